From an optimization exercise on the open Yosys and OpenROAD flow, aimed at small area and a short achievable clock period; shortcuts taken in it are not production practice.
The RTL was checked by simulation tests, not by an equivalence proof against the original design.
Order is by start time. A run may have started before the one above it ended, and the first run may already hold edits.
The series may have gaps, and a smaller design here may also do less where the tests do not look.

==> flow/design.v <==
module STACK_BASED_ALU #(parameter n = 32) (input signed [n-1:0] input_data,input clk,input rst,input [2:0] opcode,output reg signed [n-1:0] output_data,output reg overflow,output reg [4:0] sp);
    reg signed [n-1:0] stack [0:31];
    reg signed [2*n-1:0] real_res;
    reg signed  [2*n-1:0] se_out;
    reg signed  [2*n-1:0]  se_stacko;
    reg signed  [2*n-1:0]  se_stackt;
    integer i;
    always @(posedge clk or posedge rst) 
    begin
        if (rst) 
        begin
            sp = 0;
            output_data = 0;
            overflow = 0;
        end 
        else 
        begin
            case (opcode)
                3'b100: 
                begin  
                    if (sp >= 2) 
                    begin
                        output_data = stack[sp-1] + stack[sp-2];
                        se_out={ {n{output_data[n-1]}}, output_data };
                        se_stacko={ {n{stack[sp-1][n-1]}}, stack[sp-1] };
                        se_stackt={ {n{stack[sp-2][n-1]}}, stack[sp-2] };
                        real_res = se_stacko + se_stackt ;
                        if(real_res==se_out)
                        begin
                            overflow=0;
                        end 
                        else
                        begin
                            overflow=1;
                        end 
                    end 
                    else 
                    begin
                        overflow <= 0;
                    end
                end
                3'b101: 
                begin  
                    if (sp >= 2) 
                    begin
                        output_data = stack[sp-1] * stack[sp-2];
                        se_out={ {n{output_data[n-1]}}, output_data };
                        se_stacko={ {n{stack[sp-1][n-1]}}, stack[sp-1] };
                        se_stackt={ {n{stack[sp-2][n-1]}}, stack[sp-2] };
                        real_res = se_stacko * se_stackt ;
                        if(real_res==se_out)
                        begin
                            overflow=0;
                        end 
                        else
                        begin
                            overflow=1;
                        end 
                    end 
                    else 
                    begin
                        overflow <= 0;
                    end
                end
                3'b110: begin  
                    if (sp < 32) 
                    begin
                        stack[sp] <= input_data;
                        sp <= sp + 1;
                    end
                end
                3'b111: begin  
                    if (sp > 0) 
                    begin
                        output_data <= stack[sp-1]; 
                        stack[sp-1] = {n{0}};
                        sp <= sp - 1;
                    end
                end
                default: 
                begin 
                    output_data <= output_data;
                    overflow <= overflow;
                end
            endcase
        end
    end
endmodule
==> flow/run.sh <==
#!/bin/bash
# synth_recipe.tcl (not shown) runs the flow's synth.tcl, then flattens the netlist and writes it again
# the make line also repeats each setting of config.mk as NAME=value (left out here)
make -C /OpenROAD-flow-scripts/flow DESIGN_CONFIG=/design/flow/config.mk WORK_HOME=/design/flow/orfs CLKGATE_MAP_FILE= SYNTH_SCRIPT=/design/flow/synth_recipe.tcl finish
==> flow/config.mk <==
export PLATFORM = sky130hd
export DESIGN_NAME = STACK_BASED_ALU
export DESIGN_NICKNAME = STACK_BASED_ALU
export VERILOG_FILES = /design/flow/design.v
export SDC_FILE = /design/flow/constraint.sdc
export NUM_CORES = 4
export LEC_CHECK = 0
export CAP_MARGIN = 20
export CORE_MARGIN = 2
export CORE_UTILIZATION = 40
export SLEW_MARGIN = 20
==> flow/constraint.sdc <==
create_clock -name core_clock -period 14.0 [get_ports {clk}]
set_input_delay 2.8000 -clock core_clock [delete_from_list [all_inputs] [get_ports {clk}]]
set_output_delay 2.8000 -clock core_clock [all_outputs]
set_load 0.01 [all_outputs]
==> flow_summary.toml, run 1 <==
[status]
outcome = "complete, no violations"

[die]
placementRows = 167
dieWidth_um = 461
die_h_um = 461
die-area_mm2 = 0.212
ios = 75
core_area_mm2 = 0.207
initial_core_util = 0.403

[cts]
postCtsSetupBuffers = 0
clk_latency_ps = 790
numClockSinks = 1062
htree_levels = 3
cts_tree = "built"
numCtsBuffers = 110
root_buffer = "clkbuf_16"
cts_max_path_buffers = 3
clkSlewWorstSetupHoldPaths_ps = 60

[global_route]
grt_pass1_wl_um = 522000
grt_pass1_vias = 69200
track_usage = 0.350
antenna_found_initial = 16
grt_remaining_overflow = 0
grt_max_degree = 65

[drt]
wl_per_cell_um = 36.5
dr.pass1.iters = 11
drc_errors = 0
antenna_left = 0
routed_wirelength_um = 377000
viasPerCell = 6.61
dr_total_vias = 68200
first_iter_violations = 12300

[setup_path]
cp_data_arrival_time_ps = 14300
crit_fanout = 29
cp.required_ps = 14620
cp_slowest_cell = "nor3_2"
reg2reg_from = "sp[1]"
reg2reg_slack_ps = 330
slowest_delay_ps = 1000
endpoint_kind = "flip-flop"
start_kind = "flip-flop"
crit_type = "reg -> reg"
crit_top_cell = "fa_1"
crit_path_start = "sp[1]"

[synthesis]
synth_area_leader_cell = "edfxtp_1"
synth_top_area_frac = 0.368
synth_area_mm2 = 0.0835
synth_ff_type = "edfxtp_1"
synthArstFlopShare = 0.0358
syn-mean-instance-area_um2 = 11.3
synth_edf_count = 1024
seq_area_frac_synth = 0.380
yosys_register_bits = 1062
syn_inst = 7388
synth.area.top_cells = "edfxtp_1, fa_1, inv_1"
ys_types = 81
synth_warnings = 2

[placement]
postPlaceCellArea_mm2 = 0.0900
port_buffers = 74
globalplace.congestion = 1.02
dp_hpwl_um = 253000

[sta]
finalSetupViolations = 0
worstMarginPinSlew_ps = 1360
setup_tns_ps = 0
slew_headroom = 0.0897
fin_skew_ps = 61.0
fmaxAchievable_ghz = 0.0731
slew_violations = 0
period_needed_ps = 13670
hold_viol = 0
rsz0062_at_grt = "false"
period_share = 0.977

[worst_hold_path]
hold_path_class = "reg -> reg"
hp-start = "output_data[18]"

[job]
maxCapViolCount = 0

[layout]
ff_latch_area_mm2 = 0.0317
fin_nets = 8777
nFillCells = 19000
syn2layout_area_growth_pct = 12.5
multiInputGateArea_mm2 = 0.0477
final_cell_area_mm2 = 0.0939
drive_above_1_share = 0.0951
finish.utilization = 0.453
synthesized netlist by cell type (all sizes together), types with 5 or more instances:
cell and n:
inv 980, or3 8, buf 111, xor2 44, nand4 120, nor3 128
and4 5, or2 15, fa 1083, nor4 20, dfrtp 38, nor2 384
o211ai 20, a222oi 126, nand2b 13, o21ai 106, xnor2 64, clkbuf 354
a2111oi 8, a31oi 48, o21a 23, o21bai 5, a22oi 416, a41oi 6
o31ai 9, o22ai 8, clkinv 10, nor2b 309, nand2 586, nand3 131
a21boi 8, a211oi 17, mux2i 6, a221oi 195, ha 228, a21o 35
and3 33, and2 199, edfxtp 1024, a21oi 232, a22o 174
flip-flops by register name, summed over array words and instances, names as in the netlist:
register / count
stack: 1024
sp: 5
overflow: 1
output_data: 32
cell usage in the layout, fill, tap and decap left out, types with 32 or more instances in the layout:
cell type,Yosys,routed
a21o_1,35,35
a21oi_1,231,209
a221oi_1,195,195
a222oi_1,126,126
a22o_1,174,174
a22oi_1,416,416
a31oi_1,47,32
and2_1,199,199
buf_12,0,32
buf_4,2,286
clkbuf_16,0,111
clkdlybuf4s50_1,0,74
dfrtp_1,38,38
edfxtp_1,1024,1024
fa_1,1083,1083
ha_1,228,228
inv_1,976,975
nand2_1,586,585
nand3_1,131,129
nand4_1,120,120
nor2_1,384,356
nor2b_1,309,277
nor3_1,127,77
nor3_2,1,49
o21ai_0,87,83
xnor2_1,64,63
xor2_1,43,43
path summary, 6_finish.rpt:
| check | end | cells past startpoint |
|---|---|---|
| worst max-delay path | overflow | 35 |
| worst min-delay path | output_data[18] | 1 |
| worst max register to register | overflow | 35 |
| worst min register to register | output_data[18] | 1 |
| max in group asynchronous | output_data[25] | 3 |
| min in group asynchronous | sp[4] | 3 |
final cells by class:
class	count	area share
clock buffers	125	0.0301
flip-flops and latches	1062	0.337
repair buffers	394	0.0378
inverters	990	0.0396
multi-input cells	4871	0.508
clock inverters	78	0.0101
well taps	2788	0.0371
diodes	9	0.000240
cells by family (layout without fill, tap and decap cells):
logic type,Yosys count,count (layout),synth area share
AO/OA/AOI/OAI,1473,1473,0.132
XOR/XNOR,108,108,0.0114
adder cells (fa/ha/maj),1311,1311,0.294
buffers and inverters,1455,1587,0.0667
flip-flops,1062,1062,0.380
multiplexers,9,9,0.00112
other,0,9,0
AND/OR/NAND/NOR,1970,1970,0.116
per-layer routing:
metal  wire length [µm]  vias to the layer above  track usage  share of wire
met2             165000                     6167        0.538           0.44
met4              36900                       16        0.261          0.098
li1                   -                    25900            -              -
met1             125000                    34100        0.415           0.33
met5                105                        -     0.000689        0.00028
met3              50200                     1983        0.105           0.13
what timing repair did:
action	in CTS	in global routing
resized for setup	0	1
hold buffers	0	0
endpoints found under the setup margin	0	1
worst max-delay path: cells and delay by family (launching register included):
kind | cells | cell delay (ps)
DFF | 1 | 510
and+or+nand+nor | 8 | 2930
xor gates and xnor gates | 2 | 400
buffers and inverters | 5 | 1660
AOI/OAI and AO/OA | 10 | 3240
adders and majority gates | 10 | 4710
through the flow:
step	cells	setup WS, ps	hold slack (ps)
3_5_place_dp	10100	520	484
3_3_place_gp	10100	561	480
5_1_grt	10300	109	527
6_report	10300	326	493
2_1_floorplan	7388	2360	531
4_1_cts	10300	487	496
Power of run 1 is not shown: default switching activity piles up to over one toggle a cycle in this logic, so the estimate is an artifact.
## Run 2: large edit since run 1, in outline
flow/design.v: 88 -> 2616 lines; modules unchanged: 0
  STACK_BASED_ALU: edited, 88 -> 2616 lines, shown in part
==> module STACK_BASED_ALU, changes in run 2, first 47 of 2700 lines <==
@@ -1,88 +1,2616 @@
 module STACK_BASED_ALU #(parameter n = 32) (input signed [n-1:0] input_data,input clk,input rst,input [2:0] opcode,output reg signed [n-1:0] output_data,output reg overflow,output reg [4:0] sp);
-    reg signed [n-1:0] stack [0:31];
-    reg signed [2*n-1:0] real_res;
-    reg signed  [2*n-1:0] se_out;
-    reg signed  [2*n-1:0]  se_stacko;
-    reg signed  [2*n-1:0]  se_stackt;
+    localparam D = 31;                  
+    reg [31:0] st [0:D-1];
+    reg [15:0] b_one, b_two, b_neg;     
+    wire op_add  = opcode == 3'b100;
+    wire op_mul  = opcode == 3'b101;
+    wire op_push = opcode == 3'b110;
+    wire op_pop  = opcode == 3'b111;
+    wire op_hold = ~(op_push | op_pop);
+    wire sp_ge2 = |sp[4:1];
+    wire sp_ne0 = |sp;
+    wire [31:0] T = st[0];
+    wire [31:0] U = st[1];
     integer i;
-    always @(posedge clk or posedge rst) 
-    begin
-        if (rst) 
-        begin
-            sp = 0;
-            output_data = 0;
-            overflow = 0;
-        end 
-        else 
-        begin
-            case (opcode)
-                3'b100: 
-                begin  
-                    if (sp >= 2) 
-                    begin
-                        output_data = stack[sp-1] + stack[sp-2];
-                        se_out={ {n{output_data[n-1]}}, output_data };
-                        se_stacko={ {n{stack[sp-1][n-1]}}, stack[sp-1] };
-                        se_stackt={ {n{stack[sp-2][n-1]}}, stack[sp-2] };
-                        real_res = se_stacko + se_stackt ;
-                        if(real_res==se_out)
-                        begin
-                            overflow=0;
-                        end 
-                        else
-                        begin
-                            overflow=1;
==> run 2 against run 1 <==
Effect of this change: synthesized area fell by 18%; final cell count fell by 8.0%; worst setup slack improved by 6900 ps; core utilization fell by 1.6 points; critical path type unchanged; critical endpoint is now overflow; highest routed layer unchanged.
==> flow_summary.toml, run 2 <==
[sta]
fin_skew_ps = 24.7
setup_tns_ps = 0
slew_headroom = 0.272
period_share = 0.482
rsz0062_at_grt = "false"
slew_violations = 0
fmaxAchievable_ghz = 0.148
period_needed_ps = 6750
hold_viol = 0
worstMarginPinSlew_ps = 1090
finalSetupViolations = 0

[synthesis]
ys_types = 65
synth.area.top_cells = "dfxtp_1, mux2i_1, fa_1"
synth_edf_count = 32
synth_area_leader_cell = "dfxtp_1"
syn-mean-instance-area_um2 = 9.06
synth_most_common_cell = "nand2_1"
synth_warnings = 2
synth_ff_type = "dfxtp_1"
syn_inst = 7537
synth_top_area_frac = 0.290
yosys_register_bits = 1061
yosys-top-cells-count = "nand2_1, o21ai_0, dfxtp_1"
synthArstFlopShare = 0.0358
synth_area_mm2 = 0.0683
seq_area_frac_synth = 0.318

[cts]
ctsResizeCount = 0
root_buffer = "clkbuf_16"
cts_hold_buf = 0
cts_max_path_buffers = 3
htree_levels = 3
numClockSinks = 1061
clkSlewWorstSetupHoldPaths_ps = 80
numCtsBuffers = 108
postCtsSetupBuffers = 0
clk_latency_ps = 740
cts_tree = "built"

[setup_path]
slowest_delay_ps = 590
crit_top_cell = "fa_1"
endpoint_kind = "flip-flop"
setup.worst_path.end = "overflow"
cp.required_ps = 14610
r2r_cells = 20
cp_data_arrival_time_ps = 7360
cp_slowest_cell = "nor4_1"
crit_fanout = 18
reg2reg_from = "st[1][27]"
crit_type = "reg -> reg"
cp_cell_sequence = "buf_4 -> inv_2 -> xnor2_1 -> fa_1 -> inv_1 -> fa_1 -> fa_1 -> inv_1 -> fa_1 -> fa_1 -> fa_1 -> inv_1 -> ha_1 -> xnor2_1 -> nor4_1 -> nand4_1 -> nor4_1 -> o21ai_0 -> mux2i_1 -> o31ai_1"
reg2reg_slack_ps = 7250
start_kind = "flip-flop"
crit_path_start = "st[1][27]"
r2r_end = "overflow"

[layout]
largest_register = "st"
reg.largest.list = "st (959), output_data (32), b_two (16)"
mostFrequentLayoutCells = "nand2_1, o21ai_0, mux2i_1"
fin_nets = 7845
finish.utilization = 0.437
syn2layout_area_growth_pct = 8.35
layout_commonest_cell = "nand2_1"
drive_above_1_share = 0.0480
nFillCells = 16100
n_antenna_cell = 0
largest_reg_flops = 959

[global_route]
grt_remaining_overflow = 0
grt_pass1_wl_um = 288000
track_usage = 0.206
grt_pass1_vias = 50100
antenna_found_initial = 4
grt_max_degree = 294

[die]
core_area_mm2 = 0.169
die_h_um = 417
initial_core_util = 0.403
placementRows = 151
dieWidth_um = 417
die-area_mm2 = 0.174
ios = 75

[placement]
globalplace.congestion = 0.920
dp_hpwl_um = 114000
port_buffers = 74

[job]
maxCapViolCount = 0

[drt]
wl_per_cell_um = 19.2
routed_wirelength_um = 182000
dr_total_vias = 51500
viasPerCell = 5.43
drc_errors = 0
dr.pass1.iters = 8
antenna_left = 0
first_iter_violations = 4935

[status]
outcome = "complete, no violations"

[worst_hold_path]
hold_path_class = "reg -> reg"
[run 2: changes by cell type after synthesis, moves of 299 or more]
cell / previous run / this run
mux2i_1: 6 / 966
o21ai_0: 87 / 1021
nor2b_1: 309 / 3
inv_1: 976 / 556
nor2_1: 384 / 85
edfxtp_1: 1024 / 32
dfxtp_1: 0 / 991
xnor2_1: 64 / 422
fa_1: 1083 / 435
nand2_1: 586 / 1064
[run 2: per-stage QoR]
step           hold WS [ps]  cells  worst slack [ps]  instance area (µm²)
2_1_floorplan           430   7537              7720                68300
3_3_place_gp            435   9291              6970                70400
3_5_place_dp            442   9291              6910                70400
4_1_cts                 457   9495              7310                74000
5_1_grt                 476   9495              7000                74000
6_report                453   9495              7250                74000
[run 2: kinds of logic (layout without fill, tap and decap cells)]
family | after synthesis | count (layout) | synth area share
AO/OA/AOI/OAI | 1768 | 1768 | 0.154
XOR/XNOR | 665 | 665 | 0.0853
AND/OR/NAND/NOR | 1239 | 1239 | 0.0711
adder cells (fa/ha/maj) | 626 | 626 | 0.162
multiplexers | 969 | 969 | 0.142
flip-flops | 1061 | 1061 | 0.318
buffers and inverters | 1209 | 949 | 0.0666
[run 2: final cells by class]
type | instances | area [µm²] | area share
Tap cell | 2218 | 2780 | 0.0375
Clock inverter | 34 | 347 | 0.00468
Multi-Input combinational cell | 5267 | 42000 | 0.568
Inverter | 561 | 2110 | 0.0285
Sequential cell | 1061 | 21800 | 0.295
Clock buffer | 170 | 3290 | 0.0445
Timing Repair Buffer | 184 | 1650 | 0.0223
[run 2: routing by layer]
metal  share of wire  wire length, µm  vias to the layer above  GRT usage
met2            0.44            79900                     1977      0.324
met4           0.044             8090                        4     0.0854
met3           0.092            16800                      511     0.0511
met5         0.00019               34                        -          0
met1            0.42            77400                    24400      0.270
li1                -                -                    24700          -
[run 2: critical path, delay by kind of cell, from the launching register on]
kind            cells  cell delay [ps]
compound gates      2              290
xor+xnor            2              420
fa+ha+maj           7             3360
buf+inv             5              990
flops               1              320
mux                 1              190
simple gates        3             1030
[run 2: worst min path at each step]
stage          startpoint        end  slack (ps)  cells after the start
2_1_floorplan  st[29][31]  flip-flop         430                      0
6_report         st[0][5]   st[0][5]         450                      2
3_5_place_dp   st[29][24]  flip-flop         440                      0
3_3_place_gp     st[0][5]   st[0][5]         440                      2
4_1_cts          st[0][5]   st[0][5]         460                      2
5_1_grt          st[0][5]   st[0][5]         480                      2
Power of run 2 is left out for the same reason.
==> run 3: changes to the inputs <==
--- a/flow/config.mk
+++ b/flow/config.mk
@@ -7,5 +7,5 @@
 export LEC_CHECK = 0
 export CAP_MARGIN = 20
 export CORE_MARGIN = 2
-export CORE_UTILIZATION = 40
+export CORE_UTILIZATION = 30
 export SLEW_MARGIN = 20
==> run 3 against run 2 <==
Effect of this change: register-to-register slack got worse by 420 ps; non-clock buffer count increased by 4; sequential cell count unchanged; global-route usage decreased by 4.6 points; synthesized cell count unchanged; design area increased by 1.4%; synthesized area unchanged; sequential share of layout area decreased by 0.42 points; largest cell class unchanged.
==> flow_summary.toml, run 3 <==
[drt]
dr_total_vias = 51800
dr.pass1.iters = 8
first_iter_violations = 5022
routed_wirelength_um = 189000
drc_errors = 0
wl_per_cell_um = 18.4
viasPerCell = 5.04
antenna_left = 0

[status]
outcome = "complete, no violations"

[cts]
cts_tree = "built"
numClockSinks = 1061
ctsResizeCount = 0
htree_levels = 3
postCtsSetupBuffers = 0
clk_latency_ps = 750
cts_hold_buf = 0
cts_max_path_buffers = 3
root_buffer = "clkbuf_16"
numCtsBuffers = 107
clkSlewWorstSetupHoldPaths_ps = 70

[worst_hold_path]
hp-start = "st[29][21]"
hold_path_class = "reg -> reg"
hold_path_depth = 0

[sta]
hold_viol = 0
worstMarginPinSlew_ps = 1170
fin_skew_ps = 42.0
slew_headroom = 0.219
layout_setup_ws_ps = 6830
slew_violations = 0
rsz0062_at_grt = "false"
fmaxAchievable_ghz = 0.139
period_needed_ps = 7170
setup_tns_ps = 0
period_share = 0.512
finalSetupViolations = 0

[die]
placementRows = 175
die-area_mm2 = 0.232
dieWidth_um = 481
ios = 75
die_h_um = 481
initial_core_util = 0.301
core_area_mm2 = 0.227

[layout]
drive_above_1_share = 0.0478
reg.largest.list = "st (959), output_data (32), b_two (16)"
largest_register = "st"
fin_nets = 7848
syn2layout_area_growth_pct = 9.91
largest_reg_flops = 959
finish.utilization = 0.331
final_cell_area_mm2 = 0.0751
mostFrequentLayoutCells = "nand2_1, o21ai_0, mux2i_1"
nFillCells = 23200
layout_commonest_cell = "nand2_1"

[synthesis]
yosys_register_bits = 1061
ys_types = 65
seq_area_frac_synth = 0.318
synth_most_common_cell = "nand2_1"
yosys-top-cells-count = "nand2_1, o21ai_0, dfxtp_1"
synth_area_mm2 = 0.0683
synthArstFlopShare = 0.0358
synth_edf_count = 32
synth_warnings = 2
synth_top_area_frac = 0.290
synth.area.top_cells = "dfxtp_1, mux2i_1, fa_1"
synth_ff_type = "dfxtp_1"
syn-mean-instance-area_um2 = 9.06
synth_area_leader_cell = "dfxtp_1"
syn_inst = 7537

[placement]
port_buffers = 74
globalplace.congestion = 0.934
dp_hpwl_um = 119000
postPlaceCellArea_mm2 = 0.0714
pre_cts_ws_ps = 6330

[global_route]
antenna_found_initial = 7
grt_pass1_vias = 51000
grt_max_degree = 310
grt_remaining_overflow = 0
track_usage = 0.160
grt_pass1_wl_um = 296000

[setup_path]
reg2reg_from = "st[0][19]"
r2r_end = "overflow"
crit_fanout = 30
r2r_cells = 21
crit_type = "reg -> reg"
start_kind = "flip-flop"
reg2reg_slack_ps = 6830
slowest_delay_ps = 680
endpoint_kind = "flip-flop"
cpLargestDelayFamily = "adder cells"
cp.required_ps = 14620
cp_slowest_cell = "fa_1"
worst-path-buf-inv = 5
crit_top_cell = "fa_1"
cp_cell_sequence = "buf_4 -> a22oi_1 -> xor2_1 -> fa_1 -> fa_1 -> inv_1 -> fa_1 -> inv_1 -> fa_1 -> fa_1 -> fa_1 -> inv_1 -> ha_1 -> xnor2_1 -> nor4_1 -> nand4_1 -> nor4_1 -> buf_4 -> o21ai_0 -> mux2i_1 -> o31ai_1"
cp_data_arrival_time_ps = 7790

[job]
maxCapViolCount = 0
[run 3: worst reg2reg max path: cells and delay by family, from the launching register on]
kind            cells  cell delay [ps]
buf+inv             5             1040
xor+xnor            2              370
mux                 1              160
flops               1              470
compound gates      3              450
simple gates        3             1040
fa+ha+maj           7             3550
[run 3: stage by stage]
step / hold WS [ps] / cells
floorplan: 430 / 7537
global placement: 441 / 10100
detailed placement: 447 / 10100
CTS: 461 / 10300
global route: 479 / 10300
finish: 459 / 10300
[run 3: cells by family (layout without fill, tap and decap cells)]
group / after synthesis / count (layout) / share of synthesized area
muxes: 969 / 969 / 0.142
xor gates and xnor gates: 665 / 665 / 0.0853
DFF: 1061 / 1061 / 0.318
adders and majority gates: 626 / 626 / 0.162
buffers and inverters: 1209 / 947 / 0.0666
and+or+nand+nor: 1239 / 1239 / 0.0711
other: 0 / 2 / 0
AOI/OAI and AO/OA: 1768 / 1768 / 0.154
[run 3: layer usage]
layer	wire length, µm	GRT usage	vias to the layer above	part of all wire
li1	-	-	24700	-
met1	79200	0.208	24600	0.42
met2	84700	0.255	2013	0.45
met3	16500	0.0345	524	0.087
met4	8880	0.0710	6	0.047
met5	46	0	-	0.00024
[run 3: how the worst max path moves through the flow]
| stage | to | from | slack [ps] | cells after the start |
|---|---|---|---|---|
| floorplan | overflow | st[1][1] | 7720 | 23 |
| global placement | st[27][29] | opcode[0] | 6550 | 7 |
| detailed placement | st[14][25] | opcode[0] | 6330 | 7 |
| CTS | overflow | st[1][9] | 6910 | 21 |
| global route | overflow | st[1][9] | 6610 | 22 |
| finish | overflow | st[0][19] | 6830 | 21 |
[run 3: cell type report]
type,instances,area (µm²),area share
Timing Repair Buffer,188,1720,0.0229
Inverter,561,2110,0.0280
Multi-Input combinational cell,5267,42000,0.560
Sequential cell,1061,21800,0.291
Clock buffer,161,3110,0.0414
Tap cell,3009,3760,0.0501
Clock inverter,37,524,0.00698
Antenna cell,2,5.00,0.0000667
Power of run 3 is left out for the same reason.
==> run 4: changes to the inputs <==
--- a/flow/design.v
+++ b/flow/design.v
@@ -11,12 +11,18 @@
     wire sp_ne0 = |sp;
     wire [31:0] T = st[0];
     wire [31:0] U = st[1];
+    reg [D-1:0] mv_dn, mv_up;
     integer i;
+    always @(*) begin
+        for (i = 0; i < D; i = i + 1) begin
+            mv_dn[i] = op_push & (i < 2 || sp >= i);
+            mv_up[i] = op_pop  & (i < 2 || sp >= i + 2);
+        end
+    end
     always @(posedge clk) begin
-        st[0] <= ({32{op_hold}} & st[0]) | ({32{op_push}} & input_data) | ({32{op_pop}} & st[1]);
-        for (i = 1; i < D-1; i = i + 1)
-            st[i] <= ({32{op_hold}} & st[i]) | ({32{op_push}} & st[i-1]) | ({32{op_pop}} & st[i+1]);
-        st[D-1] <= ({32{~op_push}} & st[D-1]) | ({32{op_push}} & st[D-2]);
+        for (i = 0; i < D-1; i = i + 1)
+            st[i] <= ({32{~(mv_dn[i] | mv_up[i])}} & st[i]) | ({32{mv_dn[i]}} & (i == 0 ? input_data : st[i-1])) | ({32{mv_up[i]}} & st[i+1]);
+        st[D-1] <= ({32{~mv_dn[D-1]}} & st[D-1]) | ({32{mv_dn[D-1]}} & st[D-2]);
     end
     wire [31:0] U_next = ({32{op_hold}} & st[1]) | ({32{op_push}} & st[0]) | ({32{op_pop}} & st[2]);
     wire [32:0] ue = {U_next, 1'b0};
@@ -1752,72 +1758,72 @@
     assign c180 = (pp10_8 & pp11_6) | (pp10_8 & pp12_4) | (pp11_6 & pp12_4);
     assign s181 = pp13_2 ^ pp14_0 ^ c28;
     assign c182 = (pp13_2 & pp14_0) | (pp13_2 & c28) | (pp14_0 & c28);
-    assign s183 = s33 ^ c26 ^ c170;
-    assign c184 = (s33 & c26) | (s33 & c170) | (c26 & c170);
+    assign s183 = s33 ^ c26 ^ s29;
+    assign c184 = (s33 & c26) | (s33 & s29) | (c26 & s29);
     assign s185 = pp8_13 ^ pp9_11 ^ pp10_9;
     assign c186 = (pp8_13 & pp9_11) | (pp8_13 & pp10_9) | (pp9_11 & pp10_9);
     assign s187 = pp11_7 ^ pp12_5 ^ pp13_3;
     assign c188 = (pp11_7 & pp12_5) | (pp11_7 & pp13_3) | (pp12_5 & pp13_3);
     assign s189 = pp14_1 ^ c34 ^ s39;
     assign c190 = (pp14_1 & c34) | (pp14_1 & s39) | (c34 & s39);
-    assign s191 = c30 ^ c32 ^ c178;
-    assign c192 = (c30 & c32) | (c30 & c178) | (c32 & c178);
+    assign s191 = c30 ^ c32 ^ s35;
+    assign c192 = (c30 & c32) | (c30 & s35) | (c32 & s35);
     assign s193 = pp10_10 ^ pp11_8 ^ pp12_6;
     assign c194 = (pp10_10 & pp11_8) | (pp10_10 & pp12_6) | (pp11_8 & pp12_6);
     assign s195 = pp13_4 ^ pp14_2 ^ pp15_0;
     assign c196 = (pp13_4 & pp14_2) | (pp13_4 & pp15_0) | (pp14_2 & pp15_0);
     assign s197 = c40 ^ s47 ^ c36;
     assign c198 = (c40 & s47) | (c40 & c36) | (s47 & c36);
-    assign s199 = c38 ^ c186 ^ c188;
-    assign c200 = (c38 & c186) | (c38 & c188) | (c186 & c188);
+    assign s199 = c38 ^ s41 ^ s43;
+    assign c200 = (c38 & s41) | (c38 & s43) | (s41 & s43);
     assign s201 = pp11_9 ^ pp12_7 ^ pp13_5;
     assign c202 = (pp11_9 & pp12_7) | (pp11_9 & pp13_5) | (pp12_7 & pp13_5);
     assign s203 = pp14_3 ^ pp15_1 ^ c48;
     assign c204 = (pp14_3 & pp15_1) | (pp14_3 & c48) | (pp15_1 & c48);
     assign s205 = s55 ^ c42 ^ c44;
     assign c206 = (s55 & c42) | (s55 & c44) | (c42 & c44);
-    assign s207 = c46 ^ c194 ^ c196;
-    assign c208 = (c46 & c194) | (c46 & c196) | (c194 & c196);
+    assign s207 = c46 ^ s49 ^ s51;
+    assign c208 = (c46 & s49) | (c46 & s51) | (s49 & s51);
     assign s209 = pp12_8 ^ pp13_6 ^ pp14_4;
     assign c210 = (pp12_8 & pp13_6) | (pp12_8 & pp14_4) | (pp13_6 & pp14_4);
     assign s211 = pp15_2 ^ k1 ^ c56;
     assign c212 = (pp15_2 & k1) | (pp15_2 & c56) | (k1 & c56);
     assign s213 = s63 ^ c50 ^ c52;
     assign c214 = (s63 & c50) | (s63 & c52) | (c50 & c52);
-    assign s215 = c54 ^ c202 ^ s57;
-    assign c216 = (c54 & c202) | (c54 & s57) | (c202 & s57);
+    assign s215 = c54 ^ s57 ^ s59;
+    assign c216 = (c54 & s57) | (c54 & s59) | (s57 & s59);
     assign s217 = pp13_7 ^ pp14_5 ^ pp15_3;
     assign c218 = (pp13_7 & pp14_5) | (pp13_7 & pp15_3) | (pp14_5 & pp15_3);
     assign s219 = pp0_32 ^ k2 ^ c64;
     assign c220 = (pp0_32 & k2) | (pp0_32 & c64) | (k2 & c64);
     assign s221 = s71 ^ c58 ^ c60;
     assign c222 = (s71 & c58) | (s71 & c60) | (c58 & c60);
-    assign s223 = c62 ^ c210 ^ s65;
-    assign c224 = (c62 & c210) | (c62 & s65) | (c210 & s65);
+    assign s223 = c62 ^ s65 ^ s67;
+    assign c224 = (c62 & s65) | (c62 & s67) | (s65 & s67);
     assign s225 = pp12_10 ^ pp13_8 ^ pp14_6;
     assign c226 = (pp12_10 & pp13_8) | (pp12_10 & pp14_6) | (pp13_8 & pp14_6);
     assign s227 = pp15_4 ^ pp1_31 ^ c72;
     assign c228 = (pp15_4 & pp1_31) | (pp15_4 & c72) | (pp1_31 & c72);
     assign s229 = s79 ^ c66 ^ c68;
     assign c230 = (s79 & c66) | (s79 & c68) | (c66 & c68);
-    assign s231 = c70 ^ c218 ^ s73;
-    assign c232 = (c70 & c218) | (c70 & s73) | (c218 & s73);
+    assign s231 = c70 ^ s73 ^ s75;
+    assign c232 = (c70 & s73) | (c70 & s75) | (s73 & s75);
     assign s233 = pp11_13 ^ pp12_11 ^ pp13_9;
     assign c234 = (pp11_13 & pp12_11) | (pp11_13 & pp13_9) | (pp12_11 & pp13_9);
     assign s235 = pp14_7 ^ pp15_5 ^ k3;
     assign c236 = (pp14_7 & pp15_5) | (pp14_7 & k3) | (pp15_5 & k3);
     assign s237 = c80 ^ s85 ^ c74;
     assign c238 = (c80 & s85) | (c80 & c74) | (s85 & c74);
-    assign s239 = c76 ^ c78 ^ c226;
-    assign c240 = (c76 & c78) | (c76 & c226) | (c78 & c226);
+    assign s239 = c76 ^ c78 ^ s81;
+    assign c240 = (c76 & c78) | (c76 & s81) | (c78 & s81);
     assign s241 = pp10_16 ^ pp11_14 ^ pp12_12;
     assign c242 = (pp10_16 & pp11_14) | (pp10_16 & pp12_12) | (pp11_14 & pp12_12);
     assign s243 = pp13_10 ^ pp14_8 ^ pp15_6;
     assign c244 = (pp13_10 & pp14_8) | (pp13_10 & pp15_6) | (pp14_8 & pp15_6);
     assign s245 = pp2_31 ^ c86 ^ s91;
     assign c246 = (pp2_31 & c86) | (pp2_31 & s91) | (c86 & s91);
-    assign s247 = c82 ^ c84 ^ c234;
-    assign c248 = (c82 & c84) | (c82 & c234) | (c84 & c234);
+    assign s247 = c82 ^ c84 ^ s87;
+    assign c248 = (c82 & c84) | (c82 & s87) | (c84 & s87);
     assign s249 = pp9_19 ^ pp10_17 ^ pp11_15;
     assign c250 = (pp9_19 & pp10_17) | (pp9_19 & pp11_15) | (pp10_17 & pp11_15);
     assign s251 = pp12_13 ^ pp13_11 ^ pp14_9;
@@ -1918,8 +1924,8 @@
     assign c346 = (pp1_14 & pp2_12) | (pp1_14 & pp3_10) | (pp2_12 & pp3_10);
     assign s347 = pp4_8 ^ pp5_6 ^ pp6_4;
     assign c348 = (pp4_8 & pp5_6) | (pp4_8 & pp6_4) | (pp5_6 & pp6_4);
-    assign s349 = pp7_2 ^ pp8_0 ^ c344;
-    assign c350 = (pp7_2 & pp8_0) | (pp7_2 & c344) | (pp8_0 & c344);
+    assign s349 = pp7_2 ^ pp8_0 ^ s105;
+    assign c350 = (pp7_2 & pp8_0) | (pp7_2 & s105) | (pp8_0 & s105);
     assign s351 = pp2_13 ^ pp3_11 ^ pp4_9;
     assign c352 = (pp2_13 & pp3_11) | (pp2_13 & pp4_9) | (pp3_11 & pp4_9);
     assign s353 = pp5_7 ^ pp6_5 ^ pp7_3;
@@ -1930,32 +1936,32 @@
     assign c358 = (pp4_10 & pp5_8) | (pp4_10 & pp6_6) | (pp5_8 & pp6_6);
     assign s359 = pp7_4 ^ pp8_2 ^ pp9_0;
     assign c360 = (pp7_4 & pp8_2) | (pp7_4 & pp9_0) | (pp8_2 & pp9_0);
-    assign s361 = c108 ^ s111 ^ c352;
-    assign c362 = (c108 & s111) | (c108 & c352) | (s111 & c352);
+    assign s361 = c108 ^ s111 ^ s109;
+    assign c362 = (c108 & s111) | (c108 & s109) | (s111 & s109);
     assign s363 = pp5_9 ^ pp6_7 ^ pp7_5;
     assign c364 = (pp5_9 & pp6_7) | (pp5_9 & pp7_5) | (pp6_7 & pp7_5);
     assign s365 = pp8_3 ^ pp9_1 ^ c112;
     assign c366 = (pp8_3 & pp9_1) | (pp8_3 & c112) | (pp9_1 & c112);
-    assign s367 = s115 ^ c110 ^ c358;
-    assign c368 = (s115 & c110) | (s115 & c358) | (c110 & c358);
+    assign s367 = s115 ^ c110 ^ s113;
+    assign c368 = (s115 & c110) | (s115 & s113) | (c110 & s113);
     assign s369 = pp7_6 ^ pp8_4 ^ pp9_2;
     assign c370 = (pp7_6 & pp8_4) | (pp7_6 & pp9_2) | (pp8_4 & pp9_2);
     assign s371 = pp10_0 ^ c116 ^ s121;
     assign c372 = (pp10_0 & c116) | (pp10_0 & s121) | (c116 & s121);
-    assign s373 = c114 ^ c364 ^ s117;
-    assign c374 = (c114 & c364) | (c114 & s117) | (c364 & s117);
+    assign s373 = c114 ^ s117 ^ s119;
+    assign c374 = (c114 & s117) | (c114 & s119) | (s117 & s119);
     assign s375 = pp8_5 ^ pp9_3 ^ pp10_1;
     assign c376 = (pp8_5 & pp9_3) | (pp8_5 & pp10_1) | (pp9_3 & pp10_1);
     assign s377 = c122 ^ s127 ^ c118;
     assign c378 = (c122 & s127) | (c122 & c118) | (s127 & c118);
-    assign s379 = c120 ^ c370 ^ s123;
-    assign c380 = (c120 & c370) | (c120 & s123) | (c370 & s123);
+    assign s379 = c120 ^ s123 ^ s125;
+    assign c380 = (c120 & s123) | (c120 & s125) | (s123 & s125);
     assign s381 = pp10_2 ^ pp11_0 ^ c128;
     assign c382 = (pp10_2 & pp11_0) | (pp10_2 & c128) | (pp11_0 & c128);
     assign s383 = s135 ^ c124 ^ c126;
     assign c384 = (s135 & c124) | (s135 & c126) | (c124 & c126);
-    assign s385 = c376 ^ s129 ^ s131;
-    assign c386 = (c376 & s129) | (c376 & s131) | (s129 & s131);
+    assign s385 = s129 ^ s131 ^ s133;
+    assign c386 = (s129 & s131) | (s129 & s133) | (s131 & s133);
     assign s387 = pp11_1 ^ c136 ^ s143;
     assign c388 = (pp11_1 & c136) | (pp11_1 & s143) | (c136 & s143);
     assign s389 = c130 ^ c132 ^ c134;
@@ -1984,62 +1990,62 @@
     assign c412 = (c162 & c164) | (c162 & c166) | (c164 & c166);
     assign s413 = s25 ^ s169 ^ s171;
     assign c414 = (s25 & s169) | (s25 & s171) | (s169 & s171);
-    assign s415 = s173 ^ c168 ^ c406;
-    assign c416 = (s173 & c168) | (s173 & c406) | (c168 & c406);
-    assign s417 = c172 ^ c174 ^ s29;
-    assign c418 = (c172 & c174) | (c172 & s29) | (c174 & s29);
+    assign s415 = s173 ^ c168 ^ s175;
+    assign c416 = (s173 & c168) | (s173 & s175) | (c168 & s175);
+    assign s417 = c170 ^ c172 ^ c174;
+    assign c418 = (c170 & c172) | (c170 & c174) | (c172 & c174);
     assign s419 = s31 ^ s177 ^ s179;
     assign c420 = (s31 & s177) | (s31 & s179) | (s177 & s179);
-    assign s421 = s181 ^ c176 ^ c412;
-    assign c422 = (s181 & c176) | (s181 & c412) | (c176 & c412);
-    assign s423 = c180 ^ s35 ^ s37;
-    assign c424 = (c180 & s35) | (c180 & s37) | (s35 & s37);
+    assign s421 = s181 ^ c176 ^ s183;
+    assign c422 = (s181 & c176) | (s181 & s183) | (c176 & s183);
+    assign s423 = c178 ^ c180 ^ s37;
+    assign c424 = (c178 & c180) | (c178 & s37) | (c180 & s37);
     assign s425 = s185 ^ s187 ^ c182;
     assign c426 = (s185 & s187) | (s185 & c182) | (s187 & c182);
-    assign s427 = c184 ^ s189 ^ s191;
-    assign c428 = (c184 & s189) | (c184 & s191) | (s189 & s191);
-    assign s429 = s41 ^ s43 ^ s45;
-    assign c430 = (s41 & s43) | (s41 & s45) | (s43 & s45);
+    assign s427 = s189 ^ c184 ^ s191;
+    assign c428 = (s189 & c184) | (s189 & s191) | (c184 & s191);
+    assign s429 = c186 ^ c188 ^ s45;
+    assign c430 = (c186 & c188) | (c186 & s45) | (c188 & s45);
     assign s431 = s193 ^ s195 ^ c190;
     assign c432 = (s193 & s195) | (s193 & c190) | (s195 & c190);
     assign s433 = c192 ^ s197 ^ s199;
     assign c434 = (c192 & s197) | (c192 & s199) | (s197 & s199);
-    assign s435 = s49 ^ s51 ^ s53;
-    assign c436 = (s49 & s51) | (s49 & s53) | (s51 & s53);
+    assign s435 = c194 ^ c196 ^ s53;
+    assign c436 = (c194 & c196) | (c194 & s53) | (c196 & s53);
     assign s437 = s201 ^ s203 ^ c198;
     assign c438 = (s201 & s203) | (s201 & c198) | (s203 & c198);
     assign s439 = c200 ^ s205 ^ s207;
     assign c440 = (c200 & s205) | (c200 & s207) | (s205 & s207);
-    assign s441 = s59 ^ s61 ^ s209;
-    assign c442 = (s59 & s61) | (s59 & s209) | (s61 & s209);
+    assign s441 = c202 ^ s61 ^ s209;
+    assign c442 = (c202 & s61) | (c202 & s209) | (s61 & s209);
     assign s443 = c204 ^ s211 ^ c206;
     assign c444 = (c204 & s211) | (c204 & c206) | (s211 & c206);
-    assign s445 = c208 ^ s213 ^ c436;
-    assign c446 = (c208 & s213) | (c208 & c436) | (s213 & c436);
-    assign s447 = s67 ^ s69 ^ s217;
-    assign c448 = (s67 & s69) | (s67 & s217) | (s69 & s217);
+    assign s445 = c208 ^ s213 ^ s215;
+    assign c446 = (c208 & s213) | (c208 & s215) | (s213 & s215);
+    assign s447 = c210 ^ s69 ^ s217;
+    assign c448 = (c210 & s69) | (c210 & s217) | (s69 & s217);
     assign s449 = c212 ^ s219 ^ c214;
     assign c450 = (c212 & s219) | (c212 & c214) | (s219 & c214);
-    assign s451 = c216 ^ s221 ^ c442;
-    assign c452 = (c216 & s221) | (c216 & c442) | (s221 & c442);
-    assign s453 = s75 ^ s77 ^ s225;
-    assign c454 = (s75 & s77) | (s75 & s225) | (s77 & s225);
+    assign s451 = c216 ^ s221 ^ s223;
+    assign c452 = (c216 & s221) | (c216 & s223) | (s221 & s223);
+    assign s453 = c218 ^ s77 ^ s225;
+    assign c454 = (c218 & s77) | (c218 & s225) | (s77 & s225);
     assign s455 = c220 ^ s227 ^ c222;
     assign c456 = (c220 & s227) | (c220 & c222) | (s227 & c222);
-    assign s457 = c224 ^ s229 ^ c448;
-    assign c458 = (c224 & s229) | (c224 & c448) | (s229 & c448);
-    assign s459 = s81 ^ s83 ^ s233;
-    assign c460 = (s81 & s83) | (s81 & s233) | (s83 & s233);
+    assign s457 = c224 ^ s229 ^ s231;
+    assign c458 = (c224 & s229) | (c224 & s231) | (s229 & s231);
+    assign s459 = c226 ^ s83 ^ s233;
+    assign c460 = (c226 & s83) | (c226 & s233) | (s83 & s233);
     assign s461 = s235 ^ c228 ^ c230;
     assign c462 = (s235 & c228) | (s235 & c230) | (c228 & c230);
     assign s463 = c232 ^ s237 ^ s239;
     assign c464 = (c232 & s237) | (c232 & s239) | (s237 & s239);
-    assign s465 = c236 ^ s87 ^ s89;
-    assign c466 = (c236 & s87) | (c236 & s89) | (s87 & s89);
+    assign s465 = c234 ^ c236 ^ s89;
+    assign c466 = (c234 & c236) | (c234 & s89) | (c236 & s89);
     assign s467 = s241 ^ s243 ^ c238;
     assign c468 = (s241 & s243) | (s241 & c238) | (s243 & c238);
-    assign s469 = c240 ^ s245 ^ s247;
-    assign c470 = (c240 & s245) | (c240 & s247) | (s245 & s247);
+    assign s469 = s245 ^ c240 ^ s247;
+    assign c470 = (s245 & c240) | (s245 & s247) | (c240 & s247);
     assign s471 = c242 ^ c244 ^ s93;
     assign c472 = (c242 & c244) | (c242 & s93) | (c244 & s93);
     assign s473 = s249 ^ s251 ^ s253;
@@ -2052,10 +2058,10 @@
     assign c480 = (s257 & s259) | (s257 & s261) | (s259 & s261);
     assign s481 = c254 ^ c256 ^ s263;
     assign c482 = (c254 & c256) | (c254 & s263) | (c256 & s263);
-    assign s483 = c98 ^ c258 ^ c260;
-    assign c484 = (c98 & c258) | (c98 & c260) | (c258 & c260);
-    assign s485 = c262 ^ s265 ^ s267;
-    assign c486 = (c262 & s265) | (c262 & s267) | (s265 & s267);
+    assign s483 = c258 ^ c260 ^ c262;
+    assign c484 = (c258 & c260) | (c258 & c262) | (c260 & c262);
+    assign s485 = c98 ^ s265 ^ s267;
+    assign c486 = (c98 & s265) | (c98 & s267) | (s265 & s267);
     assign s487 = s269 ^ c264 ^ s271;
     assign c488 = (s269 & c264) | (s269 & s271) | (c264 & s271);
     assign s489 = s103 ^ c266 ^ c268;
@@ -2092,14 +2098,14 @@
     assign c520 = (pp13_19 & pp14_17) | (pp13_19 & pp15_15) | (pp14_17 & pp15_15);
     assign s521 = k8 ^ c308 ^ s311;
     assign c522 = (k8 & c308) | (k8 & s311) | (c308 & s311);
-    assign s523 = c304 ^ c306 ^ c514;
-    assign c524 = (c304 & c306) | (c304 & c514) | (c306 & c514);
+    assign s523 = c304 ^ c306 ^ s309;
+    assign c524 = (c304 & c306) | (c304 & s309) | (c306 & s309);
     assign s525 = pp12_22 ^ pp13_20 ^ pp14_18;
     assign c526 = (pp12_22 & pp13_20) | (pp12_22 & pp14_18) | (pp13_20 & pp14_18);
     assign s527 = pp15_16 ^ pp7_31 ^ c312;
     assign c528 = (pp15_16 & pp7_31) | (pp15_16 & c312) | (pp7_31 & c312);
-    assign s529 = s315 ^ c310 ^ c520;
-    assign c530 = (s315 & c310) | (s315 & c520) | (c310 & c520);
+    assign s529 = s315 ^ c310 ^ s313;
+    assign c530 = (s315 & c310) | (s315 & s313) | (c310 & s313);
     assign s531 = pp11_25 ^ pp12_23 ^ pp13_21;
     assign c532 = (pp11_25 & pp12_23) | (pp11_25 & pp13_21) | (pp12_23 & pp13_21);
     assign s533 = pp14_19 ^ pp15_17 ^ k9;
@@ -2150,20 +2156,20 @@
     assign c578 = pp3_3 & pp4_1;
     assign s579 = pp1_8 ^ pp2_6 ^ pp3_4;
     assign c580 = (pp1_8 & pp2_6) | (pp1_8 & pp3_4) | (pp2_6 & pp3_4);
-    assign s581 = pp4_2 ^ pp5_0 ^ c578;
-    assign c582 = (pp4_2 & pp5_0) | (pp4_2 & c578) | (pp5_0 & c578);
+    assign s581 = pp4_2 ^ pp5_0 ^ s321;
+    assign c582 = (pp4_2 & pp5_0) | (pp4_2 & s321) | (pp5_0 & s321);
     assign s583 = pp2_7 ^ pp3_5 ^ pp4_3;
     assign c584 = (pp2_7 & pp3_5) | (pp2_7 & pp4_3) | (pp3_5 & pp4_3);
     assign s585 = pp5_1 ^ c322 ^ s323;
     assign c586 = (pp5_1 & c322) | (pp5_1 & s323) | (c322 & s323);
     assign s587 = pp4_4 ^ pp5_2 ^ pp6_0;
     assign c588 = (pp4_4 & pp5_2) | (pp4_4 & pp6_0) | (pp5_2 & pp6_0);
-    assign s589 = c324 ^ s327 ^ c584;
-    assign c590 = (c324 & s327) | (c324 & c584) | (s327 & c584);
+    assign s589 = c324 ^ s327 ^ s325;
+    assign c590 = (c324 & s327) | (c324 & s325) | (s327 & s325);
     assign s591 = pp5_3 ^ pp6_1 ^ c328;
     assign c592 = (pp5_3 & pp6_1) | (pp5_3 & c328) | (pp6_1 & c328);
-    assign s593 = s331 ^ c326 ^ c588;
-    assign c594 = (s331 & c326) | (s331 & c588) | (c326 & c588);
+    assign s593 = s331 ^ c326 ^ s329;
+    assign c594 = (s331 & c326) | (s331 & s329) | (c326 & s329);
     assign s595 = pp7_0 ^ c332 ^ s337;
     assign c596 = (pp7_0 & c332) | (pp7_0 & s337) | (c332 & s337);
     assign s597 = c330 ^ s333 ^ s335;
@@ -2172,32 +2178,32 @@
     assign c600 = (c338 & s343) | (c338 & c334) | (s343 & c334);
     assign s601 = c336 ^ s339 ^ s341;
     assign c602 = (c336 & s339) | (c336 & s341) | (s339 & s341);
-    assign s603 = s105 ^ c340 ^ c342;
-    assign c604 = (s105 & c340) | (s105 & c342) | (c340 & c342);
+    assign s603 = c344 ^ c340 ^ c342;
+    assign c604 = (c344 & c340) | (c344 & c342) | (c340 & c342);
     assign s605 = s345 ^ s347 ^ s349;
     assign c606 = (s345 & s347) | (s345 & s349) | (s347 & s349);
     assign s607 = c346 ^ c348 ^ s351;
     assign c608 = (c346 & c348) | (c346 & s351) | (c348 & s351);
     assign s609 = s353 ^ c350 ^ s355;
     assign c610 = (s353 & c350) | (s353 & s355) | (c350 & s355);
-    assign s611 = c354 ^ s109 ^ s357;
-    assign c612 = (c354 & s109) | (c354 & s357) | (s109 & s357);
+    assign s611 = c352 ^ c354 ^ s357;
+    assign c612 = (c352 & c354) | (c352 & s357) | (c354 & s357);
     assign s613 = s359 ^ c356 ^ s361;
     assign c614 = (s359 & c356) | (s359 & s361) | (c356 & s361);
-    assign s615 = c360 ^ s113 ^ s363;
-    assign c616 = (c360 & s113) | (c360 & s363) | (s113 & s363);
+    assign s615 = c358 ^ c360 ^ s363;
+    assign c616 = (c358 & c360) | (c358 & s363) | (c360 & s363);
     assign s617 = s365 ^ c362 ^ s367;
     assign c618 = (s365 & c362) | (s365 & s367) | (c362 & s367);
-    assign s619 = s119 ^ s369 ^ c366;
-    assign c620 = (s119 & s369) | (s119 & c366) | (s369 & c366);
-    assign s621 = c368 ^ s371 ^ c616;
-    assign c622 = (c368 & s371) | (c368 & c616) | (s371 & c616);
-    assign s623 = s125 ^ s375 ^ c372;
-    assign c624 = (s125 & s375) | (s125 & c372) | (s375 & c372);
+    assign s619 = c364 ^ s369 ^ c366;
+    assign c620 = (c364 & s369) | (c364 & c366) | (s369 & c366);
+    assign s621 = s371 ^ c368 ^ s373;
+    assign c622 = (s371 & c368) | (s371 & s373) | (c368 & s373);
+    assign s623 = c370 ^ s375 ^ c372;
+    assign c624 = (c370 & s375) | (c370 & c372) | (s375 & c372);
     assign s625 = c374 ^ s377 ^ s379;
     assign c626 = (c374 & s377) | (c374 & s379) | (s377 & s379);
-    assign s627 = s133 ^ s381 ^ c378;
-    assign c628 = (s133 & s381) | (s133 & c378) | (s381 & c378);
+    assign s627 = c376 ^ s381 ^ c378;
+    assign c628 = (c376 & s381) | (c376 & c378) | (s381 & c378);
     assign s629 = c380 ^ s383 ^ s385;
     assign c630 = (c380 & s383) | (c380 & s385) | (s383 & s385);
     assign s631 = c382 ^ c384 ^ s387;
@@ -2214,16 +2220,16 @@
     assign c642 = (s399 & s401) | (s399 & s403) | (s401 & s403);
     assign s643 = c400 ^ c402 ^ s405;
     assign c644 = (c400 & c402) | (c400 & s405) | (c402 & s405);
-    assign s645 = s407 ^ c404 ^ c640;
-    assign c646 = (s407 & c404) | (s407 & c640) | (c404 & c640);
-    assign s647 = s175 ^ c408 ^ s411;
-    assign c648 = (s175 & c408) | (s175 & s411) | (c408 & s411);
-    assign s649 = s413 ^ c410 ^ c644;
-    assign c650 = (s413 & c410) | (s413 & c644) | (c410 & c644);
-    assign s651 = s183 ^ c414 ^ s417;
-    assign c652 = (s183 & c414) | (s183 & s417) | (c414 & s417);
-    assign s653 = s419 ^ c416 ^ c648;
-    assign c654 = (s419 & c416) | (s419 & c648) | (c416 & c648);
+    assign s645 = s407 ^ c404 ^ s409;
+    assign c646 = (s407 & c404) | (s407 & s409) | (c404 & s409);
+    assign s647 = c406 ^ c408 ^ s411;
+    assign c648 = (c406 & c408) | (c406 & s411) | (c408 & s411);
+    assign s649 = s413 ^ c410 ^ s415;
+    assign c650 = (s413 & c410) | (s413 & s415) | (c410 & s415);
+    assign s651 = c412 ^ c414 ^ s417;
+    assign c652 = (c412 & c414) | (c412 & s417) | (c414 & s417);
+    assign s653 = s419 ^ c416 ^ s421;
+    assign c654 = (s419 & c416) | (s419 & s421) | (c416 & s421);
     assign s655 = c418 ^ c420 ^ s423;
     assign c656 = (c418 & c420) | (c418 & s423) | (c420 & s423);
     assign s657 = s425 ^ c422 ^ s427;
@@ -2234,28 +2240,28 @@
     assign c662 = (s431 & c428) | (s431 & s433) | (c428 & s433);
     assign s663 = c430 ^ s435 ^ c432;
     assign c664 = (c430 & s435) | (c430 & c432) | (s435 & c432);
-    assign s665 = c434 ^ s437 ^ s439;
-    assign c666 = (c434 & s437) | (c434 & s439) | (s437 & s439);
-    assign s667 = s215 ^ s441 ^ c438;
-    assign c668 = (s215 & s441) | (s215 & c438) | (s441 & c438);
-    assign s669 = c440 ^ s443 ^ s445;
-    assign c670 = (c440 & s443) | (c440 & s445) | (s443 & s445);
-    assign s671 = s223 ^ s447 ^ c444;
-    assign c672 = (s223 & s447) | (s223 & c444) | (s447 & c444);
-    assign s673 = c446 ^ s449 ^ s451;
-    assign c674 = (c446 & s449) | (c446 & s451) | (s449 & s451);
-    assign s675 = s231 ^ s453 ^ c450;
-    assign c676 = (s231 & s453) | (s231 & c450) | (s453 & c450);
-    assign s677 = c452 ^ s455 ^ s457;
-    assign c678 = (c452 & s455) | (c452 & s457) | (s455 & s457);
+    assign s665 = s437 ^ c434 ^ s439;
+    assign c666 = (s437 & c434) | (s437 & s439) | (c434 & s439);
+    assign s667 = c436 ^ s441 ^ c438;
+    assign c668 = (c436 & s441) | (c436 & c438) | (s441 & c438);
+    assign s669 = s443 ^ c440 ^ s445;
+    assign c670 = (s443 & c440) | (s443 & s445) | (c440 & s445);
+    assign s671 = c442 ^ s447 ^ c444;
+    assign c672 = (c442 & s447) | (c442 & c444) | (s447 & c444);
+    assign s673 = s449 ^ c446 ^ s451;
+    assign c674 = (s449 & c446) | (s449 & s451) | (c446 & s451);
+    assign s675 = c448 ^ s453 ^ c450;
+    assign c676 = (c448 & s453) | (c448 & c450) | (s453 & c450);
+    assign s677 = s455 ^ c452 ^ s457;
+    assign c678 = (s455 & c452) | (s455 & s457) | (c452 & s457);
     assign s679 = c454 ^ s459 ^ c456;
     assign c680 = (c454 & s459) | (c454 & c456) | (s459 & c456);
-    assign s681 = c458 ^ s461 ^ s463;
-    assign c682 = (c458 & s461) | (c458 & s463) | (s461 & s463);
+    assign s681 = s461 ^ c458 ^ s463;
+    assign c682 = (s461 & c458) | (s461 & s463) | (c458 & s463);
     assign s683 = c460 ^ s465 ^ c462;
     assign c684 = (c460 & s465) | (c460 & c462) | (s465 & c462);
-    assign s685 = c464 ^ s467 ^ s469;
-    assign c686 = (c464 & s467) | (c464 & s469) | (s467 & s469);
+    assign s685 = s467 ^ c464 ^ s469;
+    assign c686 = (s467 & c464) | (s467 & s469) | (c464 & s469);
     assign s687 = c466 ^ s471 ^ s473;
     assign c688 = (c466 & s471) | (c466 & s473) | (s471 & s473);
     assign s689 = c468 ^ c470 ^ s475;
@@ -2288,12 +2294,12 @@
     assign c716 = (s513 & c508) | (s513 & c510) | (c508 & c510);
     assign s717 = c512 ^ s515 ^ s517;
     assign c718 = (c512 & s515) | (c512 & s517) | (s515 & s517);
-    assign s719 = s309 ^ s519 ^ c516;
-    assign c720 = (s309 & s519) | (s309 & c516) | (s519 & c516);
+    assign s719 = c514 ^ s519 ^ c516;
+    assign c720 = (c514 & s519) | (c514 & c516) | (s519 & c516);
     assign s721 = s521 ^ c518 ^ s523;
     assign c722 = (s521 & c518) | (s521 & s523) | (c518 & s523);
-    assign s723 = s313 ^ s525 ^ s527;
-    assign c724 = (s313 & s525) | (s313 & s527) | (s525 & s527);
+    assign s723 = c520 ^ s525 ^ s527;
+    assign c724 = (c520 & s525) | (c520 & s527) | (s525 & s527);
     assign s725 = c522 ^ c524 ^ s529;
     assign c726 = (c522 & c524) | (c522 & s529) | (c524 & s529);
     assign s727 = c526 ^ s531 ^ s533;
@@ -2352,16 +2358,16 @@
     assign c780 = (pp4_0 & c570) | (pp4_0 & s573) | (c570 & s573);
     assign s781 = c574 ^ s577 ^ c572;
     assign c782 = (c574 & s577) | (c574 & c572) | (s577 & c572);
-    assign s783 = s321 ^ c576 ^ s579;
-    assign c784 = (s321 & c576) | (s321 & s579) | (c576 & s579);
+    assign s783 = c578 ^ c576 ^ s579;
+    assign c784 = (c578 & c576) | (c578 & s579) | (c576 & s579);
     assign s785 = c580 ^ s583 ^ c582;
     assign c786 = (c580 & s583) | (c580 & c582) | (s583 & c582);
-    assign s787 = s325 ^ s587 ^ c586;
-    assign c788 = (s325 & s587) | (s325 & c586) | (s587 & c586);
-    assign s789 = s329 ^ s591 ^ c590;
-    assign c790 = (s329 & s591) | (s329 & c590) | (s591 & c590);
-    assign s791 = c592 ^ c594 ^ s595;
-    assign c792 = (c592 & c594) | (c592 & s595) | (c594 & s595);
+    assign s787 = c584 ^ s587 ^ c586;
+    assign c788 = (c584 & s587) | (c584 & c586) | (s587 & c586);
+    assign s789 = c588 ^ s591 ^ c590;
+    assign c790 = (c588 & s591) | (c588 & c590) | (s591 & c590);
+    assign s791 = c592 ^ s595 ^ c594;
+    assign c792 = (c592 & s595) | (c592 & c594) | (s595 & c594);
     assign s793 = c596 ^ c598 ^ s599;
     assign c794 = (c596 & c598) | (c596 & s599) | (c598 & s599);
     assign s795 = c600 ^ c602 ^ s603;
@@ -2372,8 +2378,8 @@
     assign c800 = (c608 & s611) | (c608 & c610) | (s611 & c610);
     assign s801 = c612 ^ s615 ^ c614;
     assign c802 = (c612 & s615) | (c612 & c614) | (s615 & c614);
-    assign s803 = s373 ^ s619 ^ c618;
-    assign c804 = (s373 & s619) | (s373 & c618) | (s619 & c618);
+    assign s803 = c616 ^ s619 ^ c618;
+    assign c804 = (c616 & s619) | (c616 & c618) | (s619 & c618);
     assign s805 = c620 ^ s623 ^ c622;
     assign c806 = (c620 & s623) | (c620 & c622) | (s623 & c622);
     assign s807 = c624 ^ s627 ^ c626;
@@ -2384,12 +2390,12 @@
     assign c812 = (c632 & c634) | (c632 & s635) | (c634 & s635);
     assign s813 = c636 ^ c638 ^ s639;
     assign c814 = (c636 & c638) | (c636 & s639) | (c638 & s639);
-    assign s815 = s409 ^ s643 ^ c642;
-    assign c816 = (s409 & s643) | (s409 & c642) | (s643 & c642);
-    assign s817 = s415 ^ s647 ^ c646;
-    assign c818 = (s415 & s647) | (s415 & c646) | (s647 & c646);
-    assign s819 = s421 ^ s651 ^ c650;
-    assign c820 = (s421 & s651) | (s421 & c650) | (s651 & c650);
+    assign s815 = c640 ^ s643 ^ c642;
+    assign c816 = (c640 & s643) | (c640 & c642) | (s643 & c642);
+    assign s817 = c644 ^ s647 ^ c646;
+    assign c818 = (c644 & s647) | (c644 & c646) | (s647 & c646);
+    assign s819 = c648 ^ s651 ^ c650;
+    assign c820 = (c648 & s651) | (c648 & c650) | (s651 & c650);
     assign s821 = c652 ^ s655 ^ c654;
     assign c822 = (c652 & s655) | (c652 & c654) | (s655 & c654);
     assign s823 = c656 ^ s659 ^ c658;
@@ -2458,8 +2464,8 @@
     assign c886 = b_neg[1] & pp0_2;
     assign s887 = pp0_3 ^ pp1_1;
     assign c888 = pp0_3 & pp1_1;
-    assign s889 = pp1_2 ^ pp2_0 ^ c888;
-    assign c890 = (pp1_2 & pp2_0) | (pp1_2 & c888) | (pp2_0 & c888);
+    assign s889 = pp1_2 ^ pp2_0 ^ s771;
+    assign c890 = (pp1_2 & pp2_0) | (pp1_2 & s771) | (pp2_0 & s771);
     assign s891 = pp2_1 ^ c772 ^ s773;
     assign c892 = (pp2_1 & c772) | (pp2_1 & s773) | (c772 & s773);
     assign s893 = c774 ^ s567 ^ s775;
@@ -2470,8 +2476,8 @@
     assign c898 = (s571 & c778) | (s571 & s779) | (c778 & s779);
     assign s899 = s575 ^ c780 ^ s781;
     assign c900 = (s575 & c780) | (s575 & s781) | (c780 & s781);
-    assign s901 = s581 ^ c782 ^ s783;
-    assign c902 = (s581 & c782) | (s581 & s783) | (c782 & s783);
+    assign s901 = c782 ^ s581 ^ s783;
+    assign c902 = (c782 & s581) | (c782 & s783) | (s581 & s783);
     assign s903 = s585 ^ c784 ^ s785;
     assign c904 = (s585 & c784) | (s585 & s785) | (c784 & s785);
     assign s905 = s589 ^ c786 ^ s787;
@@ -2482,8 +2488,8 @@
     assign c910 = (s597 & c790) | (s597 & s791) | (c790 & s791);
     assign s911 = s601 ^ c792 ^ s793;
     assign c912 = (s601 & c792) | (s601 & s793) | (c792 & s793);
-    assign s913 = s605 ^ c794 ^ s795;
-    assign c914 = (s605 & c794) | (s605 & s795) | (c794 & s795);
+    assign s913 = c794 ^ s605 ^ s795;
+    assign c914 = (c794 & s605) | (c794 & s795) | (s605 & s795);
     assign s915 = c796 ^ s609 ^ s797;
     assign c916 = (c796 & s609) | (c796 & s797) | (s609 & s797);
     assign s917 = s613 ^ c798 ^ s799;
@@ -2502,8 +2508,8 @@
     assign c930 = (s637 & c810) | (s637 & s811) | (c810 & s811);
     assign s931 = s641 ^ c812 ^ s813;
     assign c932 = (s641 & c812) | (s641 & s813) | (c812 & s813);
-    assign s933 = s645 ^ c814 ^ s815;
-    assign c934 = (s645 & c814) | (s645 & s815) | (c814 & s815);
+    assign s933 = c814 ^ s645 ^ s815;
+    assign c934 = (c814 & s645) | (c814 & s815) | (s645 & s815);
     assign s935 = s649 ^ c816 ^ s817;
     assign c936 = (s649 & c816) | (s649 & s817) | (c816 & s817);
     assign s937 = s653 ^ c818 ^ s819;
@@ -2576,20 +2582,23 @@
     assign c1004 = k16 & c884;
     assign s1005 = pp15_32 ^ pp15_31;
     assign c1006 = pp15_32 & pp15_31;
-    wire [63:0] mA = {1'b1, s1005, s1003, s1001, c998, c996, c994, s993, c990, c988, c986, c984, s983, c980, c978, c976, c974, c972, c970, c968, c966, c964, c962, c960, c958, c956, c954, c952, c950, c948, c946, c944, c942, c940, c938, c936, c934, c932, c930, c928, c926, c924, c922, c920, c918, c916, c914, c912, c910, c908, c906, c904, c902, c900, c898, c896, c894, c892, c890, s771, c886, pp1_0, pp0_1, b_neg[0]};
-    wire [63:0] mB = {c1006, c1004, c1002, c1000, s999, s997, s995, c992, s991, s989, s987, s985, c982, s981, s979, s977, s975, s973, s971, s969, s967, s965, s963, s961, s959, s957, s955, s953, s951, s949, s947, s945, s943, s941, s939, s937, s935, s933, s931, s929, s927, s925, s923, s921, s919, s917, s915, s913, s911, s909, s907, s905, s903, s901, s899, s897, s895, s893, s891, s889, s887, s885, 1'b0, pp0_0};
-    wire [32:0] plo = {1'b0, mA[31:0]} + {1'b0, mB[31:0]};
-    wire [31:0] prod = plo[31:0];
-    wire cy32 = plo[32];
+    wire [63:0] mA = {c1006, c1004, c1002, c1000, c998, c996, c994, c992, c990, c988, c986, c984, c982, c980, c978, c976, c974, c972, c970, c968, c966, c964, c962, c960, c958, c956, c954, c952, c950, c948, c946, c944, c942, c940, c938, c936, c934, c932, c930, c928, c926, c924, c922, c920, c918, c916, c914, c912, c910, c908, c906, c904, c902, c900, c898, c896, c894, c892, c890, c888, c886, pp1_0, pp0_1, b_neg[0]};
+    wire [63:0] mB = {1'b1, s1005, s1003, s1001, s999, s997, s995, s993, s991, s989, s987, s985, s983, s981, s979, s977, s975, s973, s971, s969, s967, s965, s963, s961, s959, s957, s955, s953, s951, s949, s947, s945, s943, s941, s939, s937, s935, s933, s931, s929, s927, s925, s923, s921, s919, s917, s915, s913, s911, s909, s907, s905, s903, s901, s899, s897, s895, s893, s891, s889, s887, s885, 1'b0, pp0_0};
+    wire [31:0] plo = mA[30:0] + mB[30:0];           
+    wire c31 = plo[31];
+    wire x31 = mA[31] ^ mB[31];
+    wire [31:0] prod = {x31 ^ c31, plo[30:0]};
     wire [31:0] hA = mA[63:32], hB = mB[63:32];
     wire [31:0] hx = hA ^ hB;
     wire [31:0] ho = hA | hB;
     wire [31:0] ha = hA & hB;
     wire z_rest = &(hx[31:1] ~^ ho[30:0]);
     wire o_rest = &(hx[31:1] ^ ha[30:0]);
-    wire all0 = z_rest & (cy32 == hx[0]) & ~prod[31];
-    wire all1 = o_rest & (cy32 != hx[0]) & prod[31];
-    wire mul_ov = ~(all0 | all1);
+    wire g31 = mA[31] & mB[31];
+    wire p31 = mA[31] | mB[31];
+    wire ov_c0 = ~((z_rest & (g31 == hx[0]) & ~x31) | (o_rest & (g31 != hx[0]) & x31));
+    wire ov_c1 = ~((z_rest & (p31 == hx[0]) & x31) | (o_rest & (p31 != hx[0]) & ~x31));
+    wire mul_ov = c31 ? ov_c1 : ov_c0;
     wire [31:0] sum = T + U;
     wire add_ov = (T[31] == U[31]) && (sum[31] != T[31]);
     always @(posedge clk or posedge rst) begin
--- a/flow/config.mk
+++ b/flow/config.mk
@@ -7,5 +7,5 @@
 export LEC_CHECK = 0
 export CAP_MARGIN = 20
 export CORE_MARGIN = 2
-export CORE_UTILIZATION = 30
+export CORE_UTILIZATION = 40
 export SLEW_MARGIN = 20
==> run 4 against run 3 <==
Effect of this change: still clean; first-iteration DRC count grew 40%; non-clock buffer count increased by 55; synthesized cell count increased by 0.77%; count of clock-buffer cells in the layout is 1 lower; global-route usage up 11 points; synthesized area decreased by 4.5%; worst setup slack gained 43 ps; die area is 28% lower; fmax is 0.60% higher; highest routed layer unchanged.
==> flow_summary.toml, run 4 <==
[cts]
ctsResizeCount = 0
clk_latency_ps = 720
htree_levels = 3
cts_tree = "built"
numCtsBuffers = 108
clkSlewWorstSetupHoldPaths_ps = 80
postCtsSetupBuffers = 0
numClockSinks = 1061
cts_hold_buf = 0
cts_max_path_buffers = 3
root_buffer = "clkbuf_16"

[synthesis]
seq_area_frac_synth = 0.333
synthArstFlopShare = 0.0358
synth_ff_type = "dfxtp_1"
synth_warnings = 2
synth_area_mm2 = 0.0652
ys_types = 71
synth_top_area_frac = 0.304
synth_area_leader_cell = "dfxtp_1"
yosys_register_bits = 1061
syn_inst = 7595
syn-mean-instance-area_um2 = 8.59
synth_edf_count = 32
synth_most_common_cell = "nand2_1"
synth.area.top_cells = "dfxtp_1, a22oi_1, fa_1"
yosys-top-cells-count = "nand2_1, a22oi_1, dfxtp_1"

[die]
ios = 75
initial_core_util = 0.402
core_area_mm2 = 0.162
dieWidth_um = 408
die_h_um = 408
placementRows = 148
die-area_mm2 = 0.166

[global_route]
track_usage = 0.268
grt_remaining_overflow = 0
antenna_found_initial = 6
grt_pass1_vias = 54200
grt_pass1_wl_um = 349000
grt_max_degree = 80

[layout]
final_cell_area_mm2 = 0.0716
largest_register = "st"
syn2layout_area_growth_pct = 9.81
reg.largest.list = "st (959), output_data (32), b_two (16)"
drive_above_1_share = 0.0604
layout_commonest_cell = "nand2_1"
mostFrequentLayoutCells = "nand2_1, a22oi_1, dfxtp_1"
fin_nets = 7988
largest_reg_flops = 959
finish.utilization = 0.441

[sta]
worstMarginPinSlew_ps = 1090
layout_setup_ws_ps = 6870
slew_violations = 0
rsz0062_at_grt = "false"
period_share = 0.509
slew_headroom = 0.274
period_needed_ps = 7130
finalSetupViolations = 0
setup_tns_ps = 0
hold_viol = 0
fmaxAchievable_ghz = 0.140
fin_skew_ps = 19.6

[drt]
routed_wirelength_um = 229000
viasPerCell = 5.86
wl_per_cell_um = 23.9
antenna_left = 0
first_iter_violations = 7020
dr.pass1.iters = 7
dr_total_vias = 56300
drc_errors = 0

[setup_path]
start_kind = "flip-flop"
endpoint_kind = "flip-flop"
slowest_delay_ps = 770
cp_cell_sequence = "buf_4 -> a22oi_1 -> xnor2_1 -> fa_1 -> fa_1 -> fa_1 -> fa_1 -> fa_1 -> fa_1 -> inv_1 -> ha_1 -> xnor2_1 -> nor4_1 -> nand4_1 -> nor2_1 -> and3_1 -> o21ai_0 -> or4_1 -> a31oi_1 -> a21oi_1"
cp_slowest_cell = "dfxtp_1"
cp_data_arrival_time_ps = 7720
crit_type = "reg -> reg"
crit_top_cell = "fa_1"
cp.required_ps = 14590
crit_fanout = 25

[placement]
globalplace.congestion = 0.928
postPlaceCellArea_mm2 = 0.0679
pre_cts_ws_ps = 6960
dp_hpwl_um = 145000
port_buffers = 74

[worst_hold_path]
hold_path_class = "reg -> reg"

[status]
outcome = "complete, no violations"

[job]
maxCapViolCount = 0
## run 4: final timing paths
check	start	to	slack, ps	cells after the start
min	flip-flop	st[29][31]	450	2
max in group asynchronous	rst	output_data[12]	10830	3
min in group asynchronous	rst	output_data[5]	2580	3
max reg2reg	st[0][25]	overflow	6870	20
max	st[0][25]	overflow	6870	20
min reg2reg	flip-flop	st[29][31]	450	2
## run 4: final cells by class
type / count / area [µm²]
fillers: 15700 / 90800
well taps: 2175 / 2720
flip-flops and latches: 1061 / 21800
clock inverters: 40 / 488
repair buffers: 243 / 2010
diodes: 3 / 7.51
multi-input cells: 5390 / 39500
clock buffers: 160 / 3200
inverters: 522 / 1960
## run 4: kinds of logic (layout without fill, tap and decap cells)
group,count (synthesis),count (layout),share of synthesized area
buffers and inverters,1144,965,0.0662
XOR/XNOR,660,660,0.0886
AND/OR/NAND/NOR,2246,2246,0.134
flip-flops,1061,1061,0.333
multiplexers,75,75,0.0115
adder cells (fa/ha/maj),626,626,0.170
AO/OA/AOI/OAI,1783,1783,0.196
other,0,3,0
## run 4: critical path, delay by kind of cell (launching register included)
family                     cells  cell delay, ps
and+or+nand+nor                5            1240
buffers and inverters          2             570
adders and majority gates      7            3410
xor gates and xnor gates       2             370
AOI/OAI and AO/OA              4             610
DFF                            1             770
## run 4: stage by stage
stage	std cells	hold WS, ps
after CTS	9591	447
after detailed placement	9391	443
after floorplan	7595	431
after global routing	9591	466
after global placement	9391	435
final	9594	454
## run 4: layer usage
layer  global-route usage  wire, µm  up-vias
met5                    0        27        -
met4               0.0816      7750        4
met3               0.0702     25400      581
met2                0.381     93700     2981
met1                0.395    102000    27600
li1                     -         -    25100
Power of run 4 is left out for the same reason.
==> run 5: too many edits to list; what changed since run 4 <==
flow/design.v: 2625 -> 2620 lines; modules unchanged: 0
  STACK_BASED_ALU: edited, 2625 -> 2620 lines, shown in part
==> module STACK_BASED_ALU as of run 5, first 44 of 2620 lines <==
module STACK_BASED_ALU #(parameter n = 32) (input signed [n-1:0] input_data,input clk,input rst,input [2:0] opcode,output reg signed [n-1:0] output_data,output reg overflow,output reg [4:0] sp);
    localparam D = 31;                  
    reg [31:0] st [0:D-1];
    reg [15:0] b_one, b_two, b_neg;     
    wire op_add  = opcode == 3'b100;
    wire op_mul  = opcode == 3'b101;
    wire op_push = opcode == 3'b110;
    wire op_pop  = opcode == 3'b111;
    wire op_hold = ~(op_push | op_pop);
    wire sp_ge2 = |sp[4:1];
    wire sp_ne0 = |sp;
    wire [31:0] T = st[0];
    wire [31:0] U = st[1];
    reg [D-1:0] mv_dn, mv_up;
    integer i;
    always @(*) begin
        for (i = 0; i < D; i = i + 1) begin
            mv_dn[i] = op_push & (i < 2 || sp >= i);
            mv_up[i] = op_pop  & (i < 2 || sp >= i + 2);
        end
    end
    always @(posedge clk) begin
        for (i = 0; i < D-1; i = i + 1)
            st[i] <= ({32{~(mv_dn[i] | mv_up[i])}} & st[i]) | ({32{mv_dn[i]}} & (i == 0 ? input_data : st[i-1])) | ({32{mv_up[i]}} & st[i+1]);
        st[D-1] <= ({32{~mv_dn[D-1]}} & st[D-1]) | ({32{mv_dn[D-1]}} & st[D-2]);
    end
    wire [31:0] U_next = ({32{op_hold}} & st[1]) | ({32{op_push}} & st[0]) | ({32{op_pop}} & st[2]);
    wire [32:0] ue = {U_next, 1'b0};
    reg  [15:0] n_one, n_two, n_neg;
    integer g;
    always @(*) begin
        for (g = 0; g < 16; g = g + 1) begin
            n_one[g] = ue[2*g+1] ^ ue[2*g];
            n_two[g] = (ue[2*g+2] & ~ue[2*g+1] & ~ue[2*g]) | (~ue[2*g+2] & ue[2*g+1] & ue[2*g]);
            n_neg[g] = ue[2*g+2];
        end
    end
    always @(posedge clk) begin
        b_one <= n_one;
        b_two <= n_two;
        b_neg <= n_neg;
    end
    wire [32:0] Tx = {T[31], T};
    wire [32:0] T2 = {T, 1'b0};
removed: flow/run.sh
==> flow/flow/run.sh (new file) <==
#!/bin/bash
# Layout flow: the standard synthesis and layout (standard.sh), with
# the ORFS timing repair asked to keep a larger setup margin so that it
# works on the design's critical paths; the clock period and constraints
# are the design's, unchanged.
set -euo pipefail
cd "$(dirname "$0")/.."
bash standard.sh synth > synth.log 2>&1
bash standard.sh SETUP_SLACK_MARGIN=9 finish > layout.log 2>&1
==> flow/standard.sh (new file) <==
#!/bin/bash
# synth_recipe.tcl (not shown) runs the flow's synth.tcl, then flattens the netlist and writes it again
# the make line also repeats each setting of config.mk as NAME=value (left out here)
make -C /OpenROAD-flow-scripts/flow DESIGN_CONFIG=/design/flow/config.mk WORK_HOME=/design/flow/orfs CLKGATE_MAP_FILE= SYNTH_SCRIPT=/design/flow/synth_recipe.tcl "${@:-finish}"
==> run 5 against run 4 <==
Effect of this change: final cell count is 1.0% higher; sequential cell count did not move; still clean; die area down 1.1%; critical endpoint unchanged; fmax is 27% higher; synthesized cell count shrank 1.3%; critical path type unchanged; critical path depth fell by 4.
==> flow_summary.toml, run 5 <==
[sta]
finalSetupViolations = 0
worstMarginPinSlew_ps = 1120
period_needed_ps = 5610
setup_tns_ps = 0
rsz0062_at_grt = "true"
slew_headroom = 0.252
period_share = 0.401
slew_violations = 0
hold_viol = 0
fmaxAchievable_ghz = 0.178
fin_skew_ps = 86.3

[drt]
wl_per_cell_um = 25.3
first_iter_violations = 6919
dr_total_vias = 57300
routed_wirelength_um = 245000
drc_errors = 0
antenna_left = 0
viasPerCell = 5.91
dr.pass1.iters = 7

[die]
placementRows = 147
die_h_um = 405
initial_core_util = 0.402
dieWidth_um = 405
core_area_mm2 = 0.160
die-area_mm2 = 0.164
ios = 75

[synthesis]
syn_inst = 7500
ys_types = 76
synth_ff_type = "dfxtp_1"
synth_area_mm2 = 0.0645
synth_edf_count = 32
synthArstFlopShare = 0.0358
yosys_register_bits = 1061
syn-mean-instance-area_um2 = 8.60
synth_top_area_frac = 0.308
synth_area_leader_cell = "dfxtp_1"
synth.area.top_cells = "dfxtp_1, a22oi_1, fa_1"
synth_most_common_cell = "nand2_1"
seq_area_frac_synth = 0.337
yosys-top-cells-count = "nand2_1, a22oi_1, dfxtp_1"
synth_warnings = 2

[layout]
largest_register = "st"
reg.largest.list = "st (959), output_data (32), b_two (16)"
syn2layout_area_growth_pct = 18.3
largest_reg_flops = 959
ff_latch_area_mm2 = 0.0220
nFillCells = 15100
fin_nets = 8070
mostFrequentLayoutCells = "nand2_1, a22oi_1, dfxtp_1"
layout_commonest_cell = "nand2_1"
drive_above_1_share = 0.130
multiInputGateArea_mm2 = 0.0404

[setup_path]
cp_data_arrival_time_ps = 6220
reg2reg_slack_ps = 8390
crit_top_cell = "fa_2"
endpoint_kind = "flip-flop"
cp_slowest_cell = "fa_2"
r2r_cells = 16
crit_fanout = 32
start_kind = "flip-flop"
slowest_delay_ps = 590
crit_type = "reg -> reg"
cp.required_ps = 14610
cp_cell_sequence = "buf_12 -> a22oi_1 -> xor2_1 -> fa_1 -> fa_2 -> fa_1 -> fa_2 -> fa_2 -> fa_2 -> ha_4 -> xor2_2 -> nand4_1 -> nor4_2 -> nand3_1 -> nor4_2 -> a21oi_1"

[global_route]
met3_usage = 0.0896
grt_max_degree = 80
use_met1 = 0.385
grt_pass1_wl_um = 364000
grt_pass1_vias = 55600
grtUsageMet2 = 0.425
track_usage = 0.290
gr-max-usage-layer = "met2"
grt_remaining_overflow = 0
antenna_found_initial = 8

[job]
maxCapViolCount = 0

[cts]
clkSlewWorstSetupHoldPaths_ps = 70
cts_max_path_buffers = 3
htree_levels = 3
cts_hold_buf = 0
root_buffer = "clkbuf_16"
cts_tree = "built"
numCtsBuffers = 110
clk_latency_ps = 740
numClockSinks = 1061

[status]
outcome = "complete, no violations"

[placement]
globalplace.congestion = 0.919
port_buffers = 74
dp_hpwl_um = 139000

[worst_hold_path]
hold_path_depth = 2
hold_path_class = "reg -> reg"
## run 5: kinds of logic after synthesis
kind of cell / after synthesis / synth area share
simple gates: 2242 / 0.135
compound gates: 1787 / 0.201
buf+inv: 1119 / 0.0654
flops: 1061 / 0.337
xor+xnor: 628 / 0.0853
fa+ha+maj: 593 / 0.166
mux: 70 / 0.0109
## run 5: stage by stage
stage | hold WS, ps | instances | util | setup slack [ps] | area [µm²]
after floorplan | 431 | 7500 | - | 8760 | 65600
after global placement | 437 | 9287 | 0.421 | 7510 | 67500
after detailed placement | 447 | 9287 | 0.421 | 7450 | 67500
after CTS | 443 | 9655 | 0.469 | 8520 | 75200
after global routing | 469 | 9686 | 0.476 | 8290 | 76300
final | 449 | 9693 | 0.476 | 8390 | 76300
## run 5: final timing paths
check                               start   endpoint
worst max-delay path             b_two[5]   overflow
min in group asynchronous             rst   overflow
worst min register to register  st[16][5]  st[17][5]
worst max register to register   b_two[5]   overflow
worst min-delay path            st[16][5]  st[17][5]
max in group asynchronous             rst      sp[2]
## run 5: per-layer routing
| metal | vias up | routed length (µm) |
|---|---|---|
| met5 | - | 147 |
| met4 | 12 | 14000 |
| met3 | 850 | 27800 |
| met2 | 3262 | 103000 |
| met1 | 27800 | 100000 |
| li1 | 25300 | - |
## run 5: worst max-delay path, delay by kind of cell (launching register included)
kind | cells | cell delay, ps
compound gates | 2 | 300
xor+xnor | 2 | 350
fa+ha+maj | 7 | 3220
buf+inv | 1 | 240
flops | 1 | 350
simple gates | 4 | 940
## run 5: what timing repair did
action,4_1_cts,5_1_grt
gates resized for setup,403,148
endpoints found under the setup margin,793,537
pin swaps,107,112
buffers inserted,127,25
cloned,43,6
## run 5: area by class of cell
type | instances | area share
clock buffer | 160 | 0.0424
inverter | 504 | 0.0251
clock inverter | 38 | 0.00645
timing repair inverter | 1 | 0.000115
timing repair buffer | 433 | 0.0730
tap | 2160 | 0.0354
multi-input combinational | 5329 | 0.530
sequential | 1061 | 0.288
antenna | 7 | 0.000230
Power of run 5 is left out for the same reason.
==> run 6: too many edits to list; what changed since run 5 <==
flow/design.v: 2620 -> 1866 lines; modules unchanged: 0
  STACK_BASED_ALU: edited, 2620 -> 1866 lines, shown in part
==> module STACK_BASED_ALU, changes in run 6, first 35 of 4348 lines <==
@@ -1,7 +1,8 @@
 module STACK_BASED_ALU #(parameter n = 32) (input signed [n-1:0] input_data,input clk,input rst,input [2:0] opcode,output reg signed [n-1:0] output_data,output reg overflow,output reg [4:0] sp);
     localparam D = 31;                  
     reg [31:0] st [0:D-1];
-    reg [15:0] b_one, b_two, b_neg;     
+    reg [10:0] b_s1, b_s2, b_s3, b_s4, b_neg;    
+    reg [33:0] t3;                      
     wire op_add  = opcode == 3'b100;
     wire op_mul  = opcode == 3'b101;
     wire op_push = opcode == 3'b110;
@@ -25,551 +26,406 @@
         st[D-1] <= ({32{~mv_dn[D-1]}} & st[D-1]) | ({32{mv_dn[D-1]}} & st[D-2]);
     end
     wire [31:0] U_next = ({32{op_hold}} & st[1]) | ({32{op_push}} & st[0]) | ({32{op_pop}} & st[2]);
-    wire [32:0] ue = {U_next, 1'b0};
-    reg  [15:0] n_one, n_two, n_neg;
+    wire [34:0] ue = {{2{U_next[31]}}, U_next, 1'b0};
+    reg  [10:0] n_s1, n_s2, n_s3, n_s4, n_neg;
     integer g;
+    reg b3, b2, b1, b0;
     always @(*) begin
-        for (g = 0; g < 16; g = g + 1) begin
-            n_one[g] = ue[2*g+1] ^ ue[2*g];
-            n_two[g] = (ue[2*g+2] & ~ue[2*g+1] & ~ue[2*g]) | (~ue[2*g+2] & ue[2*g+1] & ue[2*g]);
-            n_neg[g] = ue[2*g+2];
+        for (g = 0; g < 11; g = g + 1) begin
+            b3 = ue[3*g+3]; b2 = ue[3*g+2]; b1 = ue[3*g+1]; b0 = ue[3*g];
+            n_s1[g] = b3 ? (b2 & (b1 ^ b0)) : (~b2 & (b1 ^ b0));
+            n_s2[g] = (~b2 & b1 & b0) | (b2 & ~b1 & ~b0);
+            n_s3[g] = b3 ? (~b2 & (b1 ^ b0)) : (b2 & (b1 ^ b0));
+            n_s4[g] = b3 ? (~b2 & ~b1 & ~b0) : (b2 & b1 & b0);
+            n_neg[g] = b3;
         end
     end
+    wire [31:0] T_next = ({32{op_hold}} & st[0]) | ({32{op_push}} & input_data) | ({32{op_pop}} & st[1]);
==> flow/flow/run.sh (replaced) <==
#!/bin/bash
# Layout flow: the standard synthesis and layout (standard.sh), with
# - the ORFS timing repair asked to keep a larger setup margin, so that it
#   works on the design's critical paths, and
# - the port buffers made with sky130_fd_sc_hd__buf_4 cells (every input
#   and output port is still buffered).
# The clock period and constraints are the design's, unchanged.
set -euo pipefail
cd "$(dirname "$0")/.."
bash standard.sh synth > synth.log 2>&1
bash standard.sh SETUP_SLACK_MARGIN=9 "BUFFER_PORTS_ARGS=-buffer_cell sky130_fd_sc_hd__buf_4" finish > layout.log 2>&1
==> run 6 against run 5 <==
Effect of this change: first-iteration DRC count grew 11%; final cell count down 0.52%; critical endpoint unchanged; global-route usage grew 0.39 points; design area down 0.83%; via count grew 2.6%; sequential share of layout area grew 1.4 points; non-clock buffer count fell by 12; worst setup slack gained 20 ps; fmax increased by 0.35%; synthesized cell count up 0.39%; core utilization down 0.34 points; highest routed layer unchanged.
==> flow_summary.toml, run 6 <==
[drt]
routed_wirelength_um = 249000
first_iter_violations = 7661
dr_total_vias = 58700
drc_errors = 0
antenna_left = 0
dr.pass1.iters = 10
viasPerCell = 6.09
wl_per_cell_um = 25.8

[die]
placementRows = 147
core_area_mm2 = 0.160
dieWidth_um = 405
die_h_um = 405
initial_core_util = 0.401
die-area_mm2 = 0.164
ios = 75

[setup_path]
cp_data_arrival_time_ps = 6160
crit_fanout = 5
cp.required_ps = 14570
reg2reg_slack_ps = 8410
start_kind = "flip-flop"
crit_type = "reg -> reg"
endpoint_kind = "flip-flop"

[cts]
cts_tree = "built"
clkSlewWorstSetupHoldPaths_ps = 70
root_buffer = "clkbuf_16"
numCtsBuffers = 108
cts_hold_buf = 0
htree_levels = 3
cts_max_path_buffers = 3
clk_latency_ps = 740
numClockSinks = 1106

[layout]
fin_nets = 7892
layout_commonest_cell = "nand2_1"
drive_above_1_share = 0.144
finish.utilization = 0.472
mostFrequentLayoutCells = "nand2_1, dfxtp_1, a22oi_1"
reg.largest.list = "st (958), t3 (33), output_data (32)"
final_cell_area_mm2 = 0.0757
syn2layout_area_growth_pct = 17.6
largest_register = "st"
largest_reg_flops = 958

[sta]
worstMarginPinSlew_ps = 1110
fmaxAchievable_ghz = 0.179
setup_tns_ps = 0
holdWs_ps = 459
fin_skew_ps = 27.5
hold_viol = 0
slew_headroom = 0.258
slew_violations = 0
period_needed_ps = 5590
finalSetupViolations = 0
period_share = 0.399
rsz0062_at_grt = "true"

[synthesis]
synthArstFlopShare = 0.0344
seq_area_frac_synth = 0.352
synth_warnings = 2
synth_area_mm2 = 0.0643
synth_edf_count = 32
synth.area.top_cells = "dfxtp_1, nand2_1, a22oi_1"
syn-mean-instance-area_um2 = 8.54
synth_ff_type = "dfxtp_1"
synth_top_area_frac = 0.323
synth_area_leader_cell = "dfxtp_1"
synth_most_common_cell = "nand2_1"
syn_inst = 7529
yosys-top-cells-count = "nand2_1, dfxtp_1, a22oi_1"
ys_types = 80
yosys_register_bits = 1106

[job]
maxCapViolCount = 0

[global_route]
grt_remaining_overflow = 0
track_usage = 0.293
grt_pass1_wl_um = 367000
grt_pass1_vias = 55000
grt_max_degree = 46
antenna_found_initial = 10

[worst_hold_path]
hold_path_class = "reg -> reg"

[placement]
globalplace.congestion = 0.918
dp_hpwl_um = 151000
postPlaceCellArea_mm2 = 0.0669
port_buffers = 74

[status]
outcome = "complete, no violations"
run 6: final cells by class:
type,count,area (µm²)
diodes,5,12.5
clock buffers,170,3230
clock inverters,32,437
fillers,15100,84500
inverters,343,1290
multi-input cells,5406,40200
flip-flops and latches,1106,22800
well taps,2160,2700
repair buffers,421,4960
run 6: cell families after synthesis:
group           share of synthesized area
fa+ha+maj                           0.124
other cells                     0.0000583
compound gates                      0.245
mux                                0.0103
buf+inv                            0.0599
simple gates                        0.140
flops                               0.352
xor+xnor                           0.0685
run 6: path summary, 6_finish.rpt:
check                      cells after the start              end  startpoint
max                                           16         overflow   st[0][17]
min                                            2       st[27][27]  st[27][27]
max reg2reg                                   16         overflow   st[0][17]
min reg2reg                                    2       st[27][27]  st[27][27]
max in group asynchronous                      2  output_data[28]         rst
min in group asynchronous                      2   output_data[1]         rst
run 6: metrics by stage:
stage / instances / worst slack, ps
4_1_cts: 9590 / 8570
6_report: 9643 / 8410
3_5_place_dp: 9257 / 6470
5_1_grt: 9639 / 8360
3_3_place_gp: 9257 / 6440
2_1_floorplan: 7530 / 7820
run 6: per-layer routing:
layer,GRT usage,wire (µm),up-vias,share of wire
met5,0,86,-,0.00035
met4,0.117,12700,10,0.051
met3,0.0981,29000,883,0.12
met2,0.421,102000,3325,0.41
met1,0.403,105000,28300,0.42
li1,-,-,26200,-
run 6: critical path: stages (launching register included):
cell and delay, ps:
dfxtp_4 360, buf_6 140, bufbuf_16 280, a22o_1 230, a221oi_2 200, xor2_1 250, fa_1 490, fa_1 530
fa_1 450, fa_1 480, fa_1 570, ha_4 230, xnor2_2 140, nor4_1 330, nand4_1 240, nor4_4 320
a31oi_2 180
run 6: timing repair:
| item | in CTS | in global routing |
|---|---|---|
| setup buffers | 94 | 44 |
| gates resized for setup | 441 | 133 |
| hold endpoints to repair | 0 | 0 |
| endpoints found under the setup margin | 109 | 366 |
| cloned | 37 | 4 |
| pin swaps | 167 | 113 |
Power of run 6 is left out for the same reason.
==> run 7: changes to the inputs <==
--- a/flow/design.v
+++ b/flow/design.v
@@ -41,7 +41,101 @@
         end
     end
     wire [31:0] T_next = ({32{op_hold}} & st[0]) | ({32{op_push}} & input_data) | ({32{op_pop}} & st[1]);
-    wire [33:0] T3_next = {{2{T_next[31]}}, T_next} + {T_next[31], T_next, 1'b0};
+    wire [33:0] T3_next_g = {{2{T_next[31]}}, T_next} & {T_next[31], T_next, 1'b0};
+    wire [33:0] T3_next_p = {{2{T_next[31]}}, T_next} ^ {T_next[31], T_next, 1'b0};
+    wire T3_next_G1 = T3_next_g[1] | (T3_next_p[1] & T3_next_g[0]);
+    wire T3_next_P1 = T3_next_p[1] & T3_next_p[0];
+    wire T3_next_G2 = T3_next_g[3] | (T3_next_p[3] & T3_next_g[2]);
+    wire T3_next_P2 = T3_next_p[3] & T3_next_p[2];
+    wire T3_next_G3 = T3_next_g[5] | (T3_next_p[5] & T3_next_g[4]);
+    wire T3_next_P3 = T3_next_p[5] & T3_next_p[4];
+    wire T3_next_G4 = T3_next_g[7] | (T3_next_p[7] & T3_next_g[6]);
+    wire T3_next_P4 = T3_next_p[7] & T3_next_p[6];
+    wire T3_next_G5 = T3_next_g[9] | (T3_next_p[9] & T3_next_g[8]);
+    wire T3_next_P5 = T3_next_p[9] & T3_next_p[8];
+    wire T3_next_G6 = T3_next_g[11] | (T3_next_p[11] & T3_next_g[10]);
+    wire T3_next_P6 = T3_next_p[11] & T3_next_p[10];
+    wire T3_next_G7 = T3_next_g[13] | (T3_next_p[13] & T3_next_g[12]);
+    wire T3_next_P7 = T3_next_p[13] & T3_next_p[12];
+    wire T3_next_G8 = T3_next_g[15] | (T3_next_p[15] & T3_next_g[14]);
+    wire T3_next_P8 = T3_next_p[15] & T3_next_p[14];
+    wire T3_next_G9 = T3_next_g[17] | (T3_next_p[17] & T3_next_g[16]);
+    wire T3_next_P9 = T3_next_p[17] & T3_next_p[16];
+    wire T3_next_G10 = T3_next_g[19] | (T3_next_p[19] & T3_next_g[18]);
+    wire T3_next_P10 = T3_next_p[19] & T3_next_p[18];
+    wire T3_next_G11 = T3_next_g[21] | (T3_next_p[21] & T3_next_g[20]);
+    wire T3_next_P11 = T3_next_p[21] & T3_next_p[20];
+    wire T3_next_G12 = T3_next_g[23] | (T3_next_p[23] & T3_next_g[22]);
+    wire T3_next_P12 = T3_next_p[23] & T3_next_p[22];
+    wire T3_next_G13 = T3_next_g[25] | (T3_next_p[25] & T3_next_g[24]);
+    wire T3_next_P13 = T3_next_p[25] & T3_next_p[24];
+    wire T3_next_G14 = T3_next_g[27] | (T3_next_p[27] & T3_next_g[26]);
+    wire T3_next_P14 = T3_next_p[27] & T3_next_p[26];
+    wire T3_next_G15 = T3_next_g[29] | (T3_next_p[29] & T3_next_g[28]);
+    wire T3_next_P15 = T3_next_p[29] & T3_next_p[28];
+    wire T3_next_G16 = T3_next_g[31] | (T3_next_p[31] & T3_next_g[30]);
+    wire T3_next_P16 = T3_next_p[31] & T3_next_p[30];
+    wire T3_next_G17 = T3_next_g[33] | (T3_next_p[33] & T3_next_g[32]);
+    wire T3_next_P17 = T3_next_p[33] & T3_next_p[32];
+    wire T3_next_G18 = T3_next_G2 | (T3_next_P2 & T3_next_G1);
+    wire T3_next_P18 = T3_next_P2 & T3_next_P1;
+    wire T3_next_G19 = T3_next_G4 | (T3_next_P4 & T3_next_G3);
+    wire T3_next_P19 = T3_next_P4 & T3_next_P3;
+    wire T3_next_G20 = T3_next_G6 | (T3_next_P6 & T3_next_G5);
+    wire T3_next_P20 = T3_next_P6 & T3_next_P5;
+    wire T3_next_G21 = T3_next_G8 | (T3_next_P8 & T3_next_G7);
+    wire T3_next_P21 = T3_next_P8 & T3_next_P7;
+    wire T3_next_G22 = T3_next_G10 | (T3_next_P10 & T3_next_G9);
+    wire T3_next_P22 = T3_next_P10 & T3_next_P9;
+    wire T3_next_G23 = T3_next_G12 | (T3_next_P12 & T3_next_G11);
+    wire T3_next_P23 = T3_next_P12 & T3_next_P11;
+    wire T3_next_G24 = T3_next_G14 | (T3_next_P14 & T3_next_G13);
+    wire T3_next_P24 = T3_next_P14 & T3_next_P13;
+    wire T3_next_G25 = T3_next_G16 | (T3_next_P16 & T3_next_G15);
+    wire T3_next_P25 = T3_next_P16 & T3_next_P15;
+    wire T3_next_G26 = T3_next_G19 | (T3_next_P19 & T3_next_G18);
+    wire T3_next_P26 = T3_next_P19 & T3_next_P18;
+    wire T3_next_G27 = T3_next_G21 | (T3_next_P21 & T3_next_G20);
+    wire T3_next_P27 = T3_next_P21 & T3_next_P20;
+    wire T3_next_G28 = T3_next_G23 | (T3_next_P23 & T3_next_G22);
+    wire T3_next_P28 = T3_next_P23 & T3_next_P22;
+    wire T3_next_G29 = T3_next_G25 | (T3_next_P25 & T3_next_G24);
+    wire T3_next_P29 = T3_next_P25 & T3_next_P24;
+    wire T3_next_G30 = T3_next_G27 | (T3_next_P27 & T3_next_G26);
+    wire T3_next_P30 = T3_next_P27 & T3_next_P26;
+    wire T3_next_G31 = T3_next_G29 | (T3_next_P29 & T3_next_G28);
+    wire T3_next_P31 = T3_next_P29 & T3_next_P28;
+    wire T3_next_G32 = T3_next_G31 | (T3_next_P31 & T3_next_G30);
+    wire T3_next_P32 = T3_next_P31 & T3_next_P30;
+    wire T3_next_G33 = T3_next_G28 | (T3_next_P28 & T3_next_G30);
+    wire T3_next_G34 = T3_next_G20 | (T3_next_P20 & T3_next_G26);
+    wire T3_next_G35 = T3_next_G22 | (T3_next_P22 & T3_next_G30);
+    wire T3_next_G36 = T3_next_G24 | (T3_next_P24 & T3_next_G33);
+    wire T3_next_G37 = T3_next_G3 | (T3_next_P3 & T3_next_G18);
+    wire T3_next_G38 = T3_next_G5 | (T3_next_P5 & T3_next_G26);
+    wire T3_next_G39 = T3_next_G7 | (T3_next_P7 & T3_next_G34);
+    wire T3_next_G40 = T3_next_G9 | (T3_next_P9 & T3_next_G30);
+    wire T3_next_G41 = T3_next_G11 | (T3_next_P11 & T3_next_G35);
+    wire T3_next_G42 = T3_next_G13 | (T3_next_P13 & T3_next_G33);
+    wire T3_next_G43 = T3_next_G15 | (T3_next_P15 & T3_next_G36);
+    wire T3_next_G44 = T3_next_G17 | (T3_next_P17 & T3_next_G32);
+    wire T3_next_G45 = T3_next_g[2] | (T3_next_p[2] & T3_next_G1);
+    wire T3_next_G46 = T3_next_g[4] | (T3_next_p[4] & T3_next_G18);
+    wire T3_next_G47 = T3_next_g[6] | (T3_next_p[6] & T3_next_G37);
+    wire T3_next_G48 = T3_next_g[8] | (T3_next_p[8] & T3_next_G26);
+    wire T3_next_G49 = T3_next_g[10] | (T3_next_p[10] & T3_next_G38);
+    wire T3_next_G50 = T3_next_g[12] | (T3_next_p[12] & T3_next_G34);
+    wire T3_next_G51 = T3_next_g[14] | (T3_next_p[14] & T3_next_G39);
+    wire T3_next_G52 = T3_next_g[16] | (T3_next_p[16] & T3_next_G30);
+    wire T3_next_G53 = T3_next_g[18] | (T3_next_p[18] & T3_next_G40);
+    wire T3_next_G54 = T3_next_g[20] | (T3_next_p[20] & T3_next_G35);
+    wire T3_next_G55 = T3_next_g[22] | (T3_next_p[22] & T3_next_G41);
+    wire T3_next_G56 = T3_next_g[24] | (T3_next_p[24] & T3_next_G33);
+    wire T3_next_G57 = T3_next_g[26] | (T3_next_p[26] & T3_next_G42);
+    wire T3_next_G58 = T3_next_g[28] | (T3_next_p[28] & T3_next_G36);
+    wire T3_next_G59 = T3_next_g[30] | (T3_next_p[30] & T3_next_G43);
+    wire T3_next_G60 = T3_next_g[32] | (T3_next_p[32] & T3_next_G32);
+    wire [33:0] T3_next = T3_next_p ^ {T3_next_G60, T3_next_G32, T3_next_G59, T3_next_G43, T3_next_G58, T3_next_G36, T3_next_G57, T3_next_G42, T3_next_G56, T3_next_G33, T3_next_G55, T3_next_G41, T3_next_G54, T3_next_G35, T3_next_G53, T3_next_G40, T3_next_G52, T3_next_G30, T3_next_G51, T3_next_G39, T3_next_G50, T3_next_G34, T3_next_G49, T3_next_G38, T3_next_G48, T3_next_G26, T3_next_G47, T3_next_G37, T3_next_G46, T3_next_G18, T3_next_G45, T3_next_G1, T3_next_g[0], 1'b0};
     always @(posedge clk) begin
         b_s1 <= n_s1;
         b_s2 <= n_s2;
@@ -1840,7 +1934,97 @@
     wire [31:0] ho = hA | hB;
     wire z_rest = &(hx[31:1] ~^ ho[30:0]);
     wire mul_ov = ~z_rest | (cy32 ^ hx[0]);
-    wire [31:0] sum = T + U;
+    wire [31:0] sum_g = T & U;
+    wire [31:0] sum_p = T ^ U;
+    wire sum_G1 = sum_g[1] | (sum_p[1] & sum_g[0]);
+    wire sum_P1 = sum_p[1] & sum_p[0];
+    wire sum_G2 = sum_g[3] | (sum_p[3] & sum_g[2]);
+    wire sum_P2 = sum_p[3] & sum_p[2];
+    wire sum_G3 = sum_g[5] | (sum_p[5] & sum_g[4]);
+    wire sum_P3 = sum_p[5] & sum_p[4];
+    wire sum_G4 = sum_g[7] | (sum_p[7] & sum_g[6]);
+    wire sum_P4 = sum_p[7] & sum_p[6];
+    wire sum_G5 = sum_g[9] | (sum_p[9] & sum_g[8]);
+    wire sum_P5 = sum_p[9] & sum_p[8];
+    wire sum_G6 = sum_g[11] | (sum_p[11] & sum_g[10]);
+    wire sum_P6 = sum_p[11] & sum_p[10];
+    wire sum_G7 = sum_g[13] | (sum_p[13] & sum_g[12]);
+    wire sum_P7 = sum_p[13] & sum_p[12];
+    wire sum_G8 = sum_g[15] | (sum_p[15] & sum_g[14]);
+    wire sum_P8 = sum_p[15] & sum_p[14];
+    wire sum_G9 = sum_g[17] | (sum_p[17] & sum_g[16]);
+    wire sum_P9 = sum_p[17] & sum_p[16];
+    wire sum_G10 = sum_g[19] | (sum_p[19] & sum_g[18]);
+    wire sum_P10 = sum_p[19] & sum_p[18];
+    wire sum_G11 = sum_g[21] | (sum_p[21] & sum_g[20]);
+    wire sum_P11 = sum_p[21] & sum_p[20];
+    wire sum_G12 = sum_g[23] | (sum_p[23] & sum_g[22]);
+    wire sum_P12 = sum_p[23] & sum_p[22];
+    wire sum_G13 = sum_g[25] | (sum_p[25] & sum_g[24]);
+    wire sum_P13 = sum_p[25] & sum_p[24];
+    wire sum_G14 = sum_g[27] | (sum_p[27] & sum_g[26]);
+    wire sum_P14 = sum_p[27] & sum_p[26];
+    wire sum_G15 = sum_g[29] | (sum_p[29] & sum_g[28]);
+    wire sum_P15 = sum_p[29] & sum_p[28];
+    wire sum_G16 = sum_g[31] | (sum_p[31] & sum_g[30]);
+    wire sum_P16 = sum_p[31] & sum_p[30];
+    wire sum_G17 = sum_G2 | (sum_P2 & sum_G1);
+    wire sum_P17 = sum_P2 & sum_P1;
+    wire sum_G18 = sum_G4 | (sum_P4 & sum_G3);
+    wire sum_P18 = sum_P4 & sum_P3;
+    wire sum_G19 = sum_G6 | (sum_P6 & sum_G5);
+    wire sum_P19 = sum_P6 & sum_P5;
+    wire sum_G20 = sum_G8 | (sum_P8 & sum_G7);
+    wire sum_P20 = sum_P8 & sum_P7;
+    wire sum_G21 = sum_G10 | (sum_P10 & sum_G9);
+    wire sum_P21 = sum_P10 & sum_P9;
+    wire sum_G22 = sum_G12 | (sum_P12 & sum_G11);
+    wire sum_P22 = sum_P12 & sum_P11;
+    wire sum_G23 = sum_G14 | (sum_P14 & sum_G13);
+    wire sum_P23 = sum_P14 & sum_P13;
+    wire sum_G24 = sum_G16 | (sum_P16 & sum_G15);
+    wire sum_P24 = sum_P16 & sum_P15;
+    wire sum_G25 = sum_G18 | (sum_P18 & sum_G17);
+    wire sum_P25 = sum_P18 & sum_P17;
+    wire sum_G26 = sum_G20 | (sum_P20 & sum_G19);
+    wire sum_P26 = sum_P20 & sum_P19;
+    wire sum_G27 = sum_G22 | (sum_P22 & sum_G21);
+    wire sum_P27 = sum_P22 & sum_P21;
+    wire sum_G28 = sum_G24 | (sum_P24 & sum_G23);
+    wire sum_P28 = sum_P24 & sum_P23;
+    wire sum_G29 = sum_G26 | (sum_P26 & sum_G25);
+    wire sum_P29 = sum_P26 & sum_P25;
+    wire sum_G30 = sum_G28 | (sum_P28 & sum_G27);
+    wire sum_P30 = sum_P28 & sum_P27;
+    wire sum_G31 = sum_G30 | (sum_P30 & sum_G29);
+    wire sum_P31 = sum_P30 & sum_P29;
+    wire sum_G32 = sum_G27 | (sum_P27 & sum_G29);
+    wire sum_G33 = sum_G19 | (sum_P19 & sum_G25);
+    wire sum_G34 = sum_G21 | (sum_P21 & sum_G29);
+    wire sum_G35 = sum_G23 | (sum_P23 & sum_G32);
+    wire sum_G36 = sum_G3 | (sum_P3 & sum_G17);
+    wire sum_G37 = sum_G5 | (sum_P5 & sum_G25);
+    wire sum_G38 = sum_G7 | (sum_P7 & sum_G33);
+    wire sum_G39 = sum_G9 | (sum_P9 & sum_G29);
+    wire sum_G40 = sum_G11 | (sum_P11 & sum_G34);
+    wire sum_G41 = sum_G13 | (sum_P13 & sum_G32);
+    wire sum_G42 = sum_G15 | (sum_P15 & sum_G35);
+    wire sum_G43 = sum_g[2] | (sum_p[2] & sum_G1);
+    wire sum_G44 = sum_g[4] | (sum_p[4] & sum_G17);
+    wire sum_G45 = sum_g[6] | (sum_p[6] & sum_G36);
+    wire sum_G46 = sum_g[8] | (sum_p[8] & sum_G25);
+    wire sum_G47 = sum_g[10] | (sum_p[10] & sum_G37);
+    wire sum_G48 = sum_g[12] | (sum_p[12] & sum_G33);
+    wire sum_G49 = sum_g[14] | (sum_p[14] & sum_G38);
+    wire sum_G50 = sum_g[16] | (sum_p[16] & sum_G29);
+    wire sum_G51 = sum_g[18] | (sum_p[18] & sum_G39);
+    wire sum_G52 = sum_g[20] | (sum_p[20] & sum_G34);
+    wire sum_G53 = sum_g[22] | (sum_p[22] & sum_G40);
+    wire sum_G54 = sum_g[24] | (sum_p[24] & sum_G32);
+    wire sum_G55 = sum_g[26] | (sum_p[26] & sum_G41);
+    wire sum_G56 = sum_g[28] | (sum_p[28] & sum_G35);
+    wire sum_G57 = sum_g[30] | (sum_p[30] & sum_G42);
+    wire [31:0] sum = sum_p ^ {sum_G57, sum_G42, sum_G56, sum_G35, sum_G55, sum_G41, sum_G54, sum_G32, sum_G53, sum_G40, sum_G52, sum_G34, sum_G51, sum_G39, sum_G50, sum_G29, sum_G49, sum_G38, sum_G48, sum_G33, sum_G47, sum_G37, sum_G46, sum_G25, sum_G45, sum_G36, sum_G44, sum_G17, sum_G43, sum_G1, sum_g[0], 1'b0};
     wire add_ov = (T[31] == U[31]) && (sum[31] != T[31]);
     always @(posedge clk or posedge rst) begin
         if (rst) begin
==> run 7 against run 6 <==
Effect of this change: worst setup slack gained 75 ps; critical path depth shrank 2; via count shrank 1.3%; design area shrank 0.77%; register-to-register slack gained 80 ps; first-iteration DRC count shrank 1.5%; die area shrank 0.37%; sequential share of layout area grew 0.21 points; worst hold slack gained 1.2 ps; non-clock buffer count shrank 24.
==> flow_summary.toml, run 7 <==
[cts]
cts_max_path_buffers = 3
numClockSinks = 1106
root_buffer = "clkbuf_16"
htree_levels = 3
clkSlewWorstSetupHoldPaths_ps = 60
cts_tree = "built"
numCtsBuffers = 110
clk_latency_ps = 730
cts_hold_buf = 0

[setup_path]
setup.worst_path.end = "overflow"
crit_type = "reg -> reg"
reg2reg_slack_ps = 8480
endpoint_kind = "flip-flop"
r2r_cells = 14
cp_data_arrival_time_ps = 6080
crit_path_start = "t3[6]"
cp.required_ps = 14560
crit_fanout = 11
reg2reg_from = "t3[6]"
r2r_end = "overflow"
start_kind = "flip-flop"

[sta]
period_share = 0.394
slew_violations = 0
period_needed_ps = 5520
rsz0062_at_grt = "true"
hold_viol = 0
fin_skew_ps = 29.3
finalSetupViolations = 0
slew_headroom = 0.233
worstMarginPinSlew_ps = 1150
setup_tns_ps = 0
fmaxAchievable_ghz = 0.181

[drt]
antenna_left = 0
dr.pass1.iters = 9
viasPerCell = 6.14
routed_wirelength_um = 237000
dr_total_vias = 58000
first_iter_violations = 7543
drc_errors = 0
wl_per_cell_um = 25.1

[synthesis]
synth_area_leader_cell = "dfxtp_1"
synth_edf_count = 32
yosys-top-cells-count = "nand2_1, dfxtp_1, a22oi_1"
synth_top_area_frac = 0.324
synth_ff_type = "dfxtp_1"
synth.area.top_cells = "dfxtp_1, nand2_1, a22oi_1"
synth_warnings = 2
ys_types = 69
syn_inst = 7427
synthArstFlopShare = 0.0344
yosys_register_bits = 1106
seq_area_frac_synth = 0.354
syn-mean-instance-area_um2 = 8.63
synth_most_common_cell = "nand2_1"
synth_area_mm2 = 0.0641

[layout]
multiInputGateArea_mm2 = 0.0400
largest_reg_flops = 958
nFillCells = 14700
fin_nets = 7792
layout_commonest_cell = "nand2_1"
syn2layout_area_growth_pct = 17.2
drive_above_1_share = 0.140
ff_latch_area_mm2 = 0.0228
finish.utilization = 0.473
reg.largest.list = "st (958), t3 (33), output_data (32)"
mostFrequentLayoutCells = "nand2_1, dfxtp_1, a22oi_1"
largest_register = "st"

[worst_hold_path]
hold_path_depth = 2
hold_path_class = "reg -> reg"

[job]
maxCapViolCount = 0

[die]
core_area_mm2 = 0.159
die-area_mm2 = 0.163
placementRows = 146
ios = 75
initial_core_util = 0.404
die_h_um = 404
dieWidth_um = 404

[global_route]
grt_pass1_wl_um = 353000
grt_max_degree = 49
grt_pass1_vias = 54600
grt_remaining_overflow = 0
antenna_found_initial = 10
track_usage = 0.279

[status]
outcome = "complete, no violations"

[placement]
globalplace.congestion = 0.932
port_buffers = 74
dp_hpwl_um = 147000
run 7: final cells by class:
class | count | area share
diodes | 9 | 0.000300
clock buffers | 170 | 0.0444
clock inverters | 35 | 0.00690
inverters | 343 | 0.0172
multi-input cells | 5301 | 0.533
flip-flops and latches | 1106 | 0.304
well taps | 2072 | 0.0345
repair buffers | 397 | 0.0601
run 7: worst min-delay path by stage:
stage	endpoint	start	slack [ps]
CTS	flip-flop	st[29][5]	460
floorplan	flip-flop	st[29][0]	430
finish	st[25][23]	st[25][23]	460
global placement	flip-flop	st[29][8]	440
global route	st[12][9]	st[12][9]	470
detailed placement	flip-flop	st[29][5]	440
run 7: cell families after synthesis:
logic type,Yosys count,share of synthesized area
AOI/OAI and AO/OA,2001,0.239
xor gates and xnor gates,475,0.0649
adders and majority gates,496,0.133
buffers and inverters,1024,0.0603
DFF,1106,0.354
muxes,73,0.0114
other,1,0.0000585
and+or+nand+nor,2251,0.137
run 7: timing repair:
action,CTS,global route
resized for setup,444,149
setup endpoints to repair,890,201
cloned,28,5
pin swaps,152,75
setup buffers,68,34
run 7: critical path, stage by stage, from the launching register on:
cell	delay, ps
dfxtp_1	840
a221oi_1	240
xnor2_1	740
fa_1	550
fa_1	520
inv_1	60
fa_2	530
fa_1	450
ha_4	330
xor2_4	220
nand4_1	210
nor4_4	230
a31oi_4	200
a21oi_1	160
o21ai_1	70
run 7: per-layer routing:
| layer | share of wire | GRT usage |
|---|---|---|
| met5 | 0.00075 | 0 |
| met4 | 0.048 | 0.109 |
| met3 | 0.13 | 0.105 |
| met2 | 0.40 | 0.386 |
| met1 | 0.42 | 0.389 |
run 7: metrics by stage:
step	instances	setup slack, ps	area (µm²)	hold WS (ps)
finish	9433	8480	75100	460
global placement	9083	6770	66700	445
global route	9427	8370	75100	469
floorplan	7428	7970	64700	431
CTS	9385	8760	74000	459
detailed placement	9084	6790	66800	442
Power of run 7 is left out for the same reason.
==> run 8: changes to the inputs <==
--- a/flow/design.v
+++ b/flow/design.v
@@ -20,12 +20,15 @@
             mv_up[i] = op_pop  & (i < 2 || sp >= i + 2);
         end
     end
+    wire [31:0] S2 = ~st[2];            
     always @(posedge clk) begin
-        for (i = 0; i < D-1; i = i + 1)
-            st[i] <= ({32{~(mv_dn[i] | mv_up[i])}} & st[i]) | ({32{mv_dn[i]}} & (i == 0 ? input_data : st[i-1])) | ({32{mv_up[i]}} & st[i+1]);
-        st[D-1] <= ({32{~mv_dn[D-1]}} & st[D-1]) | ({32{mv_dn[D-1]}} & st[D-2]);
+        st[0] <= ({32{op_hold}} & st[0]) | ({32{op_push}} & input_data) | ({32{op_pop}} & st[1]);
+        st[1] <= ({32{op_hold}} & st[1]) | ({32{op_push}} & st[0]) | ({32{op_pop}} & S2);
+        for (i = 2; i < D-1; i = i + 1)
+            st[i] <= ~(({32{~(mv_dn[i] | mv_up[i])}} & ~st[i]) | ({32{mv_dn[i]}} & st[i-1]) | ({32{mv_up[i]}} & st[i+1]));
+        st[D-1] <= ~(({32{~mv_dn[D-1]}} & ~st[D-1]) | ({32{mv_dn[D-1]}} & st[D-2]));
     end
-    wire [31:0] U_next = ({32{op_hold}} & st[1]) | ({32{op_push}} & st[0]) | ({32{op_pop}} & st[2]);
+    wire [31:0] U_next = ({32{op_hold}} & st[1]) | ({32{op_push}} & st[0]) | ({32{op_pop}} & S2);
     wire [34:0] ue = {{2{U_next[31]}}, U_next, 1'b0};
     reg  [10:0] n_s1, n_s2, n_s3, n_s4, n_neg;
     integer g;
@@ -1162,68 +1165,8 @@
     wire c640;
     wire s641;
     wire c642;
-    wire s643;
-    wire c644;
-    wire s645;
-    wire c646;
-    wire s647;
-    wire c648;
-    wire s649;
-    wire c650;
-    wire s651;
-    wire c652;
-    wire s653;
-    wire c654;
-    wire s655;
-    wire c656;
-    wire s657;
-    wire c658;
-    wire s659;
-    wire c660;
-    wire s661;
-    wire c662;
-    wire s663;
-    wire c664;
-    wire s665;
-    wire c666;
-    wire s667;
-    wire c668;
-    wire s669;
-    wire c670;
-    wire s671;
-    wire c672;
-    wire s673;
-    wire c674;
-    wire s675;
-    wire c676;
-    wire s677;
-    wire c678;
-    wire s679;
-    wire c680;
-    wire s681;
-    wire c682;
-    wire s683;
-    wire c684;
-    wire s685;
-    wire c686;
-    wire s687;
-    wire c688;
-    wire s689;
-    wire c690;
-    wire s691;
-    wire c692;
-    wire s693;
-    wire c694;
-    wire s695;
-    wire c696;
-    wire s697;
-    wire c698;
-    wire s699;
-    wire c700;
-    wire s701;
-    wire c702;
     assign k1 = ~pp0_31;
-    assign k2 = ~pp0_33;
+    assign k2 = ~pp0_32;
     assign k3 = ~pp1_31;
     assign k4 = ~pp1_32;
     assign k5 = ~pp2_31;
@@ -1274,666 +1217,606 @@
     assign c50 = (pp4_19 & pp5_16) | (pp4_19 & pp6_13) | (pp5_16 & pp6_13);
     assign s51 = pp7_10 ^ pp8_7;
     assign c52 = pp7_10 & pp8_7;
-    assign s53 = pp0_32 ^ pp1_29 ^ pp2_26;
-    assign c54 = (pp0_32 & pp1_29) | (pp0_32 & pp2_26) | (pp1_29 & pp2_26);
-    assign s55 = pp3_23 ^ pp4_20 ^ pp5_17;
-    assign c56 = (pp3_23 & pp4_20) | (pp3_23 & pp5_17) | (pp4_20 & pp5_17);
-    assign s57 = pp6_14 ^ pp7_11 ^ pp8_8;
-    assign c58 = (pp6_14 & pp7_11) | (pp6_14 & pp8_8) | (pp7_11 & pp8_8);
-    assign s59 = pp1_30 ^ pp2_27 ^ pp3_24;
-    assign c60 = (pp1_30 & pp2_27) | (pp1_30 & pp3_24) | (pp2_27 & pp3_24);
-    assign s61 = pp4_21 ^ pp5_18 ^ pp6_15;
-    assign c62 = (pp4_21 & pp5_18) | (pp4_21 & pp6_15) | (pp5_18 & pp6_15);
-    assign s63 = pp7_12 ^ pp8_9;
-    assign c64 = pp7_12 & pp8_9;
+    assign s53 = pp1_29 ^ pp2_26 ^ pp3_23;
+    assign c54 = (pp1_29 & pp2_26) | (pp1_29 & pp3_23) | (pp2_26 & pp3_23);
+    assign s55 = pp4_20 ^ pp5_17 ^ pp6_14;
+    assign c56 = (pp4_20 & pp5_17) | (pp4_20 & pp6_14) | (pp5_17 & pp6_14);
+    assign s57 = pp7_11 ^ pp8_8 ^ pp9_5;
+    assign c58 = (pp7_11 & pp8_8) | (pp7_11 & pp9_5) | (pp8_8 & pp9_5);
+    assign s59 = pp0_33 ^ pp1_30 ^ pp2_27;
+    assign c60 = (pp0_33 & pp1_30) | (pp0_33 & pp2_27) | (pp1_30 & pp2_27);
+    assign s61 = pp3_24 ^ pp4_21 ^ pp5_18;
+    assign c62 = (pp3_24 & pp4_21) | (pp3_24 & pp5_18) | (pp4_21 & pp5_18);
+    assign s63 = pp6_15 ^ pp7_12 ^ pp8_9;
+    assign c64 = (pp6_15 & pp7_12) | (pp6_15 & pp8_9) | (pp7_12 & pp8_9);
     assign s65 = pp2_28 ^ pp3_25 ^ pp4_22;
     assign c66 = (pp2_28 & pp3_25) | (pp2_28 & pp4_22) | (pp3_25 & pp4_22);
     assign s67 = pp5_19 ^ pp6_16 ^ pp7_13;
     assign c68 = (pp5_19 & pp6_16) | (pp5_19 & pp7_13) | (pp6_16 & pp7_13);
-    assign s69 = pp8_10 ^ pp9_7;
-    assign c70 = pp8_10 & pp9_7;
-    assign s71 = pp2_29 ^ pp3_26 ^ pp4_23;
-    assign c72 = (pp2_29 & pp3_26) | (pp2_29 & pp4_23) | (pp3_26 & pp4_23);
-    assign s73 = pp5_20 ^ pp6_17 ^ pp7_14;
-    assign c74 = (pp5_20 & pp6_17) | (pp5_20 & pp7_14) | (pp6_17 & pp7_14);
-    assign s75 = pp8_11 ^ pp9_8;
-    assign c76 = pp8_11 & pp9_8;
-    assign s77 = pp1_33 ^ pp2_30 ^ pp3_27;
-    assign c78 = (pp1_33 & pp2_30) | (pp1_33 & pp3_27) | (pp2_30 & pp3_27);
-    assign s79 = pp4_24 ^ pp5_21 ^ pp6_18;
-    assign c80 = (pp4_24 & pp5_21) | (pp4_24 & pp6_18) | (pp5_21 & pp6_18);
-    assign s81 = pp7_15 ^ pp8_12;
-    assign c82 = pp7_15 & pp8_12;
-    assign s83 = pp3_28 ^ pp4_25 ^ pp5_22;
-    assign c84 = (pp3_28 & pp4_25) | (pp3_28 & pp5_22) | (pp4_25 & pp5_22);
-    assign s85 = pp6_19 ^ pp7_16;
-    assign c86 = pp6_19 & pp7_16;
-    assign s87 = pp3_29 ^ pp4_26 ^ pp5_23;
-    assign c88 = (pp3_29 & pp4_26) | (pp3_29 & pp5_23) | (pp4_26 & pp5_23);
-    assign s89 = pp6_20 ^ pp7_17;
-    assign c90 = pp6_20 & pp7_17;
-    assign s91 = pp2_33 ^ pp3_30 ^ pp4_27;
-    assign c92 = (pp2_33 & pp3_30) | (pp2_33 & pp4_27) | (pp3_30 & pp4_27);
-    assign s93 = pp5_24 ^ pp6_21;
-    assign c94 = pp5_24 & pp6_21;
-    assign s95 = pp4_28 ^ pp5_25;
-    assign c96 = pp4_28 & pp5_25;
-    assign s97 = pp4_29 ^ pp5_26;
-    assign c98 = pp4_29 & pp5_26;
-    assign s99 = pp3_33 ^ pp4_30;
-    assign c100 = pp3_33 & pp4_30;
-    assign s101 = b_neg[5] ^ pp0_15;
-    assign c102 = b_neg[5] & pp0_15;
-    assign s103 = pp0_16 ^ pp1_13;
-    assign c104 = pp0_16 & pp1_13;
-    assign s105 = pp0_17 ^ pp1_14;
-    assign c106 = pp0_17 & pp1_14;
-    assign s107 = b_neg[6] ^ pp0_18 ^ pp1_15;
-    assign c108 = (b_neg[6] & pp0_18) | (b_neg[6] & pp1_15) | (pp0_18 & pp1_15);
-    assign s109 = pp2_12 ^ pp3_9;
-    assign c110 = pp2_12 & pp3_9;
-    assign s111 = pp0_19 ^ pp1_16 ^ pp2_13;
-    assign c112 = (pp0_19 & pp1_16) | (pp0_19 & pp2_13) | (pp1_16 & pp2_13);
-    assign s113 = pp3_10 ^ pp4_7;
-    assign c114 = pp3_10 & pp4_7;
-    assign s115 = pp0_20 ^ pp1_17 ^ pp2_14;
-    assign c116 = (pp0_20 & pp1_17) | (pp0_20 & pp2_14) | (pp1_17 & pp2_14);
-    assign s117 = pp3_11 ^ pp4_8;
-    assign c118 = pp3_11 & pp4_8;
-    assign s119 = b_neg[7] ^ pp0_21 ^ pp1_18;
-    assign c120 = (b_neg[7] & pp0_21) | (b_neg[7] & pp1_18) | (pp0_21 & pp1_18);
-    assign s121 = pp2_15 ^ pp3_12 ^ pp4_9;
-    assign c122 = (pp2_15 & pp3_12) | (pp2_15 & pp4_9) | (pp3_12 & pp4_9);
-    assign s123 = pp5_6 ^ pp6_3;
-    assign c124 = pp5_6 & pp6_3;
-    assign s125 = pp0_22 ^ pp1_19 ^ pp2_16;
-    assign c126 = (pp0_22 & pp1_19) | (pp0_22 & pp2_16) | (pp1_19 & pp2_16);
-    assign s127 = pp3_13 ^ pp4_10 ^ pp5_7;
-    assign c128 = (pp3_13 & pp4_10) | (pp3_13 & pp5_7) | (pp4_10 & pp5_7);
-    assign s129 = pp6_4 ^ pp7_1;
-    assign c130 = pp6_4 & pp7_1;
-    assign s131 = pp0_23 ^ pp1_20 ^ pp2_17;
-    assign c132 = (pp0_23 & pp1_20) | (pp0_23 & pp2_17) | (pp1_20 & pp2_17);
-    assign s133 = pp3_14 ^ pp4_11 ^ pp5_8;
-    assign c134 = (pp3_14 & pp4_11) | (pp3_14 & pp5_8) | (pp4_11 & pp5_8);
-    assign s135 = pp6_5 ^ pp7_2;
-    assign c136 = pp6_5 & pp7_2;
-    assign s137 = pp1_21 ^ pp2_18 ^ pp3_15;
-    assign c138 = (pp1_21 & pp2_18) | (pp1_21 & pp3_15) | (pp2_18 & pp3_15);
-    assign s139 = pp4_12 ^ pp5_9 ^ pp6_6;
-    assign c140 = (pp4_12 & pp5_9) | (pp4_12 & pp6_6) | (pp5_9 & pp6_6);
-    assign s141 = pp7_3 ^ pp8_0 ^ s23;
-    assign c142 = (pp7_3 & pp8_0) | (pp7_3 & s23) | (pp8_0 & s23);
-    assign s143 = pp2_19 ^ pp3_16 ^ pp4_13;
-    assign c144 = (pp2_19 & pp3_16) | (pp2_19 & pp4_13) | (pp3_16 & pp4_13);
-    assign s145 = pp5_10 ^ pp6_7 ^ pp7_4;
-    assign c146 = (pp5_10 & pp6_7) | (pp5_10 & pp7_4) | (pp6_7 & pp7_4);
-    assign s147 = pp8_1 ^ c24 ^ s25;
-    assign c148 = (pp8_1 & c24) | (pp8_1 & s25) | (c24 & s25);
-    assign s149 = pp2_20 ^ pp3_17 ^ pp4_14;
-    assign c150 = (pp2_20 & pp3_17) | (pp2_20 & pp4_14) | (pp3_17 & pp4_14);
-    assign s151 = pp5_11 ^ pp6_8 ^ pp7_5;
-    assign c152 = (pp5_11 & pp6_8) | (pp5_11 & pp7_5) | (pp6_8 & pp7_5);
-    assign s153 = pp8_2 ^ c26 ^ s27;
-    assign c154 = (pp8_2 & c26) | (pp8_2 & s27) | (c26 & s27);
-    assign s155 = pp4_15 ^ pp5_12 ^ pp6_9;
-    assign c156 = (pp4_15 & pp5_12) | (pp4_15 & pp6_9) | (pp5_12 & pp6_9);
-    assign s157 = pp7_6 ^ pp8_3 ^ pp9_0;
-    assign c158 = (pp7_6 & pp8_3) | (pp7_6 & pp9_0) | (pp8_3 & pp9_0);
-    assign s159 = c28 ^ s31 ^ s29;
-    assign c160 = (c28 & s31) | (c28 & s29) | (s31 & s29);
-    assign s161 = pp5_13 ^ pp6_10 ^ pp7_7;
-    assign c162 = (pp5_13 & pp6_10) | (pp5_13 & pp7_7) | (pp6_10 & pp7_7);
-    assign s163 = pp8_4 ^ pp9_1 ^ c32;
-    assign c164 = (pp8_4 & pp9_1) | (pp8_4 & c32) | (pp9_1 & c32);
-    assign s165 = s35 ^ c30 ^ s33;
-    assign c166 = (s35 & c30) | (s35 & s33) | (c30 & s33);
-    assign s167 = pp5_14 ^ pp6_11 ^ pp7_8;
-    assign c168 = (pp5_14 & pp6_11) | (pp5_14 & pp7_8) | (pp6_11 & pp7_8);
-    assign s169 = pp8_5 ^ pp9_2 ^ c36;
-    assign c170 = (pp8_5 & pp9_2) | (pp8_5 & c36) | (pp9_2 & c36);
-    assign s171 = s39 ^ c34 ^ s37;
-    assign c172 = (s39 & c34) | (s39 & s37) | (c34 & s37);
-    assign s173 = pp7_9 ^ pp8_6 ^ pp9_3;
-    assign c174 = (pp7_9 & pp8_6) | (pp7_9 & pp9_3) | (pp8_6 & pp9_3);
-    assign s175 = pp10_0 ^ c40 ^ s45;
-    assign c176 = (pp10_0 & c40) | (pp10_0 & s45) | (c40 & s45);
-    assign s177 = c38 ^ s41 ^ s43;
-    assign c178 = (c38 & s41) | (c38 & s43) | (s41 & s43);
-    assign s179 = pp9_4 ^ pp10_1 ^ k1;
-    assign c180 = (pp9_4 & pp10_1) | (pp9_4 & k1) | (pp10_1 & k1);
-    assign s181 = c46 ^ s51 ^ c42;
-    assign c182 = (c46 & s51) | (c46 & c42) | (s51 & c42);
-    assign s183 = c44 ^ s47 ^ s49;
-    assign c184 = (c44 & s47) | (c44 & s49) | (s47 & s49);
-    assign s185 = pp9_5 ^ pp10_2 ^ pp0_31;
-    assign c186 = (pp9_5 & pp10_2) | (pp9_5 & pp0_31) | (pp10_2 & pp0_31);
-    assign s187 = c52 ^ c48 ^ c50;
-    assign c188 = (c52 & c48) | (c52 & c50) | (c48 & c50);
-    assign s189 = s53 ^ s55 ^ s57;
-    assign c190 = (s53 & s55) | (s53 & s57) | (s55 & s57);
-    assign s191 = pp9_6 ^ pp10_3 ^ k2;
-    assign c192 = (pp9_6 & pp10_3) | (pp9_6 & k2) | (pp10_3 & k2);
-    assign s193 = s63 ^ c54 ^ c56;
-    assign c194 = (s63 & c54) | (s63 & c56) | (c54 & c56);
-    assign s195 = c58 ^ s59 ^ s61;
-    assign c196 = (c58 & s59) | (c58 & s61) | (s59 & s61);
-    assign s197 = pp10_4 ^ pp0_33 ^ k3;
-    assign c198 = (pp10_4 & pp0_33) | (pp10_4 & k3) | (pp0_33 & k3);
-    assign s199 = c64 ^ s69 ^ c60;
-    assign c200 = (c64 & s69) | (c64 & c60) | (s69 & c60);
-    assign s201 = c62 ^ s65 ^ s67;
-    assign c202 = (c62 & s65) | (c62 & s67) | (s65 & s67);
-    assign s203 = pp10_5 ^ pp1_31 ^ k4;
-    assign c204 = (pp10_5 & pp1_31) | (pp10_5 & k4) | (pp1_31 & k4);
-    assign s205 = c70 ^ s75 ^ c66;
-    assign c206 = (c70 & s75) | (c70 & c66) | (s75 & c66);
-    assign s207 = c68 ^ s71 ^ s73;
-    assign c208 = (c68 & s71) | (c68 & s73) | (s71 & s73);
-    assign s209 = pp9_9 ^ pp10_6 ^ pp1_32;
-    assign c210 = (pp9_9 & pp10_6) | (pp9_9 & pp1_32) | (pp10_6 & pp1_32);
-    assign s211 = c76 ^ s81 ^ c72;
-    assign c212 = (c76 & s81) | (c76 & c72) | (s81 & c72);
-    assign s213 = c74 ^ s77 ^ s79;
-    assign c214 = (c74 & s77) | (c74 & s79) | (s77 & s79);
-    assign s215 = pp8_13 ^ pp9_10 ^ pp10_7;
-    assign c216 = (pp8_13 & pp9_10) | (pp8_13 & pp10_7) | (pp9_10 & pp10_7);
-    assign s217 = k5 ^ c82 ^ s85;
-    assign c218 = (k5 & c82) | (k5 & s85) | (c82 & s85);
-    assign s219 = c78 ^ c80 ^ s83;
-    assign c220 = (c78 & c80) | (c78 & s83) | (c80 & s83);
-    assign s221 = pp8_14 ^ pp9_11 ^ pp10_8;
-    assign c222 = (pp8_14 & pp9_11) | (pp8_14 & pp10_8) | (pp9_11 & pp10_8);
-    assign s223 = pp2_31 ^ k6 ^ c86;
-    assign c224 = (pp2_31 & k6) | (pp2_31 & c86) | (k6 & c86);
-    assign s225 = s89 ^ c84 ^ s87;
-    assign c226 = (s89 & c84) | (s89 & s87) | (c84 & s87);
-    assign s227 = pp7_18 ^ pp8_15 ^ pp9_12;
-    assign c228 = (pp7_18 & pp8_15) | (pp7_18 & pp9_12) | (pp8_15 & pp9_12);
-    assign s229 = pp10_9 ^ pp2_32 ^ c90;
-    assign c230 = (pp10_9 & pp2_32) | (pp10_9 & c90) | (pp2_32 & c90);
-    assign s231 = s93 ^ c88 ^ s91;
-    assign c232 = (s93 & c88) | (s93 & s91) | (c88 & s91);
-    assign s233 = pp6_22 ^ pp7_19 ^ pp8_16;
-    assign c234 = (pp6_22 & pp7_19) | (pp6_22 & pp8_16) | (pp7_19 & pp8_16);
-    assign s235 = pp9_13 ^ pp10_10 ^ k7;
-    assign c236 = (pp9_13 & pp10_10) | (pp9_13 & k7) | (pp10_10 & k7);
-    assign s237 = c94 ^ s95 ^ c92;
-    assign c238 = (c94 & s95) | (c94 & c92) | (s95 & c92);
-    assign s239 = pp6_23 ^ pp7_20 ^ pp8_17;
-    assign c240 = (pp6_23 & pp7_20) | (pp6_23 & pp8_17) | (pp7_20 & pp8_17);
-    assign s241 = pp9_14 ^ pp10_11 ^ pp3_31;
-    assign c242 = (pp9_14 & pp10_11) | (pp9_14 & pp3_31) | (pp10_11 & pp3_31);
-    assign s243 = k8 ^ c96 ^ s97;
-    assign c244 = (k8 & c96) | (k8 & s97) | (c96 & s97);
-    assign s245 = pp5_27 ^ pp6_24 ^ pp7_21;
-    assign c246 = (pp5_27 & pp6_24) | (pp5_27 & pp7_21) | (pp6_24 & pp7_21);
-    assign s247 = pp8_18 ^ pp9_15 ^ pp10_12;
-    assign c248 = (pp8_18 & pp9_15) | (pp8_18 & pp10_12) | (pp9_15 & pp10_12);
-    assign s249 = pp3_32 ^ c98 ^ s99;
-    assign c250 = (pp3_32 & c98) | (pp3_32 & s99) | (c98 & s99);
-    assign s251 = pp5_28 ^ pp6_25 ^ pp7_22;
-    assign c252 = (pp5_28 & pp6_25) | (pp5_28 & pp7_22) | (pp6_25 & pp7_22);
-    assign s253 = pp8_19 ^ pp9_16 ^ pp10_13;
-    assign c254 = (pp8_19 & pp9_16) | (pp8_19 & pp10_13) | (pp9_16 & pp10_13);
-    assign s255 = k9 ^ c100;
-    assign c256 = k9 & c100;
-    assign s257 = pp5_29 ^ pp6_26 ^ pp7_23;
-    assign c258 = (pp5_29 & pp6_26) | (pp5_29 & pp7_23) | (pp6_26 & pp7_23);
-    assign s259 = pp8_20 ^ pp9_17 ^ pp10_14;
-    assign c260 = (pp8_20 & pp9_17) | (pp8_20 & pp10_14) | (pp9_17 & pp10_14);
-    assign s261 = pp4_31 ^ k10;
-    assign c262 = pp4_31 & k10;
-    assign s263 = pp4_33 ^ pp5_30 ^ pp6_27;
-    assign c264 = (pp4_33 & pp5_30) | (pp4_33 & pp6_27) | (pp5_30 & pp6_27);
-    assign s265 = pp7_24 ^ pp8_21 ^ pp9_18;
-    assign c266 = (pp7_24 & pp8_21) | (pp7_24 & pp9_18) | (pp8_21 & pp9_18);
-    assign s267 = pp10_15 ^ pp4_32;
-    assign c268 = pp10_15 & pp4_32;
-    assign s269 = pp6_28 ^ pp7_25 ^ pp8_22;
-    assign c270 = (pp6_28 & pp7_25) | (pp6_28 & pp8_22) | (pp7_25 & pp8_22);
-    assign s271 = pp9_19 ^ pp10_16;
-    assign c272 = pp9_19 & pp10_16;
-    assign s273 = pp6_29 ^ pp7_26 ^ pp8_23;
-    assign c274 = (pp6_29 & pp7_26) | (pp6_29 & pp8_23) | (pp7_26 & pp8_23);
-    assign s275 = pp9_20 ^ pp10_17;
-    assign c276 = pp9_20 & pp10_17;
-    assign s277 = pp5_33 ^ pp6_30 ^ pp7_27;
-    assign c278 = (pp5_33 & pp6_30) | (pp5_33 & pp7_27) | (pp6_30 & pp7_27);
-    assign s279 = pp8_24 ^ pp9_21;
-    assign c280 = pp8_24 & pp9_21;
-    assign s281 = pp7_28 ^ pp8_25;
-    assign c282 = pp7_28 & pp8_25;
-    assign s283 = pp7_29 ^ pp8_26;
-    assign c284 = pp7_29 & pp8_26;
-    assign s285 = pp6_33 ^ pp7_30;
-    assign c286 = pp6_33 & pp7_30;
-    assign s287 = b_neg[3] ^ pp0_9;
-    assign c288 = b_neg[3] & pp0_9;
-    assign s289 = pp0_10 ^ pp1_7;
-    assign c290 = pp0_10 & pp1_7;
-    assign s291 = pp0_11 ^ pp1_8;
-    assign c292 = pp0_11 & pp1_8;
-    assign s293 = b_neg[4] ^ pp0_12 ^ pp1_9;
-    assign c294 = (b_neg[4] & pp0_12) | (b_neg[4] & pp1_9) | (pp0_12 & pp1_9);
-    assign s295 = pp2_6 ^ pp3_3;
-    assign c296 = pp2_6 & pp3_3;
-    assign s297 = pp0_13 ^ pp1_10 ^ pp2_7;
-    assign c298 = (pp0_13 & pp1_10) | (pp0_13 & pp2_7) | (pp1_10 & pp2_7);
-    assign s299 = pp3_4 ^ pp4_1;
-    assign c300 = pp3_4 & pp4_1;
-    assign s301 = pp0_14 ^ pp1_11 ^ pp2_8;
-    assign c302 = (pp0_14 & pp1_11) | (pp0_14 & pp2_8) | (pp1_11 & pp2_8);
-    assign s303 = pp3_5 ^ pp4_2;
-    assign c304 = pp3_5 & pp4_2;
-    assign s305 = pp1_12 ^ pp2_9 ^ pp3_6;
-    assign c306 = (pp1_12 & pp2_9) | (pp1_12 & pp3_6) | (pp2_9 & pp3_6);
-    assign s307 = pp4_3 ^ pp5_0 ^ s101;
-    assign c308 = (pp4_3 & pp5_0) | (pp4_3 & s101) | (pp5_0 & s101);
-    assign s309 = pp2_10 ^ pp3_7 ^ pp4_4;
-    assign c310 = (pp2_10 & pp3_7) | (pp2_10 & pp4_4) | (pp3_7 & pp4_4);
-    assign s311 = pp5_1 ^ c102 ^ s103;
-    assign c312 = (pp5_1 & c102) | (pp5_1 & s103) | (c102 & s103);
-    assign s313 = pp2_11 ^ pp3_8 ^ pp4_5;
-    assign c314 = (pp2_11 & pp3_8) | (pp2_11 & pp4_5) | (pp3_8 & pp4_5);
-    assign s315 = pp5_2 ^ c104 ^ s105;
-    assign c316 = (pp5_2 & c104) | (pp5_2 & s105) | (c104 & s105);
-    assign s317 = pp4_6 ^ pp5_3 ^ pp6_0;
-    assign c318 = (pp4_6 & pp5_3) | (pp4_6 & pp6_0) | (pp5_3 & pp6_0);
-    assign s319 = c106 ^ s109 ^ s107;
-    assign c320 = (c106 & s109) | (c106 & s107) | (s109 & s107);
-    assign s321 = pp5_4 ^ pp6_1 ^ c110;
-    assign c322 = (pp5_4 & pp6_1) | (pp5_4 & c110) | (pp6_1 & c110);
-    assign s323 = s113 ^ c108 ^ s111;
-    assign c324 = (s113 & c108) | (s113 & s111) | (c108 & s111);
-    assign s325 = pp5_5 ^ pp6_2 ^ c114;
-    assign c326 = (pp5_5 & pp6_2) | (pp5_5 & c114) | (pp6_2 & c114);
-    assign s327 = s117 ^ c112 ^ s115;
-    assign c328 = (s117 & c112) | (s117 & s115) | (c112 & s115);
-    assign s329 = pp7_0 ^ c118 ^ s123;
-    assign c330 = (pp7_0 & c118) | (pp7_0 & s123) | (c118 & s123);
-    assign s331 = c116 ^ s119 ^ s121;
-    assign c332 = (c116 & s119) | (c116 & s121) | (s119 & s121);
-    assign s333 = c124 ^ s129 ^ c120;
-    assign c334 = (c124 & s129) | (c124 & c120) | (s129 & c120);
-    assign s335 = c122 ^ s125 ^ s127;
-    assign c336 = (c122 & s125) | (c122 & s127) | (s125 & s127);
-    assign s337 = c130 ^ s135 ^ c126;
-    assign c338 = (c130 & s135) | (c130 & c126) | (s135 & c126);
-    assign s339 = c128 ^ s131 ^ s133;
-    assign c340 = (c128 & s131) | (c128 & s133) | (s131 & s133);
-    assign s341 = c136 ^ c132 ^ c134;
-    assign c342 = (c136 & c132) | (c136 & c134) | (c132 & c134);
-    assign s343 = s137 ^ s139 ^ s141;
-    assign c344 = (s137 & s139) | (s137 & s141) | (s139 & s141);
-    assign s345 = c138 ^ c140 ^ s143;
-    assign c346 = (c138 & c140) | (c138 & s143) | (c140 & s143);
-    assign s347 = s145 ^ c142 ^ s147;
-    assign c348 = (s145 & c142) | (s145 & s147) | (c142 & s147);
-    assign s349 = c144 ^ c146 ^ s149;
-    assign c350 = (c144 & c146) | (c144 & s149) | (c146 & s149);
-    assign s351 = s151 ^ c148 ^ s153;
-    assign c352 = (s151 & c148) | (s151 & s153) | (c148 & s153);
-    assign s353 = c150 ^ c152 ^ s155;
-    assign c354 = (c150 & c152) | (c150 & s155) | (c152 & s155);
-    assign s355 = s157 ^ c154 ^ s159;
-    assign c356 = (s157 & c154) | (s157 & s159) | (c154 & s159);
-    assign s357 = c156 ^ c158 ^ s161;
-    assign c358 = (c156 & c158) | (c156 & s161) | (c158 & s161);
-    assign s359 = s163 ^ c160 ^ s165;
-    assign c360 = (s163 & c160) | (s163 & s165) | (c160 & s165);
-    assign s361 = c162 ^ s167 ^ c164;
-    assign c362 = (c162 & s167) | (c162 & c164) | (s167 & c164);
-    assign s363 = s169 ^ c166 ^ s171;
-    assign c364 = (s169 & c166) | (s169 & s171) | (c166 & s171);
-    assign s365 = c168 ^ s173 ^ c170;
-    assign c366 = (c168 & s173) | (c168 & c170) | (s173 & c170);
-    assign s367 = s175 ^ c172 ^ s177;
-    assign c368 = (s175 & c172) | (s175 & s177) | (c172 & s177);
-    assign s369 = c174 ^ s179 ^ c176;
-    assign c370 = (c174 & s179) | (c174 & c176) | (s179 & c176);
-    assign s371 = c178 ^ s181 ^ s183;
-    assign c372 = (c178 & s181) | (c178 & s183) | (s181 & s183);
-    assign s373 = c180 ^ s185 ^ c182;
-    assign c374 = (c180 & s185) | (c180 & c182) | (s185 & c182);
-    assign s375 = c184 ^ s187 ^ s189;
-    assign c376 = (c184 & s187) | (c184 & s189) | (s187 & s189);
-    assign s377 = c186 ^ s191 ^ c188;
-    assign c378 = (c186 & s191) | (c186 & c188) | (s191 & c188);
-    assign s379 = c190 ^ s193 ^ s195;
-    assign c380 = (c190 & s193) | (c190 & s195) | (s193 & s195);
-    assign s381 = c192 ^ s197 ^ c194;
-    assign c382 = (c192 & s197) | (c192 & c194) | (s197 & c194);
-    assign s383 = c196 ^ s199 ^ s201;
-    assign c384 = (c196 & s199) | (c196 & s201) | (s199 & s201);
-    assign s385 = c198 ^ s203 ^ c200;
-    assign c386 = (c198 & s203) | (c198 & c200) | (s203 & c200);
-    assign s387 = c202 ^ s205 ^ s207;
-    assign c388 = (c202 & s205) | (c202 & s207) | (s205 & s207);
-    assign s389 = c204 ^ s209 ^ c206;
-    assign c390 = (c204 & s209) | (c204 & c206) | (s209 & c206);
-    assign s391 = c208 ^ s211 ^ s213;
-    assign c392 = (c208 & s211) | (c208 & s213) | (s211 & s213);
-    assign s393 = c210 ^ s215 ^ c212;
-    assign c394 = (c210 & s215) | (c210 & c212) | (s215 & c212);
-    assign s395 = s217 ^ c214 ^ s219;
-    assign c396 = (s217 & c214) | (s217 & s219) | (c214 & s219);
-    assign s397 = c216 ^ s221 ^ s223;
-    assign c398 = (c216 & s221) | (c216 & s223) | (s221 & s223);
-    assign s399 = c218 ^ c220 ^ s225;
-    assign c400 = (c218 & c220) | (c218 & s225) | (c220 & s225);
-    assign s401 = c222 ^ s227 ^ c224;
-    assign c402 = (c222 & s227) | (c222 & c224) | (s227 & c224);
-    assign s403 = s229 ^ c226 ^ s231;
-    assign c404 = (s229 & c226) | (s229 & s231) | (c226 & s231);
-    assign s405 = c228 ^ s233 ^ s235;
-    assign c406 = (c228 & s233) | (c228 & s235) | (s233 & s235);
-    assign s407 = c230 ^ c232 ^ s237;
-    assign c408 = (c230 & c232) | (c230 & s237) | (c232 & s237);
-    assign s409 = c234 ^ c236 ^ s239;
-    assign c410 = (c234 & c236) | (c234 & s239) | (c236 & s239);
-    assign s411 = s241 ^ c238 ^ s243;
-    assign c412 = (s241 & c238) | (s241 & s243) | (c238 & s243);
-    assign s413 = c240 ^ c242 ^ s245;
-    assign c414 = (c240 & c242) | (c240 & s245) | (c242 & s245);
-    assign s415 = s247 ^ c244 ^ s249;
-    assign c416 = (s247 & c244) | (s247 & s249) | (c244 & s249);
-    assign s417 = c246 ^ c248 ^ s251;
-    assign c418 = (c246 & c248) | (c246 & s251) | (c248 & s251);
-    assign s419 = s253 ^ s255 ^ c250;
-    assign c420 = (s253 & s255) | (s253 & c250) | (s255 & c250);
-    assign s421 = s261 ^ c256 ^ c252;
-    assign c422 = (s261 & c256) | (s261 & c252) | (c256 & c252);
-    assign s423 = c254 ^ s257 ^ s259;
-    assign c424 = (c254 & s257) | (c254 & s259) | (s257 & s259);
-    assign s425 = c262 ^ s267 ^ c258;
-    assign c426 = (c262 & s267) | (c262 & c258) | (s267 & c258);
-    assign s427 = c260 ^ s263 ^ s265;
-    assign c428 = (c260 & s263) | (c260 & s265) | (s263 & s265);
-    assign s429 = k11 ^ c268 ^ s271;
-    assign c430 = (k11 & c268) | (k11 & s271) | (c268 & s271);
-    assign s431 = c264 ^ c266 ^ s269;
-    assign c432 = (c264 & c266) | (c264 & s269) | (c266 & s269);
-    assign s433 = pp5_31 ^ k12 ^ c272;
-    assign c434 = (pp5_31 & k12) | (pp5_31 & c272) | (k12 & c272);
-    assign s435 = s275 ^ c270 ^ s273;
-    assign c436 = (s275 & c270) | (s275 & s273) | (c270 & s273);
-    assign s437 = pp10_18 ^ pp5_32 ^ c276;
-    assign c438 = (pp10_18 & pp5_32) | (pp10_18 & c276) | (pp5_32 & c276);
-    assign s439 = s279 ^ c274 ^ s277;
-    assign c440 = (s279 & c274) | (s279 & s277) | (c274 & s277);
-    assign s441 = pp9_22 ^ pp10_19 ^ k13;
-    assign c442 = (pp9_22 & pp10_19) | (pp9_22 & k13) | (pp10_19 & k13);
-    assign s443 = c280 ^ s281 ^ c278;
-    assign c444 = (c280 & s281) | (c280 & c278) | (s281 & c278);
-    assign s445 = pp9_23 ^ pp10_20 ^ pp6_31;
-    assign c446 = (pp9_23 & pp10_20) | (pp9_23 & pp6_31) | (pp10_20 & pp6_31);
-    assign s447 = k14 ^ c282 ^ s283;
-    assign c448 = (k14 & c282) | (k14 & s283) | (c282 & s283);
-    assign s449 = pp8_27 ^ pp9_24 ^ pp10_21;
-    assign c450 = (pp8_27 & pp9_24) | (pp8_27 & pp10_21) | (pp9_24 & pp10_21);
-    assign s451 = pp6_32 ^ c284 ^ s285;
-    assign c452 = (pp6_32 & c284) | (pp6_32 & s285) | (c284 & s285);
-    assign s453 = pp8_28 ^ pp9_25 ^ pp10_22;
-    assign c454 = (pp8_28 & pp9_25) | (pp8_28 & pp10_22) | (pp9_25 & pp10_22);
-    assign s455 = k15 ^ c286;
-    assign c456 = k15 & c286;
-    assign s457 = pp8_29 ^ pp9_26 ^ pp10_23;
-    assign c458 = (pp8_29 & pp9_26) | (pp8_29 & pp10_23) | (pp9_26 & pp10_23);
-    assign s459 = pp7_31 ^ k16;
-    assign c460 = pp7_31 & k16;
-    assign s461 = pp7_33 ^ pp8_30 ^ pp9_27;
-    assign c462 = (pp7_33 & pp8_30) | (pp7_33 & pp9_27) | (pp8_30 & pp9_27);
-    assign s463 = pp10_24 ^ pp7_32;
-    assign c464 = pp10_24 & pp7_32;
-    assign s465 = pp9_28 ^ pp10_25;
-    assign c466 = pp9_28 & pp10_25;
-    assign s467 = pp9_29 ^ pp10_26;
-    assign c468 = pp9_29 & pp10_26;
-    assign s469 = pp8_33 ^ pp9_30;
-    assign c470 = pp8_33 & pp9_30;
-    assign s471 = b_neg[2] ^ pp0_6;
-    assign c472 = b_neg[2] & pp0_6;
-    assign s473 = pp0_7 ^ pp1_4;
-    assign c474 = pp0_7 & pp1_4;
-    assign s475 = pp0_8 ^ pp1_5;
-    assign c476 = pp0_8 & pp1_5;
-    assign s477 = pp1_6 ^ pp2_3 ^ pp3_0;
-    assign c478 = (pp1_6 & pp2_3) | (pp1_6 & pp3_0) | (pp2_3 & pp3_0);
-    assign s479 = pp2_4 ^ pp3_1 ^ c288;
-    assign c480 = (pp2_4 & pp3_1) | (pp2_4 & c288) | (pp3_1 & c288);
-    assign s481 = pp2_5 ^ pp3_2 ^ c290;
-    assign c482 = (pp2_5 & pp3_2) | (pp2_5 & c290) | (pp3_2 & c290);
-    assign s483 = pp4_0 ^ c292 ^ s295;
-    assign c484 = (pp4_0 & c292) | (pp4_0 & s295) | (c292 & s295);
-    assign s485 = c296 ^ s299 ^ c294;
-    assign c486 = (c296 & s299) | (c296 & c294) | (s299 & c294);
-    assign s487 = c300 ^ s303 ^ c298;
-    assign c488 = (c300 & s303) | (c300 & c298) | (s303 & c298);
-    assign s489 = c304 ^ c302 ^ s305;
-    assign c490 = (c304 & c302) | (c304 & s305) | (c302 & s305);
-    assign s491 = c306 ^ s309 ^ c308;
-    assign c492 = (c306 & s309) | (c306 & c308) | (s309 & c308);
-    assign s493 = c310 ^ s313 ^ c312;
-    assign c494 = (c310 & s313) | (c310 & c312) | (s313 & c312);
-    assign s495 = c314 ^ s317 ^ c316;
-    assign c496 = (c314 & s317) | (c314 & c316) | (s317 & c316);
-    assign s497 = c318 ^ s321 ^ c320;
-    assign c498 = (c318 & s321) | (c318 & c320) | (s321 & c320);
-    assign s499 = c322 ^ s325 ^ c324;
-    assign c500 = (c322 & s325) | (c322 & c324) | (s325 & c324);
-    assign s501 = c326 ^ s329 ^ c328;
-    assign c502 = (c326 & s329) | (c326 & c328) | (s329 & c328);
-    assign s503 = c330 ^ c332 ^ s333;
-    assign c504 = (c330 & c332) | (c330 & s333) | (c332 & s333);
-    assign s505 = c334 ^ c336 ^ s337;
-    assign c506 = (c334 & c336) | (c334 & s337) | (c336 & s337);
-    assign s507 = c338 ^ c340 ^ s341;
-    assign c508 = (c338 & c340) | (c338 & s341) | (c340 & s341);
-    assign s509 = c342 ^ s345 ^ c344;
-    assign c510 = (c342 & s345) | (c342 & c344) | (s345 & c344);
-    assign s511 = c346 ^ s349 ^ c348;
-    assign c512 = (c346 & s349) | (c346 & c348) | (s349 & c348);
-    assign s513 = c350 ^ s353 ^ c352;
-    assign c514 = (c350 & s353) | (c350 & c352) | (s353 & c352);
-    assign s515 = c354 ^ s357 ^ c356;
-    assign c516 = (c354 & s357) | (c354 & c356) | (s357 & c356);
-    assign s517 = c358 ^ s361 ^ c360;
-    assign c518 = (c358 & s361) | (c358 & c360) | (s361 & c360);
-    assign s519 = c362 ^ s365 ^ c364;
-    assign c520 = (c362 & s365) | (c362 & c364) | (s365 & c364);
-    assign s521 = c366 ^ s369 ^ c368;
-    assign c522 = (c366 & s369) | (c366 & c368) | (s369 & c368);
-    assign s523 = c370 ^ s373 ^ c372;
-    assign c524 = (c370 & s373) | (c370 & c372) | (s373 & c372);
-    assign s525 = c374 ^ s377 ^ c376;
-    assign c526 = (c374 & s377) | (c374 & c376) | (s377 & c376);
-    assign s527 = c378 ^ s381 ^ c380;
-    assign c528 = (c378 & s381) | (c378 & c380) | (s381 & c380);
-    assign s529 = c382 ^ s385 ^ c384;
-    assign c530 = (c382 & s385) | (c382 & c384) | (s385 & c384);
-    assign s531 = c386 ^ s389 ^ c388;
-    assign c532 = (c386 & s389) | (c386 & c388) | (s389 & c388);
-    assign s533 = c390 ^ s393 ^ c392;
-    assign c534 = (c390 & s393) | (c390 & c392) | (s393 & c392);
-    assign s535 = s397 ^ c394 ^ c396;
-    assign c536 = (s397 & c394) | (s397 & c396) | (c394 & c396);
-    assign s537 = c398 ^ s401 ^ c400;
-    assign c538 = (c398 & s401) | (c398 & c400) | (s401 & c400);
-    assign s539 = c402 ^ s405 ^ c404;
-    assign c540 = (c402 & s405) | (c402 & c404) | (s405 & c404);
-    assign s541 = c406 ^ s409 ^ c408;
-    assign c542 = (c406 & s409) | (c406 & c408) | (s409 & c408);
-    assign s543 = c410 ^ s413 ^ c412;
-    assign c544 = (c410 & s413) | (c410 & c412) | (s413 & c412);
-    assign s545 = c414 ^ s417 ^ c416;
-    assign c546 = (c414 & s417) | (c414 & c416) | (s417 & c416);
-    assign s547 = c418 ^ s421 ^ s423;
-    assign c548 = (c418 & s421) | (c418 & s423) | (s421 & s423);
-    assign s549 = c422 ^ c424 ^ s425;
-    assign c550 = (c422 & c424) | (c422 & s425) | (c424 & s425);
-    assign s551 = c426 ^ s429 ^ c428;
-    assign c552 = (c426 & s429) | (c426 & c428) | (s429 & c428);
-    assign s553 = s433 ^ c430 ^ c432;
-    assign c554 = (s433 & c430) | (s433 & c432) | (c430 & c432);
-    assign s555 = c434 ^ s437 ^ c436;
-    assign c556 = (c434 & s437) | (c434 & c436) | (s437 & c436);
-    assign s557 = s441 ^ c438 ^ c440;
-    assign c558 = (s441 & c438) | (s441 & c440) | (c438 & c440);
-    assign s559 = c442 ^ s445 ^ c444;
-    assign c560 = (c442 & s445) | (c442 & c444) | (s445 & c444);
-    assign s561 = c446 ^ s449 ^ c448;
-    assign c562 = (c446 & s449) | (c446 & c448) | (s449 & c448);
-    assign s563 = c450 ^ s453 ^ s455;
-    assign c564 = (c450 & s453) | (c450 & s455) | (s453 & s455);
-    assign s565 = s459 ^ c456 ^ c454;
-    assign c566 = (s459 & c456) | (s459 & c454) | (c456 & c454);
-    assign s567 = c460 ^ s463 ^ c458;
-    assign c568 = (c460 & s463) | (c460 & c458) | (s463 & c458);
-    assign s569 = k17 ^ c464 ^ s465;
-    assign c570 = (k17 & c464) | (k17 & s465) | (c464 & s465);
-    assign s571 = pp8_31 ^ k18 ^ c466;
-    assign c572 = (pp8_31 & k18) | (pp8_31 & c466) | (k18 & c466);
-    assign s573 = pp10_27 ^ pp8_32 ^ c468;
-    assign c574 = (pp10_27 & pp8_32) | (pp10_27 & c468) | (pp8_32 & c468);
-    assign s575 = pp10_28 ^ k19;
-    assign c576 = pp10_28 & k19;
-    assign s577 = pp10_29 ^ pp9_31;
-    assign c578 = pp10_29 & pp9_31;
-    assign s579 = pp9_33 ^ pp10_30;
-    assign c580 = pp9_33 & pp10_30;
-    assign s581 = b_neg[1] ^ pp0_3;
-    assign c582 = b_neg[1] & pp0_3;
-    assign s583 = pp0_4 ^ pp1_1;
-    assign c584 = pp0_4 & pp1_1;
-    assign s585 = pp0_5 ^ pp1_2;
-    assign c586 = pp0_5 & pp1_2;
-    assign s587 = pp1_3 ^ pp2_0 ^ s471;
-    assign c588 = (pp1_3 & pp2_0) | (pp1_3 & s471) | (pp2_0 & s471);
-    assign s589 = pp2_1 ^ c472 ^ s473;
-    assign c590 = (pp2_1 & c472) | (pp2_1 & s473) | (c472 & s473);
-    assign s591 = pp2_2 ^ c474 ^ s475;
-    assign c592 = (pp2_2 & c474) | (pp2_2 & s475) | (c474 & s475);
-    assign s593 = c476 ^ s287 ^ s477;
-    assign c594 = (c476 & s287) | (c476 & s477) | (s287 & s477);
-    assign s595 = s289 ^ c478 ^ s479;
-    assign c596 = (s289 & c478) | (s289 & s479) | (c478 & s479);
-    assign s597 = s291 ^ c480 ^ s481;
-    assign c598 = (s291 & c480) | (s291 & s481) | (c480 & s481);
-    assign s599 = s293 ^ c482 ^ s483;
-    assign c600 = (s293 & c482) | (s293 & s483) | (c482 & s483);
-    assign s601 = s297 ^ c484 ^ s485;
-    assign c602 = (s297 & c484) | (s297 & s485) | (c484 & s485);
-    assign s603 = s301 ^ c486 ^ s487;
-    assign c604 = (s301 & c486) | (s301 & s487) | (c486 & s487);
-    assign s605 = c488 ^ s307 ^ s489;
-    assign c606 = (c488 & s307) | (c488 & s489) | (s307 & s489);
-    assign s607 = s311 ^ c490 ^ s491;
-    assign c608 = (s311 & c490) | (s311 & s491) | (c490 & s491);
-    assign s609 = s315 ^ c492 ^ s493;
-    assign c610 = (s315 & c492) | (s315 & s493) | (c492 & s493);
-    assign s611 = s319 ^ c494 ^ s495;
-    assign c612 = (s319 & c494) | (s319 & s495) | (c494 & s495);
-    assign s613 = s323 ^ c496 ^ s497;
-    assign c614 = (s323 & c496) | (s323 & s497) | (c496 & s497);
-    assign s615 = s327 ^ c498 ^ s499;
-    assign c616 = (s327 & c498) | (s327 & s499) | (c498 & s499);
-    assign s617 = s331 ^ c500 ^ s501;
-    assign c618 = (s331 & c500) | (s331 & s501) | (c500 & s501);
-    assign s619 = s335 ^ c502 ^ s503;
-    assign c620 = (s335 & c502) | (s335 & s503) | (c502 & s503);
-    assign s621 = s339 ^ c504 ^ s505;
-    assign c622 = (s339 & c504) | (s339 & s505) | (c504 & s505);
-    assign s623 = c506 ^ s343 ^ s507;
-    assign c624 = (c506 & s343) | (c506 & s507) | (s343 & s507);
-    assign s625 = c508 ^ s347 ^ s509;
-    assign c626 = (c508 & s347) | (c508 & s509) | (s347 & s509);
-    assign s627 = s351 ^ c510 ^ s511;
-    assign c628 = (s351 & c510) | (s351 & s511) | (c510 & s511);
-    assign s629 = s355 ^ c512 ^ s513;
-    assign c630 = (s355 & c512) | (s355 & s513) | (c512 & s513);
-    assign s631 = s359 ^ c514 ^ s515;
-    assign c632 = (s359 & c514) | (s359 & s515) | (c514 & s515);
-    assign s633 = s363 ^ c516 ^ s517;
-    assign c634 = (s363 & c516) | (s363 & s517) | (c516 & s517);
-    assign s635 = s367 ^ c518 ^ s519;
-    assign c636 = (s367 & c518) | (s367 & s519) | (c518 & s519);
-    assign s637 = s371 ^ c520 ^ s521;
-    assign c638 = (s371 & c520) | (s371 & s521) | (c520 & s521);
-    assign s639 = s375 ^ c522 ^ s523;
-    assign c640 = (s375 & c522) | (s375 & s523) | (c522 & s523);
-    assign s641 = s379 ^ c524 ^ s525;
-    assign c642 = (s379 & c524) | (s379 & s525) | (c524 & s525);
-    assign s643 = s383 ^ c526 ^ s527;
-    assign c644 = (s383 & c526) | (s383 & s527) | (c526 & s527);
-    assign s645 = s387 ^ c528 ^ s529;
-    assign c646 = (s387 & c528) | (s387 & s529) | (c528 & s529);
-    assign s647 = s391 ^ c530 ^ s531;
-    assign c648 = (s391 & c530) | (s391 & s531) | (c530 & s531);
-    assign s649 = s395 ^ c532 ^ s533;
-    assign c650 = (s395 & c532) | (s395 & s533) | (c532 & s533);
-    assign s651 = s399 ^ c534 ^ s535;
-    assign c652 = (s399 & c534) | (s399 & s535) | (c534 & s535);
-    assign s653 = s403 ^ c536 ^ s537;
-    assign c654 = (s403 & c536) | (s403 & s537) | (c536 & s537);
-    assign s655 = s407 ^ c538 ^ s539;
-    assign c656 = (s407 & c538) | (s407 & s539) | (c538 & s539);
-    assign s657 = s411 ^ c540 ^ s541;
-    assign c658 = (s411 & c540) | (s411 & s541) | (c540 & s541);
-    assign s659 = s415 ^ c542 ^ s543;
-    assign c660 = (s415 & c542) | (s415 & s543) | (c542 & s543);
-    assign s661 = s419 ^ c544 ^ s545;
-    assign c662 = (s419 & c544) | (s419 & s545) | (c544 & s545);
-    assign s663 = c420 ^ s547 ^ c546;
-    assign c664 = (c420 & s547) | (c420 & c546) | (s547 & c546);
-    assign s665 = s427 ^ c548 ^ s549;
-    assign c666 = (s427 & c548) | (s427 & s549) | (c548 & s549);
-    assign s667 = s431 ^ c550 ^ s551;
-    assign c668 = (s431 & c550) | (s431 & s551) | (c550 & s551);
-    assign s669 = s435 ^ c552 ^ s553;
-    assign c670 = (s435 & c552) | (s435 & s553) | (c552 & s553);
-    assign s671 = s439 ^ c554 ^ s555;
-    assign c672 = (s439 & c554) | (s439 & s555) | (c554 & s555);
-    assign s673 = s443 ^ c556 ^ s557;
-    assign c674 = (s443 & c556) | (s443 & s557) | (c556 & s557);
-    assign s675 = s447 ^ c558 ^ s559;
-    assign c676 = (s447 & c558) | (s447 & s559) | (c558 & s559);
-    assign s677 = s451 ^ c560 ^ s561;
-    assign c678 = (s451 & c560) | (s451 & s561) | (c560 & s561);
-    assign s679 = c452 ^ s563 ^ c562;
-    assign c680 = (c452 & s563) | (c452 & c562) | (s563 & c562);
-    assign s681 = s457 ^ c564 ^ s565;
-    assign c682 = (s457 & c564) | (s457 & s565) | (c564 & s565);
-    assign s683 = s461 ^ c566 ^ s567;
-    assign c684 = (s461 & c566) | (s461 & s567) | (c566 & s567);
-    assign s685 = c462 ^ c568 ^ s569;
-    assign c686 = (c462 & c568) | (c462 & s569) | (c568 & s569);
-    assign s687 = s467 ^ s571 ^ c570;
-    assign c688 = (s467 & s571) | (s467 & c570) | (s571 & c570);
-    assign s689 = s469 ^ c572 ^ s573;
-    assign c690 = (s469 & c572) | (s469 & s573) | (c572 & s573);
-    assign s691 = c470 ^ s575 ^ c574;
-    assign c692 = (c470 & s575) | (c470 & c574) | (s575 & c574);
-    assign s693 = k20 ^ c576 ^ s577;
-    assign c694 = (k20 & c576) | (k20 & s577) | (c576 & s577);
-    assign s695 = pp9_32 ^ c578 ^ s579;
-    assign c696 = (pp9_32 & c578) | (pp9_32 & s579) | (c578 & s579);
-    assign s697 = k21 ^ c580;
-    assign c698 = k21 & c580;
-    assign s699 = pp10_31 ^ k22;
-    assign c700 = pp10_31 & k22;
-    assign s701 = pp10_33 ^ pp10_32;
-    assign c702 = pp10_33 & pp10_32;
-    wire [63:0] mA = {c700, c698, c696, c694, c692, c690, c688, c686, c684, c682, c680, c678, c676, c674, c672, c670, c668, c666, c664, c662, c660, c658, c656, c654, c652, c650, c648, c646, c644, c642, c640, c638, c636, c634, c632, c630, c628, c626, c624, c622, c620, c618, c616, c614, c612, c610, c608, c606, c604, c602, c600, c598, c596, c594, c592, c590, c588, c586, c584, c582, pp1_0, pp0_2, pp0_1, b_neg[0]};
-    wire [63:0] mB = {s701, s699, s697, s695, s693, s691, s689, s687, s685, s683, s681, s679, s677, s675, s673, s671, s669, s667, s665, s663, s661, s659, s657, s655, s653, s651, s649, s647, s645, s643, s641, s639, s637, s635, s633, s631, s629, s627, s625, s623, s621, s619, s617, s615, s613, s611, s609, s607, s605, s603, s601, s599, s597, s595, s593, s591, s589, s587, s585, s583, s581, 1'b0, 1'b0, pp0_0};
+    assign s69 = pp2_29 ^ pp3_26 ^ pp4_23;
+    assign c70 = (pp2_29 & pp3_26) | (pp2_29 & pp4_23) | (pp3_26 & pp4_23);
+    assign s71 = pp5_20 ^ pp6_17 ^ pp7_14;
+    assign c72 = (pp5_20 & pp6_17) | (pp5_20 & pp7_14) | (pp6_17 & pp7_14);
+    assign s73 = pp1_33 ^ pp2_30 ^ pp3_27;
+    assign c74 = (pp1_33 & pp2_30) | (pp1_33 & pp3_27) | (pp2_30 & pp3_27);
+    assign s75 = pp4_24 ^ pp5_21 ^ pp6_18;
+    assign c76 = (pp4_24 & pp5_21) | (pp4_24 & pp6_18) | (pp5_21 & pp6_18);
+    assign s77 = pp3_28 ^ pp4_25 ^ pp5_22;
+    assign c78 = (pp3_28 & pp4_25) | (pp3_28 & pp5_22) | (pp4_25 & pp5_22);
+    assign s79 = pp3_29 ^ pp4_26 ^ pp5_23;
+    assign c80 = (pp3_29 & pp4_26) | (pp3_29 & pp5_23) | (pp4_26 & pp5_23);
+    assign s81 = pp2_33 ^ pp3_30 ^ pp4_27;
+    assign c82 = (pp2_33 & pp3_30) | (pp2_33 & pp4_27) | (pp3_30 & pp4_27);
+    assign s83 = b_neg[5] ^ pp0_15;
+    assign c84 = b_neg[5] & pp0_15;
+    assign s85 = pp0_16 ^ pp1_13;
+    assign c86 = pp0_16 & pp1_13;
+    assign s87 = pp0_17 ^ pp1_14;
+    assign c88 = pp0_17 & pp1_14;
+    assign s89 = b_neg[6] ^ pp0_18 ^ pp1_15;
+    assign c90 = (b_neg[6] & pp0_18) | (b_neg[6] & pp1_15) | (pp0_18 & pp1_15);
+    assign s91 = pp2_12 ^ pp3_9;
+    assign c92 = pp2_12 & pp3_9;
+    assign s93 = pp0_19 ^ pp1_16 ^ pp2_13;
+    assign c94 = (pp0_19 & pp1_16) | (pp0_19 & pp2_13) | (pp1_16 & pp2_13);
+    assign s95 = pp3_10 ^ pp4_7;
+    assign c96 = pp3_10 & pp4_7;
+    assign s97 = pp0_20 ^ pp1_17 ^ pp2_14;
+    assign c98 = (pp0_20 & pp1_17) | (pp0_20 & pp2_14) | (pp1_17 & pp2_14);
+    assign s99 = pp3_11 ^ pp4_8;
+    assign c100 = pp3_11 & pp4_8;
+    assign s101 = b_neg[7] ^ pp0_21 ^ pp1_18;
+    assign c102 = (b_neg[7] & pp0_21) | (b_neg[7] & pp1_18) | (pp0_21 & pp1_18);
+    assign s103 = pp2_15 ^ pp3_12 ^ pp4_9;
+    assign c104 = (pp2_15 & pp3_12) | (pp2_15 & pp4_9) | (pp3_12 & pp4_9);
+    assign s105 = pp5_6 ^ pp6_3;
+    assign c106 = pp5_6 & pp6_3;
+    assign s107 = pp0_22 ^ pp1_19 ^ pp2_16;
+    assign c108 = (pp0_22 & pp1_19) | (pp0_22 & pp2_16) | (pp1_19 & pp2_16);
+    assign s109 = pp3_13 ^ pp4_10 ^ pp5_7;
+    assign c110 = (pp3_13 & pp4_10) | (pp3_13 & pp5_7) | (pp4_10 & pp5_7);
+    assign s111 = pp6_4 ^ pp7_1;
+    assign c112 = pp6_4 & pp7_1;
+    assign s113 = pp0_23 ^ pp1_20 ^ pp2_17;
+    assign c114 = (pp0_23 & pp1_20) | (pp0_23 & pp2_17) | (pp1_20 & pp2_17);
+    assign s115 = pp3_14 ^ pp4_11 ^ pp5_8;
+    assign c116 = (pp3_14 & pp4_11) | (pp3_14 & pp5_8) | (pp4_11 & pp5_8);
+    assign s117 = pp6_5 ^ pp7_2;
+    assign c118 = pp6_5 & pp7_2;
+    assign s119 = pp1_21 ^ pp2_18 ^ pp3_15;
+    assign c120 = (pp1_21 & pp2_18) | (pp1_21 & pp3_15) | (pp2_18 & pp3_15);
+    assign s121 = pp4_12 ^ pp5_9 ^ pp6_6;
+    assign c122 = (pp4_12 & pp5_9) | (pp4_12 & pp6_6) | (pp5_9 & pp6_6);
+    assign s123 = pp7_3 ^ pp8_0 ^ s23;
+    assign c124 = (pp7_3 & pp8_0) | (pp7_3 & s23) | (pp8_0 & s23);
+    assign s125 = pp2_19 ^ pp3_16 ^ pp4_13;
+    assign c126 = (pp2_19 & pp3_16) | (pp2_19 & pp4_13) | (pp3_16 & pp4_13);
+    assign s127 = pp5_10 ^ pp6_7 ^ pp7_4;
+    assign c128 = (pp5_10 & pp6_7) | (pp5_10 & pp7_4) | (pp6_7 & pp7_4);
+    assign s129 = pp8_1 ^ c24 ^ s25;
+    assign c130 = (pp8_1 & c24) | (pp8_1 & s25) | (c24 & s25);
+    assign s131 = pp2_20 ^ pp3_17 ^ pp4_14;
+    assign c132 = (pp2_20 & pp3_17) | (pp2_20 & pp4_14) | (pp3_17 & pp4_14);
+    assign s133 = pp5_11 ^ pp6_8 ^ pp7_5;
+    assign c134 = (pp5_11 & pp6_8) | (pp5_11 & pp7_5) | (pp6_8 & pp7_5);
+    assign s135 = pp8_2 ^ c26 ^ s27;
+    assign c136 = (pp8_2 & c26) | (pp8_2 & s27) | (c26 & s27);
+    assign s137 = pp4_15 ^ pp5_12 ^ pp6_9;
+    assign c138 = (pp4_15 & pp5_12) | (pp4_15 & pp6_9) | (pp5_12 & pp6_9);
+    assign s139 = pp7_6 ^ pp8_3 ^ pp9_0;
+    assign c140 = (pp7_6 & pp8_3) | (pp7_6 & pp9_0) | (pp8_3 & pp9_0);
+    assign s141 = c28 ^ s31 ^ s29;
+    assign c142 = (c28 & s31) | (c28 & s29) | (s31 & s29);
+    assign s143 = pp5_13 ^ pp6_10 ^ pp7_7;
+    assign c144 = (pp5_13 & pp6_10) | (pp5_13 & pp7_7) | (pp6_10 & pp7_7);
+    assign s145 = pp8_4 ^ pp9_1 ^ c32;
+    assign c146 = (pp8_4 & pp9_1) | (pp8_4 & c32) | (pp9_1 & c32);
+    assign s147 = s35 ^ c30 ^ s33;
+    assign c148 = (s35 & c30) | (s35 & s33) | (c30 & s33);
+    assign s149 = pp5_14 ^ pp6_11 ^ pp7_8;
+    assign c150 = (pp5_14 & pp6_11) | (pp5_14 & pp7_8) | (pp6_11 & pp7_8);
+    assign s151 = pp8_5 ^ pp9_2 ^ c36;
+    assign c152 = (pp8_5 & pp9_2) | (pp8_5 & c36) | (pp9_2 & c36);
+    assign s153 = s39 ^ c34 ^ s37;
+    assign c154 = (s39 & c34) | (s39 & s37) | (c34 & s37);
+    assign s155 = pp7_9 ^ pp8_6 ^ pp9_3;
+    assign c156 = (pp7_9 & pp8_6) | (pp7_9 & pp9_3) | (pp8_6 & pp9_3);
+    assign s157 = pp10_0 ^ c40 ^ s45;
+    assign c158 = (pp10_0 & c40) | (pp10_0 & s45) | (c40 & s45);
+    assign s159 = c38 ^ s41 ^ s43;
+    assign c160 = (c38 & s41) | (c38 & s43) | (s41 & s43);
+    assign s161 = pp9_4 ^ pp10_1 ^ k1;
+    assign c162 = (pp9_4 & pp10_1) | (pp9_4 & k1) | (pp10_1 & k1);
+    assign s163 = c46 ^ s51 ^ c42;
+    assign c164 = (c46 & s51) | (c46 & c42) | (s51 & c42);
+    assign s165 = c44 ^ s47 ^ s49;
+    assign c166 = (c44 & s47) | (c44 & s49) | (s47 & s49);
+    assign s167 = pp10_2 ^ pp0_31 ^ k2;
+    assign c168 = (pp10_2 & pp0_31) | (pp10_2 & k2) | (pp0_31 & k2);
+    assign s169 = c52 ^ c48 ^ c50;
+    assign c170 = (c52 & c48) | (c52 & c50) | (c48 & c50);
+    assign s171 = s53 ^ s55 ^ s57;
+    assign c172 = (s53 & s55) | (s53 & s57) | (s55 & s57);
+    assign s173 = pp9_6 ^ pp10_3 ^ pp0_32;
+    assign c174 = (pp9_6 & pp10_3) | (pp9_6 & pp0_32) | (pp10_3 & pp0_32);
+    assign s175 = c54 ^ c56 ^ c58;
+    assign c176 = (c54 & c56) | (c54 & c58) | (c56 & c58);
+    assign s177 = s59 ^ s61 ^ s63;
+    assign c178 = (s59 & s61) | (s59 & s63) | (s61 & s63);
+    assign s179 = pp8_10 ^ pp9_7 ^ pp10_4;
+    assign c180 = (pp8_10 & pp9_7) | (pp8_10 & pp10_4) | (pp9_7 & pp10_4);
+    assign s181 = k3 ^ c60 ^ c62;
+    assign c182 = (k3 & c60) | (k3 & c62) | (c60 & c62);
+    assign s183 = c64 ^ s65 ^ s67;
+    assign c184 = (c64 & s65) | (c64 & s67) | (s65 & s67);
+    assign s185 = pp8_11 ^ pp9_8 ^ pp10_5;
+    assign c186 = (pp8_11 & pp9_8) | (pp8_11 & pp10_5) | (pp9_8 & pp10_5);
+    assign s187 = pp1_31 ^ k4 ^ c66;
+    assign c188 = (pp1_31 & k4) | (pp1_31 & c66) | (k4 & c66);
+    assign s189 = c68 ^ s69 ^ s71;
+    assign c190 = (c68 & s69) | (c68 & s71) | (s69 & s71);
+    assign s191 = pp7_15 ^ pp8_12 ^ pp9_9;
+    assign c192 = (pp7_15 & pp8_12) | (pp7_15 & pp9_9) | (pp8_12 & pp9_9);
+    assign s193 = pp10_6 ^ pp1_32 ^ c70;
+    assign c194 = (pp10_6 & pp1_32) | (pp10_6 & c70) | (pp1_32 & c70);
+    assign s195 = c72 ^ s73 ^ s75;
+    assign c196 = (c72 & s73) | (c72 & s75) | (s73 & s75);
+    assign s197 = pp6_19 ^ pp7_16 ^ pp8_13;
+    assign c198 = (pp6_19 & pp7_16) | (pp6_19 & pp8_13) | (pp7_16 & pp8_13);
+    assign s199 = pp9_10 ^ pp10_7 ^ k5;
+    assign c200 = (pp9_10 & pp10_7) | (pp9_10 & k5) | (pp10_7 & k5);
+    assign s201 = c74 ^ c76 ^ s77;
+    assign c202 = (c74 & c76) | (c74 & s77) | (c76 & s77);
+    assign s203 = pp6_20 ^ pp7_17 ^ pp8_14;
+    assign c204 = (pp6_20 & pp7_17) | (pp6_20 & pp8_14) | (pp7_17 & pp8_14);
+    assign s205 = pp9_11 ^ pp10_8 ^ pp2_31;
+    assign c206 = (pp9_11 & pp10_8) | (pp9_11 & pp2_31) | (pp10_8 & pp2_31);
+    assign s207 = k6 ^ c78 ^ s79;
+    assign c208 = (k6 & c78) | (k6 & s79) | (c78 & s79);
+    assign s209 = pp5_24 ^ pp6_21 ^ pp7_18;
+    assign c210 = (pp5_24 & pp6_21) | (pp5_24 & pp7_18) | (pp6_21 & pp7_18);
+    assign s211 = pp8_15 ^ pp9_12 ^ pp10_9;
+    assign c212 = (pp8_15 & pp9_12) | (pp8_15 & pp10_9) | (pp9_12 & pp10_9);
+    assign s213 = pp2_32 ^ c80 ^ s81;
+    assign c214 = (pp2_32 & c80) | (pp2_32 & s81) | (c80 & s81);
+    assign s215 = pp4_28 ^ pp5_25 ^ pp6_22;
+    assign c216 = (pp4_28 & pp5_25) | (pp4_28 & pp6_22) | (pp5_25 & pp6_22);
+    assign s217 = pp7_19 ^ pp8_16 ^ pp9_13;
+    assign c218 = (pp7_19 & pp8_16) | (pp7_19 & pp9_13) | (pp8_16 & pp9_13);
+    assign s219 = pp10_10 ^ k7 ^ c82;
+    assign c220 = (pp10_10 & k7) | (pp10_10 & c82) | (k7 & c82);
+    assign s221 = pp4_29 ^ pp5_26 ^ pp6_23;
+    assign c222 = (pp4_29 & pp5_26) | (pp4_29 & pp6_23) | (pp5_26 & pp6_23);
+    assign s223 = pp7_20 ^ pp8_17 ^ pp9_14;
+    assign c224 = (pp7_20 & pp8_17) | (pp7_20 & pp9_14) | (pp8_17 & pp9_14);
+    assign s225 = pp10_11 ^ pp3_31 ^ k8;
+    assign c226 = (pp10_11 & pp3_31) | (pp10_11 & k8) | (pp3_31 & k8);
+    assign s227 = pp3_33 ^ pp4_30 ^ pp5_27;
+    assign c228 = (pp3_33 & pp4_30) | (pp3_33 & pp5_27) | (pp4_30 & pp5_27);
+    assign s229 = pp6_24 ^ pp7_21 ^ pp8_18;
+    assign c230 = (pp6_24 & pp7_21) | (pp6_24 & pp8_18) | (pp7_21 & pp8_18);
+    assign s231 = pp9_15 ^ pp10_12 ^ pp3_32;
+    assign c232 = (pp9_15 & pp10_12) | (pp9_15 & pp3_32) | (pp10_12 & pp3_32);
+    assign s233 = pp5_28 ^ pp6_25 ^ pp7_22;
+    assign c234 = (pp5_28 & pp6_25) | (pp5_28 & pp7_22) | (pp6_25 & pp7_22);
+    assign s235 = pp8_19 ^ pp9_16 ^ pp10_13;
+    assign c236 = (pp8_19 & pp9_16) | (pp8_19 & pp10_13) | (pp9_16 & pp10_13);
+    assign s237 = pp5_29 ^ pp6_26 ^ pp7_23;
+    assign c238 = (pp5_29 & pp6_26) | (pp5_29 & pp7_23) | (pp6_26 & pp7_23);
+    assign s239 = pp8_20 ^ pp9_17 ^ pp10_14;
+    assign c240 = (pp8_20 & pp9_17) | (pp8_20 & pp10_14) | (pp9_17 & pp10_14);
+    assign s241 = pp4_33 ^ pp5_30 ^ pp6_27;
+    assign c242 = (pp4_33 & pp5_30) | (pp4_33 & pp6_27) | (pp5_30 & pp6_27);
+    assign s243 = pp7_24 ^ pp8_21 ^ pp9_18;
+    assign c244 = (pp7_24 & pp8_21) | (pp7_24 & pp9_18) | (pp8_21 & pp9_18);
+    assign s245 = pp6_28 ^ pp7_25 ^ pp8_22;
+    assign c246 = (pp6_28 & pp7_25) | (pp6_28 & pp8_22) | (pp7_25 & pp8_22);
+    assign s247 = pp6_29 ^ pp7_26 ^ pp8_23;
+    assign c248 = (pp6_29 & pp7_26) | (pp6_29 & pp8_23) | (pp7_26 & pp8_23);
+    assign s249 = pp5_33 ^ pp6_30 ^ pp7_27;
+    assign c250 = (pp5_33 & pp6_30) | (pp5_33 & pp7_27) | (pp6_30 & pp7_27);
+    assign s251 = b_neg[3] ^ pp0_9;
+    assign c252 = b_neg[3] & pp0_9;
+    assign s253 = pp0_10 ^ pp1_7;
+    assign c254 = pp0_10 & pp1_7;
+    assign s255 = pp0_11 ^ pp1_8;
+    assign c256 = pp0_11 & pp1_8;
+    assign s257 = b_neg[4] ^ pp0_12 ^ pp1_9;
+    assign c258 = (b_neg[4] & pp0_12) | (b_neg[4] & pp1_9) | (pp0_12 & pp1_9);
+    assign s259 = pp2_6 ^ pp3_3;
+    assign c260 = pp2_6 & pp3_3;
+    assign s261 = pp0_13 ^ pp1_10 ^ pp2_7;
+    assign c262 = (pp0_13 & pp1_10) | (pp0_13 & pp2_7) | (pp1_10 & pp2_7);
+    assign s263 = pp3_4 ^ pp4_1;
+    assign c264 = pp3_4 & pp4_1;
+    assign s265 = pp0_14 ^ pp1_11 ^ pp2_8;
+    assign c266 = (pp0_14 & pp1_11) | (pp0_14 & pp2_8) | (pp1_11 & pp2_8);
+    assign s267 = pp3_5 ^ pp4_2;
+    assign c268 = pp3_5 & pp4_2;
+    assign s269 = pp1_12 ^ pp2_9 ^ pp3_6;
+    assign c270 = (pp1_12 & pp2_9) | (pp1_12 & pp3_6) | (pp2_9 & pp3_6);
+    assign s271 = pp4_3 ^ pp5_0 ^ s83;
+    assign c272 = (pp4_3 & pp5_0) | (pp4_3 & s83) | (pp5_0 & s83);
+    assign s273 = pp2_10 ^ pp3_7 ^ pp4_4;
+    assign c274 = (pp2_10 & pp3_7) | (pp2_10 & pp4_4) | (pp3_7 & pp4_4);
+    assign s275 = pp5_1 ^ c84 ^ s85;
+    assign c276 = (pp5_1 & c84) | (pp5_1 & s85) | (c84 & s85);
+    assign s277 = pp2_11 ^ pp3_8 ^ pp4_5;
+    assign c278 = (pp2_11 & pp3_8) | (pp2_11 & pp4_5) | (pp3_8 & pp4_5);
+    assign s279 = pp5_2 ^ c86 ^ s87;
+    assign c280 = (pp5_2 & c86) | (pp5_2 & s87) | (c86 & s87);
+    assign s281 = pp4_6 ^ pp5_3 ^ pp6_0;
+    assign c282 = (pp4_6 & pp5_3) | (pp4_6 & pp6_0) | (pp5_3 & pp6_0);
+    assign s283 = c88 ^ s91 ^ s89;
+    assign c284 = (c88 & s91) | (c88 & s89) | (s91 & s89);
+    assign s285 = pp5_4 ^ pp6_1 ^ c92;
+    assign c286 = (pp5_4 & pp6_1) | (pp5_4 & c92) | (pp6_1 & c92);
+    assign s287 = s95 ^ c90 ^ s93;
+    assign c288 = (s95 & c90) | (s95 & s93) | (c90 & s93);
+    assign s289 = pp5_5 ^ pp6_2 ^ c96;
+    assign c290 = (pp5_5 & pp6_2) | (pp5_5 & c96) | (pp6_2 & c96);
+    assign s291 = s99 ^ c94 ^ s97;
+    assign c292 = (s99 & c94) | (s99 & s97) | (c94 & s97);
+    assign s293 = pp7_0 ^ c100 ^ s105;
+    assign c294 = (pp7_0 & c100) | (pp7_0 & s105) | (c100 & s105);
+    assign s295 = c98 ^ s101 ^ s103;
+    assign c296 = (c98 & s101) | (c98 & s103) | (s101 & s103);
+    assign s297 = c106 ^ s111 ^ c102;
+    assign c298 = (c106 & s111) | (c106 & c102) | (s111 & c102);
+    assign s299 = c104 ^ s107 ^ s109;
+    assign c300 = (c104 & s107) | (c104 & s109) | (s107 & s109);
+    assign s301 = c112 ^ s117 ^ c108;
+    assign c302 = (c112 & s117) | (c112 & c108) | (s117 & c108);
+    assign s303 = c110 ^ s113 ^ s115;
+    assign c304 = (c110 & s113) | (c110 & s115) | (s113 & s115);
+    assign s305 = c118 ^ c114 ^ c116;
+    assign c306 = (c118 & c114) | (c118 & c116) | (c114 & c116);
+    assign s307 = s119 ^ s121 ^ s123;
+    assign c308 = (s119 & s121) | (s119 & s123) | (s121 & s123);
+    assign s309 = c120 ^ c122 ^ s125;
+    assign c310 = (c120 & c122) | (c120 & s125) | (c122 & s125);
+    assign s311 = s127 ^ c124 ^ s129;
+    assign c312 = (s127 & c124) | (s127 & s129) | (c124 & s129);
+    assign s313 = c126 ^ c128 ^ s131;
+    assign c314 = (c126 & c128) | (c126 & s131) | (c128 & s131);
+    assign s315 = s133 ^ c130 ^ s135;
+    assign c316 = (s133 & c130) | (s133 & s135) | (c130 & s135);
+    assign s317 = c132 ^ c134 ^ s137;
+    assign c318 = (c132 & c134) | (c132 & s137) | (c134 & s137);
+    assign s319 = s139 ^ c136 ^ s141;
+    assign c320 = (s139 & c136) | (s139 & s141) | (c136 & s141);
+    assign s321 = c138 ^ c140 ^ s143;
+    assign c322 = (c138 & c140) | (c138 & s143) | (c140 & s143);
+    assign s323 = s145 ^ c142 ^ s147;
+    assign c324 = (s145 & c142) | (s145 & s147) | (c142 & s147);
+    assign s325 = c144 ^ s149 ^ c146;
+    assign c326 = (c144 & s149) | (c144 & c146) | (s149 & c146);
+    assign s327 = s151 ^ c148 ^ s153;
+    assign c328 = (s151 & c148) | (s151 & s153) | (c148 & s153);
+    assign s329 = c150 ^ s155 ^ c152;
+    assign c330 = (c150 & s155) | (c150 & c152) | (s155 & c152);
+    assign s331 = s157 ^ c154 ^ s159;
+    assign c332 = (s157 & c154) | (s157 & s159) | (c154 & s159);
+    assign s333 = c156 ^ s161 ^ c158;
+    assign c334 = (c156 & s161) | (c156 & c158) | (s161 & c158);
+    assign s335 = c160 ^ s163 ^ s165;
+    assign c336 = (c160 & s163) | (c160 & s165) | (s163 & s165);
+    assign s337 = c162 ^ s167 ^ c164;
+    assign c338 = (c162 & s167) | (c162 & c164) | (s167 & c164);
+    assign s339 = c166 ^ s169 ^ s171;
+    assign c340 = (c166 & s169) | (c166 & s171) | (s169 & s171);
+    assign s341 = c168 ^ s173 ^ c170;
+    assign c342 = (c168 & s173) | (c168 & c170) | (s173 & c170);
+    assign s343 = c172 ^ s175 ^ s177;
+    assign c344 = (c172 & s175) | (c172 & s177) | (s175 & s177);
+    assign s345 = c174 ^ s179 ^ c176;
+    assign c346 = (c174 & s179) | (c174 & c176) | (s179 & c176);
+    assign s347 = c178 ^ s181 ^ s183;
+    assign c348 = (c178 & s181) | (c178 & s183) | (s181 & s183);
+    assign s349 = c180 ^ s185 ^ c182;
+    assign c350 = (c180 & s185) | (c180 & c182) | (s185 & c182);
+    assign s351 = c184 ^ s187 ^ s189;
+    assign c352 = (c184 & s187) | (c184 & s189) | (s187 & s189);
+    assign s353 = c186 ^ s191 ^ c188;
+    assign c354 = (c186 & s191) | (c186 & c188) | (s191 & c188);
+    assign s355 = c190 ^ s193 ^ s195;
+    assign c356 = (c190 & s193) | (c190 & s195) | (s193 & s195);
+    assign s357 = c192 ^ s197 ^ s199;
+    assign c358 = (c192 & s197) | (c192 & s199) | (s197 & s199);
+    assign s359 = c194 ^ c196 ^ s201;
+    assign c360 = (c194 & c196) | (c194 & s201) | (c196 & s201);
+    assign s361 = c198 ^ c200 ^ s203;
+    assign c362 = (c198 & c200) | (c198 & s203) | (c200 & s203);
+    assign s363 = s205 ^ c202 ^ s207;
+    assign c364 = (s205 & c202) | (s205 & s207) | (c202 & s207);
+    assign s365 = c204 ^ c206 ^ s209;
+    assign c366 = (c204 & c206) | (c204 & s209) | (c206 & s209);
+    assign s367 = s211 ^ c208 ^ s213;
+    assign c368 = (s211 & c208) | (s211 & s213) | (c208 & s213);
+    assign s369 = c210 ^ c212 ^ s215;
+    assign c370 = (c210 & c212) | (c210 & s215) | (c212 & s215);
+    assign s371 = s217 ^ c214 ^ s219;
+    assign c372 = (s217 & c214) | (s217 & s219) | (c214 & s219);
+    assign s373 = c216 ^ c218 ^ s221;
+    assign c374 = (c216 & c218) | (c216 & s221) | (c218 & s221);
+    assign s375 = s223 ^ s225 ^ c220;
+    assign c376 = (s223 & s225) | (s223 & c220) | (s225 & c220);
+    assign s377 = c222 ^ c224 ^ c226;
+    assign c378 = (c222 & c224) | (c222 & c226) | (c224 & c226);
+    assign s379 = s227 ^ s229 ^ s231;
+    assign c380 = (s227 & s229) | (s227 & s231) | (s229 & s231);
+    assign s381 = k9 ^ c228 ^ c230;
+    assign c382 = (k9 & c228) | (k9 & c230) | (c228 & c230);
+    assign s383 = c232 ^ s233 ^ s235;
+    assign c384 = (c232 & s233) | (c232 & s235) | (s233 & s235);
+    assign s385 = pp4_31 ^ k10 ^ c234;
+    assign c386 = (pp4_31 & k10) | (pp4_31 & c234) | (k10 & c234);
+    assign s387 = c236 ^ s237 ^ s239;
+    assign c388 = (c236 & s237) | (c236 & s239) | (s237 & s239);
+    assign s389 = pp10_15 ^ pp4_32 ^ c238;
+    assign c390 = (pp10_15 & pp4_32) | (pp10_15 & c238) | (pp4_32 & c238);
+    assign s391 = c240 ^ s241 ^ s243;
+    assign c392 = (c240 & s241) | (c240 & s243) | (s241 & s243);
+    assign s393 = pp9_19 ^ pp10_16 ^ k11;
+    assign c394 = (pp9_19 & pp10_16) | (pp9_19 & k11) | (pp10_16 & k11);
+    assign s395 = c242 ^ c244 ^ s245;
+    assign c396 = (c242 & c244) | (c242 & s245) | (c244 & s245);
+    assign s397 = pp9_20 ^ pp10_17 ^ pp5_31;
+    assign c398 = (pp9_20 & pp10_17) | (pp9_20 & pp5_31) | (pp10_17 & pp5_31);
+    assign s399 = k12 ^ c246 ^ s247;
+    assign c400 = (k12 & c246) | (k12 & s247) | (c246 & s247);
+    assign s401 = pp8_24 ^ pp9_21 ^ pp10_18;
+    assign c402 = (pp8_24 & pp9_21) | (pp8_24 & pp10_18) | (pp9_21 & pp10_18);
+    assign s403 = pp5_32 ^ c248 ^ s249;
+    assign c404 = (pp5_32 & c248) | (pp5_32 & s249) | (c248 & s249);
+    assign s405 = pp7_28 ^ pp8_25 ^ pp9_22;
+    assign c406 = (pp7_28 & pp8_25) | (pp7_28 & pp9_22) | (pp8_25 & pp9_22);
+    assign s407 = pp10_19 ^ k13 ^ c250;
+    assign c408 = (pp10_19 & k13) | (pp10_19 & c250) | (k13 & c250);
+    assign s409 = pp7_29 ^ pp8_26 ^ pp9_23;
+    assign c410 = (pp7_29 & pp8_26) | (pp7_29 & pp9_23) | (pp8_26 & pp9_23);
+    assign s411 = pp10_20 ^ pp6_31 ^ k14;
+    assign c412 = (pp10_20 & pp6_31) | (pp10_20 & k14) | (pp6_31 & k14);
+    assign s413 = pp6_33 ^ pp7_30 ^ pp8_27;
+    assign c414 = (pp6_33 & pp7_30) | (pp6_33 & pp8_27) | (pp7_30 & pp8_27);
+    assign s415 = pp9_24 ^ pp10_21 ^ pp6_32;
+    assign c416 = (pp9_24 & pp10_21) | (pp9_24 & pp6_32) | (pp10_21 & pp6_32);
+    assign s417 = pp8_28 ^ pp9_25 ^ pp10_22;
+    assign c418 = (pp8_28 & pp9_25) | (pp8_28 & pp10_22) | (pp9_25 & pp10_22);
+    assign s419 = pp8_29 ^ pp9_26 ^ pp10_23;
+    assign c420 = (pp8_29 & pp9_26) | (pp8_29 & pp10_23) | (pp9_26 & pp10_23);
+    assign s421 = pp7_33 ^ pp8_30 ^ pp9_27;
+    assign c422 = (pp7_33 & pp8_30) | (pp7_33 & pp9_27) | (pp8_30 & pp9_27);
+    assign s423 = b_neg[2] ^ pp0_6;
+    assign c424 = b_neg[2] & pp0_6;
+    assign s425 = pp0_7 ^ pp1_4;
+    assign c426 = pp0_7 & pp1_4;
+    assign s427 = pp0_8 ^ pp1_5;
+    assign c428 = pp0_8 & pp1_5;
+    assign s429 = pp1_6 ^ pp2_3 ^ pp3_0;
+    assign c430 = (pp1_6 & pp2_3) | (pp1_6 & pp3_0) | (pp2_3 & pp3_0);
+    assign s431 = pp2_4 ^ pp3_1 ^ c252;
+    assign c432 = (pp2_4 & pp3_1) | (pp2_4 & c252) | (pp3_1 & c252);
+    assign s433 = pp2_5 ^ pp3_2 ^ c254;
+    assign c434 = (pp2_5 & pp3_2) | (pp2_5 & c254) | (pp3_2 & c254);
+    assign s435 = pp4_0 ^ c256 ^ s259;
+    assign c436 = (pp4_0 & c256) | (pp4_0 & s259) | (c256 & s259);
+    assign s437 = c260 ^ s263 ^ c258;
+    assign c438 = (c260 & s263) | (c260 & c258) | (s263 & c258);
+    assign s439 = c264 ^ s267 ^ c262;
+    assign c440 = (c264 & s267) | (c264 & c262) | (s267 & c262);
+    assign s441 = c268 ^ c266 ^ s269;
+    assign c442 = (c268 & c266) | (c268 & s269) | (c266 & s269);
+    assign s443 = c270 ^ s273 ^ c272;
+    assign c444 = (c270 & s273) | (c270 & c272) | (s273 & c272);
+    assign s445 = c274 ^ s277 ^ c276;
+    assign c446 = (c274 & s277) | (c274 & c276) | (s277 & c276);
+    assign s447 = c278 ^ s281 ^ c280;
+    assign c448 = (c278 & s281) | (c278 & c280) | (s281 & c280);
+    assign s449 = c282 ^ s285 ^ c284;
+    assign c450 = (c282 & s285) | (c282 & c284) | (s285 & c284);
+    assign s451 = c286 ^ s289 ^ c288;
+    assign c452 = (c286 & s289) | (c286 & c288) | (s289 & c288);
+    assign s453 = c290 ^ s293 ^ c292;
+    assign c454 = (c290 & s293) | (c290 & c292) | (s293 & c292);
+    assign s455 = c294 ^ c296 ^ s297;
+    assign c456 = (c294 & c296) | (c294 & s297) | (c296 & s297);
+    assign s457 = c298 ^ c300 ^ s301;
+    assign c458 = (c298 & c300) | (c298 & s301) | (c300 & s301);
+    assign s459 = c302 ^ c304 ^ s305;
+    assign c460 = (c302 & c304) | (c302 & s305) | (c304 & s305);
+    assign s461 = c306 ^ s309 ^ c308;
+    assign c462 = (c306 & s309) | (c306 & c308) | (s309 & c308);
+    assign s463 = c310 ^ s313 ^ c312;
+    assign c464 = (c310 & s313) | (c310 & c312) | (s313 & c312);
+    assign s465 = c314 ^ s317 ^ c316;
+    assign c466 = (c314 & s317) | (c314 & c316) | (s317 & c316);
+    assign s467 = c318 ^ s321 ^ c320;
+    assign c468 = (c318 & s321) | (c318 & c320) | (s321 & c320);
+    assign s469 = c322 ^ s325 ^ c324;
+    assign c470 = (c322 & s325) | (c322 & c324) | (s325 & c324);
+    assign s471 = c326 ^ s329 ^ c328;
+    assign c472 = (c326 & s329) | (c326 & c328) | (s329 & c328);
+    assign s473 = c330 ^ s333 ^ c332;
+    assign c474 = (c330 & s333) | (c330 & c332) | (s333 & c332);
+    assign s475 = c334 ^ s337 ^ c336;
+    assign c476 = (c334 & s337) | (c334 & c336) | (s337 & c336);
+    assign s477 = c338 ^ s341 ^ c340;
+    assign c478 = (c338 & s341) | (c338 & c340) | (s341 & c340);
+    assign s479 = c342 ^ s345 ^ c344;
+    assign c480 = (c342 & s345) | (c342 & c344) | (s345 & c344);
+    assign s481 = c346 ^ s349 ^ c348;
+    assign c482 = (c346 & s349) | (c346 & c348) | (s349 & c348);
+    assign s483 = c350 ^ s353 ^ c352;
+    assign c484 = (c350 & s353) | (c350 & c352) | (s353 & c352);
+    assign s485 = s357 ^ c354 ^ c356;
+    assign c486 = (s357 & c354) | (s357 & c356) | (c354 & c356);
+    assign s487 = c358 ^ s361 ^ c360;
+    assign c488 = (c358 & s361) | (c358 & c360) | (s361 & c360);
+    assign s489 = c362 ^ s365 ^ c364;
+    assign c490 = (c362 & s365) | (c362 & c364) | (s365 & c364);
+    assign s491 = c366 ^ s369 ^ c368;
+    assign c492 = (c366 & s369) | (c366 & c368) | (s369 & c368);
+    assign s493 = c370 ^ s373 ^ c372;
+    assign c494 = (c370 & s373) | (c370 & c372) | (s373 & c372);
+    assign s495 = c374 ^ s377 ^ s379;
+    assign c496 = (c374 & s377) | (c374 & s379) | (s377 & s379);
+    assign s497 = c378 ^ c380 ^ s381;
+    assign c498 = (c378 & c380) | (c378 & s381) | (c380 & s381);
+    assign s499 = c382 ^ c384 ^ s385;
+    assign c500 = (c382 & c384) | (c382 & s385) | (c384 & s385);
+    assign s501 = c386 ^ c388 ^ s389;
+    assign c502 = (c386 & c388) | (c386 & s389) | (c388 & s389);
+    assign s503 = s393 ^ c390 ^ c392;
+    assign c504 = (s393 & c390) | (s393 & c392) | (c390 & c392);
+    assign s505 = c394 ^ s397 ^ c396;
+    assign c506 = (c394 & s397) | (c394 & c396) | (s397 & c396);
+    assign s507 = c398 ^ s401 ^ c400;
+    assign c508 = (c398 & s401) | (c398 & c400) | (s401 & c400);
+    assign s509 = c402 ^ s405 ^ c404;
+    assign c510 = (c402 & s405) | (c402 & c404) | (s405 & c404);
+    assign s511 = c406 ^ s409 ^ s411;
+    assign c512 = (c406 & s409) | (c406 & s411) | (s409 & s411);
+    assign s513 = c410 ^ c412 ^ s413;
+    assign c514 = (c410 & c412) | (c410 & s413) | (c412 & s413);
+    assign s515 = k15 ^ c414 ^ c416;
+    assign c516 = (k15 & c414) | (k15 & c416) | (c414 & c416);
+    assign s517 = pp7_31 ^ k16 ^ c418;
+    assign c518 = (pp7_31 & k16) | (pp7_31 & c418) | (k16 & c418);
+    assign s519 = pp10_24 ^ pp7_32 ^ c420;
+    assign c520 = (pp10_24 & pp7_32) | (pp10_24 & c420) | (pp7_32 & c420);
+    assign s521 = pp9_28 ^ pp10_25 ^ k17;
+    assign c522 = (pp9_28 & pp10_25) | (pp9_28 & k17) | (pp10_25 & k17);
+    assign s523 = pp9_29 ^ pp10_26 ^ pp8_31;
+    assign c524 = (pp9_29 & pp10_26) | (pp9_29 & pp8_31) | (pp10_26 & pp8_31);
+    assign s525 = pp8_33 ^ pp9_30 ^ pp10_27;
+    assign c526 = (pp8_33 & pp9_30) | (pp8_33 & pp10_27) | (pp9_30 & pp10_27);
+    assign s527 = b_neg[1] ^ pp0_3;
+    assign c528 = b_neg[1] & pp0_3;
+    assign s529 = pp0_4 ^ pp1_1;
+    assign c530 = pp0_4 & pp1_1;
+    assign s531 = pp0_5 ^ pp1_2;
+    assign c532 = pp0_5 & pp1_2;
+    assign s533 = pp1_3 ^ pp2_0 ^ s423;
+    assign c534 = (pp1_3 & pp2_0) | (pp1_3 & s423) | (pp2_0 & s423);
+    assign s535 = pp2_1 ^ c424 ^ s425;
+    assign c536 = (pp2_1 & c424) | (pp2_1 & s425) | (c424 & s425);
+    assign s537 = pp2_2 ^ c426 ^ s427;
+    assign c538 = (pp2_2 & c426) | (pp2_2 & s427) | (c426 & s427);
+    assign s539 = c428 ^ s251 ^ s429;
+    assign c540 = (c428 & s251) | (c428 & s429) | (s251 & s429);
+    assign s541 = s253 ^ c430 ^ s431;
+    assign c542 = (s253 & c430) | (s253 & s431) | (c430 & s431);
+    assign s543 = s255 ^ c432 ^ s433;
+    assign c544 = (s255 & c432) | (s255 & s433) | (c432 & s433);
+    assign s545 = s257 ^ c434 ^ s435;
+    assign c546 = (s257 & c434) | (s257 & s435) | (c434 & s435);
+    assign s547 = s261 ^ c436 ^ s437;
+    assign c548 = (s261 & c436) | (s261 & s437) | (c436 & s437);
+    assign s549 = s265 ^ c438 ^ s439;
+    assign c550 = (s265 & c438) | (s265 & s439) | (c438 & s439);
+    assign s551 = c440 ^ s271 ^ s441;
+    assign c552 = (c440 & s271) | (c440 & s441) | (s271 & s441);
+    assign s553 = s275 ^ c442 ^ s443;
+    assign c554 = (s275 & c442) | (s275 & s443) | (c442 & s443);
+    assign s555 = s279 ^ c444 ^ s445;
+    assign c556 = (s279 & c444) | (s279 & s445) | (c444 & s445);
+    assign s557 = s283 ^ c446 ^ s447;
+    assign c558 = (s283 & c446) | (s283 & s447) | (c446 & s447);
+    assign s559 = s287 ^ c448 ^ s449;
+    assign c560 = (s287 & c448) | (s287 & s449) | (c448 & s449);
+    assign s561 = s291 ^ c450 ^ s451;
+    assign c562 = (s291 & c450) | (s291 & s451) | (c450 & s451);
+    assign s563 = s295 ^ c452 ^ s453;
+    assign c564 = (s295 & c452) | (s295 & s453) | (c452 & s453);
+    assign s565 = s299 ^ c454 ^ s455;
+    assign c566 = (s299 & c454) | (s299 & s455) | (c454 & s455);
+    assign s567 = s303 ^ c456 ^ s457;
+    assign c568 = (s303 & c456) | (s303 & s457) | (c456 & s457);
+    assign s569 = c458 ^ s307 ^ s459;
+    assign c570 = (c458 & s307) | (c458 & s459) | (s307 & s459);
+    assign s571 = c460 ^ s311 ^ s461;
+    assign c572 = (c460 & s311) | (c460 & s461) | (s311 & s461);
+    assign s573 = s315 ^ c462 ^ s463;
+    assign c574 = (s315 & c462) | (s315 & s463) | (c462 & s463);
+    assign s575 = s319 ^ c464 ^ s465;
+    assign c576 = (s319 & c464) | (s319 & s465) | (c464 & s465);
+    assign s577 = s323 ^ c466 ^ s467;
+    assign c578 = (s323 & c466) | (s323 & s467) | (c466 & s467);
+    assign s579 = s327 ^ c468 ^ s469;
+    assign c580 = (s327 & c468) | (s327 & s469) | (c468 & s469);
+    assign s581 = s331 ^ c470 ^ s471;
+    assign c582 = (s331 & c470) | (s331 & s471) | (c470 & s471);
+    assign s583 = s335 ^ c472 ^ s473;
+    assign c584 = (s335 & c472) | (s335 & s473) | (c472 & s473);
+    assign s585 = s339 ^ c474 ^ s475;
+    assign c586 = (s339 & c474) | (s339 & s475) | (c474 & s475);
+    assign s587 = s343 ^ c476 ^ s477;
+    assign c588 = (s343 & c476) | (s343 & s477) | (c476 & s477);
+    assign s589 = s347 ^ c478 ^ s479;
+    assign c590 = (s347 & c478) | (s347 & s479) | (c478 & s479);
+    assign s591 = s351 ^ c480 ^ s481;
+    assign c592 = (s351 & c480) | (s351 & s481) | (c480 & s481);
+    assign s593 = s355 ^ c482 ^ s483;
+    assign c594 = (s355 & c482) | (s355 & s483) | (c482 & s483);
+    assign s595 = s359 ^ c484 ^ s485;
+    assign c596 = (s359 & c484) | (s359 & s485) | (c484 & s485);
+    assign s597 = s363 ^ c486 ^ s487;
+    assign c598 = (s363 & c486) | (s363 & s487) | (c486 & s487);
+    assign s599 = s367 ^ c488 ^ s489;
+    assign c600 = (s367 & c488) | (s367 & s489) | (c488 & s489);
+    assign s601 = s371 ^ c490 ^ s491;
+    assign c602 = (s371 & c490) | (s371 & s491) | (c490 & s491);
+    assign s603 = s375 ^ c492 ^ s493;
+    assign c604 = (s375 & c492) | (s375 & s493) | (c492 & s493);
+    assign s605 = c376 ^ s495 ^ c494;
+    assign c606 = (c376 & s495) | (c376 & c494) | (s495 & c494);
+    assign s607 = s383 ^ c496 ^ s497;
+    assign c608 = (s383 & c496) | (s383 & s497) | (c496 & s497);
+    assign s609 = s387 ^ c498 ^ s499;
+    assign c610 = (s387 & c498) | (s387 & s499) | (c498 & s499);
+    assign s611 = s391 ^ c500 ^ s501;
+    assign c612 = (s391 & c500) | (s391 & s501) | (c500 & s501);
+    assign s613 = s395 ^ c502 ^ s503;
+    assign c614 = (s395 & c502) | (s395 & s503) | (c502 & s503);
+    assign s615 = s399 ^ c504 ^ s505;
+    assign c616 = (s399 & c504) | (s399 & s505) | (c504 & s505);
+    assign s617 = s403 ^ c506 ^ s507;
+    assign c618 = (s403 & c506) | (s403 & s507) | (c506 & s507);
+    assign s619 = s407 ^ c508 ^ s509;
+    assign c620 = (s407 & c508) | (s407 & s509) | (c508 & s509);
+    assign s621 = c408 ^ s511 ^ c510;
+    assign c622 = (c408 & s511) | (c408 & c510) | (s511 & c510);
+    assign s623 = s415 ^ c512 ^ s513;
+    assign c624 = (s415 & c512) | (s415 & s513) | (c512 & s513);
+    assign s625 = s417 ^ c514 ^ s515;
+    assign c626 = (s417 & c514) | (s417 & s515) | (c514 & s515);
+    assign s627 = s419 ^ c516 ^ s517;
+    assign c628 = (s419 & c516) | (s419 & s517) | (c516 & s517);
+    assign s629 = s421 ^ c518 ^ s519;
+    assign c630 = (s421 & c518) | (s421 & s519) | (c518 & s519);
+    assign s631 = c422 ^ s521 ^ c520;
+    assign c632 = (c422 & s521) | (c422 & c520) | (s521 & c520);
+    assign s633 = k18 ^ c522 ^ s523;
+    assign c634 = (k18 & c522) | (k18 & s523) | (c522 & s523);
+    assign s635 = pp8_32 ^ c524 ^ s525;
+    assign c636 = (pp8_32 & c524) | (pp8_32 & s525) | (c524 & s525);
+    assign s637 = pp10_28 ^ k19 ^ c526;
+    assign c638 = (pp10_28 & k19) | (pp10_28 & c526) | (k19 & c526);
+    assign s639 = pp10_29 ^ pp9_31 ^ k20;
+    assign c640 = (pp10_29 & pp9_31) | (pp10_29 & k20) | (pp9_31 & k20);
+    assign s641 = pp9_33 ^ pp10_30 ^ pp9_32;
+    assign c642 = (pp9_33 & pp10_30) | (pp9_33 & pp9_32) | (pp10_30 & pp9_32);
+    wire [63:0] mA = {pp10_33, pp10_31, c642, c640, c638, c636, c634, c632, c630, c628, c626, c624, c622, c620, c618, c616, c614, c612, c610, c608, c606, c604, c602, c600, c598, c596, c594, c592, c590, c588, c586, c584, c582, c580, c578, c576, c574, c572, c570, c568, c566, c564, c562, c560, c558, c556, c554, c552, c550, c548, c546, c544, c542, c540, c538, c536, c534, c532, c530, c528, pp1_0, pp0_2, pp0_1, b_neg[0]};
+    wire [63:0] mB = {pp10_32, k22, k21, s641, s639, s637, s635, s633, s631, s629, s627, s625, s623, s621, s619, s617, s615, s613, s611, s609, s607, s605, s603, s601, s599, s597, s595, s593, s591, s589, s587, s585, s583, s581, s579, s577, s575, s573, s571, s569, s567, s565, s563, s561, s559, s557, s555, s553, s551, s549, s547, s545, s543, s541, s539, s537, s535, s533, s531, s529, s527, 1'b0, 1'b0, pp0_0};
     wire [32:0] qlo = {1'b0, mA[31:0]} + {1'b0, mB[31:0]};
     wire [31:0] prod = {~qlo[31], qlo[30:0]};
     wire cy32 = qlo[32];
     wire [31:0] hA = mA[63:32], hB = mB[63:32];
     wire [31:0] hx = hA ^ hB;
-    wire [31:0] ho = hA | hB;
-    wire z_rest = &(hx[31:1] ~^ ho[30:0]);
-    wire mul_ov = ~z_rest | (cy32 ^ hx[0]);
+    wire [31:0] ha = hA & hB;
+    wire o_rest = &(hx[31:1] ^ ha[30:0]);
+    wire mul_ov = ~(o_rest & (cy32 ^ hx[0]));
     wire [31:0] sum_g = T & U;
     wire [31:0] sum_p = T ^ U;
     wire sum_G1 = sum_g[1] | (sum_p[1] & sum_g[0]);
==> run 8 against run 7 <==
Effect of this change: core utilization increased by 0.14 points; die area decreased by 4.2%; synthesized cell count decreased by 12%; sequential share of layout area increased by 1.2 points; sequential cell count unchanged; critical endpoint unchanged.
==> flow_summary.toml, run 8 <==
[status]
outcome = "complete, no violations"

[setup_path]
reg2reg_slack_ps = 8430
crit_type = "reg -> reg"
endpoint_kind = "flip-flop"
r2r_cells = 18
cp.required_ps = 14580
cp_data_arrival_time_ps = 6140
r2r_end = "overflow"
crit_fanout = 6
start_kind = "flip-flop"
reg2reg_from = "st[0][20]"

[synthesis]
synth.area.top_cells = "dfxtp_1, a221oi_1, fa_1"
yosys_register_bits = 1106
synth_area_leader_cell = "dfxtp_1"
synth_warnings = 2
synth_top_area_frac = 0.338
synth_area_mm2 = 0.0613
synth_ff_type = "dfxtp_1"
syn_inst = 6505
synth_most_common_cell = "a221oi_1"
synthArstFlopShare = 0.0344
seq_area_frac_synth = 0.369
ys_types = 67
syn-mean-instance-area_um2 = 9.43
synth_edf_count = 32
yosys-top-cells-count = "a221oi_1, dfxtp_1, nor2_1"

[die]
core_area_mm2 = 0.152
die_h_um = 396
dieWidth_um = 396
placementRows = 143
ios = 75
die-area_mm2 = 0.156
initial_core_util = 0.403

[global_route]
grt_pass1_vias = 53300
track_usage = 0.285
grt_max_degree = 47
grt_remaining_overflow = 0
grt_pass1_wl_um = 346000
antenna_found_initial = 5

[drt]
viasPerCell = 6.59
first_iter_violations = 7509
drc_errors = 0
dr.pass1.iters = 7
antenna_left = 0
dr_total_vias = 55700
wl_per_cell_um = 27.8
routed_wirelength_um = 235000

[layout]
drive_above_1_share = 0.163
syn2layout_area_growth_pct = 17.6
reg.largest.list = "st (958), t3 (33), output_data (32)"
mostFrequentLayoutCells = "a221oi_1, dfxtp_1, nor2_1"
nFillCells = 14000
layout_commonest_cell = "a221oi_1"
largest_register = "st"
largest_reg_flops = 958
fin_nets = 6851
n_antenna_cell = 0
finish.utilization = 0.474

[cts]
root_buffer = "clkbuf_16"
clkSlewWorstSetupHoldPaths_ps = 70
clk_latency_ps = 710
numCtsBuffers = 104
cts_max_path_buffers = 3
cts_tree = "built"
htree_levels = 3
numClockSinks = 1106

[placement]
dp_hpwl_um = 144000
port_buffers = 74
globalplace.congestion = 0.934

[sta]
holdWs_ps = 433
period_share = 0.398
worstMarginPinSlew_ps = 1170
slew_violations = 0
fmaxAchievable_ghz = 0.180
hold_viol = 0
period_needed_ps = 5570
rsz0062_at_grt = "true"
setup_tns_ps = 0
fin_skew_ps = 31.5
finalSetupViolations = 0
slew_headroom = 0.217

[worst_hold_path]
hold_path_class = "reg -> reg"
min_to = "st[29][5]"
hold_path_depth = 1

[job]
maxCapViolCount = 0
==> run 8: cell types whose count changed in the layout (fill, tap and decap cells not counted), sizes merged, moves of 14 or more <==
cell	delta
nor2	+874
a22oi	-900
a211oi	+17
a221oi	+899
or2	+25
a21oi	+15
inv	+31
nand2	-1806
mux2i	-30
o21ai	+14
ha	-30
o21a	-21
==> run 8: worst max-delay path, cell delays in order, from the launching register on <==
cell      delay (ps)
dfxtp_4          410
buf_12           170
buf_4            140
a22o_1           230
a221oi_2         200
xor2_1           140
fa_1             540
inv_1             50
fa_1             520
fa_1             480
fa_1             570
fa_1             470
ha_4             320
and3_4           190
and3_4           200
a21boi_4          70
a21oi_4          280
xor2_4           310
o21ai_1          110
==> run 8: how the worst max path moves through the flow <==
| stage | start | to | cells past startpoint |
|---|---|---|---|
| finish | st[0][20] | overflow | 18 |
| global route | b_s1[2] | overflow | 18 |
| CTS | st[0][15] | overflow | 20 |
| detailed placement | opcode[0] | t3[30] | 15 |
| global placement | opcode[0] | t3[30] | 15 |
| floorplan | opcode[0] | t3[27] | 16 |
==> run 8: metal layers <==
layer | wire, µm | share of wire | global-route usage | up-vias
met3 | 29600 | 0.13 | 0.0943 | 836
met4 | 11300 | 0.048 | 0.113 | 6
met2 | 98100 | 0.42 | 0.411 | 3417
met5 | 44 | 0.00019 | 0 | -
met1 | 96400 | 0.41 | 0.390 | 27600
li1 | - | - | - | 23900
==> run 8: what timing repair did <==
| action | CTS | global route |
|---|---|---|
| setup endpoints to repair | 934 | 165 |
| cloned | 24 | 16 |
| resized for setup | 324 | 236 |
| pin swaps | 94 | 156 |
| hold buffers | 0 | 0 |
| buffers inserted | 69 | 62 |
==> run 8: kinds of logic after synthesis <==
group | after synthesis | share of synthesized area
adder cells (fa/ha/maj) | 467 | 0.134
other | 1 | 0.0000611
multiplexers | 43 | 0.00702
flip-flops | 1106 | 0.369
XOR/XNOR | 473 | 0.0676
AO/OA/AOI/OAI | 2020 | 0.269
AND/OR/NAND/NOR | 1338 | 0.0883
buffers and inverters | 1057 | 0.0651
==> run 8: final cells by class <==
cell class,instances,area (µm²),area share
multi-input combinational,4347,37200,0.515
sequential,1106,22800,0.316
timing repair buffer,416,4760,0.0660
clock buffer,158,3060,0.0424
tap,2030,2540,0.0352
inverter,372,1400,0.0195
clock inverter,30,419,0.00581
==> run 8: per-stage QoR <==
stage / cells / setup slack [ps] / area, µm²
5_1_grt: 8459 / 8330 / 72100
6_report: 8459 / 8430 / 72100
2_1_floorplan: 6506 / 7990 / 62300
4_1_cts: 8381 / 8400 / 70200
3_3_place_gp: 8100 / 6730 / 64100
3_5_place_dp: 8100 / 6670 / 64100
Power of run 8 is left out for the same reason.
==> run 9: changes to the inputs <==
==> flow/flow/run.sh (replaced) <==
#!/bin/bash
# Layout flow: the standard synthesis and layout (standard.sh), with
# - the port buffers made with sky130_fd_sc_hd__buf_4 cells (every input
#   and output port is still buffered), and
# - the ORFS timing repair asked, up to and including clock tree synthesis,
#   to keep a larger setup margin so that it works on the design's critical
#   paths; routing and the rest run with the default margin.
# The clock period and constraints are the design's, unchanged.
set -euo pipefail
cd "$(dirname "$0")/.."
PORTS="BUFFER_PORTS_ARGS=-buffer_cell sky130_fd_sc_hd__buf_4"
bash standard.sh synth > synth.log 2>&1
bash standard.sh SETUP_SLACK_MARGIN=9 "$PORTS" cts > layout_to_cts.log 2>&1
bash standard.sh "$PORTS" finish > layout_finish.log 2>&1
==> run 9 against run 8 <==
Effect of this change: non-clock buffer count shrank 77; design area down 2.7%; register-to-register slack worse by 230 ps; sequential share of layout area is 0.84 points higher; clock skew grew 0.92 ps; synthesized cell count unchanged; final cell count shrank 0.92%; critical path type unchanged.
==> flow_summary.toml, run 9 <==
[status]
outcome = "complete, no violations"

[cts]
clk_latency_ps = 710
htree_levels = 3
cts_max_path_buffers = 3
root_buffer = "clkbuf_16"
numClockSinks = 1106
cts_tree = "built"
numCtsBuffers = 104
clkSlewWorstSetupHoldPaths_ps = 70

[die]
initial_core_util = 0.403
die_h_um = 396
dieWidth_um = 396
ios = 75
die-area_mm2 = 0.156
placementRows = 143
core_area_mm2 = 0.152

[global_route]
grt_remaining_overflow = 0
grt_max_degree = 47
grt_pass1_wl_um = 346000
grt_pass1_vias = 53300
track_usage = 0.285
antenna_found_initial = 7

[synthesis]
synth_ff_type = "dfxtp_1"
synth.area.top_cells = "dfxtp_1, a221oi_1, fa_1"
synth_area_mm2 = 0.0613
seq_area_frac_synth = 0.369
synth_warnings = 2
synth_edf_count = 32
yosys_register_bits = 1106
syn-mean-instance-area_um2 = 9.43
synth_top_area_frac = 0.338
ys_types = 67
synth_most_common_cell = "a221oi_1"
yosys-top-cells-count = "a221oi_1, dfxtp_1, nor2_1"
synthArstFlopShare = 0.0344
syn_inst = 6505
synth_area_leader_cell = "dfxtp_1"

[drt]
dr.pass1.iters = 6
first_iter_violations = 6991
dr_total_vias = 54800
viasPerCell = 6.54
antenna_left = 0
drc_errors = 0
wl_per_cell_um = 27.4
routed_wirelength_um = 229000

[sta]
slew_violations = 0
worstMarginPinSlew_ps = 1180
slew_headroom = 0.210
hold_viol = 0
rsz0062_at_grt = "false"
fmaxAchievable_ghz = 0.173
finalSetupViolations = 0
fin_skew_ps = 32.5
period_needed_ps = 5800
period_share = 0.414
setup_tns_ps = 0

[layout]
layout_commonest_cell = "a221oi_1"
largest_register = "st"
fin_nets = 6773
largest_reg_flops = 958
drive_above_1_share = 0.132
multiInputGateArea_mm2 = 0.0363
syn2layout_area_growth_pct = 14.5
ff_latch_area_mm2 = 0.0228
n_antenna_cell = 0
final_cell_area_mm2 = 0.0702
finish.utilization = 0.462
nFillCells = 14200
reg.largest.list = "st (958), t3 (33), output_data (32)"
mostFrequentLayoutCells = "a221oi_1, dfxtp_1, nor2_1"

[placement]
globalplace.congestion = 0.934
port_buffers = 74
postPlaceCellArea_mm2 = 0.0641
dp_hpwl_um = 144000

[setup_path]
reg2reg_slack_ps = 8200
r2r_end = "overflow"
reg2reg_from = "st[1][26]"
r2r_cells = 15
start_kind = "flip-flop"
crit_fanout = 26
crit_type = "reg -> reg"
cp.required_ps = 14570
cp_data_arrival_time_ps = 6370
endpoint_kind = "flip-flop"

[job]
maxCapViolCount = 0

[worst_hold_path]
min_to = "st[29][5]"
hold_path_depth = 1
hold_path_class = "reg -> reg"
[run 9: changes by cell type in the layout (fill, tap and decap cells not counted), moves of 14 or more]
cell | before | now
a221oi_2 | 106 | 64
buf_4 | 276 | 245
inv_1 | 347 | 363
a221oi_1 | 1117 | 1162
inv_2 | 21 | 7
fa_2 | 36 | 22
clkbuf_16 | 121 | 107
fa_1 | 277 | 291
[run 9: cells by family after synthesis]
| logic type | Yosys count | synth area share |
|---|---|---|
| xor+xnor | 473 | 0.0676 |
| compound gates | 2020 | 0.269 |
| buf+inv | 1057 | 0.0651 |
| mux | 43 | 0.00702 |
| fa+ha+maj | 467 | 0.134 |
| flops | 1106 | 0.369 |
| other cells | 1 | 0.0000611 |
| simple gates | 1338 | 0.0883 |
[run 9: metal layers]
metal  vias to the layer above  wire [µm]  global-route usage
li1                      23700          -                   -
met1                     27200      95700               0.390
met2                      3171      96200               0.411
met3                       760      27100              0.0943
met4                        10      10300               0.113
met5                         -         70                   0
[run 9: final cells by class]
class,count,share of cell area
clock buffer,158,0.0436
clock inverter,30,0.00597
inverter,372,0.0199
multi-input combinational,4346,0.518
sequential,1106,0.324
tap,2030,0.0362
timing repair buffer,339,0.0524
[run 9: worst max path at each step]
stage,from,end,slack (ps),cells after the start
after floorplan,opcode[0],t3[27],7990,16
after global placement,opcode[0],t3[30],6730,15
after detailed placement,opcode[0],t3[30],6670,15
after CTS,st[0][15],overflow,8400,20
after global routing,b_s2[6],overflow,8040,20
final,st[1][26],overflow,8200,15
[run 9: worst max-delay path: stages, from the launching register on]
cell	delay, ps
dfxtp_2	840
buf_4	610
xor2_1	270
fa_1	450
fa_1	540
inv_1	70
fa_1	440
fa_1	710
ha_1	300
xnor2_1	160
nor4_1	320
nand4_1	200
nor4_4	380
a21oi_1	130
a21oi_1	130
o21ai_1	80
[run 9: what timing repair did]
action / in CTS / in global routing
setup buffers: 69 / 0
endpoints found under the setup margin: 934 / 0
hold buffers: 0 / 0
gates resized for setup: 324 / 0
[run 9: stage by stage]
| step | instances | setup WS [ps] | hold slack, ps |
|---|---|---|---|
| 3_5_place_dp | 8100 | 6670 | 431 |
| 6_report | 8381 | 8200 | 429 |
| 3_3_place_gp | 8100 | 6730 | 420 |
| 5_1_grt | 8381 | 8040 | 449 |
| 4_1_cts | 8381 | 8400 | 436 |
| 2_1_floorplan | 6506 | 7990 | 416 |
Power of run 9 is left out for the same reason.
==> run 10: changes to the inputs <==
--- a/flow/flow/run.sh
+++ b/flow/flow/run.sh
@@ -10,5 +10,5 @@
 cd "$(dirname "$0")/.."
 PORTS="BUFFER_PORTS_ARGS=-buffer_cell sky130_fd_sc_hd__buf_4"
 bash standard.sh synth > synth.log 2>&1
-bash standard.sh SETUP_SLACK_MARGIN=9 "$PORTS" cts > layout_to_cts.log 2>&1
+bash standard.sh SETUP_SLACK_MARGIN=9.5 "$PORTS" cts > layout_to_cts.log 2>&1
 bash standard.sh "$PORTS" finish > layout_finish.log 2>&1
==> run 10 against run 9 <==
Effect of this change: still clean on timing, DRC and antenna; sequential cell count unchanged; fmax rose by 5.2%; count of clock-buffer cells in the layout fell by 7; core utilization is 1.4 points higher; first-iteration DRC count fell by 0.82%; critical path depth rose by 5; routed wire length increased by 6.1%; register-to-register slack better by 280 ps; worst hold slack worse by 2.3 ps; global-route usage increased by 1.6 points; final cell count grew 0.92%; critical path type unchanged; critical endpoint unchanged; highest routed layer unchanged.
==> flow_summary.toml, run 10 <==
[setup_path]
setup.worst_path.end = "overflow"
reg2reg_slack_ps = 8490
crit_path_start = "st[0][23]"
reg2reg_from = "st[0][23]"
crit_fanout = 37
r2r_end = "overflow"
start_kind = "flip-flop"
endpoint_kind = "flip-flop"
cp_cell_sequence = "buf_12 -> a22o_1 -> a221oi_2 -> xnor2_1 -> ha_1 -> fa_1 -> fa_2 -> fa_1 -> inv_1 -> fa_1 -> inv_2 -> ha_4 -> and3_4 -> and2_4 -> a221o_1 -> a31oi_1 -> a21boi_4 -> a21oi_4 -> xor2_4 -> o21ai_1"
slowest_delay_ps = 540
crit_top_cell = "fa_1"
cp_data_arrival_time_ps = 6080
cp_slowest_cell = "fa_1"
crit_type = "reg -> reg"
r2r_cells = 20
cp.required_ps = 14570

[cts]
cts_tree = "built"
htree_levels = 3
cts_hold_buf = 0
root_buffer = "clkbuf_16"
cts_max_path_buffers = 3
clkSlewWorstSetupHoldPaths_ps = 70
numCtsBuffers = 105
numClockSinks = 1106
clk_latency_ps = 720

[layout]
syn2layout_area_growth_pct = 17.9
drive_above_1_share = 0.164
largest_reg_flops = 958
final_cell_area_mm2 = 0.0723
fin_nets = 6841
final_cells = 8458
layout_commonest_cell = "a221oi_1"
mostFrequentLayoutCells = "a221oi_1, dfxtp_1, nor2_1"
reg.largest.list = "st (958), t3 (33), output_data (32)"
largest_register = "st"

[synthesis]
seq_area_frac_synth = 0.369
ys_types = 67
synth_ff_type = "dfxtp_1"
syn-mean-instance-area_um2 = 9.43
synth_top_area_frac = 0.338
synth.area.top_cells = "dfxtp_1, a221oi_1, fa_1"
synth_edf_count = 32
yosys-top-cells-count = "a221oi_1, dfxtp_1, nor2_1"
synth_area_mm2 = 0.0613
synth_most_common_cell = "a221oi_1"
syn_inst = 6505
synth_warnings = 2
synth_area_leader_cell = "dfxtp_1"
yosys_register_bits = 1106
synthArstFlopShare = 0.0344

[global_route]
grt_max_degree = 46
track_usage = 0.301
grt_pass1_wl_um = 361000
grt_pass1_vias = 54300
grt_remaining_overflow = 0
antenna_found_initial = 10

[placement]
postPlaceCellArea_mm2 = 0.0647
dpl.cell_count = 8097
globalplace.congestion = 0.911
dp_hpwl_um = 146000
port_buffers = 74

[drt]
routed_wirelength_um = 243000
wl_met3_um = 30800
first_iter_violations = 6934
wl_met2_um = 101000
dr.pass1.iters = 7
antenna_left = 0
top_layer_used = "met5"
dr_total_vias = 55900
wl_per_cell_um = 28.8
wl_met1_um = 98100
viasPerCell = 6.60
drc_errors = 0

[sta]
slew_headroom = 0.147
period_share = 0.394
hold_viol = 0
slew_violations = 0
rsz0062_at_grt = "false"
period_needed_ps = 5510
setup_tns_ps = 0
holdWs_ps = 426
worstMarginPinSlew_ps = 1270
fin_skew_ps = 20.1
fmaxAchievable_ghz = 0.181
finalSetupViolations = 0

[worst_hold_path]
hold_path_class = "reg -> reg"

[die]
die-area_mm2 = 0.156
die_h_um = 396
dieWidth_um = 396
core_area_mm2 = 0.152
initial_core_util = 0.403
ios = 75
placementRows = 143

[status]
outcome = "complete, no violations"

[job]
maxCapViolCount = 0
==> run 10: worst min-delay path by stage <==
stage | startpoint | to | slack, ps | cells after the start
after global routing | flip-flop | st[29][29] | 440 | 1
final | flip-flop | st[29][31] | 430 | 1
after detailed placement | flip-flop | st[29][28] | 430 | 1
after CTS | flip-flop | st[29][31] | 430 | 1
after floorplan | flip-flop | st[29][0] | 420 | 1
after global placement | flip-flop | st[29][9] | 420 | 1
==> run 10: worst max-delay path: cells and delay by family, from the launching register on <==
family | cells | cell delay, ps
adder cells (fa/ha/maj) | 6 | 2480
buffers and inverters | 3 | 300
AO/OA/AOI/OAI | 7 | 1490
AND/OR/NAND/NOR | 2 | 300
XOR/XNOR | 2 | 420
flip-flops | 1 | 330
==> run 10: cell families after synthesis <==
family                     Yosys count  share of synthesized area
and+or+nand+nor                   1338                     0.0883
other                                1                  0.0000611
muxes                               43                    0.00702
AOI/OAI and AO/OA                 2020                      0.269
DFF                               1106                      0.369
xor gates and xnor gates           473                     0.0676
buffers and inverters             1057                     0.0651
adders and majority gates          467                      0.134
==> run 10: layout make-up <==
type | count | area (µm²)
multi-input combinational | 4361 | 37400
fill | 14000 | 79800
clock inverter | 44 | 478
timing repair buffer | 391 | 4650
clock buffer | 151 | 3080
tap | 2030 | 2540
sequential | 1106 | 22800
inverter | 372 | 1400
antenna | 3 | 7.51
==> run 10: what timing repair did <==
action,4_1_cts,5_1_grt
setup endpoints to repair,978,0
setup buffers,110,0
gates resized for setup,422,0
==> run 10: through the flow <==
stage | utilization | setup slack (ps)
2_1_floorplan | - | 7990
3_3_place_gp | 0.425 | 7060
3_5_place_dp | 0.425 | 7050
4_1_cts | 0.475 | 8580
5_1_grt | 0.475 | 8240
6_report | 0.475 | 8490
==> run 10: routing by layer <==
| metal | track usage | vias up |
|---|---|---|
| met5 | 0 | - |
| met2 | 0.435 | 3480 |
| met1 | 0.401 | 27600 |
| met3 | 0.105 | 869 |
| li1 | - | 23900 |
| met4 | 0.136 | 14 |
Power of run 10 is left out for the same reason.
==> run 11: changes to the inputs <==
==> flow/flow/run.sh (replaced) <==
#!/bin/bash
# Layout flow: the standard synthesis and layout (standard.sh), with
# - the ORFS timing repair asked to keep a larger setup margin, so that it
#   works on the design's critical paths, and
# - the port buffers made with sky130_fd_sc_hd__buf_4 cells (every input
#   and output port is still buffered).
# The clock period and constraints are the design's, unchanged.
set -euo pipefail
cd "$(dirname "$0")/.."
bash standard.sh synth > synth.log 2>&1
bash standard.sh SETUP_SLACK_MARGIN=9 "BUFFER_PORTS_ARGS=-buffer_cell sky130_fd_sc_hd__buf_4" finish > layout.log 2>&1
--- a/flow/config.mk
+++ b/flow/config.mk
@@ -7,5 +7,5 @@
 export LEC_CHECK = 0
 export CAP_MARGIN = 20
 export CORE_MARGIN = 2
-export CORE_UTILIZATION = 40
+export CORE_UTILIZATION = 50
 export SLEW_MARGIN = 20
==> run 11 against run 10 <==
Effect of this change: still clean on timing, DRC and antenna; design area about the same; non-clock buffer count is 63 higher; count of clock-buffer cells in the layout grew 17; highest routed layer unchanged.
==> flow_summary.toml, run 11 <==
[status]
outcome = "complete, no violations"

[sta]
holdWs_ps = 435
finalSetupViolations = 0
fin_skew_ps = 53.0
fmaxAchievable_ghz = 0.182
slew_violations = 0
worstMarginPinSlew_ps = 1100
hold_viol = 0
period_share = 0.393
slew_headroom = 0.262
rsz0062_at_grt = "true"
layout_setup_ws_ps = 8500
setup_tns_ps = 0
period_needed_ps = 5500

[placement]
globalplace.congestion = 0.937
port_buffers = 74
pre_cts_ws_ps = 6690
dp_hpwl_um = 140000
dpl.cell_count = 7708

[cts]
root_buffer = "clkbuf_16"
numClockSinks = 1106
htree_levels = 3
cts_tree = "built"
numCtsBuffers = 112
cts_max_path_buffers = 3
clkSlewWorstSetupHoldPaths_ps = 80
clk_latency_ps = 720

[setup_path]
r2r_end = "overflow"
crit_fanout = 34
r2r_cells = 19
crit_type = "reg -> reg"
worst-path-buf-inv = 4
cp_cell_sequence = "buf_4 -> a221oi_2 -> xor2_1 -> fa_1 -> inv_1 -> fa_1 -> fa_2 -> inv_2 -> fa_1 -> fa_1 -> inv_2 -> ha_4 -> xor2_4 -> nand4_1 -> or4_4 -> nor4_4 -> a21oi_2 -> a21oi_1 -> o21ai_1"
cp.depth = 19
cp_data_arrival_time_ps = 6080
slowest_delay_ps = 530
cp_slowest_cell = "buf_4"
cpLargestDelayFamily = "adder cells"
reg2reg_from = "b_s1[5]"
reg2reg_slack_ps = 8500
endpoint_kind = "flip-flop"
crit_top_cell = "fa_1"
start_kind = "flip-flop"
cp.required_ps = 14580

[synthesis]
syn_inst = 6505
synth_ff_type = "dfxtp_1"
synth.area.top_cells = "dfxtp_1, a221oi_1, fa_1"
synth_area_mm2 = 0.0613
ys_types = 67
synth_edf_count = 32
synthArstFlopShare = 0.0344
synth_warnings = 2
syn-mean-instance-area_um2 = 9.43
yosys-top-cells-count = "a221oi_1, dfxtp_1, nor2_1"
synth_most_common_cell = "a221oi_1"
yosys_register_bits = 1106
synth_area_leader_cell = "dfxtp_1"
seq_area_frac_synth = 0.369
synth_top_area_frac = 0.338

[layout]
mostFrequentLayoutCells = "a221oi_1, dfxtp_1, nor2_1"
layout_commonest_cell = "a221oi_1"
fin_nets = 6904
syn2layout_area_growth_pct = 18.0
reg.largest.list = "st (958), t3 (33), output_data (32)"
largest_register = "st"
largest_reg_flops = 958
final_cells = 8131
drive_above_1_share = 0.171

[job]
maxCapViolCount = 0

[die]
die-area_mm2 = 0.125
initial_core_util = 0.504
dieWidth_um = 354
die_h_um = 354
placementRows = 128
core_area_mm2 = 0.122
ios = 75

[worst_hold_path]
hold_path_depth = 1
min_to = "st[29][29]"
hold_path_class = "reg -> reg"

[global_route]
grt_pass1_vias = 52900
track_usage = 0.360
grt_pass1_wl_um = 348000
grt_max_degree = 41
antenna_found_initial = 9
grt_remaining_overflow = 0

[drt]
wl_per_cell_um = 29.0
antenna_left = 0
dr.pass1.iters = 10
drc_errors = 0
dr_total_vias = 56200
first_iter_violations = 8761
routed_wirelength_um = 236000
viasPerCell = 6.91
## run 11: cell counts after synthesis
Identical to the previous run, type by type.
## run 11: layout make-up
cell class | instances | area [µm²]
fill | 10300 | 49300
multi-input combinational | 4354 | 37200
sequential | 1106 | 22800
timing repair buffer | 454 | 5090
clock buffer | 168 | 3380
tap | 1625 | 2030
inverter | 372 | 1400
clock inverter | 45 | 477
antenna | 7 | 17.5
## run 11: cell families after synthesis
logic type / Yosys count / synth area share
other: 1 / 0.0000611
adder cells (fa/ha/maj): 467 / 0.134
XOR/XNOR: 473 / 0.0676
AND/OR/NAND/NOR: 1338 / 0.0883
flip-flops: 1106 / 0.369
multiplexers: 43 / 0.00702
buffers and inverters: 1057 / 0.0651
AO/OA/AOI/OAI: 2020 / 0.269
## run 11: worst reg2reg max path: stages, from the launching register on
cell	delay, ps
dfxtp_1	320
buf_4	530
a221oi_2	160
xor2_1	190
fa_1	530
inv_1	60
fa_1	500
fa_2	400
inv_2	70
fa_1	440
fa_1	540
inv_2	50
ha_4	280
xor2_4	230
nand4_1	110
or4_4	440
nor4_4	230
a21oi_2	100
a21oi_1	130
o21ai_1	70
## run 11: routing by layer
layer,vias to the layer above,GRT usage,part of all wire
met2,3820,0.480,0.39
li1,24000,-,-
met4,8,0.151,0.051
met1,27400,0.512,0.42
met5,-,0.00113,0.00026
met3,962,0.138,0.14
## run 11: how the worst max path moves through the flow
stage | to | slack [ps] | startpoint
after floorplan | t3[27] | 7990 | opcode[0]
after global placement | t3[30] | 6700 | opcode[0]
after detailed placement | t3[30] | 6690 | opcode[0]
after CTS | overflow | 8580 | st[0][24]
after global routing | overflow | 8370 | b_s1[5]
final | overflow | 8500 | b_s1[5]
## run 11: what timing repair did
item,in CTS,in global routing
hold buffers,0,0
hold endpoints to repair,0,0
gates resized for setup,369,170
buffers inserted,117,40
gates cloned,31,13
pin swaps,138,129
endpoints found under the setup margin,786,353
## run 11: through the flow
step / instance area (µm²) / util
2_1_floorplan: 62300 / -
3_3_place_gp: 63700 / 0.523
3_5_place_dp: 63700 / 0.523
4_1_cts: 71100 / 0.584
5_1_grt: 72400 / 0.594
6_report: 72400 / 0.595
Power of run 11 is left out for the same reason.
==> run 12: changes to the inputs <==
--- a/flow/config.mk
+++ b/flow/config.mk
@@ -7,5 +7,5 @@
 export LEC_CHECK = 0
 export CAP_MARGIN = 20
 export CORE_MARGIN = 2
-export CORE_UTILIZATION = 50
+export CORE_UTILIZATION = 30
 export SLEW_MARGIN = 20
==> run 12 against run 11 <==
Effect of this change: sequential share of layout area down 0.47 points; synthesized area unchanged; register-to-register slack better by 20 ps; final cell count up 12%; count of clock-buffer cells in the layout up 3; synthesized cell count unchanged; fmax up 0.42%; design area up 1.6%; global-route usage down 13 points; critical path depth up 2; sequential cell count unchanged; worst hold slack worse by 1.2 ps; highest routed layer unchanged.
==> flow_summary.toml, run 12 <==
[layout]
largest_reg_flops = 958
ff_latch_area_mm2 = 0.0228
layout_commonest_cell = "a221oi_1"
syn2layout_area_growth_pct = 19.9
multiInputGateArea_mm2 = 0.0373
nFillCells = 19900
mostFrequentLayoutCells = "a221oi_1, dfxtp_1, nor2_1"
fin_nets = 6867
largest_register = "st"
reg.largest.list = "st (958), t3 (33), output_data (32)"
drive_above_1_share = 0.169

[cts]
clk_latency_ps = 790
numClockSinks = 1106
root_buffer = "clkbuf_16"
numCtsBuffers = 109
cts_tree = "built"
cts_max_path_buffers = 3
clkSlewWorstSetupHoldPaths_ps = 70
htree_levels = 3

[setup_path]
endpoint_kind = "flip-flop"
cp_data_arrival_time_ps = 6070
worst-path-buf-inv = 6
crit_fanout = 16
cp_cell_sequence = "buf_4 -> clkbuf_16 -> a22o_1 -> a221oi_1 -> xnor2_1 -> fa_1 -> inv_1 -> fa_2 -> inv_2 -> fa_1 -> inv_2 -> fa_1 -> inv_2 -> ha_4 -> a21o_1 -> a21o_1 -> a221o_1 -> a31oi_1 -> a21boi_4 -> xor2_2 -> o221ai_1"
r2r_cells = 21
cpLargestDelayFamily = "adder cells"
cp.required_ps = 14590
crit_type = "reg -> reg"
cp.depth = 21
slowest_delay_ps = 530
cp_slowest_cell = "fa_1"
start_kind = "flip-flop"

[job]
maxCapViolCount = 0

[sta]
period_share = 0.391
slew_violations = 0
rsz0062_at_grt = "true"
worstMarginPinSlew_ps = 1260
slew_headroom = 0.158
setup_tns_ps = 0
hold_viol = 0
fmaxAchievable_ghz = 0.183
period_needed_ps = 5480
finalSetupViolations = 0
fin_skew_ps = 77.4

[placement]
dp_hpwl_um = 150000
globalplace.congestion = 0.921
port_buffers = 74

[drt]
antenna_left = 0
drc_errors = 0
dr.pass1.iters = 9
dr_total_vias = 56600
wl_per_cell_um = 27.4
first_iter_violations = 7610
routed_wirelength_um = 250000
viasPerCell = 6.20

[synthesis]
synth_ff_type = "dfxtp_1"
yosys_register_bits = 1106
synth_area_leader_cell = "dfxtp_1"
yosys-top-cells-count = "a221oi_1, dfxtp_1, nor2_1"
synth_area_mm2 = 0.0613
synthArstFlopShare = 0.0344
ys_types = 67
syn-mean-instance-area_um2 = 9.43
synth_most_common_cell = "a221oi_1"
synth.area.top_cells = "dfxtp_1, a221oi_1, fa_1"
synth_top_area_frac = 0.338
synth_edf_count = 32
synth_warnings = 2
syn_inst = 6505
seq_area_frac_synth = 0.369

[die]
die_h_um = 456
initial_core_util = 0.302
die-area_mm2 = 0.208
ios = 75
core_area_mm2 = 0.203
placementRows = 165
dieWidth_um = 456

[global_route]
grt_remaining_overflow = 0
grt_pass1_wl_um = 366000
grt_max_degree = 43
track_usage = 0.228
grt_pass1_vias = 55100
antenna_found_initial = 5

[worst_hold_path]
hold_path_depth = 1
hold_path_class = "reg -> reg"

[status]
outcome = "complete, no violations"
run 12: cell count changes in the layout (fill, tap and decap cells not counted), sizes merged, moves of 3 or more:
cell	previous run	this run
buf	427	395
bufbuf	19	23
clkinv	32	20
diode	7	2
inv	374	377
or2	33	30
run 12: cell type report:
type / count / area share
sequential: 1106 / 0.310
multi-input combinational: 4351 / 0.508
antenna: 2 / 0.0000681
tap: 2672 / 0.0455
clock inverter: 32 / 0.00529
timing repair buffer: 423 / 0.0673
clock buffer: 171 / 0.0448
inverter: 372 / 0.0190
run 12: worst register-to-register path: cells and delay by family (launching register included):
| kind | cells | cell delay [ps] |
|---|---|---|
| compound gates | 8 | 1920 |
| flops | 1 | 360 |
| xor+xnor | 2 | 380 |
| buf+inv | 6 | 660 |
| fa+ha+maj | 5 | 1990 |
run 12: metrics by stage:
step	setup WS, ps	util	hold slack, ps	cell area, µm²	cells
6_report	8520	0.363	433	73500	9129
2_1_floorplan	7990	-	416	62300	6506
3_3_place_gp	6520	0.320	427	64800	8742
3_5_place_dp	6510	0.320	431	64900	8743
5_1_grt	8380	0.363	454	73500	9129
4_1_cts	8600	0.356	431	72100	9077
run 12: per-layer routing:
layer  wire length [µm]  vias to the layer above  share of wire  global-route usage
li1                   -                    23900              -                   -
met2             107000                     3532           0.43               0.344
met4              17000                        6          0.068               0.124
met5                106                        -        0.00042             0.00367
met1              98400                    28100           0.39               0.292
met3              27300                      995           0.11              0.0682
run 12: timing repair:
item                                    in CTS  in global routing
cloned                                      35                  4
hold buffers                                 0                  0
endpoints found under the setup margin     233                151
pin swaps                                  138                107
setup buffers                               96                 43
resized for setup                          397                170
run 12: path summary, 6_finish.rpt:
kind / startpoint / endpoint / slack, ps
setup / recovery: b_s2[2] / output_data[30] / 8520
hold / removal: flip-flop / st[29][13] / 430
setup reg to reg: b_s2[2] / output_data[30] / 8520
hold reg to reg: flip-flop / st[29][13] / 430
max in group asynchronous: rst / output_data[8] / 11230
min in group asynchronous: rst / overflow / 2180
run 12: cells by family (layout without fill, tap and decap cells):
family / count (synthesis) / after routing / share of synthesized area
other cells: 1 / 4 / 0.0000611
simple gates: 1338 / 1345 / 0.0883
flops: 1106 / 1106 / 0.369
compound gates: 2020 / 2021 / 0.269
buf+inv: 1057 / 998 / 0.0651
mux: 43 / 43 / 0.00702
xor+xnor: 473 / 473 / 0.0676
fa+ha+maj: 467 / 467 / 0.134
Power of run 12 is left out for the same reason.

[afterwards: timing with drivers on the ports]
Ports are ideal in the flow. The routed layouts listed here were re-timed in OpenROAD. Step 1 assumes that a clkbuf_16 drives the clock port and a buf_2 every other input. Step 2 also shifts input and output timing later by t, the mid clock arrival at the registers, as if the neighbouring blocks saw the same clock. Slacks: ideal / step 1 / step 2; pairs: ideal / step 1.
run | t, ns | setup WS [ns] | clock arrival spread, ns
run 1 | 0.838 | 0.326 / 0.326 / 0.326 | 0.072 / 0.072
run 2 | 0.809 | 7.249 / 7.249 / 6.809 | 0.028 / 0.029
run 3 | 0.825 | 6.831 / 6.831 / 6.516 | 0.062 / 0.062
run 4 | 0.778 | 6.874 / 6.874 / 6.874 | 0.024 / 0.023
run 5 | 0.777 | 8.388 / 8.388 / 8.304 | 0.117 / 0.117
run 6 | 0.807 | 8.408 / 8.408 / 7.730 | 0.028 / 0.028
run 7 | 0.792 | 8.483 / 8.483 / 7.892 | 0.036 / 0.035
run 8 | 0.770 | 8.431 / 8.431 / 7.843 | 0.039 / 0.039
run 9 | 0.770 | 8.204 / 8.204 / 7.827 | 0.040 / 0.040
run 10 | 0.778 | 8.488 / 8.488 / 7.799 | 0.024 / 0.024
run 11 | 0.762 | 8.500 / 8.500 / 7.786 | 0.058 / 0.058
run 12 | 0.827 | 8.523 / 8.523 / 7.830 | 0.088 / 0.088
After both steps setup and hold are still met in every run listed. The setup slack of run 11, which loses most, moves by 0.000 ns with the drivers and by -0.714 ns with both steps.
